Source: an optimization exercise on an open RTL-to-GDS flow (aim: small area, a short achievable clock period and few clock cycles per item). Production flows keep margins and buffers that such runs may drop. RTL that was checked went through simulation tests only; none was proved equivalent to the original. The runs stand in the order in which they began. Some may have run side by side, so a run need not build on the results above it, and the first need not be the original design. Some runs may be left out. An edit can pass the tests and still lose a function that they never use. Only the layout flow was run in runs 2 to 15 and 19 to 21; the RTL was not checked for function there.

==> design/flow/design.v <==
module basediv(
  input                          clk           ,
  input                          reset         ,
  input  [31:0] x,
  input  [31:0] y,
  input         in_valid,
  input         div_signed,
  output reg    in_ready,
  output reg    out_valid,
  output [31:0] s,
  output [31:0] r
);
reg [63:0] dividend;
reg [31:0] divisor,qutient,remain;
reg doing,divisor_s,dividend_s;
reg [5:0] count;
wire calculate_done,ready_to_doing,doing_to_done,done_to_ready;
assign ready_to_doing = in_ready && in_valid;
assign doing_to_done  =  calculate_done;
assign done_to_ready  = out_valid;
assign calculate_done = doing &&  count == 6'h20;
always @(posedge clk) begin
    if (reset  || done_to_ready) begin
        in_ready <= 1'b1;
    end
    else if (ready_to_doing) begin
        in_ready <= 1'b0;
    end 
end
always @(posedge clk) begin
    if (reset || doing_to_done ) begin
        doing <= 1'b0;
    end
    else if (ready_to_doing) begin
        doing <= 1'b1;
    end 
end
always @(posedge clk) begin
    if (reset || done_to_ready ) begin
        out_valid <= 1'b0;
    end
    else if (doing_to_done) begin
        out_valid <= 1'b1;
    end 
end
always @(posedge clk) begin
    if (reset) begin
        divisor_s <= 1'b0;
        dividend_s <= 1'b0;        
    end
    else if (ready_to_doing) begin
        divisor_s <= div_signed & y[31];
        dividend_s <= div_signed & x[31];
    end    
end
wire sub_cout;
wire [32:0] sub_result;
wire op_correct;
wire [31:0] qutient_correct,remain_correct;
wire [31:0] x_adder_result,y_adder_result,x_abs,y_abs;
wire [31:0] x_adder_src1,y_adder_src1;
assign x_adder_src1 = op_correct ? dividend[63:32] : x;
assign y_adder_src1 = op_correct ? qutient : y;
adder_32 x_adder(
    .src1  (~x_adder_src1),
    .src2  ({32'b1}),
    .cin    (1'b0),
    .cout   (),
    .result (x_adder_result)
);
adder_32 y_adder(
    .src1  (~y_adder_src1),
    .src2  ({32'b1}),
    .cin    (1'b0),
    .cout   (),
    .result (y_adder_result)
);
adder_33 suber(
    .src1  (dividend[63:31]),
    .src2  ({1'b1,~divisor}),
    .cin    (1'b1),
    .cout   (sub_cout),
    .result (sub_result)
);
assign x_abs = div_signed & x[31] ? x_adder_result : x ;
assign y_abs = div_signed & y[31] ? y_adder_result : y ;
always @(posedge clk) begin
    if (ready_to_doing) begin
        dividend <= {32'b0,x_abs};
        divisor <= y_abs;
    end
    else if (doing ) begin
       dividend <= sub_cout ? {sub_result[31:0],dividend[30:0],1'b0} : {dividend[62:0],1'b0};
    end
end
always @(posedge clk) begin
    if (reset || done_to_ready ) begin
        count <= 6'b0;
    end
    else if (doing) begin
        count <= count +1'b1;
    end
end
wire qutient_need_correct,remain_need_correct;
assign op_correct = calculate_done;
assign remain_correct  = x_adder_result;
assign qutient_correct = y_adder_result;
assign qutient_need_correct = ~dividend_s & divisor_s | dividend_s & ~divisor_s;
assign remain_need_correct  = dividend_s;
always @(posedge clk ) begin
    if (op_correct) begin
        remain  <= remain_need_correct  ? remain_correct  : dividend[63:32];
    end
   if (op_correct) begin
        qutient <= qutient_need_correct ? qutient_correct : qutient;
    end 
    else if (doing) begin
        qutient <= {qutient[30:0],sub_cout};
    end    
end
assign s = qutient;
assign r = remain;
endmodule
module adder_32 (
    input [31:0] src1,
    input [31:0] src2,
    input        cin,
    output       cout,
    output [31:0] result
);
assign {cout, result} = src1 + src2 + {31'b0,cin};
endmodule
module adder_33 (
    input [32:0] src1,
    input [32:0] src2,
    input        cin,
    output       cout,
    output [32:0] result
);
assign {cout, result} = src1 + src2 + {32'b0,cin};
endmodule
==> design/flow/run.sh <==
#!/bin/bash
# synth_recipe.tcl (not shown) runs the flow's synth.tcl, then flattens the netlist and writes it again
# the make line also repeats each setting of config.mk as NAME=value (left out here)
make -C /OpenROAD-flow-scripts/flow DESIGN_CONFIG=/design/flow/config.mk WORK_HOME=/design/flow/orfs CLKGATE_MAP_FILE= SYNTH_SCRIPT=/design/flow/synth_recipe.tcl finish
==> design/flow/config.mk <==
export PLATFORM = sky130hd
export DESIGN_NAME = basediv
export DESIGN_NICKNAME = basediv
export VERILOG_FILES = /design/flow/design.v
export SDC_FILE = /design/flow/constraint.sdc
export NUM_CORES = 4
export LEC_CHECK = 0
export CAP_MARGIN = 20
export CORE_MARGIN = 2
export CORE_UTILIZATION = 40
export SLEW_MARGIN = 20
==> design/flow/constraint.sdc <==
create_clock -name core_clock -period 5.5 [get_ports {clk}]
set_input_delay 1.1000 -clock core_clock [delete_from_list [all_inputs] [get_ports {clk}]]
set_output_delay 1.1000 -clock core_clock [all_outputs]
set_load 0.01 [all_outputs]
==> out/qor.txt, run 1 <==
STA
-----------------------------------------------------------------------------------------------------
Period utilization                                                                              81.6%
Final count of hold timing violations                                                               0
Hold slack                                                                                   0.474 ns
Final total negative setup slack                                                                 0 ns
Fin worst setup slack                                                                         1.01 ns
Clock period minus worst slack                                                                4.49 ns
Transition at the pin with the smallest max-transition slack                                  1.03 ns
Highest clock rate                                                                            223 MHz
Number of max-slew violations in the final report                                                   0
Relative slew slack                                                                             31.4%
Worst Clk Skew                                                                              0.0127 ns
Final-report setup violation count                                                                  0
Unrepaired setup endpoints after global routing                                                 false

CTS
-----------------------------------------------------------------------------------------------------
Number of post-CTS setup repair buffers                                                             0
Number of resized instances in the post-cts repair step                                             0
Max H-tree Level                                                                                    4
Cell at the root of the clock tree                                                          clkbuf_16
Clock buffer depth                                                                                  2
Clock latency (worst-skew pair)                                                               0.45 ns
TritonCTS sink count                                                                              171
Clock tree from TritonCTS                                                                        done
Clk pin slew, worst setup/hold paths                                                          0.07 ns
CTS Hold Bufs                                                                                       0
Number of buffers added by the clock tree synthesis step                                           17

FINISH
-----------------------------------------------------------------------------------------------------
Layout cells sized above 1                                                                      5.14%
Fill cells                                                                                      3,052
Net count of the finished layout                                                                1,706
Synth-to-Final Area Change                                                                      17.7%

GRT
-----------------------------------------------------------------------------------------------------
Vias in the first global route                                                                 11,100
GRT Resource Usage Total                                                                        23.8%
Antenna violations before repair                                                                    1
Wire length of the first global-routing pass                                             62,500 microns
Largest net degree at the start of global routing                                                 168
Overflow after GRT                                                                                  0

SETUP PATH
-----------------------------------------------------------------------------------------------------
Critical path's largest stage delay                                                           0.71 ns
Startpoint kind of the worst setup timing path                                           primary input
Cell chain of the critical path                                                          clkdlybuf4s50_1, mux2i_1, ha_1, inv_1, nor4b_2, mux2i_1, a21oi_2, nor4b_1, and4bb_1, xor2_1, nor2_1, o21ai_1
Required time worst endpoint                                                                  5.78 ns
Critical path endpoint category                                                              register
Critical path class                                                                      primary input to register
Critical path fanouts, max                                                                          7
Critical-path top delay cell                                                                  nor4b_1
Cell occurring most often along the worst timing path                                         mux2i_1
Arrival @ worst endpoint                                                                      4.76 ns

DETAILED ROUTING
-----------------------------------------------------------------------------------------------------
Length of routed met2 wiring                                                             18,900 microns
Average wire per standard cell                                                           19.6 microns
Count of antenna-violating nets left after detailed routing                                         0
Routed wire length on met3                                                               1860 microns
Vias per cell                                                                                    5.87
DRC                                                                                                 0
Via count                                                                                      11,800
Initial drt markers                                                                             1,090
Highest metal layer used by the detailed router                                                  met4
First-pass iteration count of the detailed router                                                   7
Drt total wl                                                                             39,600 microns
Length of routed wiring on met1                                                          18,300 microns

LOGIC SYNTHESIS
-----------------------------------------------------------------------------------------------------
Number of enable flip-flop cells after synthesis                                                  128
Portion of the post-synthesis area used by sequential elements                                  37.2%
Post-synthesis share of cell area spent on full adders, half adders and majority gates          3.72%
Area share of the leading cell type in the synthesized netlist                                  30.4%
Share of cell area taken by muxes after synthesis                                               4.72%
Flip-flop cell with the highest count after synthesis                                        edfxtp_1
Main combinational cell family by area after synthesis                                   compound AO/OA/AOI/OAI gates
Number of warnings reported in the yosys synthesis log                                              1
Simple-gate share of the synthesized area                                                       19.6%
Library cell occupying the most area in the post-synthesis netlist                           edfxtp_1
Avg Synthesized Cell Area                                                                  8.26 sq um
Complex-gate fraction of the synthesized area                                                   23.3%
Number of different library cells in the post-synthesis netlist                                    74
Asr flop ratio synth                                                                               0%
Number of nets produced by synthesis                                                            1,637
Cell types occupying the most area after synthesis                                       edfxtp_1 (30%), a21oi_1 (6.9%), dfxtp_1 (6.8%), nor2_1 (5.4%), nand2_1 (4.9%)
Number of cells produced by synthesis                                                           1,532
Area of the mapped netlist                                                               12,700 sq um
Register bit count reported by yosys                                                              171
Xor-xnor portion of the synthesized cell area                                                   6.51%

FLOORPLAN
-----------------------------------------------------------------------------------------------------
Number of placed I/O pins                                                                         134
Number of rows in the core area                                                                    65
Die Span X                                                                                182 microns
Die boundary height                                                                       182 microns
Initial Util                                                                                    40.3%
Area of the die                                                                          33,100 sq um
Area of the placeable core                                                               31,400 sq um

PLACED DESIGN
-----------------------------------------------------------------------------------------------------
Global placer's final weighted congestion                                                       0.910
Number of buffer cells added on primary ports                                                     133
Worst setup timing slack at the placement stage                                              0.664 ns
HPWL Detailed                                                                            28,400 microns

MIN PATH
-----------------------------------------------------------------------------------------------------
Worst Hold Class                                                                         register to register

FLOW RUN
-----------------------------------------------------------------------------------------------------
Max-cap viol count                                                                                  0

RUN STATUS
-----------------------------------------------------------------------------------------------------
Status                                                                                   complete, no violations

## logic make-up after synthesis
family / Yosys count
multiplexers: 58
adder cells (fa/ha/maj): 37
flip-flops: 171
AO/OA/AOI/OAI: 481
XOR/XNOR: 94
buffers and inverters: 159
AND/OR/NAND/NOR: 532
## through the flow
stage | instances | utilization (%) | cell area (sq um)
after floorplan | 1532 | - | 12700
after global placement | 1984 | 45.5 | 14300
after detailed placement | 1984 | 45.5 | 14300
after CTS | 2016 | 47.5 | 14900
after global routing | 2017 | 47.5 | 14900
final | 2017 | 47.5 | 14900
## synth_stat cells (all sizes together), types with 7 or more instances
| library cell | number |
|---|---|
| o21a | 9 |
| clkbuf | 70 |
| dfxtp | 43 |
| nor2 | 182 |
| a221oi | 11 |
| o21ai | 133 |
| nor3b | 9 |
| a21oi | 178 |
| nand4 | 12 |
| a31oi | 19 |
| mux2 | 13 |
| nor3 | 66 |
| edfxtp | 128 |
| nor4b | 7 |
| nor4 | 17 |
| a2111oi | 9 |
| nand3 | 13 |
| and3 | 8 |
| o211ai | 7 |
| nand2 | 164 |
| ha | 36 |
| a211oi | 21 |
| a21o | 19 |
| or4 | 9 |
| buf | 31 |
| o22ai | 11 |
| inv | 58 |
| mux2i | 45 |
| or3 | 21 |
| xnor2 | 60 |
| o31ai | 7 |
| xor2 | 34 |
## routing by layer
metal | vias to the layer above | track usage [%]
li1 | 5762 | -
met1 | 5650 | 32.7
met2 | 389 | 40.0
met3 | 35 | 2.87
met4 | 0 | 5.71
met5 | - | 0
## cell usage in the layout, fill, tap and decap left out, drive strengths merged, types with 11 or more instances in the layout
master / count
nor2: 182
a21oi: 178
nand2: 164
clkdlybuf4s50: 133
o21ai: 133
edfxtp: 128
inv: 69
nor3: 66
xnor2: 60
mux2i: 45
dfxtp: 43
ha: 36
xor2: 34
or3: 21
a211oi: 21
clkbuf: 20
a21o: 19
a31oi: 19
buf: 18
nor4: 17
mux2: 13
nand3: 13
nand4: 12
a221oi: 11
o22ai: 11
## final cells by class
class | count | area, sq um | share of cell area, %
multi-input combinational | 1202 | 7340 | 49.3
sequential | 171 | 4710 | 31.6
timing repair buffer | 151 | 1500 | 10.1
tap | 402 | 503 | 3.38
clock buffer | 20 | 489 | 3.28
inverter | 58 | 220 | 1.48
clock inverter | 12 | 131 | 0.882
antenna | 1 | 2.50 | 0.0168
## sequential cells by signal, summed over array words and instances, names as in the netlist
signal,flops
dividend,64
divisor,32
qutient,32
remain,32
count,6
dividend_s,1
divisor_s,1
doing,1
in_ready,1
out_valid,1
## final timing paths
| path | start | to | slack [ns] | cells after the start |
|---|---|---|---|---|
| setup / recovery | x[0] | dividend[30]$_DFFE_PP_ | 1.01 | 12 |
| hold / removal | divisor_s$_SDFFE_PP0P_ | divisor_s$_SDFFE_PP0P_ | 0.47 | 2 |
| setup reg to reg | count[0]$_SDFFE_PP0P_ | dividend[30]$_DFFE_PP_ | 1.06 | 14 |
| hold reg to reg | divisor_s$_SDFFE_PP0P_ | divisor_s$_SDFFE_PP0P_ | 0.47 | 2 |
## worst max-delay path, delay by kind of cell
| kind | cells | cell delay, ns |
|---|---|---|
| xor+xnor | 1 | 0.20 |
| simple gates | 4 | 1.44 |
| buf+inv | 2 | 0.61 |
| compound gates | 2 | 0.57 |
| mux | 2 | 0.52 |
| fa+ha+maj | 1 | 0.33 |
Testbench counts, summed over its fixed seeds: cycles 112,000, items 3,200.
Power of run 1 is not shown: the default activity estimate is doubtful for this run.
==> inputs of run 2 (changes only) <==
==> design/flow/design.v (replaced) <==
module basediv(
  input             clk,
  input             reset,
  input      [31:0] x,
  input      [31:0] y,
  input             in_valid,
  input             div_signed,
  output            in_ready,
  output reg        out_valid,
  output     [31:0] s,
  output     [31:0] r
);
reg        busy;       
reg        prep;       
reg [31:0] R;          
reg [31:0] Q;          
reg [32:0] D;          
reg [4:0]  cnt;        
reg        sx, sy, sq;
assign in_ready = ~busy;
wire accept = in_valid & ~busy;
function [5:0] lzc32(input [31:0] v);
  integer i;
  reg found;
  begin
    lzc32 = 6'd32;
    found = 1'b0;
    for (i = 31; i >= 0; i = i - 1)
      if (!found && v[i]) begin
        lzc32 = 31 - i;
        found = 1'b1;
      end
  end
endfunction
wire [31:0] rneg = (R ^ {32{sx}}) + {31'b0, sx};
wire [31:0] xm  = R ^ {32{sx}};
wire [31:0] ym  = Q ^ {32{sy}};
wire [5:0]  lzx = lzc32(xm);
wire [5:0]  lzy0 = lzc32(ym);
wire [5:0]  lzy = (lzy0 == 6'd32) ? 6'd31 : lzy0;
wire [6:0]  kd  = {1'b0, lzy} + {6'b0, sx} - {1'b0, lzx};
wire        skip  = kd[6];
wire        yzero = ~sy & (lzy0 == 6'd32);
wire [4:0]  k   = kd[4:0];
wire [32:0] dsh = ({sy, Q} << k) ^ {33{~sy}};
wire [33:0] sum  = {2'b0, R} + {1'b0, D} + {33'b0, ~sy};
wire        cond = sum[33];
always @(posedge clk) begin
  if (reset) begin
    busy <= 1'b0;
    prep <= 1'b0;
    out_valid <= 1'b0;
  end else if (accept) begin
    busy <= 1'b1;
    prep <= 1'b1;
    out_valid <= 1'b0;
  end else if (prep) begin
    prep <= 1'b0;
    if (skip | yzero) begin
      busy <= 1'b0;
      out_valid <= 1'b1;
    end
  end else if (busy) begin
    if (cnt == 5'd0) begin
      busy <= 1'b0;
      out_valid <= 1'b1;
    end
  end else begin
    out_valid <= 1'b0;
  end
end
always @(posedge clk) begin
  if (accept) begin
    R  <= x;
    Q  <= y;
    sx <= div_signed & x[31];
    sy <= div_signed & y[31];
    sq <= div_signed & (x[31] ^ y[31]);
  end else if (prep) begin
    R   <= rneg;
    Q   <= {32{sq ^ yzero}};
    D   <= dsh;
    cnt <= k;
  end else if (busy) begin
    if (cond) R <= sum[31:0];
    Q   <= {Q[30:0], cond ^ sq};
    D   <= {1'b1, D[32:1]};
    cnt <= cnt - 5'd1;
  end
end
assign s = Q + {31'b0, sq};
assign r = rneg;
endmodule
==> run 2 against run 1 <==
Still clean. Synthesized area shrank 3.9%. Sequential cell count shrank 63. Core utilization grew 4.7 points. Cell area grew 4.2%. Global-route usage grew 2.0 points. Worst hold slack gained 0.044 ns. Non-clock buffer count grew 163. Setup slack lost 0.83 ns.
==> out/qor.txt, run 2 <==
RUN STATUS
---------------------------------------------------------------------------------
Status                                                               complete, no violations

LOGIC SYNTHESIS
---------------------------------------------------------------------------------
Portion of the post-synthesis area used by sequential elements              26.4%
Area share of the leading cell type in the synthesized netlist              25.9%
Number of cells produced by synthesis                                       1,536
Library cell with the highest instance count after synthesis              nand2_1
Post-synth top cells                                                 nand2_1 (165), nor2_1 (151), a21oi_1 (146), edfxtp_1 (105), xnor2_1 (105)
Area of the mapped netlist                                           12,200 sq um
Avg Synthesized Cell Area                                              7.92 sq um
Flip-flop cell with the highest count after synthesis                    edfxtp_1
Library cell occupying the most area in the post-synthesis netlist       edfxtp_1
Number of different library cells in the post-synthesis netlist                83
Number of warnings reported in the yosys synthesis log                          1
Register bit count reported by yosys                                          108
Cell types occupying the most area after synthesis                   edfxtp_1 (26%), xnor2_1 (7.6%), a21oi_1 (6.0%), nand2_1 (5.1%), ha_1 (5.0%)
Number of nets produced by synthesis                                        1,656
Asr flop ratio synth                                                           0%
Number of enable flip-flop cells after synthesis                              105

DETAILED ROUTING
---------------------------------------------------------------------------------
Drt total wl                                                         41,400 microns
Average wire per standard cell                                       19.5 microns
Initial drt markers                                                         1,196
First-pass iteration count of the detailed router                               5
Via count                                                                  12,400
Vias per cell                                                                5.83
DRC                                                                             0
Count of antenna-violating nets left after detailed routing                     0

GRT
---------------------------------------------------------------------------------
Overflow after GRT                                                              0
Largest net degree at the start of global routing                              82
Vias in the first global route                                             11,500
Wire length of the first global-routing pass                         64,000 microns
Antenna violations before repair                                                1
GRT Resource Usage Total                                                    25.8%

FLOORPLAN
---------------------------------------------------------------------------------
Number of rows in the core area                                                63
Area of the placeable core                                           29,800 sq um
Number of placed I/O pins                                                     134
Area of the die                                                      31,800 sq um
Die Span X                                                            178 microns
Die boundary height                                                   178 microns
Initial Util                                                                40.8%

SETUP PATH
---------------------------------------------------------------------------------
Reg2reg end                                                          D[15]$_DFFE_PP_
Critical path fanouts, max                                                      8
Worst Reg-to-Reg Cells                                                         23
Critical path class                                                  register to register
R2R setup slack                                                           0.18 ns
Critical path endpoint category                                          register
Origin of the critical flop-to-flop path                             Q[18]$_DFFE_PP_
Required time worst endpoint                                              5.63 ns
Arrival @ worst endpoint                                                  5.45 ns
Start point of the critical path                                     Q[18]$_DFFE_PP_
Capturing element of the worst setup path                            D[15]$_DFFE_PP_
Startpoint kind of the worst setup timing path                           register

STA
---------------------------------------------------------------------------------
Unrepaired setup endpoints after global routing                              true
Final count of hold timing violations                                           0
Period utilization                                                          96.8%
Worst Clk Skew                                                          0.0203 ns
Transition at the pin with the smallest max-transition slack             0.913 ns
Number of max-slew violations in the final report                               0
Highest clock rate                                                        188 MHz
Clock period minus worst slack                                            5.32 ns
Relative slew slack                                                         39.1%
Final-report setup violation count                                              0

FINISH
---------------------------------------------------------------------------------
Number of antenna repair diodes                                                 0
Fill cells                                                                  2,904
Largest Register                                                                D
Largest regs                                                         D: 33 flops, Q: 32 flops, R: 32 flops
Area taken by multi-input logic gates                                  8540 sq um
Layout cells sized above 1                                                  18.1%
Synth-to-Final Area Change                                                  27.7%
Number of flip-flops in the largest register                                   33
Storage cell area                                                      3220 sq um
Net count of the finished layout                                            1,846
Final Core Density                                                          52.1%
Leading cell type in the layout, fill and taps excluded                     buf_4
Most frequent cells in the layout                                    buf_4 (169), nand2_1 (163), nor2_1 (149)

CTS
---------------------------------------------------------------------------------
Clock latency (worst-skew pair)                                           0.39 ns
Clock tree from TritonCTS                                                    done
Number of buffers added by the clock tree synthesis step                        9
Max H-tree Level                                                                3
Cell at the root of the clock tree                                      clkbuf_16
Clock buffer depth                                                              2
Clk pin slew, worst setup/hold paths                                      0.10 ns
TritonCTS sink count                                                          108

FLOW RUN
---------------------------------------------------------------------------------
Max-cap viol count                                                              0

MIN PATH
---------------------------------------------------------------------------------
Worst Hold Class                                                     register to register
Worst Hold Launch                                                    busy$_SDFFE_PP0P_

PLACED DESIGN
---------------------------------------------------------------------------------
Global placer's final weighted congestion                                   0.958
Number of buffer cells added on primary ports                                 133
HPWL Detailed                                                        31,000 microns

run 2: cell types whose count changed after synthesis, sizes merged, moves of 32 or more:
cell	previous run	this run
a21oi	178	146
xnor2	60	106
nand3	13	49
clkbuf	70	104
dfxtp	43	3
run 2: how the worst min path moves through the flow:
stage	end	cells past startpoint
2_1_floorplan	busy$_SDFFE_PP0P_	2
3_3_place_gp	busy$_SDFFE_PP0P_	2
3_5_place_dp	busy$_SDFFE_PP0P_	2
4_1_cts	busy$_SDFFE_PP0P_	2
5_1_grt	busy$_SDFFE_PP0P_	2
6_report	busy$_SDFFE_PP0P_	2
run 2: kinds of logic after synthesis:
| logic type | after synthesis | share of synthesized area [%] |
|---|---|---|
| buf+inv | 180 | 6.01 |
| flops | 108 | 26.4 |
| simple gates | 539 | 20.8 |
| fa+ha+maj | 52 | 5.54 |
| mux | 76 | 8.13 |
| other cells | 1 | 0.0308 |
| xor+xnor | 146 | 10.6 |
| compound gates | 434 | 22.5 |
run 2: per-stage QoR:
stage,setup WS (ns),hold slack (ns),area (sq um),setup TNS [ns],cells
global placement,-0.198,0.497,14800,-1.74,2083
detailed placement,-0.166,0.502,14800,-1.26,2083
floorplan,0.0274,0.473,12200,0,1536
finish,0.178,0.518,15500,0,2121
global route,-0.0947,0.539,15500,-0.870,2121
CTS,0.0332,0.517,15100,0,2100
run 2: final cells by class:
class | count | share of cell area, %
clock inverter | 5 | 0.403
timing repair buffer | 314 | 18.2
clock buffer | 11 | 1.50
tap | 390 | 3.14
multi-input combinational | 1248 | 55.0
sequential | 108 | 20.7
inverter | 45 | 1.09
run 2: critical path, cell delays in order (launching register included):
cell       delay [ns]
edfxtp_1         0.47
or4_4            0.53
nor3_2           0.15
a21oi_2          0.08
nor3_4           0.27
nand2_2          0.12
a21oi_4          0.17
a31oi_1          0.13
mux2i_2          0.27
a2111oi_4        0.08
ha_1             0.33
inv_1            0.06
ha_1             0.16
inv_1            0.07
fa_2             0.62
buf_8            0.15
mux2_2           0.35
nor2_1           0.09
a21oi_1          0.07
mux2i_2          0.25
a21oi_2          0.10
and2_4           0.15
xnor2_1          0.11
mux2_2           0.27
run 2: metal layers:
| layer | vias up | track usage (%) | share of wire (%) |
|---|---|---|---|
| met1 | 5913 | 37.2 | 47 |
| met4 | 0 | 6.13 | 1.5 |
| met5 | - | 0 | 0 |
| met2 | 434 | 39.1 | 44 |
| li1 | 5976 | - | - |
| met3 | 34 | 5.86 | 8.0 |
run 2: timing repair:
action | in CTS | in global routing
hold buffers | 0 | 0
pin swaps | 0 | 18
setup buffers | 1 | 19
hold endpoints to repair | 0 | 0
cloned | 0 | 2
setup endpoints to repair | 19 | 33
resized for setup | 4 | 74
Power of run 2 is not shown: the default activity estimate is doubtful for this run.
==> inputs of run 3 (changes only) <==
==> design/flow/design.v (replaced) <==
module basediv(
  input             clk,
  input             reset,
  input      [31:0] x,
  input      [31:0] y,
  input             in_valid,
  input             div_signed,
  output            in_ready,
  output reg        out_valid,
  output     [31:0] s,
  output     [31:0] r
);
reg        busy;       
reg        prep;       
reg [31:0] R;          
reg [31:0] Q;          
reg [32:0] D;          
reg [4:0]  cnt;        
reg [4:0]  lzxr;       
reg        xzero;      
reg        sx, sy, sq;
assign in_ready = ~busy;
wire accept = in_valid & ~busy;
function [5:0] lzc32(input [31:0] a);    
  reg [15:0] v1; reg [15:0] c1;
  reg [7:0]  v2; reg [15:0] c2;
  reg [3:0]  v3; reg [11:0] c3;
  reg [1:0]  v4; reg [7:0]  c4;
  integer i;
  begin
    for (i = 0; i < 16; i = i + 1) begin
      v1[i] = a[2*i+1] | a[2*i];
      c1[i] = ~a[2*i+1];
    end
    for (i = 0; i < 8; i = i + 1) begin
      v2[i] = v1[2*i+1] | v1[2*i];
      c2[2*i+1] = ~v1[2*i+1];
      c2[2*i]   = v1[2*i+1] ? c1[2*i+1] : c1[2*i];
    end
    for (i = 0; i < 4; i = i + 1) begin
      v3[i] = v2[2*i+1] | v2[2*i];
      c3[3*i+2] = ~v2[2*i+1];
      c3[3*i+1 -: 2] = v2[2*i+1] ? c2[4*i+3 -: 2] : c2[4*i+1 -: 2];
    end
    for (i = 0; i < 2; i = i + 1) begin
      v4[i] = v3[2*i+1] | v3[2*i];
      c4[4*i+3] = ~v3[2*i+1];
      c4[4*i+2 -: 3] = v3[2*i+1] ? c3[6*i+5 -: 3] : c3[6*i+2 -: 3];
    end
    lzc32 = {v4[1] | v4[0], ~v4[1], v4[1] ? c4[7:4] : c4[3:0]};
  end
endfunction
function [31:0] inc32(input [31:0] a, input cin);
  reg [31:0] p;
  integer i, d;
  begin
    p = a;
    for (d = 1; d < 32; d = d * 2)
      for (i = 31; i >= 0; i = i - 1)
        if ((i / d) % 2 == 1) p[i] = p[i] & p[(i / d) * d - 1];
    inc32 = a ^ {p[30:0] & {31{cin}}, cin};
  end
endfunction
wire        sx_in = div_signed & x[31];
wire        sy_in = div_signed & y[31];
wire [5:0]  lzx_in = lzc32(x ^ {32{sx_in}});
wire [5:0]  lzy_in = lzc32(y ^ {32{sy_in}});
wire [5:0]  kd    = {1'b0, cnt} - {1'b0, lzxr};
wire        skip  = kd[5] | xzero;
wire        yzero = ~sy & (Q == 32'd0);
wire [4:0]  k     = kd[4:0];
wire [32:0] dsh   = ({sy, Q} << k) ^ {33{~sy}};
wire [31:0] rneg = inc32(R ^ {32{sx}}, sx);
reg  [33:0] c;
reg  [32:0] G, P;
integer i, d;
wire [32:0] pa = {1'b0, R} ^ D;
wire [32:0] ga = {1'b0, R} & D;
wire        cin = ~sy;
always @* begin
  G = ga; P = pa;
  G[0] = ga[0] | (pa[0] & cin);
  for (d = 1; d < 33; d = d * 2)
    for (i = 2*d-1; i < 33; i = i + 2*d) begin
      G[i] = G[i] | (P[i] & G[i-d]);
      P[i] = P[i] & P[i-d];
    end
  for (d = 16; d >= 1; d = d / 2)
    for (i = 3*d-1; i < 33; i = i + 2*d) begin
      G[i] = G[i] | (P[i] & G[i-d]);
      P[i] = P[i] & P[i-d];
    end
  c[0] = cin;
  for (i = 0; i < 33; i = i + 1) c[i+1] = G[i];
end
wire [31:0] sum  = pa[31:0] ^ c[31:0];
wire        cond = c[33];
always @(posedge clk) begin
  if (reset) begin
    busy <= 1'b0;
    prep <= 1'b0;
    out_valid <= 1'b0;
  end else if (accept) begin
    busy <= 1'b1;
    prep <= 1'b1;
    out_valid <= 1'b0;
  end else if (prep) begin
    prep <= 1'b0;
    if (skip | yzero) begin
      busy <= 1'b0;
      out_valid <= 1'b1;
    end
  end else if (busy) begin
    if (cnt == 5'd0) begin
      busy <= 1'b0;
      out_valid <= 1'b1;
    end
  end else begin
    out_valid <= 1'b0;
  end
end
always @(posedge clk) begin
  if (accept) begin
    R     <= x;
    Q     <= y;
    cnt   <= lzy_in[4:0];
    lzxr  <= lzx_in[4:0] - {4'b0, sx_in};
    xzero <= ~lzx_in[5] & ~sx_in;
    sx    <= sx_in;
    sy    <= sy_in;
    sq    <= sx_in ^ sy_in;
  end else if (prep) begin
    R   <= rneg;
    Q   <= {32{sq ^ yzero}};
    D   <= dsh;
    cnt <= k;
  end else if (busy) begin
    if (cond) R <= sum;
    Q   <= {Q[30:0], cond ^ sq};
    D   <= {1'b1, D[32:1]};
    cnt <= cnt - 5'd1;
  end
end
assign s = inc32(Q, sq);
assign r = rneg;
endmodule
==> run 3 against run 2 <==
Critical path type is now register to output pin. Non-clock buffer count shrank 159. Die area down 7.4%. Critical endpoint is now r[30]. Sequential share of layout area increased by 4.5 points. Register-to-register slack improved by 0.79 ns.
==> out/qor.txt, run 3 <==
GRT
---------------------------------------------------------------------------------
Overflow after GRT                                                              0
Largest net degree at the start of global routing                              78
Wire length of the first global-routing pass                         54,100 microns
GRT Resource Usage Total                                                    23.9%
Vias in the first global route                                              9,707
Antenna violations before repair                                                0

FINISH
---------------------------------------------------------------------------------
Layout cells sized above 1                                                  8.18%
Fill cells                                                                  2,651
Area taken by multi-input logic gates                                  7330 sq um
Net count of the finished layout                                            1,556
Number of antenna repair diodes                                                 0
Final Core Density                                                          48.7%
Leading cell type in the layout, fill and taps excluded                   nand2_1
Synth-to-Final Area Change                                                  20.1%
Number of flip-flops in the largest register                                   33
Largest regs                                                         D: 33 flops, Q: 32 flops, R: 32 flops
Storage cell area                                                      3400 sq um
Largest Register                                                                D
Number of standard cells in the final layout excluding fillers              1,820
Most frequent cells in the layout                                    nand2_1 (189), o21ai_0 (146), clkdlybuf4s50_1 (133)

CTS
---------------------------------------------------------------------------------
Clock latency (worst-skew pair)                                           0.43 ns
Clock buffer depth                                                              2
Clock tree from TritonCTS                                                    done
Number of resized instances in the post-cts repair step                         0
Cell at the root of the clock tree                                      clkbuf_16
Number of post-CTS setup repair buffers                                         0
TritonCTS sink count                                                          114
Clk pin slew, worst setup/hold paths                                      0.06 ns
CTS Hold Bufs                                                                   0
Max H-tree Level                                                                4
Number of buffers added by the clock tree synthesis step                       17

STA
---------------------------------------------------------------------------------
Final count of hold timing violations                                           0
Number of max-slew violations in the final report                               0
Transition at the pin with the smallest max-transition slack              1.00 ns
Highest clock rate                                                        207 MHz
Relative slew slack                                                         33.4%
Final total negative setup slack                                             0 ns
Unrepaired setup endpoints after global routing                             false
Clock period minus worst slack                                            4.82 ns
Final-report setup violation count                                              0
Period utilization                                                          87.7%
Worst Clk Skew                                                          0.0104 ns

FLOW RUN
---------------------------------------------------------------------------------
Max-cap viol count                                                              0

FLOORPLAN
---------------------------------------------------------------------------------
Area of the die                                                      29,500 sq um
Number of placed I/O pins                                                     134
Initial Util                                                                40.6%
Die Span X                                                            172 microns
Die boundary height                                                   172 microns
Number of rows in the core area                                                61
Area of the placeable core                                           27,700 sq um

RUN STATUS
---------------------------------------------------------------------------------
Status                                                               complete, no violations

DETAILED ROUTING
---------------------------------------------------------------------------------
Initial drt markers                                                         1,005
DRC                                                                             0
First-pass iteration count of the detailed router                               5
Drt total wl                                                         34,900 microns
Vias per cell                                                                5.75
Average wire per standard cell                                       19.2 microns
Count of antenna-violating nets left after detailed routing                     0
Via count                                                                  10,500

SETUP PATH
---------------------------------------------------------------------------------
Required time worst endpoint                                              4.40 ns
Critical-path top delay cell                                         clkdlybuf4s50_1
Critical path class                                                  register to output pin
Startpoint kind of the worst setup timing path                           register
Worst Reg-to-Reg Cells                                                         15
Critical path's largest stage delay                                       0.61 ns
Cell chain of the critical path                                      inv_1, ha_1, or4_1, or2_1, or3_4, nor2b_4, nand2_1, o31ai_2, xnor2_1, clkdlybuf4s50_1
Critical path endpoint category                                        output pin
Arrival @ worst endpoint                                                  3.72 ns
Critical path fanouts, max                                                      5

LOGIC SYNTHESIS
---------------------------------------------------------------------------------
Avg Synthesized Cell Area                                              8.35 sq um
Number of nets produced by synthesis                                        1,472
Flip-flop cell with the highest count after synthesis                    edfxtp_1
Asr flop ratio synth                                                           0%
Library cell occupying the most area in the post-synthesis netlist       edfxtp_1
Post-synth top cells                                                 nand2_1 (189), o21ai_0 (146), edfxtp_1 (111), xnor2_1 (101), nor2_1 (98)
Number of different library cells in the post-synthesis netlist                74
Portion of the post-synthesis area used by sequential elements              30.2%
Number of warnings reported in the yosys synthesis log                          1
Number of cells produced by synthesis                                       1,345
Cell types occupying the most area after synthesis                   edfxtp_1 (30%), xnor2_1 (7.9%), o21ai_0 (6.5%), nand2_1 (6.3%), ha_1 (4.6%)
Area share of the leading cell type in the synthesized netlist              29.7%
Area of the mapped netlist                                           11,200 sq um
Number of enable flip-flop cells after synthesis                              111
Library cell with the highest instance count after synthesis              nand2_1
Register bit count reported by yosys                                          114

MIN PATH
---------------------------------------------------------------------------------
Worst Hold Class                                                     register to register
Hold-critical path depth                                                        2

PLACED DESIGN
---------------------------------------------------------------------------------
Number of buffer cells added on primary ports                                 133
Global placer's final weighted congestion                                   0.885
Cell count after placement                                                  1,788
HPWL Detailed                                                        26,400 microns

run 3: metal layers:
layer  track usage [%]  vias to the layer above  share of wire [%]
li1                  -                     5057                  -
met1              35.5                     4997                 47
met2              37.1                      386                 46
met3              2.90                       25                6.2
met4              5.08                        0               0.90
met5                 0                        -                  0
run 3: cells by family (layout without fill, tap and decap cells):
group | count (synthesis) | in the layout | synth area share [%]
xor+xnor | 124 | 124 | 9.66
flops | 114 | 114 | 30.2
simple gates | 457 | 457 | 18.9
compound gates | 379 | 379 | 20.6
mux | 69 | 69 | 8.01
buf+inv | 143 | 240 | 4.84
fa+ha+maj | 59 | 59 | 7.77
run 3: worst max-delay path: cells and delay by family (launching register included):
| kind | cells | cell delay [ns] |
|---|---|---|
| compound gates | 1 | 0.21 |
| fa+ha+maj | 1 | 0.36 |
| flops | 1 | 0.37 |
| buf+inv | 2 | 0.67 |
| xor+xnor | 1 | 0.23 |
| simple gates | 5 | 1.47 |
run 3: final cells by class:
cell class,count,share of cell area [%]
tap,378,3.51
timing repair buffer,155,11.2
clock buffer,17,3.15
sequential,114,25.2
inverter,53,1.47
multi-input combinational,1088,54.3
clock inverter,15,1.17
run 3: path summary, 6_finish.rpt:
check | from | endpoint | slack [ns]
worst max-delay path | R[0]$_DFFE_PP_ | r[30] | 0.68
worst min-delay path | out_valid$_SDFFE_PP0P_ | out_valid$_SDFFE_PP0P_ | 0.51
worst max register to register | D[0]$_DFFE_PP_ | R[31]$_DFFE_PP_ | 0.97
worst min register to register | out_valid$_SDFFE_PP0P_ | out_valid$_SDFFE_PP0P_ | 0.51
run 3: stage by stage:
step | setup slack (ns) | area, sq um | hold WS, ns
after floorplan | 0.635 | 11200 | 0.470
after global placement | 1.18 | 12900 | 0.499
after detailed placement | 1.06 | 12900 | 0.497
after CTS | 0.684 | 13500 | 0.514
after global routing | 0.563 | 13500 | 0.540
final | 0.678 | 13500 | 0.511
Power of run 3 is not shown: the default activity estimate is doubtful for this run.
==> inputs of run 4 (changes only) <==
--- a/design/flow/config.mk
+++ b/design/flow/config.mk
@@ -8,4 +8,5 @@
 export CAP_MARGIN = 20
 export CORE_MARGIN = 2
 export CORE_UTILIZATION = 40
+export SETUP_SLACK_MARGIN = 2.5
 export SLEW_MARGIN = 20
==> run 4 against run 3 <==
Still clean on timing, DRC and antenna. Sequential cell count did not move. Clock-buffer cell count unchanged. Cell area increased by 23%. Wire length is 19% higher. Via count increased by 13%. Core utilization up 11 points. Clock skew is 0.00062 ns higher. Highest routed layer unchanged.
==> out/qor.txt, run 4 <==
DETAILED ROUTING
-----------------------------------------------------------------------------------------------------
Initial drt markers                                                                             1,319
Via count                                                                                      11,800
Drt total wl                                                                             41,400 microns
First-pass iteration count of the detailed router                                                   5
DRC                                                                                                 0
Vias per cell                                                                                    5.94
Count of antenna-violating nets left after detailed routing                                         0
Average wire per standard cell                                                           20.9 microns

SETUP PATH
-----------------------------------------------------------------------------------------------------
CP bufs+invs                                                                                        2
Required time worst endpoint                                                                  4.40 ns
Cell family with the largest share of critical-path delay                                simple AND/OR/NAND/NOR gates
Critical-path top delay cell                                                                 edfxtp_1
Critical path endpoint category                                                            output pin
Critical path fanouts, max                                                                          5
Critical path's largest stage delay                                                           0.45 ns
Startpoint kind of the worst setup timing path                                               register
Arrival @ worst endpoint                                                                      3.15 ns
Critical path class                                                                      register to output pin
Cell chain of the critical path                                                          ha_4, or4_4, or2_1, or3_4, nor2b_4, nand2_4, buf_6, o31ai_4, xnor2_2, buf_2

FLOORPLAN
-----------------------------------------------------------------------------------------------------
Number of rows in the core area                                                                    61
Area of the placeable core                                                               27,700 sq um
Number of placed I/O pins                                                                         134
Die Span X                                                                                172 microns
Initial Util                                                                                    40.6%
Area of the die                                                                          29,500 sq um
Die boundary height                                                                       172 microns

GRT
-----------------------------------------------------------------------------------------------------
Largest net degree at the start of global routing                                                  89
Vias in the first global route                                                                 10,700
Wire length of the first global-routing pass                                             59,900 microns
GRT Resource Usage Total                                                                        26.5%
Antenna violations before repair                                                                    1
Overflow after GRT                                                                                  0

CTS
-----------------------------------------------------------------------------------------------------
Clock tree from TritonCTS                                                                        done
Clk pin slew, worst setup/hold paths                                                          0.06 ns
TritonCTS sink count                                                                              114
Number of buffers added by the clock tree synthesis step                                           17
CTS Hold Bufs                                                                                       0
Cell at the root of the clock tree                                                          clkbuf_16
Clock buffer depth                                                                                  2
Clock latency (worst-skew pair)                                                               0.43 ns
Max H-tree Level                                                                                    4

LOGIC SYNTHESIS
-----------------------------------------------------------------------------------------------------
Complex-gate fraction of the synthesized area                                                   20.6%
Library cell with the highest instance count after synthesis                                  nand2_1
Number of nets produced by synthesis                                                            1,472
Area share of the leading cell type in the synthesized netlist                                  29.7%
Post-synthesis share of cell area spent on full adders, half adders and majority gates          7.77%
Cell types occupying the most area after synthesis                                       edfxtp_1 (30%), xnor2_1 (7.9%), o21ai_0 (6.5%), nand2_1 (6.3%), ha_1 (4.6%)
Number of warnings reported in the yosys synthesis log                                              1
Share of cell area taken by muxes after synthesis                                               8.01%
Flip-flop cell with the highest count after synthesis                                        edfxtp_1
Number of cells produced by synthesis                                                           1,345
Xor-xnor portion of the synthesized cell area                                                   9.66%
Area of the mapped netlist                                                               11,200 sq um
Asr flop ratio synth                                                                               0%
Post-synth top cells                                                                     nand2_1 (189), o21ai_0 (146), edfxtp_1 (111), xnor2_1 (101), nor2_1 (98)
Number of enable flip-flop cells after synthesis                                                  111
Simple-gate share of the synthesized area                                                       18.9%
Portion of the post-synthesis area used by sequential elements                                  30.2%
Main combinational cell family by area after synthesis                                   compound AO/OA/AOI/OAI gates
Number of different library cells in the post-synthesis netlist                                    74
Register bit count reported by yosys                                                              114
Avg Synthesized Cell Area                                                                  8.35 sq um
Library cell occupying the most area in the post-synthesis netlist                           edfxtp_1

PLACED DESIGN
-----------------------------------------------------------------------------------------------------
Global placer's final weighted congestion                                                       0.893
Standard cell area after detailed placement                                              13,400 sq um
HPWL Detailed                                                                            26,800 microns
Number of buffer cells added on primary ports                                                     133

FINISH
-----------------------------------------------------------------------------------------------------
Synth-to-Final Area Change                                                                      47.9%
Area taken by multi-input logic gates                                                      9090 sq um
Storage cell area                                                                          3400 sq um
Number of flip-flops in the largest register                                                       33
Fill cells                                                                                      2,306
Layout cells sized above 1                                                                      37.2%
Largest Register                                                                                    D
Most frequent cells in the layout                                                        nand2_1 (159), buf_4 (114), edfxtp_1 (111)
Final Cell Area                                                                          16,600 sq um
Leading cell type in the layout, fill and taps excluded                                       nand2_1
Net count of the finished layout                                                                1,721
Number of antenna repair diodes                                                                     0
Largest regs                                                                             D: 33 flops, Q: 32 flops, R: 32 flops

STA
-----------------------------------------------------------------------------------------------------
Number of max-slew violations in the final report                                                   0
Clock period minus worst slack                                                                4.25 ns
Highest clock rate                                                                            236 MHz
Final-report setup violation count                                                                  0
Worst Clk Skew                                                                              0.0111 ns
Transition at the pin with the smallest max-transition slack                                  1.04 ns
Relative slew slack                                                                             30.7%
Final count of hold timing violations                                                               0
Final total negative setup slack                                                                 0 ns
Period utilization                                                                              77.2%
Unrepaired setup endpoints after global routing                                                  true

RUN STATUS
-----------------------------------------------------------------------------------------------------
Status                                                                                   complete, no violations

FLOW RUN
-----------------------------------------------------------------------------------------------------
Max-cap viol count                                                                                  0

MIN PATH
-----------------------------------------------------------------------------------------------------
Worst Hold Class                                                                         register to register

==> run 4: through the flow <==
step                instances  worst slack (ns)  hold WS (ns)  utilization, %
floorplan                1345              1.66         0.481               -
global placement         1785              1.22         0.501            48.3
detailed placement       1785              1.14         0.509            48.3
CTS                      1917              1.19         0.522            55.4
global route             1985              1.18         0.540            60.0
finish                   1985              1.25         0.543            60.0
==> run 4: layout make-up <==
type	instances	area share, %
tap	378	2.84
sequential	114	20.4
timing repair inverter	3	0.128
clock inverter	15	1.03
inverter	53	1.39
timing repair buffer	313	16.9
clock buffer	17	2.56
multi-input combinational	1092	54.7
==> run 4: path summary, 6_finish.rpt <==
path                           from                      to  slack, ns  cells past startpoint
max                    sx$_DFFE_PP_                   r[26]       1.25                     10
min          out_valid$_SDFFE_PP0P_  out_valid$_SDFFE_PP0P_       0.54                      2
max reg2reg            sy$_DFFE_PP_         R[31]$_DFFE_PP_       1.74                     16
min reg2reg  out_valid$_SDFFE_PP0P_  out_valid$_SDFFE_PP0P_       0.54                      2
==> run 4: routing by layer <==
layer  vias up  part of all wire, %  global-route usage, %  wire [microns]
li1       5392                    -                      -               -
met1      5738                   43                   38.5           17900
met3        80                  8.0                   3.73            3290
met2       590                   46                   41.0           19200
met5         -                    0                      0               0
met4         0                  2.3                   7.74             972
==> run 4: timing repair <==
item | in CTS | in global routing
cloned | 7 | 2
resized for setup | 440 | 173
endpoints found under the hold margin | 0 | 0
setup endpoints to repair | 195 | 188
pin swaps | 120 | 114
buffers inserted | 93 | 66
==> run 4: kinds of logic (layout without fill, tap and decap cells) <==
family | count (synthesis) | count (layout)
buf+inv | 143 | 401
xor+xnor | 124 | 126
mux | 69 | 69
simple gates | 457 | 459
fa+ha+maj | 59 | 59
compound gates | 379 | 379
flops | 114 | 114
==> run 4: worst min-delay path, stage by stage (launching register included) <==
cell     delay (ns)
dfxtp_1        0.32
nor2_1         0.11
nor3_1         0.06
Power of run 4 is not shown: the default activity estimate is doubtful for this run.
==> inputs of run 5 (changes only) <==
--- a/design/flow/config.mk
+++ b/design/flow/config.mk
@@ -8,5 +8,5 @@
 export CAP_MARGIN = 20
 export CORE_MARGIN = 2
 export CORE_UTILIZATION = 40
-export SETUP_SLACK_MARGIN = 2.5
+export SETUP_SLACK_MARGIN = 1.5
 export SLEW_MARGIN = 20
==> run 5 against run 4 <==
Still clean. First-iteration DRC count shrank 11%. Register-to-register slack lost 0.27 ns. Worst hold slack lost 0.020 ns. Clock-buffer cell count grew 1. Global-route usage shrank 1.7 points. Critical endpoint is now r[27].
==> out/qor.txt, run 5 <==
DETAILED ROUTING
---------------------------------------------------------------------------------
Average wire per standard cell                                       19.9 microns
Drt total wl                                                         37,200 microns
Via count                                                                  10,800
DRC                                                                             0
Count of antenna-violating nets left after detailed routing                     0
Vias per cell                                                                5.80
Initial drt markers                                                         1,173
First-pass iteration count of the detailed router                               5

LOGIC SYNTHESIS
---------------------------------------------------------------------------------
Library cell occupying the most area in the post-synthesis netlist       edfxtp_1
Number of cells produced by synthesis                                       1,345
Flip-flop cell with the highest count after synthesis                    edfxtp_1
Asr flop ratio synth                                                           0%
Post-synth top cells                                                 nand2_1 (189), o21ai_0 (146), edfxtp_1 (111), xnor2_1 (101), nor2_1 (98)
Portion of the post-synthesis area used by sequential elements              30.2%
Library cell with the highest instance count after synthesis              nand2_1
Number of warnings reported in the yosys synthesis log                          1
Area share of the leading cell type in the synthesized netlist              29.7%
Area of the mapped netlist                                           11,200 sq um
Number of nets produced by synthesis                                        1,472
Cell types occupying the most area after synthesis                   edfxtp_1 (30%), xnor2_1 (7.9%), o21ai_0 (6.5%), nand2_1 (6.3%), ha_1 (4.6%)
Avg Synthesized Cell Area                                              8.35 sq um
Register bit count reported by yosys                                          114
Number of different library cells in the post-synthesis netlist                74
Number of enable flip-flop cells after synthesis                              111

SETUP PATH
---------------------------------------------------------------------------------
Cell chain of the critical path                                      ha_4, or4_4, or2_4, or3_4, nor2b_4, buf_6, nand2_4, o41ai_4, xnor2_1, buf_2
Critical path fanouts, max                                                      5
Required time worst endpoint                                              4.40 ns
Critical-path top delay cell                                             edfxtp_1
Critical path class                                                  register to output pin
Arrival @ worst endpoint                                                  3.10 ns
Startpoint kind of the worst setup timing path                           register
Critical path endpoint category                                        output pin
Critical path's largest stage delay                                       0.44 ns

CTS
---------------------------------------------------------------------------------
Cell at the root of the clock tree                                      clkbuf_16
TritonCTS sink count                                                          114
Clk pin slew, worst setup/hold paths                                      0.06 ns
Clock latency (worst-skew pair)                                           0.42 ns
Clock buffer depth                                                              2
Max H-tree Level                                                                4
Number of buffers added by the clock tree synthesis step                       17
Clock tree from TritonCTS                                                    done

GRT
---------------------------------------------------------------------------------
Vias in the first global route                                             10,100
Antenna violations before repair                                                0
Wire length of the first global-routing pass                         56,400 microns
Global-route met2 utilization                                               38.4%
Largest net degree at the start of global routing                              83
Global-route track usage on met3                                            3.45%
Overflow after GRT                                                              0
Met1 layer usage reported by global route                                   36.8%
GRT busiest layer                                                            met2
GRT Resource Usage Total                                                    24.9%

FINISH
---------------------------------------------------------------------------------
Storage cell area                                                      3400 sq um
Number of flip-flops in the largest register                                   33
Final Cell Area                                                      14,300 sq um
Net count of the finished layout                                            1,608
Fill cells                                                                  2,623
Largest regs                                                         D: 33 flops, Q: 32 flops, R: 32 flops
Largest Register                                                                D
Layout cells sized above 1                                                  16.7%
Number of antenna repair diodes                                                 0
Area taken by multi-input logic gates                                  7750 sq um
Leading cell type in the layout, fill and taps excluded                   nand2_1
Synth-to-Final Area Change                                                  27.1%
Most frequent cells in the layout                                    nand2_1 (182), o21ai_0 (133), edfxtp_1 (111)

PLACED DESIGN
---------------------------------------------------------------------------------
Global placer's final weighted congestion                                   0.908
Number of buffer cells added on primary ports                                 133
Worst setup timing slack at the placement stage                           1.07 ns
Standard cell area after detailed placement                          12,900 sq um
HPWL Detailed                                                        26,400 microns

STA
---------------------------------------------------------------------------------
Number of max-slew violations in the final report                               0
Worst Clk Skew                                                         0.00837 ns
Final total negative setup slack                                             0 ns
Fin worst setup slack                                                     1.30 ns
Unrepaired setup endpoints after global routing                              true
Highest clock rate                                                        238 MHz
Period utilization                                                          76.4%
Final-report setup violation count                                              0
Relative slew slack                                                         35.3%
Transition at the pin with the smallest max-transition slack             0.971 ns
Clock period minus worst slack                                            4.20 ns
Final count of hold timing violations                                           0

MIN PATH
---------------------------------------------------------------------------------
Worst Hold Class                                                     register to register

FLOORPLAN
---------------------------------------------------------------------------------
Area of the die                                                      29,500 sq um
Initial Util                                                                40.6%
Number of placed I/O pins                                                     134
Number of rows in the core area                                                61
Die boundary height                                                   172 microns
Die Span X                                                            172 microns
Area of the placeable core                                           27,700 sq um

FLOW RUN
---------------------------------------------------------------------------------
Max-cap viol count                                                              0

RUN STATUS
---------------------------------------------------------------------------------
Status                                                               complete, no violations

[run 5: cell count changes in the layout (fill, tap and decap cells not counted), moves of 18 or more]
cell,previous run,this run
nand2_1,159,182
nand2_2,22,2
a21oi_1,65,89
o21ai_0,101,133
buf_4,114,67
buf_2,52,23
clkdlybuf4s50_1,53,98
a21oi_2,20,2
xnor2_1,48,84
xnor2_2,50,17
buf_6,54,4
[run 5: what timing repair did]
| action | 4_1_cts | 5_1_grt |
|---|---|---|
| gates resized for setup | 149 | 57 |
| buffers inserted | 28 | 22 |
| pin swaps | 28 | 44 |
| setup endpoints to repair | 76 | 71 |
| cloned | 1 | 1 |
| hold buffers | 0 | 0 |
[run 5: logic make-up after synthesis]
group / count (synthesis) / share of synthesized area, %
multiplexers: 69 / 8.01
adder cells (fa/ha/maj): 59 / 7.77
AND/OR/NAND/NOR: 457 / 18.9
AO/OA/AOI/OAI: 379 / 20.6
XOR/XNOR: 124 / 9.66
flip-flops: 114 / 30.2
buffers and inverters: 143 / 4.84
[run 5: worst paths after layout]
check                               from                      to  slack, ns  cells after the start
setup / recovery            sx$_DFFE_PP_                   r[27]       1.30                     10
hold / removal    out_valid$_SDFFE_PP0P_  out_valid$_SDFFE_PP0P_       0.52                      2
setup reg to reg          R[0]$_DFFE_PP_         R[31]$_DFFE_PP_       1.47                     16
hold reg to reg   out_valid$_SDFFE_PP0P_  out_valid$_SDFFE_PP0P_       0.52                      2
[run 5: area by class of cell]
| type | instances | share of cell area, % |
|---|---|---|
| timing repair buffer | 207 | 12.9 |
| clock buffer | 18 | 3.01 |
| clock inverter | 12 | 1.33 |
| sequential | 114 | 23.8 |
| tap | 378 | 3.31 |
| inverter | 53 | 1.43 |
| multi-input combinational | 1088 | 54.3 |
[run 5: layer usage]
layer / vias to the layer above / share of wire [%] / wire, microns
met4: 0 / 1.5 / 567
met2: 443 / 46 / 17100
met5: - / 0 / 0
met1: 5203 / 45 / 16700
li1: 5158 / - / -
met3: 40 / 7.6 / 2820
[run 5: worst max-delay path, delay by kind of cell, from the launching register on]
family                     cells  cell delay [ns]
DFF                            1             0.44
adders and majority gates      1             0.27
and+or+nand+nor                5             1.26
xor gates and xnor gates       1             0.18
buffers and inverters          2             0.30
AOI/OAI and AO/OA              1             0.21
[run 5: through the flow]
| step | hold slack [ns] | util (%) | instances |
|---|---|---|---|
| final | 0.523 | 51.5 | 1870 |
| after global routing | 0.537 | 51.5 | 1870 |
| after CTS | 0.514 | 50.2 | 1847 |
| after detailed placement | 0.495 | 46.6 | 1788 |
| after global placement | 0.501 | 46.6 | 1788 |
| after floorplan | 0.470 | - | 1345 |
Power of run 5 is not shown: the default activity estimate is doubtful for this run.
==> inputs of run 6 (changes only) <==
--- a/design/flow/design.v
+++ b/design/flow/design.v
@@ -12,9 +12,9 @@
 );
 reg        busy;       
 reg        prep;       
-reg [31:0] R;          
+reg [32:0] R;          
 reg [31:0] Q;          
-reg [32:0] D;          
+reg [33:0] D;          
 reg [4:0]  cnt;        
 reg [4:0]  lzxr;       
 reg        xzero;      
@@ -69,32 +69,32 @@
 wire        skip  = kd[5] | xzero;
 wire        yzero = ~sy & (Q == 32'd0);
 wire [4:0]  k     = kd[4:0];
-wire [32:0] dsh   = ({sy, Q} << k) ^ {33{~sy}};
-wire [31:0] rneg = inc32(R ^ {32{sx}}, sx);
-reg  [33:0] c;
-reg  [32:0] G, P;
+wire [33:0] dsh   = ({sy, sy, Q} << k) ^ {34{~sq}};
+wire [33:0] a   = {R[32], R};
+wire        cin = ~sq;
+wire [33:0] pa  = a ^ D;
+wire [33:0] ga  = a & D;
+reg  [33:0] G, P;
 integer i, d;
-wire [32:0] pa = {1'b0, R} ^ D;
-wire [32:0] ga = {1'b0, R} & D;
-wire        cin = ~sy;
 always @* begin
   G = ga; P = pa;
   G[0] = ga[0] | (pa[0] & cin);
-  for (d = 1; d < 33; d = d * 2)
-    for (i = 2*d-1; i < 33; i = i + 2*d) begin
+  for (d = 1; d < 34; d = d * 2)
+    for (i = 2*d-1; i < 34; i = i + 2*d) begin
       G[i] = G[i] | (P[i] & G[i-d]);
       P[i] = P[i] & P[i-d];
     end
   for (d = 16; d >= 1; d = d / 2)
-    for (i = 3*d-1; i < 33; i = i + 2*d) begin
+    for (i = 3*d-1; i < 34; i = i + 2*d) begin
       G[i] = G[i] | (P[i] & G[i-d]);
       P[i] = P[i] & P[i-d];
     end
-  c[0] = cin;
-  for (i = 0; i < 33; i = i + 1) c[i+1] = G[i];
 end
-wire [31:0] sum  = pa[31:0] ^ c[31:0];
-wire        cond = c[33];
+wire [33:0] cy   = {G[32:0], cin};
+wire [33:0] T    = pa ^ cy;
+wire [33:0] kz   = {a[32:0] | D[32:0], cin};
+wire        tz   = (pa == kz);
+wire        cond = sx ? (T[33] | tz) : ~T[33];
 always @(posedge clk) begin
   if (reset) begin
     busy <= 1'b0;
@@ -121,7 +121,7 @@
 end
 always @(posedge clk) begin
   if (accept) begin
-    R     <= x;
+    R     <= {sx_in, x};
     Q     <= y;
     cnt   <= lzy_in[4:0];
     lzxr  <= lzx_in[4:0] - {4'b0, sx_in};
@@ -130,17 +130,16 @@
     sy    <= sy_in;
     sq    <= sx_in ^ sy_in;
   end else if (prep) begin
-    R   <= rneg;
     Q   <= {32{sq ^ yzero}};
     D   <= dsh;
     cnt <= k;
   end else if (busy) begin
-    if (cond) R <= sum;
+    if (cond) R <= T[32:0];
     Q   <= {Q[30:0], cond ^ sq};
-    D   <= {1'b1, D[32:1]};
+    D   <= {~sx, D[33:1]};
     cnt <= cnt - 5'd1;
   end
 end
 assign s = inc32(Q, sq);
-assign r = rneg;
+assign r = R[31:0];
 endmodule
--- a/design/flow/config.mk
+++ b/design/flow/config.mk
@@ -8,5 +8,4 @@
 export CAP_MARGIN = 20
 export CORE_MARGIN = 2
 export CORE_UTILIZATION = 40
-export SETUP_SLACK_MARGIN = 1.5
 export SLEW_MARGIN = 20
==> run 6 against run 5 <==
Maximum frequency down 10%. Critical endpoint is now s[30]. Sequential share of layout area up 1.4 points. Critical path type unchanged. First-iteration DRC count down 23%. Die area up 4.8%. Clock skew up 0.0053 ns. Core utilization down 4.0 points. Wire length down 8.3%. Synthesized cell count down 2.4%.
==> out/qor.txt, run 6 <==
RUN STATUS
---------------------------------------------------------------------------------
Status                                                               complete, no violations

LOGIC SYNTHESIS
---------------------------------------------------------------------------------
Asr flop ratio synth                                                           0%
Number of warnings reported in the yosys synthesis log                          1
Register bit count reported by yosys                                          116
Area share of the leading cell type in the synthesized netlist              28.8%
Flip-flop cell with the highest count after synthesis                    edfxtp_1
Cell types occupying the most area after synthesis                   edfxtp_1 (29%), ha_1 (7.8%), xnor2_1 (7.0%), mux2i_1 (5.5%), a21oi_1 (4.8%)
Library cell occupying the most area in the post-synthesis netlist       edfxtp_1
Area of the mapped netlist                                           11,800 sq um
Number of cells produced by synthesis                                       1,313
Library cell with the highest instance count after synthesis               nor2_1
Portion of the post-synthesis area used by sequential elements              29.3%
Number of enable flip-flop cells after synthesis                              113
Avg Synthesized Cell Area                                              8.98 sq um
Number of different library cells in the post-synthesis netlist                79
Post-synth top cells                                                 nor2_1 (140), nand2_1 (115), edfxtp_1 (113), a21oi_1 (112), inv_1 (100)
Number of nets produced by synthesis                                        1,473

STA
---------------------------------------------------------------------------------
Final-report setup violation count                                              0
Number of max-slew violations in the final report                               0
Final total negative setup slack                                             0 ns
Transition at the pin with the smallest max-transition slack             0.885 ns
Fin worst setup slack                                                    0.820 ns
Clock period minus worst slack                                            4.68 ns
Unrepaired setup endpoints after global routing                             false
Hold slack                                                               0.629 ns
Final count of hold timing violations                                           0
Highest clock rate                                                        214 MHz
Period utilization                                                          85.1%
Worst Clk Skew                                                          0.0137 ns
Relative slew slack                                                         40.7%

CTS
---------------------------------------------------------------------------------
Clock buffer depth                                                              2
Max H-tree Level                                                                4
Clock tree from TritonCTS                                                    done
TritonCTS sink count                                                          116
CTS Hold Bufs                                                                   0
Clk pin slew, worst setup/hold paths                                      0.06 ns
Clock latency (worst-skew pair)                                           0.43 ns
Cell at the root of the clock tree                                      clkbuf_16
Number of post-CTS setup repair buffers                                         0
Number of resized instances in the post-cts repair step                         0
Number of buffers added by the clock tree synthesis step                       17

MIN PATH
---------------------------------------------------------------------------------
Hold-critical path depth                                                        2
Worst Hold Class                                                     register to register

PLACED DESIGN
---------------------------------------------------------------------------------
Cell count after placement                                                  1,746
Number of buffer cells added on primary ports                                 133
HPWL Detailed                                                        26,400 microns
Worst setup timing slack at the placement stage                          0.888 ns
Global placer's final weighted congestion                                   0.891

FINISH
---------------------------------------------------------------------------------
Largest regs                                                         D: 34 flops, R: 33 flops, Q: 32 flops
Leading cell type in the layout, fill and taps excluded                    nor2_1
Layout cells sized above 1                                                  7.68%
Number of flip-flops in the largest register                                   34
Synth-to-Final Area Change                                                  16.5%
Most frequent cells in the layout                                    nor2_1 (140), clkdlybuf4s50_1 (133), nand2_1 (114)
Number of antenna repair diodes                                                 0
Number of standard cells in the final layout excluding fillers              1,777
Net count of the finished layout                                            1,541
Largest Register                                                                D

SETUP PATH
---------------------------------------------------------------------------------
Critical path class                                                  register to output pin
Worst Reg-to-Reg Cells                                                         16
Critical path endpoint category                                        output pin
Critical path's largest stage delay                                       0.56 ns
Startpoint kind of the worst setup timing path                           register
Required time worst endpoint                                              4.40 ns
Critical-path top delay cell                                         clkdlybuf4s50_1
Cell occurring most often along the worst timing path                      nor4_4
Cell chain of the critical path                                      buf_4, nand4_4, nor4_4, nand2_4, nor4_4, nand3_1, xnor2_1, clkdlybuf4s50_1
Critical path fanouts, max                                                     40
Arrival @ worst endpoint                                                  3.58 ns

GRT
---------------------------------------------------------------------------------
Vias in the first global route                                              9,333
GRT Resource Usage Total                                                    21.9%
Wire length of the first global-routing pass                         52,300 microns
Largest net degree at the start of global routing                              62
Antenna violations before repair                                                1
Overflow after GRT                                                              0

FLOORPLAN
---------------------------------------------------------------------------------
Area of the placeable core                                           28,900 sq um
Initial Util                                                                40.8%
Area of the die                                                      30,900 sq um
Number of rows in the core area                                                62
Die Span X                                                            176 microns
Die boundary height                                                   176 microns
Number of placed I/O pins                                                     134

DETAILED ROUTING
---------------------------------------------------------------------------------
Initial drt markers                                                           901
Drt total wl                                                         34,100 microns
Average wire per standard cell                                       19.2 microns
Via count                                                                   9,826
Vias per cell                                                                5.53
First-pass iteration count of the detailed router                               5
DRC                                                                             0
Count of antenna-violating nets left after detailed routing                     0

FLOW RUN
---------------------------------------------------------------------------------
Max-cap viol count                                                              0

## run 6: cell types whose count changed after synthesis, sizes merged, moves of 29 or more
cell / previous run / this run
o21ai: 149 / 42
buf: 21 / 63
inv: 53 / 100
nor2: 98 / 140
clkbuf: 69 / 40
nand2: 191 / 116
ha: 41 / 73
## run 6: area by class of cell
class                           instances  area [sq um]
Fill cell                            2748         15100
Timing Repair Buffer                  154          1490
Inverter                              101           379
Clock inverter                         14           163
Clock buffer                           17           425
Sequential cell                       116          3450
Multi-Input combinational cell        991          7340
Tap cell                              384           480
## run 6: critical path: cells and delay by family, from the launching register on
kind / cells / cell delay (ns)
XOR/XNOR: 1 / 0.18
buffers and inverters: 2 / 1.09
flip-flops: 1 / 0.36
AND/OR/NAND/NOR: 5 / 1.50
## run 6: worst paths after layout
path	end	slack, ns	from
setup / recovery	s[30]	0.82	sq$_DFFE_PP_
hold / removal	busy$_SDFFE_PP0P_	0.63	busy$_SDFFE_PP0P_
setup reg to reg	R[6]$_DFFE_PP_	0.87	R[0]$_DFFE_PP_
hold reg to reg	busy$_SDFFE_PP0P_	0.63	busy$_SDFFE_PP0P_
## run 6: kinds of logic after synthesis
group                      synth area share [%]
buffers and inverters                      8.70
adders and majority gates                  11.0
muxes                                      11.2
and+or+nand+nor                            16.2
DFF                                        29.3
AOI/OAI and AO/OA                          13.9
xor gates and xnor gates                   9.78
## run 6: metal layers
metal  routed length, microns  GRT usage [%]
met5                        0              0
met3                     2160           4.61
met2                    15500           33.7
met1                    16000           31.7
met4                      461           4.89
## run 6: per-stage QoR
stage | instance area (sq um) | util (%)
global route | 13700 | 47.6
finish | 13700 | 47.6
floorplan | 11800 | -
detailed placement | 13100 | 45.5
CTS | 13700 | 47.6
global placement | 13100 | 45.5
Power of run 6 is not shown: the default activity estimate is doubtful for this run.
==> inputs of run 7 (changes only) <==
--- a/design/flow/config.mk
+++ b/design/flow/config.mk
@@ -8,4 +8,5 @@
 export CAP_MARGIN = 20
 export CORE_MARGIN = 2
 export CORE_UTILIZATION = 40
+export SETUP_SLACK_MARGIN = 1.5
 export SLEW_MARGIN = 20
==> run 7 against run 6 <==
Worst hold slack lost 0.011 ns. Maximum frequency up 13%. Cell area grew 4.3%. Synthesized cell count did not move. Setup slack better by 0.52 ns. Via count grew 2.5%. First-iteration DRC count is 6.7% lower. Register-to-register slack gained 0.47 ns.
==> out/qor.txt, run 7 <==
CTS
---------------------------------------------------------------------------------
Number of buffers added by the clock tree synthesis step                       17
Clock tree from TritonCTS                                                    done
Clk pin slew, worst setup/hold paths                                      0.06 ns
Max H-tree Level                                                                4
Cell at the root of the clock tree                                      clkbuf_16
Clock latency (worst-skew pair)                                           0.43 ns
Clock buffer depth                                                              2
TritonCTS sink count                                                          116
CTS Hold Bufs                                                                   0

FINISH
---------------------------------------------------------------------------------
Layout cells sized above 1                                                  11.1%
Storage cell area                                                      3450 sq um
Final Cell Area                                                      14,300 sq um
Largest Register                                                                D
Number of antenna repair diodes                                                 0
Most frequent cells in the layout                                    nor2_1 (140), clkdlybuf4s50_1 (133), edfxtp_1 (113)
Number of flip-flops in the largest register                                   34
Synth-to-Final Area Change                                                  21.5%
Fill cells                                                                  2,754
Leading cell type in the layout, fill and taps excluded                    nor2_1
Area taken by multi-input logic gates                                  7470 sq um
Net count of the finished layout                                            1,575
Largest regs                                                         D: 34 flops, R: 33 flops, Q: 32 flops

STA
---------------------------------------------------------------------------------
Transition at the pin with the smallest max-transition slack              1.13 ns
Relative slew slack                                                         25.0%
Final total negative setup slack                                             0 ns
Final-report setup violation count                                              0
Number of max-slew violations in the final report                               0
Period utilization                                                          75.6%
Highest clock rate                                                        241 MHz
Worst Clk Skew                                                         0.00952 ns
Unrepaired setup endpoints after global routing                              true
Hold slack                                                               0.618 ns
Clock period minus worst slack                                            4.16 ns
Final count of hold timing violations                                           0

DETAILED ROUTING
---------------------------------------------------------------------------------
Vias per cell                                                                5.56
Via count                                                                  10,100
DRC                                                                             0
Initial drt markers                                                           841
Average wire per standard cell                                       19.9 microns
Drt total wl                                                         36,100 microns
First-pass iteration count of the detailed router                               7
Count of antenna-violating nets left after detailed routing                     0

LOGIC SYNTHESIS
---------------------------------------------------------------------------------
Post-synth top cells                                                 nor2_1 (140), nand2_1 (115), edfxtp_1 (113), a21oi_1 (112), inv_1 (100)
Number of warnings reported in the yosys synthesis log                          1
Number of nets produced by synthesis                                        1,473
Number of enable flip-flop cells after synthesis                              113
Area of the mapped netlist                                           11,800 sq um
Library cell occupying the most area in the post-synthesis netlist       edfxtp_1
Cell types occupying the most area after synthesis                   edfxtp_1 (29%), ha_1 (7.8%), xnor2_1 (7.0%), mux2i_1 (5.5%), a21oi_1 (4.8%)
Register bit count reported by yosys                                          116
Area share of the leading cell type in the synthesized netlist              28.8%
Number of different library cells in the post-synthesis netlist                79
Number of cells produced by synthesis                                       1,313
Library cell with the highest instance count after synthesis               nor2_1
Flip-flop cell with the highest count after synthesis                    edfxtp_1
Avg Synthesized Cell Area                                              8.98 sq um
Portion of the post-synthesis area used by sequential elements              29.3%
Asr flop ratio synth                                                           0%

GRT
---------------------------------------------------------------------------------
Vias in the first global route                                              9,684
Largest net degree at the start of global routing                              61
Overflow after GRT                                                              0
Antenna violations before repair                                                1
GRT Resource Usage Total                                                    23.1%
Wire length of the first global-routing pass                         54,900 microns

FLOORPLAN
---------------------------------------------------------------------------------
Die Span X                                                            176 microns
Number of placed I/O pins                                                     134
Area of the die                                                      30,900 sq um
Area of the placeable core                                           28,900 sq um
Number of rows in the core area                                                62
Initial Util                                                                40.8%
Die boundary height                                                   176 microns

RUN STATUS
---------------------------------------------------------------------------------
Status                                                               complete, no violations

SETUP PATH
---------------------------------------------------------------------------------
Required time worst endpoint                                              5.69 ns
Critical path fanouts, max                                                      8
Critical path endpoint category                                          register
R2R setup slack                                                           1.34 ns
Startpoint kind of the worst setup timing path                           register
Arrival @ worst endpoint                                                  4.34 ns
Critical path class                                                  register to register

FLOW RUN
---------------------------------------------------------------------------------
Max-cap viol count                                                              0

MIN PATH
---------------------------------------------------------------------------------
Worst Hold Class                                                     register to register

PLACED DESIGN
---------------------------------------------------------------------------------
Number of buffer cells added on primary ports                                 133
Global placer's final weighted congestion                                   0.886
Standard cell area after detailed placement                          13,100 sq um
HPWL Detailed                                                        26,700 microns

==> run 7: final cells by class <==
type	count	share of cell area, %
clock buffer	17	2.97
timing repair buffer	187	13.1
sequential	116	24.1
clock inverter	15	1.59
multi-input combinational	992	52.2
inverter	101	2.67
tap	384	3.35
==> run 7: worst paths after layout <==
path,start,depth (start not counted),endpoint
worst max register to register,R[0]$_DFFE_PP_,17,R[31]$_DFFE_PP_
worst max-delay path,R[0]$_DFFE_PP_,17,R[31]$_DFFE_PP_
worst min register to register,out_valid$_SDFFE_PP0P_,2,out_valid$_SDFFE_PP0P_
worst min-delay path,out_valid$_SDFFE_PP0P_,2,out_valid$_SDFFE_PP0P_
==> run 7: kinds of logic after synthesis <==
kind of cell    count (synthesis)  share of synthesized area [%]
simple gates                  407                           16.2
compound gates                264                           13.9
buf+inv                       206                           8.70
xor+xnor                      129                           9.78
flops                         116                           29.3
mux                            99                           11.2
fa+ha+maj                      92                           11.0
==> run 7: layer usage <==
metal / global-route usage, % / wire [microns]
met3: 3.48 / 2500
met4: 5.51 / 536
met2: 36.5 / 16600
met1: 33.4 / 16400
met5: 0 / 0
==> run 7: repair_timing <==
action / in CTS / in global routing
cloned: 2 / 2
setup buffers: 16 / 16
resized for setup: 20 / 5
pin swaps: 8 / 6
endpoints found under the setup margin: 53 / 63
==> run 7: per-stage QoR <==
stage,instances,setup WS (ns),util [%]
2_1_floorplan,1313,1.51,-
3_3_place_gp,1744,1.06,45.6
3_5_place_dp,1744,0.968,45.6
4_1_cts,1794,1.42,48.8
5_1_grt,1812,1.20,49.6
6_report,1812,1.34,49.6
==> run 7: worst max-delay path, cell delays in order (launching register included) <==
cell and delay (ns):
edfxtp_1 0.40, inv_2 0.10, fa_2 0.22, inv_2 0.04, fa_2 0.36, a211oi_2 0.22
o211ai_1 0.13, a32oi_1 0.27, nand2_2 0.13, a2111oi_4 0.32, o31ai_2 0.11, a31o_2 0.26
fa_2 0.38, xor2_4 0.19, buf_6 0.15, o2111ai_4 0.25, nand2_4 0.14, clkbuf_16 0.24
Power of run 7 is not shown: the default activity estimate is doubtful for this run.
==> inputs of run 8 (changes only) <==
--- a/design/flow/design.v
+++ b/design/flow/design.v
@@ -74,21 +74,19 @@
 wire        cin = ~sq;
 wire [33:0] pa  = a ^ D;
 wire [33:0] ga  = a & D;
-reg  [33:0] G, P;
+reg  [33:0] G, P, Gn, Pn;
 integer i, d;
 always @* begin
   G = ga; P = pa;
-  G[0] = ga[0] | (pa[0] & cin);
-  for (d = 1; d < 34; d = d * 2)
-    for (i = 2*d-1; i < 34; i = i + 2*d) begin
-      G[i] = G[i] | (P[i] & G[i-d]);
-      P[i] = P[i] & P[i-d];
+  for (d = 1; d < 34; d = d * 2) begin
+    Gn = G; Pn = P;
+    for (i = d; i < 34; i = i + 1) begin
+      Gn[i] = G[i] | (P[i] & G[i-d]);
+      Pn[i] = P[i] & P[i-d];
     end
-  for (d = 16; d >= 1; d = d / 2)
-    for (i = 3*d-1; i < 34; i = i + 2*d) begin
-      G[i] = G[i] | (P[i] & G[i-d]);
-      P[i] = P[i] & P[i-d];
-    end
+    G = Gn; P = Pn;
+  end
+  G = G | (P & {34{cin}});
 end
 wire [33:0] cy   = {G[32:0], cin};
 wire [33:0] T    = pa ^ cy;
==> run 8 against run 7 <==
Non-clock buffer count is 17 lower. Global-route usage is 0.47 points higher. Cell area is 2.6% lower. Worst hold slack worse by 0.0076 ns.
==> out/qor.txt, run 8 <==
LOGIC SYNTHESIS
---------------------------------------------------------------------------------
Area share of the leading cell type in the synthesized netlist              29.0%
Avg Synthesized Cell Area                                              8.27 sq um
Register bit count reported by yosys                                          116
Number of nets produced by synthesis                                        1,562
Cell types occupying the most area after synthesis                   edfxtp_1 (29%), ha_1 (8.1%), a21oi_1 (6.1%), xor2_1 (5.1%), nor2_1 (4.7%)
Library cell with the highest instance count after synthesis               nor2_1
Library cell occupying the most area in the post-synthesis netlist       edfxtp_1
Number of warnings reported in the yosys synthesis log                          1
Asr flop ratio synth                                                           0%
Post-synth top cells                                                 nor2_1 (146), a21oi_1 (143), edfxtp_1 (113), nand2_1 (107), inv_1 (105)
Number of different library cells in the post-synthesis netlist                73
Number of enable flip-flop cells after synthesis                              113
Number of cells produced by synthesis                                       1,416
Area of the mapped netlist                                           11,700 sq um
Portion of the post-synthesis area used by sequential elements              29.5%
Flip-flop cell with the highest count after synthesis                    edfxtp_1

PLACED DESIGN
---------------------------------------------------------------------------------
Number of buffer cells added on primary ports                                 133
Global placer's final weighted congestion                                   0.922
HPWL Detailed                                                        27,800 microns
Cell count after placement                                                  1,831
Worst setup timing slack at the placement stage                          0.872 ns

STA
---------------------------------------------------------------------------------
Clock period minus worst slack                                            3.92 ns
Relative slew slack                                                         33.5%
Number of max-slew violations in the final report                               0
Final count of hold timing violations                                           0
Highest clock rate                                                        255 MHz
Transition at the pin with the smallest max-transition slack             0.997 ns
Period utilization                                                          71.3%
Fin worst setup slack                                                     1.58 ns
Unrepaired setup endpoints after global routing                              true
Final-report setup violation count                                              0
Worst Clk Skew                                                          0.0117 ns
Final total negative setup slack                                             0 ns

FINISH
---------------------------------------------------------------------------------
Largest Register                                                                D
Synth-to-Final Area Change                                                  19.1%
Largest regs                                                         D: 34 flops, R: 33 flops, Q: 32 flops
Net count of the finished layout                                            1,632
Most frequent cells in the layout                                    nor2_1 (143), a21oi_1 (143), clkdlybuf4s50_1 (116)
Number of flip-flops in the largest register                                   34
Number of antenna repair diodes                                                 0
Number of standard cells in the final layout excluding fillers              1,883
Layout cells sized above 1                                                  8.54%

RUN STATUS
---------------------------------------------------------------------------------
Status                                                               complete, no violations

SETUP PATH
---------------------------------------------------------------------------------
Startpoint kind of the worst setup timing path                           register
Worst Reg-to-Reg Cells                                                         13
Arrival @ worst endpoint                                                  2.82 ns
Critical path class                                                  register to output pin
Required time worst endpoint                                              4.40 ns
Critical path fanouts, max                                                      5
Critical path endpoint category                                        output pin
R2R setup slack                                                           1.64 ns

FLOW RUN
---------------------------------------------------------------------------------
Max-cap viol count                                                              0

FLOORPLAN
---------------------------------------------------------------------------------
Number of placed I/O pins                                                     134
Die boundary height                                                   175 microns
Area of the placeable core                                           28,800 sq um
Area of the die                                                      30,700 sq um
Initial Util                                                                40.7%
Die Span X                                                            175 microns
Number of rows in the core area                                                62

GRT
---------------------------------------------------------------------------------
GRT Resource Usage Total                                                    23.6%
Wire length of the first global-routing pass                         56,300 microns
Largest net degree at the start of global routing                              87
Overflow after GRT                                                              0
Vias in the first global route                                              9,911
Antenna violations before repair                                                0

CTS
---------------------------------------------------------------------------------
CTS Hold Bufs                                                                   0
Clock tree from TritonCTS                                                    done
Clock buffer depth                                                              2
Cell at the root of the clock tree                                      clkbuf_16
Max H-tree Level                                                                4
Clk pin slew, worst setup/hold paths                                      0.06 ns
Number of buffers added by the clock tree synthesis step                       17
Clock latency (worst-skew pair)                                           0.42 ns
TritonCTS sink count                                                          116

MIN PATH
---------------------------------------------------------------------------------
Hold-critical path depth                                                        2
Worst Hold Class                                                     register to register

DETAILED ROUTING
---------------------------------------------------------------------------------
Initial drt markers                                                         1,039
Count of antenna-violating nets left after detailed routing                     0
First-pass iteration count of the detailed router                               5
Drt total wl                                                         36,800 microns
Average wire per standard cell                                       19.5 microns
Via count                                                                  10,800
DRC                                                                             0
Vias per cell                                                                5.75

[run 8: path summary, 6_finish.rpt]
| path | from | endpoint |
|---|---|---|
| max | Q[0]$_DFFE_PP_ | s[31] |
| min | busy$_SDFFE_PP0P_ | busy$_SDFFE_PP0P_ |
| max reg2reg | sq$_DFFE_PP_ | R[24]$_DFFE_PP_ |
| min reg2reg | busy$_SDFFE_PP0P_ | busy$_SDFFE_PP0P_ |
[run 8: metrics by stage]
step                      util, %  hold slack [ns]  cell area (sq um)
after floorplan                 -            0.531              11700
after global placement       45.7            0.580              13100
after detailed placement     45.7            0.594              13100
after CTS                    48.1            0.609              13800
after global routing         48.5            0.663              14000
final                        48.5            0.610              14000
[run 8: worst max-delay path, stage by stage (launching register included)]
cell and delay (ns):
edfxtp_1 0.36, and4_4 0.26, nand4_1 0.15, nor2_2 0.16, and4_4 0.23, nand4_1 0.15, nor2_2 0.17, and4_4 0.27
and4_4 0.25, nand3_2 0.10, xnor2_2 0.16, buf_2 0.15
[run 8: cell families (layout without fill, tap and decap cells)]
group                      Yosys count  count (layout)  share of synthesized area [%]
AOI/OAI and AO/OA                  351             351                           17.9
xor gates and xnor gates           125             125                           9.35
adders and majority gates           78              78                           8.46
buffers and inverters              225             308                           8.31
DFF                                116             116                           29.5
muxes                               72              72                           8.24
and+or+nand+nor                    449             449                           18.2
[run 8: cell type report]
type	instances	area, sq um
Fill cell	2820	14800
Multi-Input combinational cell	1075	7420
Inverter	106	400
Timing Repair Buffer	170	1620
Clock inverter	15	154
Sequential cell	116	3450
Clock buffer	17	425
Tap cell	384	480
[run 8: repair_timing]
action / in CTS / in global routing
resized for setup: 27 / 27
endpoints found under the setup margin: 26 / 52
setup buffers: 12 / 8
pin swaps: 4 / 7
gates cloned: 0 / 0
[run 8: metal layers]
metal,vias up,part of all wire [%],global-route usage (%)
met4,0,2.3,6.98
met3,55,6.2,3.24
li1,5159,-,-
met2,406,46,37.0
met5,-,0,0
met1,5208,46,33.8
Power of run 8 is not shown: the default activity estimate is doubtful for this run.
==> inputs of run 9 (changes only) <==
--- a/design/flow/config.mk
+++ b/design/flow/config.mk
@@ -7,6 +7,6 @@
 export LEC_CHECK = 0
 export CAP_MARGIN = 20
 export CORE_MARGIN = 2
-export CORE_UTILIZATION = 40
+export CORE_UTILIZATION = 60
 export SETUP_SLACK_MARGIN = 1.5
 export SLEW_MARGIN = 20
==> run 9 against run 8 <==
Clock-buffer cell count stayed put. Core utilization is 23 points higher. Register-to-register slack better by 0.02 ns. Wire length is 6.0% lower. Cell count is 5.9% lower. Cell area is 0.91% lower. Maximum frequency is 1.8% lower. Worst hold slack better by 0.0062 ns. First-iteration DRC count is 9.7% higher. Via count is 1.0% higher. Die area is 33% lower. Global-route usage is 9.9 points higher. Critical path type unchanged. Critical endpoint unchanged.
==> out/qor.txt, run 9 <==
RUN STATUS
-----------------------------------------------------------------------------------------------------
Status                                                                                   complete, no violations

LOGIC SYNTHESIS
-----------------------------------------------------------------------------------------------------
Complex-gate fraction of the synthesized area                                                   17.9%
Avg Synthesized Cell Area                                                                  8.27 sq um
Post-synth top cells                                                                     nor2_1 (146), a21oi_1 (143), edfxtp_1 (113), nand2_1 (107), inv_1 (105)
Register bit count reported by yosys                                                              116
Cell types occupying the most area after synthesis                                       edfxtp_1 (29%), ha_1 (8.1%), a21oi_1 (6.1%), xor2_1 (5.1%), nor2_1 (4.7%)
Share of cell area taken by muxes after synthesis                                               8.24%
Library cell occupying the most area in the post-synthesis netlist                           edfxtp_1
Number of different library cells in the post-synthesis netlist                                    73
Xor-xnor portion of the synthesized cell area                                                   9.35%
Number of nets produced by synthesis                                                            1,562
Area share of the leading cell type in the synthesized netlist                                  29.0%
Area of the mapped netlist                                                               11,700 sq um
Asr flop ratio synth                                                                               0%
Library cell with the highest instance count after synthesis                                   nor2_1
Portion of the post-synthesis area used by sequential elements                                  29.5%
Main combinational cell family by area after synthesis                                   simple AND/OR/NAND/NOR gates
Post-synthesis share of cell area spent on full adders, half adders and majority gates          8.46%
Flip-flop cell with the highest count after synthesis                                        edfxtp_1
Number of cells produced by synthesis                                                           1,416
Simple-gate share of the synthesized area                                                       18.2%
Number of enable flip-flop cells after synthesis                                                  113
Number of warnings reported in the yosys synthesis log                                              1

FLOORPLAN
-----------------------------------------------------------------------------------------------------
Number of placed I/O pins                                                                         134
Number of rows in the core area                                                                    51
Die Span X                                                                                144 microns
Area of the die                                                                          20,600 sq um
Area of the placeable core                                                               19,300 sq um
Initial Util                                                                                    60.6%
Die boundary height                                                                       144 microns

PLACED DESIGN
-----------------------------------------------------------------------------------------------------
HPWL Detailed                                                                            25,700 microns
Global placer's final weighted congestion                                                       0.922
Number of buffer cells added on primary ports                                                     133

FINISH
-----------------------------------------------------------------------------------------------------
Synth-to-Final Area Change                                                                      18.1%
Number of flip-flops in the largest register                                                       34
Largest Register                                                                                    D
Area taken by multi-input logic gates                                                      7390 sq um
Net count of the finished layout                                                                1,640
Storage cell area                                                                          3450 sq um
Layout cells sized above 1                                                                      8.89%
Largest regs                                                                             D: 34 flops, R: 33 flops, Q: 32 flops
Number of antenna repair diodes                                                                     0
Fill cells                                                                                      1,584
Most frequent cells in the layout                                                        nor2_1 (143), a21oi_1 (143), clkdlybuf4s50_1 (117)

SETUP PATH
-----------------------------------------------------------------------------------------------------
Critical path class                                                                      register to output pin
Worst Reg-to-Reg Cells                                                                             13
Critical path endpoint category                                                            output pin
Critical path fanouts, max                                                                          5
Arrival @ worst endpoint                                                                      2.89 ns
Reg2reg end                                                                              R[3]$_DFFE_PP_
Startpoint kind of the worst setup timing path                                               register
Origin of the critical flop-to-flop path                                                 R[1]$_DFFE_PP_
Required time worst endpoint                                                                  4.40 ns
R2R setup slack                                                                               1.66 ns

MIN PATH
-----------------------------------------------------------------------------------------------------
Hold-critical path depth                                                                            2
Worst Hold Class                                                                         register to register
Worst Hold Endpoint                                                                      out_valid$_SDFFE_PP0P_
Worst Hold Launch                                                                        out_valid$_SDFFE_PP0P_

STA
-----------------------------------------------------------------------------------------------------
Worst Clk Skew                                                                              0.0120 ns
Highest clock rate                                                                            251 MHz
Period utilization                                                                              72.6%
Clock period minus worst slack                                                                3.99 ns
Relative slew slack                                                                             25.3%
Final total negative setup slack                                                                 0 ns
Transition at the pin with the smallest max-transition slack                                  1.12 ns
Unrepaired setup endpoints after global routing                                                  true
Final-report setup violation count                                                                  0
Final count of hold timing violations                                                               0
Number of max-slew violations in the final report                                                   0
Hold slack                                                                                   0.616 ns

DETAILED ROUTING
-----------------------------------------------------------------------------------------------------
Vias per cell                                                                                    6.17
DRC                                                                                                 0
Via count                                                                                      10,900
Initial drt markers                                                                             1,140
Drt total wl                                                                             34,600 microns
Average wire per standard cell                                                           19.5 microns
Count of antenna-violating nets left after detailed routing                                         0
First-pass iteration count of the detailed router                                                   5

GRT
-----------------------------------------------------------------------------------------------------
Overflow after GRT                                                                                  0
Vias in the first global route                                                                  9,766
Largest net degree at the start of global routing                                                  87
Antenna violations before repair                                                                    0
GRT Resource Usage Total                                                                        33.5%
Wire length of the first global-routing pass                                             52,900 microns

CTS
-----------------------------------------------------------------------------------------------------
TritonCTS sink count                                                                              116
Max H-tree Level                                                                                    4
CTS Hold Bufs                                                                                       0
Clock tree from TritonCTS                                                                        done
Clock latency (worst-skew pair)                                                               0.44 ns
Clock buffer depth                                                                                  2
Number of buffers added by the clock tree synthesis step                                           17
Clk pin slew, worst setup/hold paths                                                          0.05 ns
Cell at the root of the clock tree                                                          clkbuf_16

FLOW RUN
-----------------------------------------------------------------------------------------------------
Max-cap viol count                                                                                  0

## run 9: changes by cell type in the layout (fill, tap and decap cells not counted), sizes merged
cell,before,now
buf,39,45
dlygate4sd2,8,3
dlymetal6s2s,5,9
clkinvlp,2,4
bufinv,2,1
clkbuf,19,20
clkdlybuf4s50,116,117
## run 9: timing repair
item                                    in CTS  in global routing
cloned                                       0                  1
endpoints found under the hold margin        0                  0
buffers inserted                            17                 12
gates resized for setup                     19                 27
pin swaps                                    6                  6
endpoints found under the setup margin      55                 57
## run 9: routing by layer
metal / GRT usage [%] / part of all wire (%)
met5: 0 / 0
met2: 47.6 / 42
met4: 9.60 / 2.2
met1: 52.0 / 45
met3: 5.93 / 10
## run 9: final cells by class
class / instances / share of cell area, %
timing repair buffer: 177 / 12.2
tap: 265 / 2.40
multi-input combinational: 1075 / 53.5
clock inverter: 15 / 0.941
sequential: 116 / 25.0
inverter: 106 / 2.93
clock buffer: 17 / 3.08
timing repair inverter: 1 / 0.0362
## run 9: cells by family (layout without fill, tap and decap cells)
kind of cell | Yosys count | count (layout)
flops | 116 | 116
compound gates | 351 | 351
xor+xnor | 125 | 125
buf+inv | 225 | 316
simple gates | 449 | 449
mux | 72 | 72
fa+ha+maj | 78 | 78
## run 9: worst max-delay path by stage
| stage | startpoint | to | slack, ns | cells after the start |
|---|---|---|---|---|
| 5_1_grt | Q[3]$_DFFE_PP_ | s[31] | 1.40 | 10 |
| 6_report | sq$_DFFE_PP_ | s[31] | 1.51 | 11 |
| 4_1_cts | sq$_DFFE_PP_ | s[31] | 1.48 | 11 |
| 2_1_floorplan | R[7]$_DFFE_PP_ | R[0]$_DFFE_PP_ | 1.70 | 12 |
| 3_3_place_gp | x[31] | lzxr[4]$_DFFE_PP_ | 1.10 | 13 |
| 3_5_place_dp | x[31] | lzxr[4]$_DFFE_PP_ | 0.88 | 13 |
## run 9: stage by stage
| step | instances | util (%) | area, sq um | setup WS (ns) |
|---|---|---|---|---|
| after floorplan | 1416 | - | 11700 | 1.70 |
| after global placement | 1710 | 67.1 | 13000 | 1.10 |
| after detailed placement | 1710 | 67.1 | 13000 | 0.883 |
| after CTS | 1759 | 70.8 | 13700 | 1.48 |
| after global routing | 1772 | 71.5 | 13800 | 1.40 |
| final | 1772 | 71.5 | 13800 | 1.51 |
## run 9: critical path, stage by stage (launching register included)
cell and delay, ns:
edfxtp_1 0.37, and4_4 0.25, nand4_1 0.16, nor2_2 0.19, and4_4 0.24, nand4_1 0.15
nor2_2 0.19, and4_4 0.27, and4_4 0.25, nand3_1 0.09, xnor2_1 0.15, clkbuf_2 0.15
Power of run 9 is not shown: the default activity estimate is doubtful for this run.
==> inputs of run 10 (changes only) <==
--- a/design/flow/design.v
+++ b/design/flow/design.v
@@ -16,8 +16,7 @@
 reg [31:0] Q;          
 reg [33:0] D;          
 reg [4:0]  cnt;        
-reg [4:0]  lzxr;       
-reg        xzero;      
+reg        zq;         
 reg        sx, sy, sq;
 assign in_ready = ~busy;
 wire accept = in_valid & ~busy;
@@ -65,11 +64,13 @@
 wire        sy_in = div_signed & y[31];
 wire [5:0]  lzx_in = lzc32(x ^ {32{sx_in}});
 wire [5:0]  lzy_in = lzc32(y ^ {32{sy_in}});
-wire [5:0]  kd    = {1'b0, cnt} - {1'b0, lzxr};
-wire        skip  = kd[5] | xzero;
+wire [4:0]  lzxe   = lzx_in[4:0] - {4'b0, sx_in};
+wire [5:0]  kd     = {1'b0, lzy_in[4:0]} - {1'b0, lzxe};
+wire        xzero  = ~lzx_in[5] & ~sx_in;
+wire        yz_in  = ~lzy_in[5] & ~sy_in;
+wire        early  = (kd[5] | xzero) & ~yz_in;
 wire        yzero = ~sy & (Q == 32'd0);
-wire [4:0]  k     = kd[4:0];
-wire [33:0] dsh   = ({sy, sy, Q} << k) ^ {34{~sq}};
+wire [33:0] dsh   = ({sy, sy, Q} << cnt) ^ {34{~sq}};
 wire [33:0] a   = {R[32], R};
 wire        cin = ~sq;
 wire [33:0] pa  = a ^ D;
@@ -99,12 +100,12 @@
     prep <= 1'b0;
     out_valid <= 1'b0;
   end else if (accept) begin
-    busy <= 1'b1;
-    prep <= 1'b1;
-    out_valid <= 1'b0;
+    busy <= ~early;
+    prep <= ~early;
+    out_valid <= early;
   end else if (prep) begin
     prep <= 1'b0;
-    if (skip | yzero) begin
+    if (yzero) begin
       busy <= 1'b0;
       out_valid <= 1'b1;
     end
@@ -121,16 +122,14 @@
   if (accept) begin
     R     <= {sx_in, x};
     Q     <= y;
-    cnt   <= lzy_in[4:0];
-    lzxr  <= lzx_in[4:0] - {4'b0, sx_in};
-    xzero <= ~lzx_in[5] & ~sx_in;
+    cnt   <= kd[4:0];
+    zq    <= early;
     sx    <= sx_in;
     sy    <= sy_in;
     sq    <= sx_in ^ sy_in;
   end else if (prep) begin
     Q   <= {32{sq ^ yzero}};
     D   <= dsh;
-    cnt <= k;
   end else if (busy) begin
     if (cond) R <= T[32:0];
     Q   <= {Q[30:0], cond ^ sq};
@@ -138,6 +137,6 @@
     cnt <= cnt - 5'd1;
   end
 end
-assign s = inc32(Q, sq);
+assign s = inc32(Q, sq) & {32{~zq}};
 assign r = R[31:0];
 endmodule
--- a/design/flow/config.mk
+++ b/design/flow/config.mk
@@ -7,6 +7,6 @@
 export LEC_CHECK = 0
 export CAP_MARGIN = 20
 export CORE_MARGIN = 2
-export CORE_UTILIZATION = 60
+export CORE_UTILIZATION = 40
 export SETUP_SLACK_MARGIN = 1.5
 export SLEW_MARGIN = 20
==> run 10 against run 9 <==
Clock skew increased by 0.0082 ns. Clock-buffer cell count decreased by 8. Die area increased by 50%. Sequential cell count decreased by 5. Highest routed layer unchanged. Worst hold slack improved by 0.030 ns. Synthesized area increased by 0.92%. Critical endpoint is now out_valid$_SDFFE_PP0P_.
==> out/qor.txt, run 10 <==
RUN STATUS
---------------------------------------------------------------------------------
Status                                                               complete, no violations

SETUP PATH
---------------------------------------------------------------------------------
Startpoint kind of the worst setup timing path                       primary input
R2R setup slack                                                           1.87 ns
Cell chain of the critical path                                      buf_12, buf_4, and2_4, buf_12, or3_4, a21oi_2, a32oi_2, a21oi_2, a21oi_2, o32ai_4, ha_4, nor2b_2, o21ai_2, a21boi_2, o21a_1, o22a_1, o21ai_2, a31o_1, nor2b_1
Critical path endpoint category                                          register
Required time worst endpoint                                              5.80 ns
Critical path's largest stage delay                                       0.34 ns
Worst Reg-to-Reg Cells                                                         10
Critical path fanouts, max                                                      9
Cell occurring most often along the worst timing path                     a21oi_2
Origin of the critical flop-to-flop path                             R[32]$_DFFE_PP_
Critical-path top delay cell                                              o32ai_4
Reg2reg end                                                          R[11]$_DFFE_PP_
Critical path class                                                  primary input to register
Arrival @ worst endpoint                                                  4.33 ns

FINISH
---------------------------------------------------------------------------------
Net count of the finished layout                                            1,681
Largest Register                                                                D
Most frequent cells in the layout                                    nor2_1 (188), a21oi_1 (127), edfxtp_1 (108)
Largest regs                                                         D: 34 flops, R: 33 flops, Q: 32 flops
Number of flip-flops in the largest register                                   34
Number of antenna repair diodes                                                 0
Synth-to-Final Area Change                                                  19.7%
Fill cells                                                                  2,824
Leading cell type in the layout, fill and taps excluded                    nor2_1
Layout cells sized above 1                                                  13.1%

MIN PATH
---------------------------------------------------------------------------------
Worst Hold Endpoint                                                  D[10]$_DFFE_PP_
Hold-critical path depth                                                        2
Worst Hold Launch                                                    D[11]$_DFFE_PP_
Worst Hold Class                                                     register to register

LOGIC SYNTHESIS
---------------------------------------------------------------------------------
Library cell occupying the most area in the post-synthesis netlist       edfxtp_1
Asr flop ratio synth                                                           0%
Flip-flop cell with the highest count after synthesis                    edfxtp_1
Number of enable flip-flop cells after synthesis                              108
Avg Synthesized Cell Area                                              8.16 sq um
Number of warnings reported in the yosys synthesis log                          1
Post-synth top cells                                                 nor2_1 (191), a21oi_1 (132), edfxtp_1 (108), nand2_1 (107), inv_1 (90)
Register bit count reported by yosys                                          111
Cell types occupying the most area after synthesis                   edfxtp_1 (27%), ha_1 (8.0%), xor2_1 (6.1%), nor2_1 (6.1%), a21oi_1 (5.6%)
Portion of the post-synthesis area used by sequential elements              28.0%
Library cell with the highest instance count after synthesis               nor2_1
Number of cells produced by synthesis                                       1,449
Area of the mapped netlist                                           11,800 sq um
Area share of the leading cell type in the synthesized netlist              27.4%
Number of different library cells in the post-synthesis netlist                73
Number of nets produced by synthesis                                        1,595

STA
---------------------------------------------------------------------------------
Unrepaired setup endpoints after global routing                              true
Period utilization                                                          73.3%
Number of max-slew violations in the final report                               0
Final count of hold timing violations                                           0
Final-report setup violation count                                              0
Highest clock rate                                                        248 MHz
Worst Clk Skew                                                          0.0203 ns
Hold slack                                                               0.646 ns
Transition at the pin with the smallest max-transition slack              1.04 ns
Final total negative setup slack                                             0 ns
Clock period minus worst slack                                            4.03 ns
Relative slew slack                                                         30.0%

GRT
---------------------------------------------------------------------------------
Vias in the first global route                                             10,300
Overflow after GRT                                                              0
Antenna violations before repair                                                0
GRT Resource Usage Total                                                    24.4%
Largest net degree at the start of global routing                              71
Wire length of the first global-routing pass                         58,700 microns

DETAILED ROUTING
---------------------------------------------------------------------------------
Drt total wl                                                         38,600 microns
Initial drt markers                                                         1,058
Average wire per standard cell                                       20.1 microns
DRC                                                                             0
Via count                                                                  11,000
Count of antenna-violating nets left after detailed routing                     0
First-pass iteration count of the detailed router                               5
Vias per cell                                                                5.73

CTS
---------------------------------------------------------------------------------
Clk pin slew, worst setup/hold paths                                      0.08 ns
Cell at the root of the clock tree                                      clkbuf_16
CTS Hold Bufs                                                                   0
Clock latency (worst-skew pair)                                           0.37 ns
Number of buffers added by the clock tree synthesis step                        9
Max H-tree Level                                                                3
TritonCTS sink count                                                          111
Clock buffer depth                                                              2
Clock tree from TritonCTS                                                    done

FLOORPLAN
---------------------------------------------------------------------------------
Number of rows in the core area                                                62
Area of the die                                                      30,900 sq um
Number of placed I/O pins                                                     134
Initial Util                                                                40.8%
Die Span X                                                            176 microns
Die boundary height                                                   176 microns
Area of the placeable core                                           28,900 sq um

FLOW RUN
---------------------------------------------------------------------------------
Max-cap viol count                                                              0

PLACED DESIGN
---------------------------------------------------------------------------------
Number of buffer cells added on primary ports                                 133
Global placer's final weighted congestion                                   0.890
HPWL Detailed                                                        28,900 microns

## run 10: changes by cell type after synthesis, moves of 7 or more
cell,previous run,this run
nor2_1,146,191
nor3_1,21,41
xnor2_1,57,41
inv_1,105,90
xor2_1,68,82
a21oi_1,143,132
o21ai_0,85,75
o31ai_1,7,17
mux2i_1,48,40
mux2_2,5,12
## run 10: metrics by stage
stage / instance area (sq um) / instances / util, % / setup WS, ns
global route: 14100 / 1924 / 48.9 / 1.27
finish: 14100 / 1924 / 48.9 / 1.47
floorplan: 11900 / 1449 / - / 1.28
CTS: 14000 / 1911 / 48.3 / 1.43
global placement: 13300 / 1857 / 45.8 / 0.494
detailed placement: 13300 / 1857 / 45.8 / 0.419
## run 10: area by class of cell
type / instances / area, sq um / share of cell area, %
multi-input combinational: 1119 / 7850 / 55.5
sequential: 111 / 3300 / 23.4
timing repair buffer: 200 / 1830 / 13.0
tap: 384 / 480 / 3.40
inverter: 94 / 360 / 2.55
clock buffer: 9 / 225 / 1.59
clock inverter: 7 / 83.8 / 0.593
## run 10: worst max path at each step
stage / startpoint / end / slack (ns) / cells past startpoint
3_3_place_gp: div_signed / out_valid$_SDFFE_PP0P_ / 0.49 / 19
5_1_grt: y[3] / out_valid$_SDFFE_PP0P_ / 1.27 / 17
6_report: div_signed / out_valid$_SDFFE_PP0P_ / 1.47 / 19
3_5_place_dp: div_signed / out_valid$_SDFFE_PP0P_ / 0.42 / 19
2_1_floorplan: div_signed / out_valid$_SDFFE_PP0P_ / 1.28 / 19
4_1_cts: div_signed / out_valid$_SDFFE_PP0P_ / 1.43 / 19
## run 10: layer usage
layer | up-vias | track usage [%] | part of all wire, %
li1 | 5293 | - | -
met1 | 5312 | 35.7 | 46
met2 | 398 | 39.3 | 46
met3 | 29 | 2.36 | 6.1
met4 | 0 | 5.06 | 1.5
met5 | - | 0 | 0
## run 10: timing repair
| action | 4_1_cts | 5_1_grt |
|---|---|---|
| buffers inserted | 36 | 12 |
| gates cloned | 2 | 0 |
| resized for setup | 102 | 53 |
| endpoints found under the setup margin | 25 | 15 |
| pin swaps | 30 | 31 |
## run 10: cell families after synthesis
kind of cell	Yosys count	share of synthesized area (%)
and+or+nand+nor	510	20.2
AOI/OAI and AO/OA	332	17.2
buffers and inverters	220	8.18
xor gates and xnor gates	123	9.12
DFF	111	28.0
adders and majority gates	78	8.39
muxes	75	8.91
## run 10: worst max-delay path: cells and delay by family
| family | cells | cell delay [ns] |
|---|---|---|
| compound gates | 11 | 1.85 |
| fa+ha+maj | 1 | 0.25 |
| buf+inv | 3 | 0.39 |
| simple gates | 4 | 0.75 |
Power of run 10 is not shown: the default activity estimate is doubtful for this run.
==> inputs of run 11 (changes only) <==
--- a/design/flow/config.mk
+++ b/design/flow/config.mk
@@ -8,5 +8,5 @@
 export CAP_MARGIN = 20
 export CORE_MARGIN = 2
 export CORE_UTILIZATION = 40
-export SETUP_SLACK_MARGIN = 1.5
+export SETUP_SLACK_MARGIN = 2.0
 export SLEW_MARGIN = 20
==> run 11 against run 10 <==
Largest cell class unchanged. Highest routed layer unchanged. Cell area rose by 1.4%. First-iteration DRC count rose by 7.3%. Synthesized cell count did not move. Global-route usage rose by 0.24 points. Setup slack improved by 0.029 ns. Synthesized area did not move. Die area did not move. Critical path type unchanged. Worst hold slack improved by 0.010 ns. Clock-buffer cell count did not move.
==> out/qor.txt, run 11 <==
DETAILED ROUTING
---------------------------------------------------------------------------------
DRC                                                                             0
Drt total wl                                                         38,400 microns
Average wire per standard cell                                       19.8 microns
First-pass iteration count of the detailed router                               5
Count of antenna-violating nets left after detailed routing                     0
Via count                                                                  11,100
Length of routed wiring on met1                                      17,500 microns
Routed wire length on met3                                           2560 microns
Initial drt markers                                                         1,135
Vias per cell                                                                5.73
Length of routed met2 wiring                                         17,600 microns
Highest metal layer used by the detailed router                              met4

PLACED DESIGN
---------------------------------------------------------------------------------
Number of buffer cells added on primary ports                                 133
Global placer's final weighted congestion                                   0.905
HPWL Detailed                                                        28,700 microns

STA
---------------------------------------------------------------------------------
Final total negative setup slack                                             0 ns
Clock period minus worst slack                                            4.00 ns
Final count of hold timing violations                                           0
Worst Clk Skew                                                          0.0143 ns
Final-report setup violation count                                              0
Number of max-slew violations in the final report                               0
Period utilization                                                          72.8%
Transition at the pin with the smallest max-transition slack              1.06 ns
Unrepaired setup endpoints after global routing                              true
Highest clock rate                                                        250 MHz
Relative slew slack                                                         29.5%

CTS
---------------------------------------------------------------------------------
Clock buffer depth                                                              2
Number of buffers added by the clock tree synthesis step                        9
Clk pin slew, worst setup/hold paths                                      0.08 ns
CTS Hold Bufs                                                                   0
Cell at the root of the clock tree                                      clkbuf_16
Clock tree from TritonCTS                                                    done
Clock latency (worst-skew pair)                                           0.37 ns
Max H-tree Level                                                                3
TritonCTS sink count                                                          111

LOGIC SYNTHESIS
---------------------------------------------------------------------------------
Asr flop ratio synth                                                           0%
Number of enable flip-flop cells after synthesis                              108
Area share of the leading cell type in the synthesized netlist              27.4%
Area of the mapped netlist                                           11,800 sq um
Flip-flop cell with the highest count after synthesis                    edfxtp_1
Number of nets produced by synthesis                                        1,595
Post-synth top cells                                                 nor2_1 (191), a21oi_1 (132), edfxtp_1 (108), nand2_1 (107), inv_1 (90)
Portion of the post-synthesis area used by sequential elements              28.0%
Register bit count reported by yosys                                          111
Cell types occupying the most area after synthesis                   edfxtp_1 (27%), ha_1 (8.0%), xor2_1 (6.1%), nor2_1 (6.1%), a21oi_1 (5.6%)
Avg Synthesized Cell Area                                              8.16 sq um
Library cell with the highest instance count after synthesis               nor2_1
Number of cells produced by synthesis                                       1,449
Number of warnings reported in the yosys synthesis log                          1
Library cell occupying the most area in the post-synthesis netlist       edfxtp_1
Number of different library cells in the post-synthesis netlist                73

GRT
---------------------------------------------------------------------------------
Wire length of the first global-routing pass                         59,300 microns
Largest net degree at the start of global routing                              71
Antenna violations before repair                                                0
GRT Resource Usage Total                                                    24.7%
Vias in the first global route                                             10,600
Overflow after GRT                                                              0

FLOORPLAN
---------------------------------------------------------------------------------
Die Span X                                                            176 microns
Die boundary height                                                   176 microns
Initial Util                                                                40.8%
Area of the placeable core                                           28,900 sq um
Number of rows in the core area                                                62
Area of the die                                                      30,900 sq um
Number of placed I/O pins                                                     134

SETUP PATH
---------------------------------------------------------------------------------
Critical path class                                                  primary input to register
Critical-path top delay cell                                              a211o_1
Cell family with the largest share of critical-path delay            compound AO/OA/AOI/OAI gates
Startpoint kind of the worst setup timing path                       primary input
CP bufs+invs                                                                    3
R2R setup slack                                                           2.24 ns
Worst Reg-to-Reg Cells                                                         10
Required time worst endpoint                                              5.80 ns
Cell chain of the critical path                                      buf_6, buf_6, buf_4, a211o_1, o22a_1, nor2_4, nand3_4, nor3_4, a22oi_2, ha_2, ha_4, ha_4, nor2b_4, o21ai_2, a21boi_2, o21a_1, o22a_1, o21ai_2, a31o_1, nor2b_1
Reg2reg end                                                          R[14]$_DFFE_PP_
Critical path fanouts, max                                                      4
Critical path endpoint category                                          register
Origin of the critical flop-to-flop path                             R[32]$_DFFE_PP_
Critical path's largest stage delay                                       0.30 ns
Arrival @ worst endpoint                                                  4.30 ns

FINISH
---------------------------------------------------------------------------------
Leading cell type in the layout, fill and taps excluded                    nor2_1
Fill cells                                                                  2,783
Storage cell area                                                      3300 sq um
Largest Register                                                                D
Net count of the finished layout                                            1,693
Area taken by multi-input logic gates                                  8070 sq um
Number of flip-flops in the largest register                                   34
Layout cells sized above 1                                                  16.8%
Synth-to-Final Area Change                                                  21.3%
Largest regs                                                         D: 34 flops, R: 33 flops, Q: 32 flops
Number of antenna repair diodes                                                 0
Most frequent cells in the layout                                    nor2_1 (186), a21oi_1 (127), edfxtp_1 (108)

FLOW RUN
---------------------------------------------------------------------------------
Max-cap viol count                                                              0

MIN PATH
---------------------------------------------------------------------------------
Hold-critical path depth                                                        2
Worst Hold Endpoint                                                  D[0]$_DFFE_PP_
Worst Hold Launch                                                    D[1]$_DFFE_PP_
Worst Hold Class                                                     register to register

RUN STATUS
---------------------------------------------------------------------------------
Status                                                               complete, no violations

==> run 11: worst max-delay path by stage <==
stage | start | endpoint | slack, ns | cells past startpoint
6_report | div_signed | out_valid$_SDFFE_PP0P_ | 1.50 | 20
5_1_grt | x[30] | out_valid$_SDFFE_PP0P_ | 1.33 | 17
4_1_cts | div_signed | out_valid$_SDFFE_PP0P_ | 1.39 | 20
3_5_place_dp | div_signed | out_valid$_SDFFE_PP0P_ | 0.36 | 20
3_3_place_gp | div_signed | out_valid$_SDFFE_PP0P_ | 0.45 | 20
2_1_floorplan | div_signed | out_valid$_SDFFE_PP0P_ | 1.28 | 19
==> run 11: through the flow <==
step / setup slack (ns) / cells / hold slack (ns) / utilization [%] / cell area (sq um)
finish: 1.50 / 1936 / 0.656 / 49.6 / 14300
floorplan: 1.28 / 1449 / 0.592 / - / 11900
CTS: 1.39 / 1920 / 0.650 / 48.4 / 14000
detailed placement: 0.362 / 1859 / 0.644 / 45.9 / 13300
global route: 1.33 / 1936 / 0.706 / 49.6 / 14300
global placement: 0.451 / 1859 / 0.630 / 45.8 / 13300
==> run 11: layer usage <==
metal  GRT usage [%]  vias to the layer above
met5               0                        -
met4            6.03                        0
met3            3.87                       44
met2            39.1                      405
met1            35.2                     5309
li1                -                     5334
==> run 11: layout make-up <==
class	count	area share (%)
multi-input combinational	1119	56.3
sequential	111	23.0
timing repair buffer	212	12.7
tap	384	3.35
inverter	94	2.51
clock buffer	9	1.57
clock inverter	7	0.506
==> run 11: kinds of logic after synthesis <==
family | Yosys count | share of synthesized area, %
adder cells (fa/ha/maj) | 78 | 8.39
XOR/XNOR | 123 | 9.12
AO/OA/AOI/OAI | 332 | 17.2
multiplexers | 75 | 8.91
AND/OR/NAND/NOR | 510 | 20.2
flip-flops | 111 | 28.0
buffers and inverters | 220 | 8.18
==> run 11: timing repair <==
| action | 4_1_cts | 5_1_grt |
|---|---|---|
| pin swaps | 32 | 40 |
| setup buffers | 44 | 16 |
| gates resized for setup | 169 | 105 |
| setup endpoints to repair | 67 | 80 |
| cloned | 1 | 0 |
==> run 11: tightest hold or removal path, delay by kind of cell (launching register included) <==
family	cells	cell delay, ns
DFF	1	0.36
AOI/OAI and AO/OA	1	0.13
buffers and inverters	1	0.06
Power of run 11 is not shown: the default activity estimate is doubtful for this run.
==> inputs of run 12 (changes only) <==
--- a/design/flow/design.v
+++ b/design/flow/design.v
@@ -17,6 +17,8 @@
 reg [33:0] D;          
 reg [4:0]  cnt;        
 reg        zq;         
+reg        ok;         
+reg        fix;        
 reg        sx, sy, sq;
 assign in_ready = ~busy;
 wire accept = in_valid & ~busy;
@@ -71,10 +73,12 @@
 wire        early  = (kd[5] | xzero) & ~yz_in;
 wire        yzero = ~sy & (Q == 32'd0);
 wire [33:0] dsh   = ({sy, sy, Q} << cnt) ^ {34{~sq}};
+wire        f   = ~ok;
 wire [33:0] a   = {R[32], R};
-wire        cin = ~sq;
-wire [33:0] pa  = a ^ D;
-wire [33:0] ga  = a & D;
+wire [33:0] b   = D ^ {34{f}};
+wire        cin = ~sq ^ f;
+wire [33:0] pa  = a ^ b;
+wire [33:0] ga  = a & b;
 reg  [33:0] G, P, Gn, Pn;
 integer i, d;
 always @* begin
@@ -91,13 +95,15 @@
 end
 wire [33:0] cy   = {G[32:0], cin};
 wire [33:0] T    = pa ^ cy;
-wire [33:0] kz   = {a[32:0] | D[32:0], cin};
+wire [33:0] kz   = {a[32:0] | b[32:0], cin};
 wire        tz   = (pa == kz);
-wire        cond = sx ? (T[33] | tz) : ~T[33];
+wire        tok  = sx ? (T[33] | tz) : ~T[33];
+wire        last = (cnt == 5'd0);
 always @(posedge clk) begin
   if (reset) begin
     busy <= 1'b0;
     prep <= 1'b0;
+    fix  <= 1'b0;
     out_valid <= 1'b0;
   end else if (accept) begin
     busy <= ~early;
@@ -109,10 +115,18 @@
       busy <= 1'b0;
       out_valid <= 1'b1;
     end
+  end else if (fix) begin
+    fix  <= 1'b0;
+    busy <= 1'b0;
+    out_valid <= 1'b1;
   end else if (busy) begin
-    if (cnt == 5'd0) begin
-      busy <= 1'b0;
-      out_valid <= 1'b1;
+    if (last) begin
+      if (tok) begin
+        busy <= 1'b0;
+        out_valid <= 1'b1;
+      end else begin
+        fix <= 1'b1;
+      end
     end
   end else begin
     out_valid <= 1'b0;
@@ -121,6 +135,7 @@
 always @(posedge clk) begin
   if (accept) begin
     R     <= {sx_in, x};
+    ok    <= 1'b1;
     Q     <= y;
     cnt   <= kd[4:0];
     zq    <= early;
@@ -130,10 +145,13 @@
   end else if (prep) begin
     Q   <= {32{sq ^ yzero}};
     D   <= dsh;
+  end else if (fix) begin
+    R   <= T[32:0];
   end else if (busy) begin
-    if (cond) R <= T[32:0];
-    Q   <= {Q[30:0], cond ^ sq};
-    D   <= {~sx, D[33:1]};
+    R   <= T[32:0];
+    ok  <= tok;
+    Q   <= {Q[30:0], tok ^ sq};
+    if (!last) D <= {~sx, D[33:1]};
     cnt <= cnt - 5'd1;
   end
 end
--- a/design/flow/config.mk
+++ b/design/flow/config.mk
@@ -8,5 +8,5 @@
 export CAP_MARGIN = 20
 export CORE_MARGIN = 2
 export CORE_UTILIZATION = 40
-export SETUP_SLACK_MARGIN = 2.0
+export SETUP_SLACK_MARGIN = 1.5
 export SLEW_MARGIN = 20
==> run 12 against run 11 <==
Still clean on timing, DRC and antenna. Synthesized cell count up 5.9%. Global-route usage down 1.7 points. Clock-buffer cell count up 10. Clock skew down 0.0059 ns. Setup slack worse by 0.20 ns. Register-to-register slack worse by 0.80 ns. Via count up 4.8%. Cell area up 5.3%. Non-clock buffer count down 19. Maximum frequency down 4.8%. Cell count up 4.4%. Highest routed layer unchanged.
==> out/qor.txt, run 12 <==
CTS
-----------------------------------------------------------------------------------------------------
Cell at the root of the clock tree                                                          clkbuf_16
Number of buffers added by the clock tree synthesis step                                           17
Clock tree from TritonCTS                                                                        done
Clock buffer depth                                                                                  2
Clock latency (worst-skew pair)                                                               0.42 ns
Clk pin slew, worst setup/hold paths                                                          0.05 ns
Max H-tree Level                                                                                    4
CTS Hold Bufs                                                                                       0
TritonCTS sink count                                                                              113

STA
-----------------------------------------------------------------------------------------------------
Worst Clk Skew                                                                             0.00844 ns
Transition at the pin with the smallest max-transition slack                                  1.03 ns
Final-report setup violation count                                                                  0
Final total negative setup slack                                                                 0 ns
Period utilization                                                                              76.5%
Number of max-slew violations in the final report                                                   0
Clock period minus worst slack                                                                4.21 ns
Final count of hold timing violations                                                               0
Unrepaired setup endpoints after global routing                                                  true
Highest clock rate                                                                            238 MHz
Relative slew slack                                                                             31.1%

FLOORPLAN
-----------------------------------------------------------------------------------------------------
Area of the die                                                                          32,900 sq um
Area of the placeable core                                                               30,700 sq um
Die Span X                                                                                181 microns
Number of placed I/O pins                                                                         134
Number of rows in the core area                                                                    64
Initial Util                                                                                    40.9%
Die boundary height                                                                       181 microns

DETAILED ROUTING
-----------------------------------------------------------------------------------------------------
Length of routed met2 wiring                                                             17,700 microns
First-pass iteration count of the detailed router                                                   5
Highest metal layer used by the detailed router                                                  met4
Via count                                                                                      11,600
Routed wire length on met3                                                               2160 microns
Drt total wl                                                                             38,800 microns
Initial drt markers                                                                               880
Count of antenna-violating nets left after detailed routing                                         0
Average wire per standard cell                                                           19.2 microns
Length of routed wiring on met1                                                          18,200 microns
DRC                                                                                                 0
Vias per cell                                                                                    5.75

GRT
-----------------------------------------------------------------------------------------------------
Wire length of the first global-routing pass                                             59,300 microns
Antenna violations before repair                                                                    0
Vias in the first global route                                                                 10,700
Overflow after GRT                                                                                  0
Largest net degree at the start of global routing                                                  88
GRT Resource Usage Total                                                                        23.0%

MIN PATH
-----------------------------------------------------------------------------------------------------
Worst Hold Class                                                                         register to register

PLACED DESIGN
-----------------------------------------------------------------------------------------------------
HPWL Detailed                                                                            29,300 microns
Global placer's final weighted congestion                                                       0.894
Number of buffer cells added on primary ports                                                     133

FINISH
-----------------------------------------------------------------------------------------------------
Net count of the finished layout                                                                1,759
Largest Register                                                                                    D
Number of antenna repair diodes                                                                     0
Leading cell type in the layout, fill and taps excluded                                        nor2_1
Synth-to-Final Area Change                                                                      20.0%
Largest regs                                                                             D: 34 flops, R: 33 flops, Q: 32 flops
Number of flip-flops in the largest register                                                       34
Layout cells sized above 1                                                                      13.9%
Most frequent cells in the layout                                                        nor2_1 (145), nand2_1 (133), a21oi_1 (111)

LOGIC SYNTHESIS
-----------------------------------------------------------------------------------------------------
Post-synth top cells                                                                     nor2_1 (147), nand2_1 (136), a21oi_1 (115), edfxtp_1 (108), inv_1 (104)
Area share of the leading cell type in the synthesized netlist                                  25.8%
Avg Synthesized Cell Area                                                                  8.20 sq um
Share of cell area taken by muxes after synthesis                                               7.24%
Complex-gate fraction of the synthesized area                                                   17.9%
Library cell occupying the most area in the post-synthesis netlist                           edfxtp_1
Number of warnings reported in the yosys synthesis log                                              1
Main combinational cell family by area after synthesis                                   simple AND/OR/NAND/NOR gates
Asr flop ratio synth                                                                               0%
Library cell with the highest instance count after synthesis                                   nor2_1
Register bit count reported by yosys                                                              113
Number of cells produced by synthesis                                                           1,534
Area of the mapped netlist                                                               12,600 sq um
Number of nets produced by synthesis                                                            1,680
Number of different library cells in the post-synthesis netlist                                    76
Number of enable flip-flop cells after synthesis                                                  108
Cell types occupying the most area after synthesis                                       edfxtp_1 (26%), ha_1 (7.6%), xnor2_1 (6.4%), xor2_1 (5.3%), a21oi_1 (4.6%)
Flip-flop cell with the highest count after synthesis                                        edfxtp_1
Simple-gate share of the synthesized area                                                       20.1%
Portion of the post-synthesis area used by sequential elements                                  26.6%
Post-synthesis share of cell area spent on full adders, half adders and majority gates          7.88%
Xor-xnor portion of the synthesized cell area                                                   11.9%

SETUP PATH
-----------------------------------------------------------------------------------------------------
Arrival @ worst endpoint                                                                      4.57 ns
Startpoint kind of the worst setup timing path                                           primary input
Required time worst endpoint                                                                  5.87 ns
Critical path fanouts, max                                                                         18
Critical path endpoint category                                                              register
Critical path class                                                                      primary input to register

RUN STATUS
-----------------------------------------------------------------------------------------------------
Status                                                                                   complete, no violations

FLOW RUN
-----------------------------------------------------------------------------------------------------
Max-cap viol count                                                                                  0

-- run 12: changes by cell type in the layout (fill, tap and decap cells not counted), sizes merged, moves of 17 or more --
cell | before | now
xnor2 | 41 | 92
nand2 | 107 | 136
a211o | 5 | 28
buf | 96 | 71
clkdlybuf4s50 | 59 | 88
nor3b | 1 | 26
dlygate4sd2 | 34 | 17
nor2 | 191 | 149
-- run 12: worst paths after layout --
kind	start	end	slack, ns	depth (start not counted)
setup / recovery	y[31]	out_valid$_SDFFE_PP0P_	1.29	22
hold / removal	fix$_SDFFE_PP0P_	fix$_SDFFE_PP0P_	0.51	2
setup reg to reg	ok$_SDFFE_PP1P_	out_valid$_SDFFE_PP0P_	1.44	14
hold reg to reg	fix$_SDFFE_PP0P_	fix$_SDFFE_PP0P_	0.51	2
-- run 12: timing repair --
action | in CTS | in global routing
hold endpoints to repair | 0 | 0
gates cloned | 1 | 0
gates resized for setup | 96 | 66
buffers inserted | 21 | 17
endpoints found under the setup margin | 35 | 25
pin swaps | 30 | 20
-- run 12: cell type report --
type	count	area, sq um
clock inverter	12	166
timing repair inverter	1	8.76
timing repair buffer	193	1740
tap	396	495
fill	2961	15700
clock buffer	19	433
multi-input combinational	1180	8480
inverter	107	417
sequential	113	3350
-- run 12: per-stage QoR --
stage,hold slack (ns),std cells,setup slack [ns],util [%],cell area (sq um)
final,0.514,2021,1.29,49.1,15100
after global placement,0.493,1950,0.259,45.6,14000
after global routing,0.542,2021,1.07,49.1,15100
after detailed placement,0.504,1951,0.178,45.7,14100
after CTS,0.511,2004,1.34,48.3,14900
after floorplan,0.464,1534,1.21,-,12700
-- run 12: layer usage --
layer  GRT usage [%]  vias to the layer above
met2            36.4                      383
met1            33.0                     5623
met4            5.76                        0
li1                -                     5574
met3            2.92                       42
met5               0                        -
-- run 12: cell families after synthesis --
kind of cell,after synthesis
and+or+nand+nor,514
AOI/OAI and AO/OA,350
adders and majority gates,78
muxes,69
buffers and inverters,241
DFF,113
xor gates and xnor gates,169
-- run 12: worst max-delay path: stages --
cell,delay (ns)
buf_2,0.16
nand2_4,0.08
inv_4,0.11
buf_12,0.15
or3_1,0.10
nand2_1,0.06
a22oi_2,0.16
o22ai_1,0.12
a221oi_2,0.27
a21oi_1,0.08
a311oi_2,0.33
a31oi_1,0.16
mux2_4,0.32
ha_4,0.24
nor2b_4,0.12
o21ai_2,0.17
a21oi_2,0.10
o21ai_2,0.16
a21oi_2,0.08
a41oi_2,0.19
nand2b_4,0.16
o211a_1,0.13
Power of run 12 is not shown: the default activity estimate is doubtful for this run.
==> inputs of run 13 (changes only) <==
--- a/design/flow/config.mk
+++ b/design/flow/config.mk
@@ -8,5 +8,5 @@
 export CAP_MARGIN = 20
 export CORE_MARGIN = 2
 export CORE_UTILIZATION = 40
-export SETUP_SLACK_MARGIN = 1.5
+export SETUP_SLACK_MARGIN = 2.0
 export SLEW_MARGIN = 20
==> run 13 against run 12 <==
Still clean. Synthesized area unchanged. Clock skew up 0.0046 ns. Cell count up 2.5%. Maximum frequency increased by 0.46%. Critical path depth is 3 lower. Sequential cell count unchanged. Via count up 1.7%. First-iteration DRC count rose by 16%. Die area unchanged. Worst hold slack worse by 0.0034 ns. Sequential share of layout area shrank 1.5 points. Synthesized cell count did not move.
==> out/qor.txt, run 13 <==
RUN STATUS
---------------------------------------------------------------------------------
Status                                                               complete, no violations

FINISH
---------------------------------------------------------------------------------
Number of standard cells in the final layout excluding fillers              2,071
Number of flip-flops in the largest register                                   34
Final Cell Area                                                      16,200 sq um
Largest regs                                                         D: 34 flops, R: 33 flops, Q: 32 flops
Storage cell area                                                      3350 sq um
Number of antenna repair diodes                                                 0
Fill cells                                                                  2,873
Largest Register                                                                D
Synth-to-Final Area Change                                                  28.9%
Layout cells sized above 1                                                  23.5%
Leading cell type in the layout, fill and taps excluded                    nor2_1
Most frequent cells in the layout                                    nor2_1 (143), nand2_1 (129), edfxtp_1 (108)
Final Core Density                                                          52.7%
Net count of the finished layout                                            1,808
Area taken by multi-input logic gates                                  9210 sq um

LOGIC SYNTHESIS
---------------------------------------------------------------------------------
Number of nets produced by synthesis                                        1,680
Number of enable flip-flop cells after synthesis                              108
Register bit count reported by yosys                                          113
Library cell with the highest instance count after synthesis               nor2_1
Area of the mapped netlist                                           12,600 sq um
Area share of the leading cell type in the synthesized netlist              25.8%
Asr flop ratio synth                                                           0%
Post-synth top cells                                                 nor2_1 (147), nand2_1 (136), a21oi_1 (115), edfxtp_1 (108), inv_1 (104)
Number of warnings reported in the yosys synthesis log                          1
Cell types occupying the most area after synthesis                   edfxtp_1 (26%), ha_1 (7.6%), xnor2_1 (6.4%), xor2_1 (5.3%), a21oi_1 (4.6%)
Library cell occupying the most area in the post-synthesis netlist       edfxtp_1
Avg Synthesized Cell Area                                              8.20 sq um
Portion of the post-synthesis area used by sequential elements              26.6%
Flip-flop cell with the highest count after synthesis                    edfxtp_1
Number of cells produced by synthesis                                       1,534
Number of different library cells in the post-synthesis netlist                76

FLOORPLAN
---------------------------------------------------------------------------------
Number of placed I/O pins                                                     134
Die boundary height                                                   181 microns
Area of the die                                                      32,900 sq um
Die Span X                                                            181 microns
Area of the placeable core                                           30,700 sq um
Number of rows in the core area                                                64
Initial Util                                                                40.9%

MIN PATH
---------------------------------------------------------------------------------
Worst Hold Class                                                     register to register

SETUP PATH
---------------------------------------------------------------------------------
Startpoint kind of the worst setup timing path                       primary input
Required time worst endpoint                                              5.87 ns
Critical path class                                                  primary input to register
Arrival @ worst endpoint                                                  4.55 ns
Critical path endpoint category                                          register
Critical path fanouts, max                                                      3

CTS
---------------------------------------------------------------------------------
Cell at the root of the clock tree                                      clkbuf_16
Clock tree from TritonCTS                                                    done
TritonCTS sink count                                                          113
Max H-tree Level                                                                4
Number of buffers added by the clock tree synthesis step                       17
Clock latency (worst-skew pair)                                           0.43 ns
Clock buffer depth                                                              2
Clk pin slew, worst setup/hold paths                                      0.06 ns

PLACED DESIGN
---------------------------------------------------------------------------------
Global placer's final weighted congestion                                   0.880
Standard cell area after detailed placement                          14,000 sq um
Number of buffer cells added on primary ports                                 133
HPWL Detailed                                                        29,300 microns
Cell count after placement                                                  1,948

GRT
---------------------------------------------------------------------------------
Wire length of the first global-routing pass                         61,200 microns
Overflow after GRT                                                              0
Vias in the first global route                                             10,900
Antenna violations before repair                                                2
GRT Resource Usage Total                                                    23.6%
Largest net degree at the start of global routing                              59

DETAILED ROUTING
---------------------------------------------------------------------------------
First-pass iteration count of the detailed router                               5
Drt total wl                                                         40,900 microns
Average wire per standard cell                                       19.7 microns
DRC                                                                             0
Initial drt markers                                                         1,023
Via count                                                                  11,800
Count of antenna-violating nets left after detailed routing                     0
Vias per cell                                                                5.71

FLOW RUN
---------------------------------------------------------------------------------
Max-cap viol count                                                              0

STA
---------------------------------------------------------------------------------
Period utilization                                                          76.1%
Unrepaired setup endpoints after global routing                              true
Final total negative setup slack                                             0 ns
Final-report setup violation count                                              0
Worst Clk Skew                                                          0.0131 ns
Number of max-slew violations in the final report                               0
Highest clock rate                                                        239 MHz
Relative slew slack                                                         48.0%
Clock period minus worst slack                                            4.19 ns
Final count of hold timing violations                                           0
Transition at the pin with the smallest max-transition slack             0.772 ns

[run 13: cell counts after synthesis]
No cell type changed its count.
[run 13: what timing repair did]
action                     CTS  global route
pin swaps                   44            82
setup endpoints to repair   51            47
buffers inserted            53            36
resized for setup          216           168
gates cloned                 1             1
hold buffers                 0             0
[run 13: worst paths after layout]
check / start / end / slack, ns / cells past startpoint
worst max register to register: ok$_SDFFE_PP1P_ / R[32]$_DFFE_PP_ / 1.95 / 14
worst min-delay path: fix$_SDFFE_PP0P_ / fix$_SDFFE_PP0P_ / 0.51 / 2
worst min register to register: fix$_SDFFE_PP0P_ / fix$_SDFFE_PP0P_ / 0.51 / 2
worst max-delay path: y[8] / out_valid$_SDFFE_PP0P_ / 1.31 / 19
[run 13: worst max-delay path, cell delays in order]
cell	delay (ns)
clkdlybuf4s15_1	0.25
nor3_2	0.26
o32ai_2	0.13
a22oi_2	0.19
o22ai_1	0.12
a221oi_2	0.28
a21oi_1	0.08
a311oi_2	0.34
a31oi_1	0.16
mux2_4	0.32
ha_4	0.24
nor2b_4	0.12
o21ai_2	0.16
a21oi_2	0.08
o21ai_2	0.15
a21oi_2	0.07
a41oi_2	0.20
nand2b_4	0.17
o211a_1	0.14
[run 13: layout make-up]
| cell class | instances | area share [%] |
|---|---|---|
| Clock inverter | 14 | 0.826 |
| Inverter | 107 | 2.58 |
| Clock buffer | 18 | 2.65 |
| Timing Repair inverter | 1 | 0.0540 |
| Multi-Input combinational cell | 1180 | 56.8 |
| Tap cell | 396 | 3.06 |
| Sequential cell | 113 | 20.6 |
| Timing Repair Buffer | 242 | 13.4 |
[run 13: per-stage QoR]
stage,setup WS (ns),hold slack [ns]
detailed placement,0.210,0.501
finish,1.31,0.511
global route,1.13,0.569
CTS,1.31,0.510
floorplan,1.21,0.464
global placement,0.243,0.488
[run 13: cells by family after synthesis]
family | count (synthesis) | synth area share (%)
AO/OA/AOI/OAI | 350 | 17.9
AND/OR/NAND/NOR | 514 | 20.1
adder cells (fa/ha/maj) | 78 | 7.88
buffers and inverters | 241 | 8.34
flip-flops | 113 | 26.6
XOR/XNOR | 169 | 11.9
multiplexers | 69 | 7.24
[run 13: per-layer routing]
metal / up-vias / global-route usage [%] / share of wire (%)
met3: 47 / 3.71 / 6.2
met1: 5689 / 34.1 / 46
met5: - / 0 / 0
met2: 407 / 37.0 / 46
li1: 5680 / - / -
met4: 0 / 5.59 / 1.9
Power of run 13 is not shown: the default activity estimate is doubtful for this run.
==> inputs of run 14 (changes only) <==
--- a/design/flow/design.v
+++ b/design/flow/design.v
@@ -16,9 +16,8 @@
 reg [31:0] Q;          
 reg [33:0] D;          
 reg [4:0]  cnt;        
+reg [4:0]  lzxr;       
 reg        zq;         
-reg        ok;         
-reg        fix;        
 reg        sx, sy, sq;
 assign in_ready = ~busy;
 wire accept = in_valid & ~busy;
@@ -51,6 +50,28 @@
     lzc32 = {v4[1] | v4[0], ~v4[1], v4[1] ? c4[7:4] : c4[3:0]};
   end
 endfunction
+function lt5(input [4:0] a, input [4:0] b);
+  reg [4:0] l, e;
+  begin
+    l = ~a & b;
+    e = ~(a ^ b);
+    lt5 = l[4] | e[4] & (l[3] | e[3] & (l[2] | e[2] & (l[1] | e[1] & l[0])));
+  end
+endfunction
+function [4:0] sub5(input [4:0] a, input [4:0] b);
+  reg [4:0] p, g, c;
+  begin
+    p = a ^ ~b;
+    g = a & ~b;
+    c[0] = 1'b1;
+    c[1] = g[0] | p[0];
+    c[2] = g[1] | p[1] & g[0] | p[1] & p[0];
+    c[3] = g[2] | p[2] & g[1] | p[2] & p[1] & g[0] | p[2] & p[1] & p[0];
+    c[4] = g[3] | p[3] & g[2] | p[3] & p[2] & g[1] | p[3] & p[2] & p[1] & g[0]
+         | p[3] & p[2] & p[1] & p[0];
+    sub5 = p ^ c;
+  end
+endfunction
 function [31:0] inc32(input [31:0] a, input cin);
   reg [31:0] p;
   integer i, d;
@@ -64,21 +85,18 @@
 endfunction
 wire        sx_in = div_signed & x[31];
 wire        sy_in = div_signed & y[31];
-wire [5:0]  lzx_in = lzc32(x ^ {32{sx_in}});
+wire [5:0]  lzx_in = lzc32(sx_in ? {~x[30:0], 1'b1} : x);
 wire [5:0]  lzy_in = lzc32(y ^ {32{sy_in}});
-wire [4:0]  lzxe   = lzx_in[4:0] - {4'b0, sx_in};
-wire [5:0]  kd     = {1'b0, lzy_in[4:0]} - {1'b0, lzxe};
-wire        xzero  = ~lzx_in[5] & ~sx_in;
+wire        xzero  = ~lzx_in[5];
 wire        yz_in  = ~lzy_in[5] & ~sy_in;
-wire        early  = (kd[5] | xzero) & ~yz_in;
+wire        early  = (lt5(lzy_in[4:0], lzx_in[4:0]) | xzero) & ~yz_in;
 wire        yzero = ~sy & (Q == 32'd0);
-wire [33:0] dsh   = ({sy, sy, Q} << cnt) ^ {34{~sq}};
-wire        f   = ~ok;
+wire [4:0]  k     = sub5(cnt, lzxr);
+wire [33:0] dsh   = ({sy, sy, Q} << k) ^ {34{~sq}};
 wire [33:0] a   = {R[32], R};
-wire [33:0] b   = D ^ {34{f}};
-wire        cin = ~sq ^ f;
-wire [33:0] pa  = a ^ b;
-wire [33:0] ga  = a & b;
+wire        cin = ~sq;
+wire [33:0] pa  = a ^ D;
+wire [33:0] ga  = a & D;
 reg  [33:0] G, P, Gn, Pn;
 integer i, d;
 always @* begin
@@ -95,15 +113,13 @@
 end
 wire [33:0] cy   = {G[32:0], cin};
 wire [33:0] T    = pa ^ cy;
-wire [33:0] kz   = {a[32:0] | b[32:0], cin};
+wire [33:0] kz   = {a[32:0] | D[32:0], cin};
 wire        tz   = (pa == kz);
-wire        tok  = sx ? (T[33] | tz) : ~T[33];
-wire        last = (cnt == 5'd0);
+wire        cond = sx ? (T[33] | tz) : ~T[33];
 always @(posedge clk) begin
   if (reset) begin
     busy <= 1'b0;
     prep <= 1'b0;
-    fix  <= 1'b0;
     out_valid <= 1'b0;
   end else if (accept) begin
     busy <= ~early;
@@ -115,18 +131,10 @@
       busy <= 1'b0;
       out_valid <= 1'b1;
     end
-  end else if (fix) begin
-    fix  <= 1'b0;
-    busy <= 1'b0;
-    out_valid <= 1'b1;
   end else if (busy) begin
-    if (last) begin
-      if (tok) begin
-        busy <= 1'b0;
-        out_valid <= 1'b1;
-      end else begin
-        fix <= 1'b1;
-      end
+    if (cnt == 5'd0) begin
+      busy <= 1'b0;
+      out_valid <= 1'b1;
     end
   end else begin
     out_valid <= 1'b0;
@@ -135,9 +143,9 @@
 always @(posedge clk) begin
   if (accept) begin
     R     <= {sx_in, x};
-    ok    <= 1'b1;
     Q     <= y;
-    cnt   <= kd[4:0];
+    cnt   <= lzy_in[4:0];
+    lzxr  <= lzx_in[4:0];
     zq    <= early;
     sx    <= sx_in;
     sy    <= sy_in;
@@ -145,13 +153,11 @@
   end else if (prep) begin
     Q   <= {32{sq ^ yzero}};
     D   <= dsh;
-  end else if (fix) begin
-    R   <= T[32:0];
+    cnt <= k;
   end else if (busy) begin
-    R   <= T[32:0];
-    ok  <= tok;
-    Q   <= {Q[30:0], tok ^ sq};
-    if (!last) D <= {~sx, D[33:1]};
+    if (cond) R <= T[32:0];
+    Q   <= {Q[30:0], cond ^ sq};
+    D   <= {~sx, D[33:1]};
     cnt <= cnt - 5'd1;
   end
 end
--- a/design/flow/config.mk
+++ b/design/flow/config.mk
@@ -8,5 +8,5 @@
 export CAP_MARGIN = 20
 export CORE_MARGIN = 2
 export CORE_UTILIZATION = 40
-export SETUP_SLACK_MARGIN = 2.0
+export SETUP_SLACK_MARGIN = 1.5
 export SLEW_MARGIN = 20
==> run 14 against run 13 <==
Setup slack better by 0.17 ns. Non-clock buffer count down 57. Register-to-register slack worse by 0.22 ns. Critical path type is now register to output pin.
==> out/qor.txt, run 14 <==
MIN PATH
---------------------------------------------------------------------------------
Worst Hold Endpoint                                                  out_valid$_SDFFE_PP0P_
Worst Hold Launch                                                    out_valid$_SDFFE_PP0P_
Hold-critical path depth                                                        1
Worst Hold Class                                                     register to register

STA
---------------------------------------------------------------------------------
Final total negative setup slack                                             0 ns
Transition at the pin with the smallest max-transition slack             0.832 ns
Unrepaired setup endpoints after global routing                              true
Final count of hold timing violations                                           0
Final-report setup violation count                                              0
Highest clock rate                                                        249 MHz
Number of max-slew violations in the final report                               0
Period utilization                                                          73.0%
Fin worst setup slack                                                     1.49 ns
Worst Clk Skew                                                          0.0113 ns
Clock period minus worst slack                                            4.01 ns
Relative slew slack                                                         44.6%

PLACED DESIGN
---------------------------------------------------------------------------------
Number of buffer cells added on primary ports                                 133
Worst setup timing slack at the placement stage                          0.527 ns
Cell count after placement                                                  1,896
HPWL Detailed                                                        28,400 microns
Global placer's final weighted congestion                                   0.920

CTS
---------------------------------------------------------------------------------
Cell at the root of the clock tree                                      clkbuf_16
Max H-tree Level                                                                4
Clock latency (worst-skew pair)                                           0.43 ns
TritonCTS sink count                                                          116
Clk pin slew, worst setup/hold paths                                      0.06 ns
Number of buffers added by the clock tree synthesis step                       17
Clock tree from TritonCTS                                                    done
Clock buffer depth                                                              2

FINISH
---------------------------------------------------------------------------------
Fill cells                                                                  2,837
Leading cell type in the layout, fill and taps excluded                    nor2_1
Layout cells sized above 1                                                  10.0%
Net count of the finished layout                                            1,701
Most frequent cells in the layout                                    nor2_1 (188), edfxtp_1 (113), nand2_1 (108)
Largest Register                                                                D
Number of antenna repair diodes                                                 0
Area taken by multi-input logic gates                                  7820 sq um
Storage cell area                                                      3450 sq um
Number of flip-flops in the largest register                                   34
Largest regs                                                         D: 34 flops, R: 33 flops, Q: 32 flops
Synth-to-Final Area Change                                                  19.8%
Final Core Density                                                          48.7%
Number of standard cells in the final layout excluding fillers              1,957

FLOORPLAN
---------------------------------------------------------------------------------
Area of the die                                                      31,600 sq um
Die boundary height                                                   178 microns
Die Span X                                                            178 microns
Area of the placeable core                                           29,700 sq um
Number of rows in the core area                                                63
Number of placed I/O pins                                                     134
Initial Util                                                                40.6%

LOGIC SYNTHESIS
---------------------------------------------------------------------------------
Number of enable flip-flop cells after synthesis                              113
Post-synth top cells                                                 nor2_1 (190), edfxtp_1 (113), nand2_1 (112), a21oi_1 (107), inv_1 (102)
Library cell with the highest instance count after synthesis               nor2_1
Flip-flop cell with the highest count after synthesis                    edfxtp_1
Portion of the post-synthesis area used by sequential elements              28.6%
Area share of the leading cell type in the synthesized netlist              28.1%
Cell types occupying the most area after synthesis                   edfxtp_1 (28%), ha_1 (8.1%), mux2i_1 (7.5%), nor2_1 (5.9%), xnor2_1 (5.5%)
Asr flop ratio synth                                                           0%
Area of the mapped netlist                                           12,100 sq um
Number of nets produced by synthesis                                        1,620
Number of cells produced by synthesis                                       1,473
Number of warnings reported in the yosys synthesis log                          1
Library cell occupying the most area in the post-synthesis netlist       edfxtp_1
Register bit count reported by yosys                                          116
Number of different library cells in the post-synthesis netlist                77
Avg Synthesized Cell Area                                              8.20 sq um

FLOW RUN
---------------------------------------------------------------------------------
Max-cap viol count                                                              0

GRT
---------------------------------------------------------------------------------
Antenna violations before repair                                                0
Overflow after GRT                                                              0
Vias in the first global route                                             10,300
Largest net degree at the start of global routing                              72
Wire length of the first global-routing pass                         58,300 microns
GRT Resource Usage Total                                                    23.9%

SETUP PATH
---------------------------------------------------------------------------------
Critical path fanouts, max                                                      3
Arrival @ worst endpoint                                                  2.91 ns
Reg2reg end                                                          R[10]$_DFFE_PP_
Critical path class                                                  register to output pin
R2R setup slack                                                           1.73 ns
Required time worst endpoint                                              4.40 ns
Origin of the critical flop-to-flop path                             R[13]$_DFFE_PP_
Critical path endpoint category                                        output pin
Worst Reg-to-Reg Cells                                                         11
Startpoint kind of the worst setup timing path                           register

RUN STATUS
---------------------------------------------------------------------------------
Status                                                               complete, no violations

DETAILED ROUTING
---------------------------------------------------------------------------------
Count of antenna-violating nets left after detailed routing                     0
Via count                                                                  11,200
Average wire per standard cell                                       19.3 microns
Initial drt markers                                                           898
First-pass iteration count of the detailed router                               6
Drt total wl                                                         37,800 microns
Vias per cell                                                                5.71
DRC                                                                             0

run 14: changes by cell type after synthesis, sizes merged, moves of 20 or more:
| cell | delta |
|---|---|
| xor2 | -27 |
| a211o | -20 |
| nand2 | -23 |
| nor3b | -22 |
| nor2 | +41 |
| mux2i | +59 |
run 14: layout make-up:
type,instances,share of cell area [%]
timing repair buffer,185,12.0
clock inverter,15,1.07
sequential,116,23.9
tap,390,3.37
timing repair inverter,1,0.0346
inverter,103,2.72
multi-input combinational,1130,54.0
clock buffer,17,2.94
run 14: cell families (layout without fill, tap and decap cells):
group | Yosys count | after routing | share of synthesized area, %
buffers and inverters | 227 | 321 | 8.46
AND/OR/NAND/NOR | 494 | 494 | 19.3
multiplexers | 111 | 111 | 9.42
XOR/XNOR | 127 | 127 | 9.27
flip-flops | 116 | 116 | 28.6
adder cells (fa/ha/maj) | 79 | 79 | 8.25
AO/OA/AOI/OAI | 319 | 319 | 16.7
run 14: metrics by stage:
stage               hold WS, ns  area (sq um)
finish                    0.524         14500
global route              0.543         14500
CTS                       0.529         14300
detailed placement        0.506         13500
global placement          0.497         13500
floorplan                 0.540         12100
run 14: worst max-delay path: stages, from the launching register on:
cell and delay, ns:
edfxtp_1 0.40, and4_4 0.28, nand4_4 0.13, nor4_4 0.20
nand4_2 0.18, nor4_4 0.39, nand4_1 0.21, buf_4 0.20
nor3_4 0.15, xnor2_2 0.15, nor2_1 0.06, clkbuf_2 0.13
run 14: what timing repair did:
item / in CTS / in global routing
hold buffers: 0 / 0
cloned: 1 / 0
setup endpoints to repair: 56 / 50
pin swaps: 14 / 22
buffers inserted: 20 / 8
gates resized for setup: 46 / 32
run 14: worst max path at each step:
| stage | depth (start not counted) | end | slack [ns] | start |
|---|---|---|---|---|
| final | 11 | s[31] | 1.49 | sq$_DFFE_PP_ |
| after global routing | 11 | s[31] | 1.33 | sq$_DFFE_PP_ |
| after CTS | 10 | s[30] | 1.33 | sq$_DFFE_PP_ |
| after detailed placement | 16 | out_valid$_SDFFE_PP0P_ | 0.53 | div_signed |
| after global placement | 16 | out_valid$_SDFFE_PP0P_ | 0.58 | div_signed |
| after floorplan | 1 | D[0]$_DFFE_PP_ | 1.50 | in_valid |
run 14: layer usage:
metal	wire length [microns]	up-vias	GRT usage (%)
met1	17500	5360	34.9
met4	448	0	5.23
met3	2700	29	3.68
li1	-	5368	-
met5	0	-	0
met2	17100	419	37.0
Power of run 14 is not shown: the default activity estimate is doubtful for this run.
==> inputs of run 15 (changes only) <==
--- a/design/flow/design.v
+++ b/design/flow/design.v
@@ -18,6 +18,8 @@
 reg [4:0]  cnt;        
 reg [4:0]  lzxr;       
 reg        zq;         
+reg        ok;         
+reg        fix;        
 reg        sx, sy, sq;
 assign in_ready = ~busy;
 wire accept = in_valid & ~busy;
@@ -93,10 +95,12 @@
 wire        yzero = ~sy & (Q == 32'd0);
 wire [4:0]  k     = sub5(cnt, lzxr);
 wire [33:0] dsh   = ({sy, sy, Q} << k) ^ {34{~sq}};
+wire        f   = ~ok;
 wire [33:0] a   = {R[32], R};
-wire        cin = ~sq;
-wire [33:0] pa  = a ^ D;
-wire [33:0] ga  = a & D;
+wire [33:0] b   = D ^ {34{f}};
+wire        cin = ~sq ^ f;
+wire [33:0] pa  = a ^ b;
+wire [33:0] ga  = a & b;
 reg  [33:0] G, P, Gn, Pn;
 integer i, d;
 always @* begin
@@ -113,13 +117,15 @@
 end
 wire [33:0] cy   = {G[32:0], cin};
 wire [33:0] T    = pa ^ cy;
-wire [33:0] kz   = {a[32:0] | D[32:0], cin};
+wire [33:0] kz   = {a[32:0] | b[32:0], cin};
 wire        tz   = (pa == kz);
-wire        cond = sx ? (T[33] | tz) : ~T[33];
+wire        tok  = sx ? (T[33] | tz) : ~T[33];
+wire        last = (cnt == 5'd0);
 always @(posedge clk) begin
   if (reset) begin
     busy <= 1'b0;
     prep <= 1'b0;
+    fix  <= 1'b0;
     out_valid <= 1'b0;
   end else if (accept) begin
     busy <= ~early;
@@ -131,10 +137,18 @@
       busy <= 1'b0;
       out_valid <= 1'b1;
     end
+  end else if (fix) begin
+    fix  <= 1'b0;
+    busy <= 1'b0;
+    out_valid <= 1'b1;
   end else if (busy) begin
-    if (cnt == 5'd0) begin
-      busy <= 1'b0;
-      out_valid <= 1'b1;
+    if (last) begin
+      if (tok) begin
+        busy <= 1'b0;
+        out_valid <= 1'b1;
+      end else begin
+        fix <= 1'b1;
+      end
     end
   end else begin
     out_valid <= 1'b0;
@@ -143,6 +157,7 @@
 always @(posedge clk) begin
   if (accept) begin
     R     <= {sx_in, x};
+    ok    <= 1'b1;
     Q     <= y;
     cnt   <= lzy_in[4:0];
     lzxr  <= lzx_in[4:0];
@@ -154,10 +169,13 @@
     Q   <= {32{sq ^ yzero}};
     D   <= dsh;
     cnt <= k;
+  end else if (fix) begin
+    R   <= T[32:0];
   end else if (busy) begin
-    if (cond) R <= T[32:0];
-    Q   <= {Q[30:0], cond ^ sq};
-    D   <= {~sx, D[33:1]};
+    R   <= T[32:0];
+    ok  <= tok;
+    Q   <= {Q[30:0], tok ^ sq};
+    if (!last) D <= {~sx, D[33:1]};
     cnt <= cnt - 5'd1;
   end
 end
==> run 15 against run 14 <==
Still clean. Maximum frequency decreased by 0.34%. Wire length is 11% higher. Global-route usage is 0.83 points higher. Clock skew rose by 0.0095 ns. Sequential cell count rose by 2. Die area up 5.7%. Cell count is 5.7% higher. Critical path depth did not move. Via count grew 5.1%. Sequential share of layout area shrank 1.2 points. Highest routed layer unchanged.
==> out/qor.txt, run 15 <==
RUN STATUS
---------------------------------------------------------------------------------
Status                                                               complete, no violations

LOGIC SYNTHESIS
---------------------------------------------------------------------------------
Number of nets produced by synthesis                                        1,708
Number of warnings reported in the yosys synthesis log                          1
Number of cells produced by synthesis                                       1,561
Post-synth top cells                                                 nor2_1 (140), nand2_1 (135), xnor2_1 (116), edfxtp_1 (113), inv_1 (108)
Number of enable flip-flop cells after synthesis                              113
Register bit count reported by yosys                                          118
Area share of the leading cell type in the synthesized netlist              26.6%
Number of different library cells in the post-synthesis netlist                83
Avg Synthesized Cell Area                                              8.18 sq um
Portion of the post-synthesis area used by sequential elements              27.3%
Flip-flop cell with the highest count after synthesis                    edfxtp_1
Area of the mapped netlist                                           12,800 sq um
Asr flop ratio synth                                                           0%
Library cell with the highest instance count after synthesis               nor2_1
Library cell occupying the most area in the post-synthesis netlist       edfxtp_1
Cell types occupying the most area after synthesis                   edfxtp_1 (27%), xnor2_1 (8.0%), ha_1 (7.6%), mux2i_1 (6.0%), nor2_1 (4.1%)

FINISH
---------------------------------------------------------------------------------
Largest Register                                                                D
Largest regs                                                         D: 34 flops, R: 33 flops, Q: 32 flops
Number of flip-flops in the largest register                                   34
Leading cell type in the layout, fill and taps excluded                    nor2_1
Number of standard cells in the final layout excluding fillers              2,068
Layout cells sized above 1                                                  11.4%
Synth-to-Final Area Change                                                  20.6%
Most frequent cells in the layout                                    nor2_1 (138), nand2_1 (131), xnor2_1 (114)
Fill cells                                                                  2,989
Net count of the finished layout                                            1,799

STA
---------------------------------------------------------------------------------
Number of max-slew violations in the final report                               0
Clock period minus worst slack                                            4.03 ns
Unrepaired setup endpoints after global routing                              true
Final count of hold timing violations                                           0
Transition at the pin with the smallest max-transition slack              1.07 ns
Period utilization                                                          73.2%
Final total negative setup slack                                             0 ns
Final-report setup violation count                                              0
Highest clock rate                                                        248 MHz
Relative slew slack                                                         28.5%
Worst Clk Skew                                                          0.0208 ns

MIN PATH
---------------------------------------------------------------------------------
Hold-critical path depth                                                        2
Worst Hold Launch                                                    fix$_SDFFE_PP0P_
Worst Hold Class                                                     register to register
Worst Hold Endpoint                                                  fix$_SDFFE_PP0P_

CTS
---------------------------------------------------------------------------------
Clock latency (worst-skew pair)                                           0.44 ns
Clock buffer depth                                                              2
Cell at the root of the clock tree                                      clkbuf_16
TritonCTS sink count                                                          118
Clk pin slew, worst setup/hold paths                                      0.06 ns
Max H-tree Level                                                                4
Number of buffers added by the clock tree synthesis step                       17
Clock tree from TritonCTS                                                    done

GRT
---------------------------------------------------------------------------------
Largest net degree at the start of global routing                              90
Antenna violations before repair                                                0
Overflow after GRT                                                              0
GRT Resource Usage Total                                                    24.7%
Wire length of the first global-routing pass                         64,000 microns
Vias in the first global route                                             11,300

SETUP PATH
---------------------------------------------------------------------------------
Critical path fanouts, max                                                      3
Arrival @ worst endpoint                                                  2.93 ns
Startpoint kind of the worst setup timing path                           register
R2R setup slack                                                           1.69 ns
Origin of the critical flop-to-flop path                             ok$_SDFFE_PP1P_
Critical path endpoint category                                        output pin
Critical path class                                                  register to output pin
Reg2reg end                                                          Q[0]$_DFFE_PP_
Worst Reg-to-Reg Cells                                                         13
Required time worst endpoint                                              4.40 ns

PLACED DESIGN
---------------------------------------------------------------------------------
Global placer's final weighted congestion                                   0.899
Cell count after placement                                                  1,983
HPWL Detailed                                                        31,300 microns
Number of buffer cells added on primary ports                                 133

DETAILED ROUTING
---------------------------------------------------------------------------------
Via count                                                                  11,800
Count of antenna-violating nets left after detailed routing                     0
Initial drt markers                                                         1,066
Vias per cell                                                                5.68
First-pass iteration count of the detailed router                               7
DRC                                                                             0
Drt total wl                                                         41,900 microns
Average wire per standard cell                                       20.3 microns

FLOORPLAN
---------------------------------------------------------------------------------
Area of the placeable core                                           31,500 sq um
Number of placed I/O pins                                                     134
Initial Util                                                                40.6%
Number of rows in the core area                                                65
Area of the die                                                      33,400 sq um
Die Span X                                                            183 microns
Die boundary height                                                   183 microns

FLOW RUN
---------------------------------------------------------------------------------
Max-cap viol count                                                              0

-- run 15: cell count changes in the layout (fill, tap and decap cells not counted), moves of 12 or more --
| cell | previous run | this run |
|---|---|---|
| o21ai_1 | 0 | 87 |
| nor2_1 | 188 | 138 |
| xnor2_1 | 73 | 114 |
| nand2_1 | 108 | 131 |
| o21ai_0 | 73 | 52 |
| buf_4 | 47 | 66 |
| a21oi_1 | 106 | 88 |
| mux2i_1 | 90 | 75 |
| nand3_1 | 45 | 33 |
-- run 15: kinds of logic after synthesis --
kind of cell | after synthesis | share of synthesized area, %
AOI/OAI and AO/OA | 379 | 18.4
muxes | 108 | 8.78
adders and majority gates | 79 | 7.80
buffers and inverters | 246 | 8.54
xor gates and xnor gates | 171 | 12.1
DFF | 118 | 27.3
and+or+nand+nor | 460 | 17.0
-- run 15: stage by stage --
stage / instance area [sq um] / worst slack, ns / util, % / hold slack, ns
final: 15400 / 1.47 / 48.9 / 0.561
after detailed placement: 14100 / 0.686 / 44.9 / 0.545
after CTS: 15000 / 1.35 / 47.6 / 0.555
after global routing: 15400 / 1.28 / 48.9 / 0.612
after floorplan: 12800 / 1.50 / - / 0.492
after global placement: 14100 / 0.767 / 44.9 / 0.530
-- run 15: worst max-delay path by stage --
stage                          from                     end  slack, ns  cells after the start
global placement              y[31]  out_valid$_SDFFE_PP0P_       0.77                     17
detailed placement            y[31]  out_valid$_SDFFE_PP0P_       0.69                     17
floorplan                  in_valid          D[0]$_DFFE_PP_       1.50                      1
global route        Q[15]$_DFFE_PP_                   s[31]       1.28                     10
CTS                    sq$_DFFE_PP_                   s[21]       1.35                     10
finish                 sq$_DFFE_PP_                   s[31]       1.47                     11
-- run 15: per-layer routing --
layer  global-route usage [%]  part of all wire [%]
met5                        0                     0
met4                     8.23                   2.9
met3                     3.61                   5.6
met2                     42.0                    48
met1                     32.2                    44
-- run 15: timing repair --
item	4_1_cts	5_1_grt
setup endpoints to repair	27	24
endpoints found under the hold margin	0	0
hold buffers	0	0
cloned	0	1
pin swaps	19	14
buffers inserted	21	29
resized for setup	63	51
-- run 15: cell type report --
class	count	area, sq um	share of cell area, %
diodes	1	2.50	0.0162
clock buffers	24	502	3.26
clock inverters	8	120	0.780
inverters	111	433	2.81
multi-input cells	1197	8430	54.7
flip-flops and latches	118	3500	22.7
well taps	402	503	3.26
repair buffers	206	1910	12.4
repair inverters	1	8.76	0.0569
-- run 15: worst max-delay path, stage by stage, from the launching register on --
cell	delay [ns]
edfxtp_1	0.43
and4_4	0.28
nand4_1	0.19
nor4_4	0.25
nand4_1	0.19
buf_4	0.20
nor3_4	0.23
nand4_1	0.19
nor2_2	0.18
xnor2_1	0.14
nor2_1	0.05
buf_2	0.15
Power of run 15 is not shown: the default activity estimate is doubtful for this run.
==> inputs of run 16 (changes only) <==
--- a/design/flow/design.v
+++ b/design/flow/design.v
@@ -15,11 +15,10 @@
 reg [32:0] R;          
 reg [31:0] Q;          
 reg [33:0] D;          
+reg        yz;         
 reg [4:0]  cnt;        
 reg [4:0]  lzxr;       
 reg        zq;         
-reg        ok;         
-reg        fix;        
 reg        sx, sy, sq;
 assign in_ready = ~busy;
 wire accept = in_valid & ~busy;
@@ -74,33 +73,28 @@
     sub5 = p ^ c;
   end
 endfunction
-function [31:0] inc32(input [31:0] a, input cin);
-  reg [31:0] p;
-  integer i, d;
-  begin
-    p = a;
-    for (d = 1; d < 32; d = d * 2)
-      for (i = 31; i >= 0; i = i - 1)
-        if ((i / d) % 2 == 1) p[i] = p[i] & p[(i / d) * d - 1];
-    inc32 = a ^ {p[30:0] & {31{cin}}, cin};
-  end
-endfunction
 wire        sx_in = div_signed & x[31];
 wire        sy_in = div_signed & y[31];
+wire        sq_in = sx_in ^ sy_in;
 wire [5:0]  lzx_in = lzc32(sx_in ? {~x[30:0], 1'b1} : x);
 wire [5:0]  lzy_in = lzc32(y ^ {32{sy_in}});
 wire        xzero  = ~lzx_in[5];
 wire        yz_in  = ~lzy_in[5] & ~sy_in;
 wire        early  = (lt5(lzy_in[4:0], lzx_in[4:0]) | xzero) & ~yz_in;
-wire        yzero = ~sy & (Q == 32'd0);
 wire [4:0]  k     = sub5(cnt, lzxr);
-wire [33:0] dsh   = ({sy, sy, Q} << k) ^ {34{~sq}};
-wire        f   = ~ok;
+reg  [33:0] dsh;
+integer j, m;
+always @* begin
+  dsh = D;
+  for (j = 0; j < 5; j = j + 1)
+    if (k[j])
+      for (m = 33; m >= 0; m = m - 1)
+        dsh[m] = (m >= (1 << j)) ? dsh[m - (1 << j)] : ~sq;
+end
 wire [33:0] a   = {R[32], R};
-wire [33:0] b   = D ^ {34{f}};
-wire        cin = ~sq ^ f;
-wire [33:0] pa  = a ^ b;
-wire [33:0] ga  = a & b;
+wire        cin = ~sq;
+wire [33:0] pa  = a ^ D;
+wire [33:0] ga  = a & D;
 reg  [33:0] G, P, Gn, Pn;
 integer i, d;
 always @* begin
@@ -117,15 +111,13 @@
 end
 wire [33:0] cy   = {G[32:0], cin};
 wire [33:0] T    = pa ^ cy;
-wire [33:0] kz   = {a[32:0] | b[32:0], cin};
+wire [33:0] kz   = {a[32:0] | D[32:0], cin};
 wire        tz   = (pa == kz);
-wire        tok  = sx ? (T[33] | tz) : ~T[33];
-wire        last = (cnt == 5'd0);
+wire        cond = sx ? (T[33] | tz) : ~T[33];
 always @(posedge clk) begin
   if (reset) begin
     busy <= 1'b0;
     prep <= 1'b0;
-    fix  <= 1'b0;
     out_valid <= 1'b0;
   end else if (accept) begin
     busy <= ~early;
@@ -133,22 +125,14 @@
     out_valid <= early;
   end else if (prep) begin
     prep <= 1'b0;
-    if (yzero) begin
+    if (yz | ~cond) begin
       busy <= 1'b0;
       out_valid <= 1'b1;
     end
-  end else if (fix) begin
-    fix  <= 1'b0;
-    busy <= 1'b0;
-    out_valid <= 1'b1;
   end else if (busy) begin
-    if (last) begin
-      if (tok) begin
-        busy <= 1'b0;
-        out_valid <= 1'b1;
-      end else begin
-        fix <= 1'b1;
-      end
+    if (cnt == 5'd0) begin
+      busy <= 1'b0;
+      out_valid <= 1'b1;
     end
   end else begin
     out_valid <= 1'b0;
@@ -157,28 +141,27 @@
 always @(posedge clk) begin
   if (accept) begin
     R     <= {sx_in, x};
-    ok    <= 1'b1;
-    Q     <= y;
+    D     <= {sy_in, sy_in, y} ^ {34{~sq_in}};
     cnt   <= lzy_in[4:0];
     lzxr  <= lzx_in[4:0];
     zq    <= early;
+    yz    <= yz_in;
     sx    <= sx_in;
     sy    <= sy_in;
-    sq    <= sx_in ^ sy_in;
+    sq    <= sq_in;
   end else if (prep) begin
-    Q   <= {32{sq ^ yzero}};
+    if (sq & cond) R <= T[32:0];
+    zq  <= ~yz & ~cond;
+    Q   <= {{31{yz}}, yz & ~sq};
     D   <= dsh;
     cnt <= k;
-  end else if (fix) begin
-    R   <= T[32:0];
   end else if (busy) begin
-    R   <= T[32:0];
-    ok  <= tok;
-    Q   <= {Q[30:0], tok ^ sq};
-    if (!last) D <= {~sx, D[33:1]};
+    if (cond) R <= T[32:0];
+    Q   <= {Q[30:0], cond};
+    D   <= {~sx, D[33:1]};
     cnt <= cnt - 5'd1;
   end
 end
-assign s = inc32(Q, sq) & {32{~zq}};
+assign s = (Q ^ {32{sq}}) & {32{~zq}};
 assign r = R[31:0];
 endmodule
==> run 16 against run 15 <==
First-iteration DRC count is 16% higher. Die area is 6.1% lower. Wire length is 9.1% lower. Sequential share of layout area is 1.9 points higher. Non-clock buffer count is 47 lower.
==> out/qor.txt, run 16 <==
GRT
---------------------------------------------------------------------------------
Wire length of the first global-routing pass                         59,300 microns
Vias in the first global route                                             10,100
GRT Resource Usage Total                                                    24.5%
Antenna violations before repair                                                0
Largest net degree at the start of global routing                              78
Overflow after GRT                                                              0

STA
---------------------------------------------------------------------------------
Worst Clk Skew                                                          0.0122 ns
Clock period minus worst slack                                            3.82 ns
Unrepaired setup endpoints after global routing                             false
Final-report setup violation count                                              0
Highest clock rate                                                        262 MHz
Number of max-slew violations in the final report                               0
Final count of hold timing violations                                           0
Transition at the pin with the smallest max-transition slack              1.02 ns
Relative slew slack                                                         31.8%
Period utilization                                                          69.5%
Final total negative setup slack                                             0 ns

DETAILED ROUTING
---------------------------------------------------------------------------------
Average wire per standard cell                                       20.5 microns
Via count                                                                  10,800
First-pass iteration count of the detailed router                               6
Vias per cell                                                                5.78
Count of antenna-violating nets left after detailed routing                     0
Drt total wl                                                         38,100 microns
DRC                                                                             0
Initial drt markers                                                         1,232

FLOORPLAN
---------------------------------------------------------------------------------
Die Span X                                                            177 microns
Number of rows in the core area                                                63
Initial Util                                                                40.5%
Area of the die                                                      31,400 sq um
Area of the placeable core                                           29,600 sq um
Number of placed I/O pins                                                     134
Die boundary height                                                   177 microns

SETUP PATH
---------------------------------------------------------------------------------
Critical path class                                                  primary input to register
Required time worst endpoint                                              5.65 ns
Arrival @ worst endpoint                                                  3.97 ns
Cell family with the largest share of critical-path delay            compound AO/OA/AOI/OAI gates
Critical-path top delay cell                                         clkdlybuf4s50_1
Critical path endpoint category                                          register
Startpoint kind of the worst setup timing path                       primary input
Critical path fanouts, max                                                     36
Cell chain of the critical path                                      clkdlybuf4s50_1, buf_12, a211o_1, a22oi_4, nor3b_4, nand3_2, inv_2, nand3_1, o21ai_2, ha_1, a41oi_2, o21bai_2, nand2_1, o2bb2ai_1
CP bufs+invs                                                                    3
Critical path's largest stage delay                                       0.48 ns

CTS
---------------------------------------------------------------------------------
Clock latency (worst-skew pair)                                           0.42 ns
Clock tree from TritonCTS                                                    done
Cell at the root of the clock tree                                      clkbuf_16
Max H-tree Level                                                                4
TritonCTS sink count                                                          116
CTS Hold Bufs                                                                   0
Clk pin slew, worst setup/hold paths                                      0.06 ns
Clock buffer depth                                                              2
Number of buffers added by the clock tree synthesis step                       17

FINISH
---------------------------------------------------------------------------------
Area taken by multi-input logic gates                                  7430 sq um
Fill cells                                                                  2,844
Number of standard cells in the final layout excluding fillers              1,863
Storage cell area                                                      3450 sq um
Most frequent cells in the layout                                    clkdlybuf4s50_1 (132), inv_1 (130), o21ai_0 (114)
Number of flip-flops in the largest register                                   34
Largest regs                                                         D: 34 flops, R: 33 flops, Q: 32 flops
Net count of the finished layout                                            1,606
Largest Register                                                                D
Layout cells sized above 1                                                  7.81%
Leading cell type in the layout, fill and taps excluded              clkdlybuf4s50_1
Final Core Density                                                          47.5%
Synth-to-Final Area Change                                                  17.3%
Number of antenna repair diodes                                                 0

LOGIC SYNTHESIS
---------------------------------------------------------------------------------
Number of cells produced by synthesis                                       1,403
Avg Synthesized Cell Area                                              8.54 sq um
Post-synth top cells                                                 inv_1 (132), o21ai_0 (117), edfxtp_1 (113), nand2_1 (110), nor2_1 (97)
Number of nets produced by synthesis                                        1,549
Asr flop ratio synth                                                           0%
Portion of the post-synthesis area used by sequential elements              28.8%
Number of different library cells in the post-synthesis netlist                87
Number of enable flip-flop cells after synthesis                              113
Number of warnings reported in the yosys synthesis log                          1
Area of the mapped netlist                                           12,000 sq um
Cell types occupying the most area after synthesis                   edfxtp_1 (28%), ha_1 (8.0%), mux2i_1 (6.6%), xnor2_1 (5.8%), o21ai_0 (4.9%)
Flip-flop cell with the highest count after synthesis                    edfxtp_1
Area share of the leading cell type in the synthesized netlist              28.3%
Library cell with the highest instance count after synthesis                inv_1
Library cell occupying the most area in the post-synthesis netlist       edfxtp_1
Register bit count reported by yosys                                          116

PLACED DESIGN
---------------------------------------------------------------------------------
Global placer's final weighted congestion                                   0.987
Number of buffer cells added on primary ports                                 133
HPWL Detailed                                                        29,300 microns
Cell count after placement                                                  1,826

RUN STATUS
---------------------------------------------------------------------------------
Status                                                               complete, no violations

MIN PATH
---------------------------------------------------------------------------------
Worst Hold Class                                                     register to register

FLOW RUN
---------------------------------------------------------------------------------
Max-cap viol count                                                              0

## run 16: cells by family (layout without fill, tap and decap cells)
kind of cell	Yosys count	after routing	synth area share, %
compound gates	399	399	22.5
simple gates	346	346	13.6
buf+inv	254	324	9.68
flops	116	116	28.8
xor+xnor	111	111	8.40
mux	99	99	8.79
fa+ha+maj	78	78	8.21
## run 16: cell type report
class | instances | share of cell area (%)
Multi-Input combinational cell | 1033 | 52.9
Sequential cell | 116 | 24.6
Timing Repair Buffer | 159 | 11.0
Inverter | 133 | 3.55
Tap cell | 390 | 3.47
Clock buffer | 17 | 3.03
Clock inverter | 15 | 1.55
## run 16: repair_timing
item / 4_1_cts / 5_1_grt
setup buffers: 1 / 4
pin swaps: 1 / 0
gates resized for setup: 7 / 9
setup endpoints to repair: 24 / 3
## run 16: final timing paths
kind,startpoint,to,slack (ns),cells past startpoint
worst min register to register,busy$_SDFFE_PP0P_,busy$_SDFFE_PP0P_,0.51,2
worst max-delay path,div_signed,zq$_DFFE_PP_,1.68,14
worst max register to register,cnt[1]$_DFFE_PP_,D[24]$_DFFE_PP_,1.79,11
worst min-delay path,busy$_SDFFE_PP0P_,busy$_SDFFE_PP0P_,0.51,2
## run 16: layer usage
metal / wire, microns / vias to the layer above / global-route usage (%)
met1: 17900 / 5128 / 36.5
met3: 2720 / 50 / 3.37
met4: 870 / 0 / 6.99
met2: 16600 / 440 / 36.6
li1: - / 5159 / -
met5: 0 / - / 0
## run 16: metrics by stage
| stage | setup slack (ns) | instance area (sq um) | hold WS, ns |
|---|---|---|---|
| after floorplan | 1.84 | 12000 | 0.456 |
| after global placement | 0.873 | 13300 | 0.484 |
| after detailed placement | 0.749 | 13300 | 0.507 |
| after CTS | 1.53 | 14000 | 0.517 |
| after global routing | 1.50 | 14100 | 0.546 |
| final | 1.68 | 14100 | 0.506 |
## run 16: worst register-to-register path, cell delays in order (launching register included)
cell and delay, ns:
edfxtp_1 0.42, ha_1 0.42, xnor2_4 0.78, buf_4 0.40, mux2i_1 0.31, mux2i_1 0.15
mux2i_1 0.27, nand2_1 0.10, o211ai_1 0.13, o211ai_1 0.19, o211ai_1 0.16, o21ai_0 0.10
Testbench counts for the RTL of run 16, summed over its fixed seeds: cycles 23,329, items 3,200.
Power of run 16 is not shown: the default activity estimate is doubtful for this run.
==> inputs of run 17 (changes only) <==
--- a/design/flow/config.mk
+++ b/design/flow/config.mk
@@ -8,5 +8,5 @@
 export CAP_MARGIN = 20
 export CORE_MARGIN = 2
 export CORE_UTILIZATION = 40
-export SETUP_SLACK_MARGIN = 1.5
+export SETUP_SLACK_MARGIN = 2.0
 export SLEW_MARGIN = 20
==> run 17 against run 16 <==
Clock skew shrank 0.0038 ns. Non-clock buffer count grew 47. Wire length grew 2.0%. Cell count grew 2.6%. Clock-buffer cell count is the same. Critical endpoint is now R[21]$_DFFE_PP_. Register-to-register slack gained 0.25 ns. Synthesized area is the same. Sequential cell count is the same. Still clean on timing, DRC and antenna. Die area is the same. Worst hold slack lost 0.017 ns. Sequential share of layout area shrank 1.3 points. Via count grew 1.6%.
==> out/qor.txt, run 17 <==
STA
---------------------------------------------------------------------------------
Worst Clk Skew                                                         0.00839 ns
Transition at the pin with the smallest max-transition slack              1.02 ns
Final count of hold timing violations                                           0
Unrepaired setup endpoints after global routing                              true
Final-report setup violation count                                              0
Highest clock rate                                                        289 MHz
Period utilization                                                          62.9%
Relative slew slack                                                         31.8%
Clock period minus worst slack                                            3.46 ns
Number of max-slew violations in the final report                               0
Final total negative setup slack                                             0 ns

PLACED DESIGN
---------------------------------------------------------------------------------
Cell count after placement                                                  1,827
Global placer's final weighted congestion                                   0.938
Number of buffer cells added on primary ports                                 133
HPWL Detailed                                                        28,500 microns

CTS
---------------------------------------------------------------------------------
TritonCTS sink count                                                          116
Clock tree from TritonCTS                                                    done
Clk pin slew, worst setup/hold paths                                      0.06 ns
Clock latency (worst-skew pair)                                           0.43 ns
Clock buffer depth                                                              2
CTS Hold Bufs                                                                   0
Cell at the root of the clock tree                                      clkbuf_16
Max H-tree Level                                                                4
Number of buffers added by the clock tree synthesis step                       17

FINISH
---------------------------------------------------------------------------------
Number of standard cells in the final layout excluding fillers              1,911
Most frequent cells in the layout                                    inv_1 (129), edfxtp_1 (113), nand2_1 (107), o21ai_0 (107), nor2_1 (97)
Layout cells sized above 1                                                  13.7%
Leading cell type in the layout, fill and taps excluded                     inv_1
Synth-to-Final Area Change                                                  23.7%
Largest regs                                                         D: 34 flops, R: 33 flops, Q: 32 flops
Number of antenna repair diodes                                                 0
Storage cell area                                                      3460 sq um
Largest Register                                                                D
Area taken by multi-input logic gates                                  7710 sq um
Final Core Density                                                          50.1%
Number of flip-flops in the largest register                                   34
Fill cells                                                                  2,769
Net count of the finished layout                                            1,654

FLOORPLAN
---------------------------------------------------------------------------------
Number of placed I/O pins                                                     134
Initial Util                                                                40.5%
Die Span X                                                            177 microns
Die boundary height                                                   177 microns
Area of the die                                                      31,400 sq um
Area of the placeable core                                           29,600 sq um
Number of rows in the core area                                                63

DETAILED ROUTING
---------------------------------------------------------------------------------
Initial drt markers                                                           995
Via count                                                                  10,900
DRC                                                                             0
Drt total wl                                                         38,900 microns
Average wire per standard cell                                       20.3 microns
First-pass iteration count of the detailed router                               6
Vias per cell                                                                5.73
Count of antenna-violating nets left after detailed routing                     0

SETUP PATH
---------------------------------------------------------------------------------
Required time worst endpoint                                              5.63 ns
Critical path endpoint category                                          register
Critical path's largest stage delay                                       0.47 ns
Critical path fanouts, max                                                     17
Cell family with the largest share of critical-path delay            compound AO/OA/AOI/OAI gates
Cell chain of the critical path                                      inv_1, ha_2, a211oi_1, nand2_1, a311oi_2, nor4b_2, a31oi_2, o21a_1, o21ai_2, mux2_4, o21ai_4, buf_12
Critical path class                                                  register to register
R2R setup slack                                                           2.04 ns
Startpoint kind of the worst setup timing path                           register
CP bufs+invs                                                                    2
Critical-path top delay cell                                             edfxtp_1
Arrival @ worst endpoint                                                  3.59 ns

GRT
---------------------------------------------------------------------------------
GRT Resource Usage Total                                                    24.0%
Antenna violations before repair                                                2
Wire length of the first global-routing pass                         57,700 microns
Overflow after GRT                                                              0
Largest net degree at the start of global routing                              70
Vias in the first global route                                              9,922

LOGIC SYNTHESIS
---------------------------------------------------------------------------------
Number of different library cells in the post-synthesis netlist                87
Number of warnings reported in the yosys synthesis log                          1
Asr flop ratio synth                                                           0%
Area of the mapped netlist                                           12,000 sq um
Area share of the leading cell type in the synthesized netlist              28.3%
Library cell occupying the most area in the post-synthesis netlist       edfxtp_1
Post-synth top cells                                                 inv_1 (132), o21ai_0 (117), edfxtp_1 (113), nand2_1 (110), nor2_1 (97)
Number of nets produced by synthesis                                        1,549
Avg Synthesized Cell Area                                              8.54 sq um
Cell types occupying the most area after synthesis                   edfxtp_1 (28%), ha_1 (8.0%), mux2i_1 (6.6%), xnor2_1 (5.8%), o21ai_0 (4.9%)
Portion of the post-synthesis area used by sequential elements              28.8%
Library cell with the highest instance count after synthesis                inv_1
Flip-flop cell with the highest count after synthesis                    edfxtp_1
Register bit count reported by yosys                                          116
Number of cells produced by synthesis                                       1,403
Number of enable flip-flop cells after synthesis                              113

MIN PATH
---------------------------------------------------------------------------------
Worst Hold Class                                                     register to register

FLOW RUN
---------------------------------------------------------------------------------
Max-cap viol count                                                              0

RUN STATUS
---------------------------------------------------------------------------------
Status                                                               complete, no violations

-- run 17: cell counts after synthesis --
Identical to the previous run, type by type.
-- run 17: worst reg2reg max path, stage by stage, from the launching register on --
cell	delay, ns
edfxtp_1	0.47
inv_1	0.09
ha_2	0.31
a211oi_1	0.26
nand2_1	0.12
a311oi_2	0.38
nor4b_2	0.13
a31oi_2	0.23
o21a_1	0.21
o21ai_2	0.09
mux2_4	0.37
o21ai_4	0.28
buf_12	0.21
-- run 17: metrics by stage --
step           setup WS [ns]  area (sq um)  hold WS (ns)
2_1_floorplan           2.00         12000         0.456
3_3_place_gp           0.864         13300         0.472
3_5_place_dp           0.799         13300         0.474
4_1_cts                 2.00         14300         0.482
5_1_grt                 1.92         14800         0.523
6_report                2.04         14800         0.489
-- run 17: area by class of cell --
type                            instances  area share [%]
Sequential cell                       116            23.3
Inverter                              133            3.40
Multi-Input combinational cell       1034            52.0
Timing Repair Buffer                  206            13.6
Clock inverter                         15            1.47
Tap cell                              390            3.29
Clock buffer                           17            2.87
-- run 17: layer usage --
layer	global-route usage (%)	wire length, microns	part of all wire (%)	vias up
met1	34.5	17700	45	5167
met5	0	24	0.062	-
li1	-	-	-	5256
met3	5.39	3130	8.0	58
met4	7.02	1040	2.7	4
met2	35.9	17000	44	460
-- run 17: timing repair --
| item | in CTS | in global routing |
|---|---|---|
| gates cloned | 2 | 3 |
| setup buffers | 17 | 29 |
| pin swaps | 20 | 30 |
| endpoints found under the setup margin | 56 | 61 |
| endpoints found under the hold margin | 0 | 0 |
| resized for setup | 70 | 74 |
-- run 17: cells by family (layout without fill, tap and decap cells) --
group,after synthesis,in the layout,share of synthesized area (%)
compound gates,399,399,22.5
xor+xnor,111,112,8.40
fa+ha+maj,78,78,8.21
buf+inv,254,371,9.68
flops,116,116,28.8
mux,99,99,8.79
simple gates,346,346,13.6
-- run 17: worst paths after layout --
check / start / to / depth (start not counted)
max: R[18]$_DFFE_PP_ / R[21]$_DFFE_PP_ / 12
min: busy$_SDFFE_PP0P_ / busy$_SDFFE_PP0P_ / 2
max reg2reg: R[18]$_DFFE_PP_ / R[21]$_DFFE_PP_ / 12
min reg2reg: busy$_SDFFE_PP0P_ / busy$_SDFFE_PP0P_ / 2
Power of run 17 is not shown: the default activity estimate is doubtful for this run.
==> inputs of run 18 (changes only) <==
--- a/design/flow/config.mk
+++ b/design/flow/config.mk
@@ -8,5 +8,5 @@
 export CAP_MARGIN = 20
 export CORE_MARGIN = 2
 export CORE_UTILIZATION = 40
-export SETUP_SLACK_MARGIN = 2.0
+export SETUP_SLACK_MARGIN = 2.5
 export SLEW_MARGIN = 20
==> run 18 against run 17 <==
Still clean. Worst hold slack lost 0.0058 ns. Global-route usage grew 3.2 points. Setup slack gained 0.0084 ns. Clock-buffer cell count is the same. Maximum frequency grew 0.24%. Critical endpoint is now busy$_SDFFE_PP0P_. Largest cell class unchanged.
==> out/qor.txt, run 18 <==
STA
---------------------------------------------------------------------------------
Final total negative setup slack                                             0 ns
Final count of hold timing violations                                           0
Worst Clk Skew                                                          0.0127 ns
Highest clock rate                                                        290 MHz
Clock period minus worst slack                                            3.45 ns
Period utilization                                                          62.7%
Hold slack                                                               0.483 ns
Relative slew slack                                                         30.0%
Number of max-slew violations in the final report                               0
Final-report setup violation count                                              0
Unrepaired setup endpoints after global routing                              true
Transition at the pin with the smallest max-transition slack              1.05 ns

LOGIC SYNTHESIS
---------------------------------------------------------------------------------
Number of nets produced by synthesis                                        1,549
Portion of the post-synthesis area used by sequential elements              28.8%
Post-synth top cells                                                 inv_1 (132), o21ai_0 (117), edfxtp_1 (113), nand2_1 (110), nor2_1 (97)
Asr flop ratio synth                                                           0%
Flip-flop cell with the highest count after synthesis                    edfxtp_1
Avg Synthesized Cell Area                                              8.54 sq um
Area share of the leading cell type in the synthesized netlist              28.3%
Number of different library cells in the post-synthesis netlist                87
Register bit count reported by yosys                                          116
Cell types occupying the most area after synthesis                   edfxtp_1 (28%), ha_1 (8.0%), mux2i_1 (6.6%), xnor2_1 (5.8%), o21ai_0 (4.9%)
Library cell with the highest instance count after synthesis                inv_1
Number of warnings reported in the yosys synthesis log                          1
Library cell occupying the most area in the post-synthesis netlist       edfxtp_1
Number of cells produced by synthesis                                       1,403
Number of enable flip-flop cells after synthesis                              113
Area of the mapped netlist                                           12,000 sq um

DETAILED ROUTING
---------------------------------------------------------------------------------
First-pass iteration count of the detailed router                               6
Vias per cell                                                                5.92
DRC                                                                             0
Initial drt markers                                                         1,343
Count of antenna-violating nets left after detailed routing                     0
Average wire per standard cell                                       22.0 microns
Drt total wl                                                         44,200 microns
Via count                                                                  11,900

PLACED DESIGN
---------------------------------------------------------------------------------
Cell count after placement                                                  1,827
Global placer's final weighted congestion                                   0.954
Number of buffer cells added on primary ports                                 133
HPWL Detailed                                                        29,000 microns

SETUP PATH
---------------------------------------------------------------------------------
Critical path fanouts, max                                                      9
Critical path class                                                  primary input to register
Startpoint kind of the worst setup timing path                       primary input
Arrival @ worst endpoint                                                  3.76 ns
Critical path endpoint category                                          register
Required time worst endpoint                                              5.81 ns

MIN PATH
---------------------------------------------------------------------------------
Worst Hold Class                                                     register to register

GRT
---------------------------------------------------------------------------------
Largest net degree at the start of global routing                              62
Met1 layer usage reported by global route                                   37.9%
Global-route met2 utilization                                               43.2%
Global-route track usage on met3                                            3.16%
Antenna violations before repair                                                1
Overflow after GRT                                                              0
Vias in the first global route                                             11,000
GRT busiest layer                                                            met2
Wire length of the first global-routing pass                         65,200 microns
GRT Resource Usage Total                                                    27.2%

FINISH
---------------------------------------------------------------------------------
Final Core Density                                                          55.6%
Most frequent cells in the layout                                    buf_4 (126), inv_1 (119), edfxtp_1 (113)
Synth-to-Final Area Change                                                  37.2%
Largest Register                                                                D
Number of flip-flops in the largest register                                   34
Largest regs                                                         D: 34 flops, R: 33 flops, Q: 32 flops
Number of standard cells in the final layout excluding fillers              2,005
Fill cells                                                                  2,636
Net count of the finished layout                                            1,748
Storage cell area                                                      3450 sq um
Leading cell type in the layout, fill and taps excluded                     buf_4
Number of antenna repair diodes                                                 0
Layout cells sized above 1                                                  25.1%
Area taken by multi-input logic gates                                  8440 sq um

CTS
---------------------------------------------------------------------------------
Clk pin slew, worst setup/hold paths                                      0.06 ns
Clock buffer depth                                                              2
Number of buffers added by the clock tree synthesis step                       17
Clock latency (worst-skew pair)                                           0.44 ns
Clock tree from TritonCTS                                                    done
Cell at the root of the clock tree                                      clkbuf_16
Max H-tree Level                                                                4
TritonCTS sink count                                                          116

FLOW RUN
---------------------------------------------------------------------------------
Max-cap viol count                                                              0

FLOORPLAN
---------------------------------------------------------------------------------
Number of rows in the core area                                                63
Initial Util                                                                40.5%
Die boundary height                                                   177 microns
Number of placed I/O pins                                                     134
Die Span X                                                            177 microns
Area of the die                                                      31,400 sq um
Area of the placeable core                                           29,600 sq um

RUN STATUS
---------------------------------------------------------------------------------
Status                                                               complete, no violations

[run 18: cell counts after synthesis]
No cell type changed its count.
[run 18: routing by layer]
| metal | vias up | share of wire [%] | routed length, microns |
|---|---|---|---|
| met5 | - | 0 | 0 |
| met4 | 0 | 3.5 | 1560 |
| met3 | 94 | 7.9 | 3490 |
| met2 | 615 | 46 | 20300 |
| met1 | 5698 | 43 | 18800 |
| li1 | 5470 | - | - |
[run 18: worst paths after layout]
path	start	end	slack [ns]	depth (start not counted)
max	div_signed	busy$_SDFFE_PP0P_	2.05	14
min	busy$_SDFFE_PP0P_	busy$_SDFFE_PP0P_	0.48	2
max reg2reg	D[11]$_DFFE_PP_	R[32]$_DFFE_PP_	2.15	15
min reg2reg	busy$_SDFFE_PP0P_	busy$_SDFFE_PP0P_	0.48	2
[run 18: worst max-delay path: stages]
cell	delay, ns
buf_8	0.10
buf_12	0.12
buf_6	0.14
a211o_1	0.34
a22oi_4	0.24
nor3b_4	0.28
nand3_4	0.12
buf_4	0.16
o31ai_4	0.37
a41oi_4	0.21
buf_6	0.17
o31ai_4	0.19
a21o_1	0.16
o41ai_2	0.06
[run 18: cell families (layout without fill, tap and decap cells)]
logic type               after synthesis  in the layout  share of synthesized area, %
multiplexers                          99             99                          8.79
buffers and inverters                254            464                          9.68
XOR/XNOR                             111            113                          8.40
AND/OR/NAND/NOR                      346            346                          13.6
AO/OA/AOI/OAI                        399            399                          22.5
flip-flops                           116            116                          28.8
adder cells (fa/ha/maj)               78             78                          8.21
[run 18: through the flow]
stage	setup slack (ns)	instance area, sq um
floorplan	2.01	12100
global placement	0.848	13400
detailed placement	0.750	13400
CTS	2.08	15700
global route	2.00	16400
finish	2.05	16400
[run 18: area by class of cell]
cell class	instances	area share, %
Clock buffer	17	2.59
Inverter	133	3.10
Multi-Input combinational cell	1035	51.4
Tap cell	390	2.97
Sequential cell	116	21.0
Clock inverter	15	1.19
Timing Repair Buffer	299	17.8
[run 18: repair_timing]
action,in CTS,in global routing
gates cloned,10,2
pin swaps,57,58
setup buffers,106,28
resized for setup,263,117
endpoints found under the setup margin,140,83
hold buffers,0,0
Power of run 18 is not shown: the default activity estimate is doubtful for this run.
==> inputs of run 19 (changes only) <==
--- a/design/flow/design.v
+++ b/design/flow/design.v
@@ -152,16 +152,16 @@
   end else if (prep) begin
     if (sq & cond) R <= T[32:0];
     zq  <= ~yz & ~cond;
-    Q   <= {{31{yz}}, yz & ~sq};
+    Q   <= yz ? {{31{~sq}}, 1'b1} : {32{sq}};
     D   <= dsh;
     cnt <= k;
   end else if (busy) begin
     if (cond) R <= T[32:0];
-    Q   <= {Q[30:0], cond};
+    Q   <= {Q[30:0], cond ^ sq};
     D   <= {~sx, D[33:1]};
     cnt <= cnt - 5'd1;
   end
 end
-assign s = (Q ^ {32{sq}}) & {32{~zq}};
+assign s = Q & {32{~zq}};
 assign r = R[31:0];
 endmodule
--- a/design/flow/config.mk
+++ b/design/flow/config.mk
@@ -8,5 +8,5 @@
 export CAP_MARGIN = 20
 export CORE_MARGIN = 2
 export CORE_UTILIZATION = 40
-export SETUP_SLACK_MARGIN = 2.5
+export SETUP_SLACK_MARGIN = 2.0
 export SLEW_MARGIN = 20
==> run 19 against run 18 <==
Still clean on timing, DRC and antenna. Setup slack got worse by 0.18 ns. Register-to-register slack got worse by 0.25 ns. Core utilization fell by 3.7 points. Synthesized cell count decreased by 2.5%. Non-clock buffer count decreased by 64. Clock skew fell by 0.0018 ns. First-iteration DRC count down 6.6%. Global-route usage is 0.62 points lower. Synthesized area fell by 3.6%. Critical path type unchanged. Critical endpoint unchanged.
==> out/qor.txt, run 19 <==
RUN STATUS
---------------------------------------------------------------------------------
Status                                                               complete, no violations

FINISH
---------------------------------------------------------------------------------
Largest regs                                                         D: 34 flops, R: 33 flops, Q: 32 flops
Final Cell Area                                                      14,800 sq um
Number of standard cells in the final layout excluding fillers              1,911
Leading cell type in the layout, fill and taps excluded                     inv_1
Synth-to-Final Area Change                                                  28.3%
Fill cells                                                                  2,761
Largest Register                                                                D
Most frequent cells in the layout                                    inv_1 (127), edfxtp_1 (113), nor2_1 (108)
Number of flip-flops in the largest register                                   34
Net count of the finished layout                                            1,662
Layout cells sized above 1                                                  18.1%
Number of antenna repair diodes                                                 0

GRT
---------------------------------------------------------------------------------
Antenna violations before repair                                                0
Overflow after GRT                                                              0
Vias in the first global route                                             10,400
Wire length of the first global-routing pass                         61,800 microns
GRT Resource Usage Total                                                    26.6%
Largest net degree at the start of global routing                              92

SETUP PATH
---------------------------------------------------------------------------------
Critical path endpoint category                                          register
Critical-path top delay cell                                                or4_4
Arrival @ worst endpoint                                                  3.95 ns
Critical path fanouts, max                                                      5
R2R setup slack                                                           1.90 ns
Critical path's largest stage delay                                       0.53 ns
Cell chain of the critical path                                      clkdlybuf4s15_2, or4_4, o22ai_4, nand2_2, a221o_1, o2111ai_2, o21ai_2, ha_2, and3_4, o211ai_1, o211ai_1, nand2_2, o31a_1
Origin of the critical flop-to-flop path                             D[2]$_DFFE_PP_
Startpoint kind of the worst setup timing path                       primary input
Worst Reg-to-Reg Cells                                                         13
Required time worst endpoint                                              5.82 ns
Reg2reg end                                                          R[11]$_DFFE_PP_
Critical path class                                                  primary input to register

CTS
---------------------------------------------------------------------------------
Cell at the root of the clock tree                                      clkbuf_16
Max H-tree Level                                                                4
CTS Hold Bufs                                                                   0
TritonCTS sink count                                                          116
Number of buffers added by the clock tree synthesis step                       17
Clock latency (worst-skew pair)                                           0.43 ns
Clock buffer depth                                                              2
Clock tree from TritonCTS                                                    done
Clk pin slew, worst setup/hold paths                                      0.07 ns

LOGIC SYNTHESIS
---------------------------------------------------------------------------------
Number of nets produced by synthesis                                        1,516
Number of warnings reported in the yosys synthesis log                          1
Register bit count reported by yosys                                          116
Cell types occupying the most area after synthesis                   edfxtp_1 (29%), ha_1 (8.6%), mux2i_1 (6.2%), xnor2_1 (5.8%), o21ai_0 (4.6%)
Flip-flop cell with the highest count after synthesis                    edfxtp_1
Number of different library cells in the post-synthesis netlist                87
Avg Synthesized Cell Area                                              8.44 sq um
Number of enable flip-flop cells after synthesis                              113
Post-synth top cells                                                 inv_1 (134), edfxtp_1 (113), nand2_1 (113), nor2_1 (111), o21ai_0 (106)
Asr flop ratio synth                                                           0%
Library cell occupying the most area in the post-synthesis netlist       edfxtp_1
Number of cells produced by synthesis                                       1,368
Portion of the post-synthesis area used by sequential elements              29.9%
Area share of the leading cell type in the synthesized netlist              29.4%
Library cell with the highest instance count after synthesis                inv_1
Area of the mapped netlist                                           11,500 sq um

PLACED DESIGN
---------------------------------------------------------------------------------
Standard cell area after detailed placement                          13,000 sq um
Cell count after placement                                                  1,794
HPWL Detailed                                                        28,600 microns
Global placer's final weighted congestion                                   0.974
Number of buffer cells added on primary ports                                 133

STA
---------------------------------------------------------------------------------
Period utilization                                                          66.0%
Final count of hold timing violations                                           0
Clock period minus worst slack                                            3.63 ns
Worst Clk Skew                                                          0.0109 ns
Transition at the pin with the smallest max-transition slack              1.11 ns
Final-report setup violation count                                              0
Highest clock rate                                                        276 MHz
Relative slew slack                                                         26.0%
Final total negative setup slack                                             0 ns
Number of max-slew violations in the final report                               0
Unrepaired setup endpoints after global routing                              true

MIN PATH
---------------------------------------------------------------------------------
Worst Hold Endpoint                                                  out_valid$_SDFFE_PP0P_
Hold-critical path depth                                                        2
Worst Hold Launch                                                    out_valid$_SDFFE_PP0P_
Worst Hold Class                                                     register to register

FLOORPLAN
---------------------------------------------------------------------------------
Area of the die                                                      30,200 sq um
Die boundary height                                                   174 microns
Area of the placeable core                                           28,500 sq um
Die Span X                                                            174 microns
Number of rows in the core area                                                62
Initial Util                                                                40.5%
Number of placed I/O pins                                                     134

DETAILED ROUTING
---------------------------------------------------------------------------------
First-pass iteration count of the detailed router                               7
Via count                                                                  11,100
Count of antenna-violating nets left after detailed routing                     0
DRC                                                                             0
Drt total wl                                                         41,200 microns
Initial drt markers                                                         1,254
Average wire per standard cell                                       21.6 microns
Vias per cell                                                                5.82

FLOW RUN
---------------------------------------------------------------------------------
Max-cap viol count                                                              0

run 19: cell types whose count changed after synthesis, moves of 9 or more:
cell | before | now
o21a_1 | 18 | 9
o31ai_1 | 21 | 12
xor2_1 | 29 | 16
clkbuf_1 | 39 | 49
o21ai_0 | 117 | 106
nor2_1 | 97 | 111
buf_2 | 27 | 17
run 19: layout make-up:
class	instances	area [sq um]	area share (%)
timing repair buffer	235	2120	14.3
sequential	116	3450	23.3
inverter	136	512	3.45
tap	384	480	3.24
multi-input combinational	1008	7670	51.7
clock buffer	17	425	2.87
clock inverter	15	158	1.06
run 19: logic make-up (layout without fill, tap and decap cells):
family | Yosys count | count (layout) | share of synthesized area, %
fa+ha+maj | 80 | 80 | 8.73
xor+xnor | 95 | 95 | 7.33
flops | 116 | 116 | 29.9
buf+inv | 249 | 403 | 9.39
mux | 85 | 85 | 7.71
simple gates | 366 | 367 | 14.9
compound gates | 377 | 381 | 22.1
run 19: worst max-delay path, delay by kind of cell:
| family | cells | cell delay (ns) |
|---|---|---|
| compound gates | 7 | 1.37 |
| simple gates | 4 | 0.91 |
| fa+ha+maj | 1 | 0.33 |
| buf+inv | 1 | 0.22 |
run 19: how the worst max path moves through the flow:
stage                          start                     end  depth (start not counted)
after floorplan                y[11]            zq$_DFFE_PP_                         14
after global placement    div_signed            zq$_DFFE_PP_                         13
after detailed placement  div_signed            zq$_DFFE_PP_                         13
after CTS                      y[11]            zq$_DFFE_PP_                         15
after global routing           y[13]  out_valid$_SDFFE_PP0P_                         16
final                          x[14]       busy$_SDFFE_PP0P_                         13
run 19: timing repair:
action,in CTS,in global routing
pin swaps,46,27
cloned,5,0
endpoints found under the hold margin,0,0
buffers inserted,61,19
resized for setup,178,52
endpoints found under the setup margin,72,48
run 19: layer usage:
layer / up-vias / part of all wire (%) / track usage (%)
li1: 5191 / - / -
met1: 5384 / 45 / 36.9
met2: 475 / 45 / 41.5
met3: 63 / 7.1 / 4.72
met4: 0 / 3.5 / 9.80
met5: - / 0 / 0
run 19: metrics by stage:
stage | hold slack [ns] | setup slack (ns) | util (%)
3_3_place_gp | 0.489 | 0.508 | 45.5
2_1_floorplan | 0.493 | 1.79 | -
4_1_cts | 0.516 | 1.95 | 50.8
3_5_place_dp | 0.485 | 0.482 | 45.5
6_report | 0.533 | 1.87 | 51.9
5_1_grt | 0.558 | 1.78 | 51.9
Power of run 19 is not shown: the default activity estimate is doubtful for this run.
==> inputs of run 20 (changes only) <==
--- a/design/flow/design.v
+++ b/design/flow/design.v
@@ -101,10 +101,11 @@
   G = ga; P = pa;
   for (d = 1; d < 34; d = d * 2) begin
     Gn = G; Pn = P;
-    for (i = d; i < 34; i = i + 1) begin
-      Gn[i] = G[i] | (P[i] & G[i-d]);
-      Pn[i] = P[i] & P[i-d];
-    end
+    for (i = 0; i < 34; i = i + 1)
+      if (i % (2*d) >= d) begin
+        Gn[i] = G[i] | (P[i] & G[(i / (2*d)) * (2*d) + d - 1]);
+        Pn[i] = P[i] & P[(i / (2*d)) * (2*d) + d - 1];
+      end
     G = Gn; P = Pn;
   end
   G = G | (P & {34{cin}});
==> run 20 against run 19 <==
Sequential share of layout area fell by 0.15 points. Global-route usage increased by 1.1 points. Via count rose by 2.2%. Die area down 0.54%. Still clean. Maximum frequency shrank 9.5%. Cell count is 2.4% higher. Synthesized area shrank 0.55%. Setup slack worse by 0.38 ns.
==> out/qor.txt, run 20 <==
FINISH
---------------------------------------------------------------------------------
Largest Register                                                                D
Final Core Density                                                          52.4%
Number of antenna repair diodes                                                 0
Number of flip-flops in the largest register                                   34
Synth-to-Final Area Change                                                  29.9%
Largest regs                                                         D: 34 flops, R: 33 flops, Q: 32 flops
Most frequent cells in the layout                                    nand2_1 (135), inv_1 (131), nor2_1 (122)
Leading cell type in the layout, fill and taps excluded                   nand2_1
Layout cells sized above 1                                                  17.4%
Final Cell Area                                                      14,900 sq um
Net count of the finished layout                                            1,707

STA
---------------------------------------------------------------------------------
Final count of hold timing violations                                           0
Number of max-slew violations in the final report                               0
Unrepaired setup endpoints after global routing                              true
Transition at the pin with the smallest max-transition slack              1.10 ns
Relative slew slack                                                         26.5%
Highest clock rate                                                        249 MHz
Period utilization                                                          72.9%
Clock period minus worst slack                                            4.01 ns
Worst Clk Skew                                                          0.0128 ns
Hold slack                                                               0.604 ns
Final total negative setup slack                                             0 ns
Final-report setup violation count                                              0

SETUP PATH
---------------------------------------------------------------------------------
Capturing element of the worst setup path                            zq$_DFFE_PP_
Origin of the critical flop-to-flop path                             D[0]$_DFFE_PP_
Critical path fanouts, max                                                      5
Required time worst endpoint                                              5.64 ns
CP bufs+invs                                                                    2
Arrival @ worst endpoint                                                  4.16 ns
R2R setup slack                                                           1.62 ns
Worst path depth                                                               18
Critical path's largest stage delay                                       0.37 ns
Critical path endpoint category                                          register
Cell family with the largest share of critical-path delay            compound AO/OA/AOI/OAI gates
Critical path class                                                  primary input to register
Start point of the critical path                                             x[3]
Critical-path top delay cell                                               nor4_1
Worst Reg-to-Reg Cells                                                         16
Cell chain of the critical path                                      dlygate4sd2_1, nor2_1, nor3_1, nor3_1, nor4_1, a31oi_1, o22ai_1, a221o_1, nand2_2, ha_2, a21o_1, a21o_1, a21oi_4, o41ai_4, a32oi_1, buf_4, or2_4, o31ai_1
Reg2reg end                                                          R[32]$_DFFE_PP_
Startpoint kind of the worst setup timing path                       primary input

LOGIC SYNTHESIS
---------------------------------------------------------------------------------
Area of the mapped netlist                                           11,500 sq um
Flip-flop cell with the highest count after synthesis                    edfxtp_1
Register bit count reported by yosys                                          116
Number of nets produced by synthesis                                        1,546
Avg Synthesized Cell Area                                              8.22 sq um
Number of warnings reported in the yosys synthesis log                          1
Library cell with the highest instance count after synthesis              nand2_1
Asr flop ratio synth                                                           0%
Number of enable flip-flop cells after synthesis                              113
Number of different library cells in the post-synthesis netlist                86
Library cell occupying the most area in the post-synthesis netlist       edfxtp_1
Area share of the leading cell type in the synthesized netlist              29.5%
Post-synth top cells                                                 nand2_1 (139), inv_1 (135), nor2_1 (126), o21ai_0 (114), edfxtp_1 (113)
Cell types occupying the most area after synthesis                   edfxtp_1 (30%), ha_1 (8.6%), mux2i_1 (6.7%), o21ai_0 (5.0%), nand2_1 (4.5%)
Number of cells produced by synthesis                                       1,398
Portion of the post-synthesis area used by sequential elements              30.1%

FLOORPLAN
---------------------------------------------------------------------------------
Area of the placeable core                                           28,500 sq um
Die boundary height                                                   173 microns
Number of rows in the core area                                                62
Die Span X                                                            173 microns
Number of placed I/O pins                                                     134
Initial Util                                                                40.3%
Area of the die                                                      30,100 sq um

CTS
---------------------------------------------------------------------------------
TritonCTS sink count                                                          116
Max H-tree Level                                                                4
Clk pin slew, worst setup/hold paths                                      0.06 ns
Clock buffer depth                                                              2
Clock latency (worst-skew pair)                                           0.43 ns
Clock tree from TritonCTS                                                    done
Number of buffers added by the clock tree synthesis step                       17
Cell at the root of the clock tree                                      clkbuf_16
CTS Hold Bufs                                                                   0

GRT
---------------------------------------------------------------------------------
Largest net degree at the start of global routing                              71
GRT Resource Usage Total                                                    27.6%
Antenna violations before repair                                                0
Overflow after GRT                                                              0
Wire length of the first global-routing pass                         63,900 microns
Vias in the first global route                                             10,700

MIN PATH
---------------------------------------------------------------------------------
Worst Hold Class                                                     register to register

DETAILED ROUTING
---------------------------------------------------------------------------------
DRC                                                                             0
Via count                                                                  11,400
Average wire per standard cell                                       21.8 microns
Vias per cell                                                                5.81
First-pass iteration count of the detailed router                               6
Count of antenna-violating nets left after detailed routing                     0
Drt total wl                                                         42,700 microns
Initial drt markers                                                         1,236

PLACED DESIGN
---------------------------------------------------------------------------------
Global placer's final weighted congestion                                   0.939
Standard cell area after detailed placement                          13,000 sq um
HPWL Detailed                                                        29,200 microns
Number of buffer cells added on primary ports                                 133

FLOW RUN
---------------------------------------------------------------------------------
Max-cap viol count                                                              0

RUN STATUS
---------------------------------------------------------------------------------
Status                                                               complete, no violations

==> run 20: cell families after synthesis <==
family	synth area share, %
xor gates and xnor gates	7.68
adders and majority gates	8.78
DFF	30.1
muxes	7.59
AOI/OAI and AO/OA	19.9
buffers and inverters	9.58
and+or+nand+nor	16.4
==> run 20: layout make-up <==
cell class	count	area [sq um]
multi-input cells	1034	7520
well taps	384	480
inverters	138	537
flip-flops and latches	116	3450
repair inverters	1	8.76
fillers	2689	13600
clock inverters	15	155
clock buffers	17	425
repair buffers	251	2330
==> run 20: worst min path at each step <==
stage                      start  cells past startpoint           endpoint
3_5_place_dp      Q[8]$_DFFE_PP_                      2     Q[9]$_DFFE_PP_
5_1_grt          Q[21]$_DFFE_PP_                      2    Q[22]$_DFFE_PP_
3_3_place_gp      Q[9]$_DFFE_PP_                      2    Q[10]$_DFFE_PP_
4_1_cts           Q[9]$_DFFE_PP_                      2    Q[10]$_DFFE_PP_
2_1_floorplan  busy$_SDFFE_PP0P_                      3  busy$_SDFFE_PP0P_
6_report          Q[9]$_DFFE_PP_                      2    Q[10]$_DFFE_PP_
==> run 20: what timing repair did <==
item / in CTS / in global routing
pin swaps: 39 / 26
cloned: 8 / 0
setup buffers: 72 / 17
resized for setup: 192 / 34
endpoints found under the setup margin: 47 / 58
==> run 20: per-layer routing <==
layer / part of all wire (%) / track usage, % / up-vias
met5: 0 / 0 / -
met4: 5.2 / 14.1 / 0
met3: 8.9 / 6.82 / 143
met2: 45 / 42.6 / 606
met1: 41 / 36.1 / 5355
li1: - / - / 5259
==> run 20: worst register-to-register path, cell delays in order (launching register included) <==
cell	delay [ns]
edfxtp_1	0.41
inv_2	0.08
ha_4	0.25
nor2b_4	0.15
o31a_2	0.16
o211ai_1	0.12
buf_4	0.18
a2111oi_4	0.50
nor2_4	0.08
buf_6	0.14
o311ai_4	0.23
a21oi_2	0.14
nor3b_4	0.18
ha_2	0.18
a221o_2	0.50
buf_8	0.19
buf_12	0.14
==> run 20: per-stage QoR <==
stage | std cells | setup WS, ns
finish | 1956 | 1.49
global route | 1956 | 1.41
CTS | 1939 | 1.58
detailed placement | 1827 | 0.231
global placement | 1827 | 0.325
floorplan | 1398 | 1.66
Power of run 20 is not shown: the default activity estimate is doubtful for this run.
==> inputs of run 21 (changes only) <==
--- a/design/flow/design.v
+++ b/design/flow/design.v
@@ -101,13 +101,19 @@
   G = ga; P = pa;
   for (d = 1; d < 34; d = d * 2) begin
     Gn = G; Pn = P;
-    for (i = 0; i < 34; i = i + 1)
-      if (i % (2*d) >= d) begin
-        Gn[i] = G[i] | (P[i] & G[(i / (2*d)) * (2*d) + d - 1]);
-        Pn[i] = P[i] & P[(i / (2*d)) * (2*d) + d - 1];
+    for (i = 1; i < 34; i = i + 2)
+      if (i >= d) begin
+        Gn[i] = G[i] | (P[i] & G[i-d]);
+        Pn[i] = P[i] & P[i-d];
       end
     G = Gn; P = Pn;
   end
+  Gn = G; Pn = P;
+  for (i = 2; i < 34; i = i + 2) begin
+    Gn[i] = G[i] | (P[i] & G[i-1]);
+    Pn[i] = P[i] & P[i-1];
+  end
+  G = Gn; P = Pn;
   G = G | (P & {34{cin}});
 end
 wire [33:0] cy   = {G[32:0], cin};
==> run 21 against run 20 <==
Still clean. Worst hold slack got worse by 0.12 ns. Cell area rose by 0.33%. Maximum frequency up 7.8%. Core utilization fell by 0.40 points. Die area grew 1.9%. Critical path type unchanged. Highest routed layer unchanged.
==> out/qor.txt, run 21 <==
STA
---------------------------------------------------------------------------------
Relative slew slack                                                         32.1%
Final total negative setup slack                                             0 ns
Period utilization                                                          67.6%
Final count of hold timing violations                                           0
Final-report setup violation count                                              0
Transition at the pin with the smallest max-transition slack              1.02 ns
Fin worst setup slack                                                     1.78 ns
Worst Clk Skew                                                          0.0121 ns
Unrepaired setup endpoints after global routing                              true
Number of max-slew violations in the final report                               0
Highest clock rate                                                        269 MHz
Clock period minus worst slack                                            3.72 ns

DETAILED ROUTING
---------------------------------------------------------------------------------
Via count                                                                  10,900
Initial drt markers                                                         1,270
First-pass iteration count of the detailed router                               5
Average wire per standard cell                                       21.4 microns
Drt total wl                                                         40,300 microns
Count of antenna-violating nets left after detailed routing                     0
Vias per cell                                                                5.77
DRC                                                                             0

LOGIC SYNTHESIS
---------------------------------------------------------------------------------
Number of enable flip-flop cells after synthesis                              113
Area share of the leading cell type in the synthesized netlist              29.0%
Number of warnings reported in the yosys synthesis log                          1
Portion of the post-synthesis area used by sequential elements              29.5%
Cell types occupying the most area after synthesis                   edfxtp_1 (29%), ha_1 (8.4%), mux2i_1 (6.7%), o21ai_0 (4.3%), o211ai_1 (4.1%)
Avg Synthesized Cell Area                                              8.71 sq um
Number of nets produced by synthesis                                        1,493
Number of different library cells in the post-synthesis netlist               101
Number of cells produced by synthesis                                       1,345
Library cell with the highest instance count after synthesis                inv_1
Library cell occupying the most area in the post-synthesis netlist       edfxtp_1
Area of the mapped netlist                                           11,700 sq um
Post-synth top cells                                                 inv_1 (122), edfxtp_1 (113), nor2_1 (111), o21ai_0 (101), nand2_1 (97)
Register bit count reported by yosys                                          116
Asr flop ratio synth                                                           0%
Flip-flop cell with the highest count after synthesis                    edfxtp_1

FINISH
---------------------------------------------------------------------------------
Area taken by multi-input logic gates                                  7840 sq um
Synth-to-Final Area Change                                                  27.8%
Largest Register                                                                D
Net count of the finished layout                                            1,635
Largest regs                                                         D: 34 flops, R: 33 flops, Q: 32 flops
Number of antenna repair diodes                                                 0
Number of flip-flops in the largest register                                   34
Most frequent cells in the layout                                    inv_1 (116), edfxtp_1 (113), nor2_1 (110)
Storage cell area                                                      3450 sq um
Leading cell type in the layout, fill and taps excluded                     inv_1
Final Core Density                                                          52.0%
Layout cells sized above 1                                                  19.9%
Final Cell Area                                                      15,000 sq um
Fill cells                                                                  2,729

FLOORPLAN
---------------------------------------------------------------------------------
Area of the die                                                      30,700 sq um
Die Span X                                                            175 microns
Area of the placeable core                                           28,800 sq um
Number of placed I/O pins                                                     134
Die boundary height                                                   175 microns
Number of rows in the core area                                                62
Initial Util                                                                40.7%

SETUP PATH
---------------------------------------------------------------------------------
Critical path's largest stage delay                                       0.43 ns
Required time worst endpoint                                              5.78 ns
Critical path endpoint category                                          register
Origin of the critical flop-to-flop path                             R[3]$_DFFE_PP_
Critical path class                                                  primary input to register
R2R setup slack                                                           1.95 ns
Reg2reg end                                                          R[5]$_DFFE_PP_
Critical-path top delay cell                                                or4_4
Arrival @ worst endpoint                                                  4.00 ns
Worst Reg-to-Reg Cells                                                         15
Critical path fanouts, max                                                      5
Startpoint kind of the worst setup timing path                       primary input
Cell chain of the critical path                                      buf_12, and2_4, or4_4, a32oi_4, a2111oi_4, o211ai_1, a22o_1, nand2_1, a32oi_2, ha_2, a21o_1, a21o_1, a21oi_2, a21oi_2, a311oi_2, buf_4, or2_1, o22ai_1

GRT
---------------------------------------------------------------------------------
Antenna violations before repair                                                0
Largest net degree at the start of global routing                              62
Overflow after GRT                                                              0
GRT Resource Usage Total                                                    25.6%
Vias in the first global route                                             10,200
Wire length of the first global-routing pass                         60,400 microns

RUN STATUS
---------------------------------------------------------------------------------
Status                                                               complete, no violations

MIN PATH
---------------------------------------------------------------------------------
Worst Hold Launch                                                    out_valid$_SDFFE_PP0P_
Worst Hold Class                                                     register to register
Hold-critical path depth                                                        1
Worst Hold Endpoint                                                  out_valid$_SDFFE_PP0P_

PLACED DESIGN
---------------------------------------------------------------------------------
Number of buffer cells added on primary ports                                 133
Worst setup timing slack at the placement stage                          0.342 ns
HPWL Detailed                                                        28,000 microns
Global placer's final weighted congestion                                   0.964
Standard cell area after detailed placement                          13,000 sq um

CTS
---------------------------------------------------------------------------------
Clock tree from TritonCTS                                                    done
Clk pin slew, worst setup/hold paths                                      0.06 ns
TritonCTS sink count                                                          116
Max H-tree Level                                                                4
CTS Hold Bufs                                                                   0
Cell at the root of the clock tree                                      clkbuf_16
Number of buffers added by the clock tree synthesis step                       17
Clock buffer depth                                                              2
Clock latency (worst-skew pair)                                           0.44 ns

FLOW RUN
---------------------------------------------------------------------------------
Max-cap viol count                                                              0

==> run 21: changes by cell type after synthesis, moves of 7 or more <==
cell,delta
a211oi_1,-7
buf_6,+10
o21ai_0,-13
o21ai_1,+18
o31ai_1,-8
nor3_1,-20
nor2_1,-15
mux2_2,+17
clkbuf_1,-26
o22ai_1,-22
inv_1,-13
o211ai_1,+46
nand2_1,-42
and3_1,-8
==> run 21: per-stage QoR <==
step,hold slack (ns),std cells
2_1_floorplan,0.471,1345
3_3_place_gp,0.481,1773
3_5_place_dp,0.483,1773
4_1_cts,0.498,1851
5_1_grt,0.525,1884
6_report,0.488,1884
==> run 21: timing repair <==
item,CTS,global route
cloned,3,2
setup buffers,43,31
hold endpoints to repair,0,0
endpoints found under the setup margin,55,54
pin swaps,39,24
resized for setup,188,76
==> run 21: worst max-delay path by stage <==
stage                           from           end  slack (ns)  depth (start not counted)
after floorplan           div_signed  zq$_DFFE_PP_        1.60                         14
after global placement    div_signed  zq$_DFFE_PP_        0.36                         18
after detailed placement  div_signed  zq$_DFFE_PP_        0.34                         18
after CTS                 div_signed  zq$_DFFE_PP_        1.78                         18
after global routing      div_signed  zq$_DFFE_PP_        1.67                         18
final                     div_signed  zq$_DFFE_PP_        1.78                         18
==> run 21: cells by family after synthesis <==
logic type / after synthesis / share of synthesized area [%]
adders and majority gates: 80 / 8.61
buffers and inverters: 235 / 9.91
and+or+nand+nor: 344 / 14.2
DFF: 116 / 29.5
AOI/OAI and AO/OA: 368 / 20.6
xor gates and xnor gates: 101 / 7.91
muxes: 101 / 9.28
==> run 21: critical path, delay by kind of cell <==
kind | cells | cell delay (ns)
compound gates | 11 | 1.53
buf+inv | 2 | 0.30
fa+ha+maj | 1 | 0.21
simple gates | 4 | 0.86
==> run 21: routing by layer <==
| layer | vias to the layer above | part of all wire, % | GRT usage, % |
|---|---|---|---|
| met5 | - | 0 | 0 |
| met2 | 506 | 46 | 41.4 |
| met4 | 0 | 3.1 | 7.71 |
| li1 | 5076 | - | - |
| met1 | 5231 | 44 | 35.5 |
| met3 | 63 | 7.0 | 3.52 |
==> run 21: cell type report <==
| class | count | area share [%] |
|---|---|---|
| Multi-Input combinational cell | 997 | 52.4 |
| Sequential cell | 116 | 23.1 |
| Timing Repair Buffer | 232 | 14.2 |
| Tap cell | 384 | 3.21 |
| Inverter | 123 | 3.09 |
| Clock buffer | 17 | 2.84 |
| Clock inverter | 15 | 1.24 |
Power of run 21 is not shown: the default activity estimate is doubtful for this run.
==> inputs of run 22 (changes only) <==
--- a/design/flow/design.v
+++ b/design/flow/design.v
@@ -51,12 +51,18 @@
     lzc32 = {v4[1] | v4[0], ~v4[1], v4[1] ? c4[7:4] : c4[3:0]};
   end
 endfunction
-function lt5(input [4:0] a, input [4:0] b);
-  reg [4:0] l, e;
+function msbgt8(input [7:0] a, input [7:0] b);
+  reg [7:0] va, vb, g;
+  integer i, w;
   begin
-    l = ~a & b;
-    e = ~(a ^ b);
-    lt5 = l[4] | e[4] & (l[3] | e[3] & (l[2] | e[2] & (l[1] | e[1] & l[0])));
+    va = a; vb = b; g = b & ~a;
+    for (w = 4; w >= 1; w = w / 2)
+      for (i = 0; i < w; i = i + 1) begin
+        g[i]  = vb[2*i+1] & (~va[2*i+1] | g[2*i+1]) | ~vb[2*i+1] & ~va[2*i+1] & g[2*i];
+        va[i] = va[2*i+1] | va[2*i];
+        vb[i] = vb[2*i+1] | vb[2*i];
+      end
+    msbgt8 = g[0];
   end
 endfunction
 function [4:0] sub5(input [4:0] a, input [4:0] b);
@@ -76,12 +82,21 @@
 wire        sx_in = div_signed & x[31];
 wire        sy_in = div_signed & y[31];
 wire        sq_in = sx_in ^ sy_in;
-wire [5:0]  lzx_in = lzc32(sx_in ? {~x[30:0], 1'b1} : x);
-wire [5:0]  lzy_in = lzc32(y ^ {32{sy_in}});
-wire        xzero  = ~lzx_in[5];
-wire        yz_in  = ~lzy_in[5] & ~sy_in;
-wire        early  = (lt5(lzy_in[4:0], lzx_in[4:0]) | xzero) & ~yz_in;
+wire [31:0] xe     = sx_in ? {~x[30:0], 1'b1} : x;
+wire [31:0] ye     = y ^ {32{sy_in}};
+wire [5:0]  lzx_in = lzc32(xe);
+wire [5:0]  lzy_in = lzc32(ye);
+reg  [7:0]  xn, yn;
+integer n;
+always @* for (n = 0; n < 8; n = n + 1) begin
+  xn[n] = |xe[4*n+3 -: 4];
+  yn[n] = |ye[4*n+3 -: 4];
+end
+wire        xzero  = ~|xn;
+wire        yz_in  = ~|yn & ~sy_in;
+wire        early  = (msbgt8(xn, yn) | xzero) & ~yz_in;
 wire [4:0]  k     = sub5(cnt, lzxr);
+wire        k0    = (k == 5'd0);
 reg  [33:0] dsh;
 integer j, m;
 always @* begin
@@ -101,19 +116,12 @@
   G = ga; P = pa;
   for (d = 1; d < 34; d = d * 2) begin
     Gn = G; Pn = P;
-    for (i = 1; i < 34; i = i + 2)
-      if (i >= d) begin
-        Gn[i] = G[i] | (P[i] & G[i-d]);
-        Pn[i] = P[i] & P[i-d];
-      end
+    for (i = d; i < 34; i = i + 1) begin
+      Gn[i] = G[i] | (P[i] & G[i-d]);
+      Pn[i] = P[i] & P[i-d];
+    end
     G = Gn; P = Pn;
   end
-  Gn = G; Pn = P;
-  for (i = 2; i < 34; i = i + 2) begin
-    Gn[i] = G[i] | (P[i] & G[i-1]);
-    Pn[i] = P[i] & P[i-1];
-  end
-  G = Gn; P = Pn;
   G = G | (P & {34{cin}});
 end
 wire [33:0] cy   = {G[32:0], cin};
@@ -132,7 +140,7 @@
     out_valid <= early;
   end else if (prep) begin
     prep <= 1'b0;
-    if (yz | ~cond) begin
+    if (yz | ~cond | k0) begin
       busy <= 1'b0;
       out_valid <= 1'b1;
     end
@@ -157,9 +165,9 @@
     sy    <= sy_in;
     sq    <= sq_in;
   end else if (prep) begin
-    if (sq & cond) R <= T[32:0];
+    if ((sq | k0) & cond) R <= T[32:0];
     zq  <= ~yz & ~cond;
-    Q   <= yz ? {{31{~sq}}, 1'b1} : {32{sq}};
+    Q   <= yz ? {{31{~sq}}, 1'b1} : {{31{sq}}, sq | k0 & cond};
     D   <= dsh;
     cnt <= k;
   end else if (busy) begin
==> design/flow/flow/run.sh (new file) <==
#!/bin/bash
# Standard layout with two changes: the port buffers use the smallest buffer
# cell, and ABC's mapping skips its own buffering and gate sizing (the
# timing-driven repair after placement sizes the gates instead).
set -e
rm -rf scripts_mod
cp -r "$FLOW_HOME/scripts" scripts_mod
grep -v -e '^buffer' -e '^upsize' -e '^dnsize' "$FLOW_HOME/scripts/abc_speed.script" > scripts_mod/abc_speed.script
cp scripts_mod/abc_speed.script abc_speed_script.log
export SCRIPTS_DIR="$PWD/scripts_mod"
export BUFFER_PORTS_ARGS="-buffer_cell sky130_fd_sc_hd__buf_1"
bash standard.sh > standard.log 2>&1
==> design/flow/standard.sh (new file) <==
#!/bin/bash
# synth_recipe.tcl (not shown) runs the flow's synth.tcl, then flattens the netlist and writes it again
# the make line also repeats each setting of config.mk as NAME=value (left out here)
make -C /OpenROAD-flow-scripts/flow DESIGN_CONFIG=/design/flow/config.mk WORK_HOME=/design/flow/orfs CLKGATE_MAP_FILE= SYNTH_SCRIPT=/design/flow/synth_recipe.tcl "${@:-finish}"
--- a/design/flow/config.mk
+++ b/design/flow/config.mk
@@ -7,6 +7,7 @@
 export LEC_CHECK = 0
 export CAP_MARGIN = 20
 export CORE_MARGIN = 2
-export CORE_UTILIZATION = 40
+export CORE_UTILIZATION = 65
+export CTS_BUF_LIST = sky130_fd_sc_hd__clkbuf_8
 export SETUP_SLACK_MARGIN = 2.0
 export SLEW_MARGIN = 20
removed: design/flow/run.sh
==> run 22 against run 21 <==
Highest routed layer unchanged. Critical path type is now register to register. Cell count down 9.6%. Global-route usage increased by 14 points. Setup slack improved by 0.25 ns. Critical path depth down 9. Synthesized area down 4.1%. Still clean on timing, DRC and antenna. Maximum frequency grew 7.3%.
==> out/qor.txt, run 22 <==
RUN STATUS
---------------------------------------------------------------------------------
Status                                                               complete, no violations

CTS
---------------------------------------------------------------------------------
Cell at the root of the clock tree                                       clkbuf_8
Clk pin slew, worst setup/hold paths                                      0.08 ns
Clock tree from TritonCTS                                                    done
Max H-tree Level                                                                4
Clock latency (worst-skew pair)                                           0.47 ns
CTS Hold Bufs                                                                   0
Number of buffers added by the clock tree synthesis step                       17
TritonCTS sink count                                                          116
Clock buffer depth                                                              2

FLOORPLAN
---------------------------------------------------------------------------------
Area of the die                                                      18,400 sq um
Number of rows in the core area                                                48
Initial Util                                                                65.7%
Die Span X                                                            135 microns
Number of placed I/O pins                                                     134
Die boundary height                                                   135 microns
Area of the placeable core                                           17,100 sq um

FINISH
---------------------------------------------------------------------------------
Number of antenna repair diodes                                                 0
Largest Register                                                                D
Number of standard cells in the final layout excluding fillers              1,703
Number of flip-flops in the largest register                                   34
Net count of the finished layout                                            1,607
Leading cell type in the layout, fill and taps excluded                    nor2_1
Most frequent cells in the layout                                    nor2_1 (132), buf_1 (131), clkinv_1 (126)
Fill cells                                                                  1,382
Largest regs                                                         D: 34 flops, R: 33 flops, Q: 32 flops
Area taken by multi-input logic gates                                  7330 sq um
Storage cell area                                                      3450 sq um
Final Core Density                                                          75.1%
Layout cells sized above 1                                                  7.24%
Synth-to-Final Area Change                                                  14.4%

STA
---------------------------------------------------------------------------------
Period utilization                                                          63.1%
Transition at the pin with the smallest max-transition slack              1.12 ns
Worst Clk Skew                                                          0.0167 ns
Hold slack                                                               0.500 ns
Relative slew slack                                                         24.9%
Final-report setup violation count                                              0
Final total negative setup slack                                             0 ns
Clock period minus worst slack                                            3.47 ns
Unrepaired setup endpoints after global routing                              true
Number of max-slew violations in the final report                               0
Final count of hold timing violations                                           0
Highest clock rate                                                        288 MHz

MIN PATH
---------------------------------------------------------------------------------
Worst Hold Class                                                     register to register

DETAILED ROUTING
---------------------------------------------------------------------------------
DRC                                                                             0
Initial drt markers                                                         1,527
Count of antenna-violating nets left after detailed routing                     0
Drt total wl                                                         36,500 microns
Average wire per standard cell                                       21.4 microns
First-pass iteration count of the detailed router                               7
Vias per cell                                                                6.57
Via count                                                                  11,200

LOGIC SYNTHESIS
---------------------------------------------------------------------------------
Number of cells produced by synthesis                                       1,305
Asr flop ratio synth                                                           0%
Number of enable flip-flop cells after synthesis                              113
Cell types occupying the most area after synthesis                   edfxtp_1 (30%), ha_1 (8.1%), mux2i_1 (6.9%), o21ai_0 (5.6%), nor2_1 (4.5%)
Flip-flop cell with the highest count after synthesis                    edfxtp_1
Number of different library cells in the post-synthesis netlist                65
Register bit count reported by yosys                                          116
Library cell occupying the most area in the post-synthesis netlist       edfxtp_1
Number of nets produced by synthesis                                        1,447
Library cell with the highest instance count after synthesis               nor2_1
Area share of the leading cell type in the synthesized netlist              30.2%
Number of warnings reported in the yosys synthesis log                          1
Area of the mapped netlist                                           11,200 sq um
Portion of the post-synthesis area used by sequential elements              30.7%
Avg Synthesized Cell Area                                              8.61 sq um
Post-synth top cells                                                 nor2_1 (136), clkinv_1 (129), o21ai_0 (125), edfxtp_1 (113), nand2_1 (85)

SETUP PATH
---------------------------------------------------------------------------------
Required time worst endpoint                                              5.69 ns
Critical path class                                                  register to register
Critical path fanouts, max                                                     20
Arrival @ worst endpoint                                                  3.66 ns
Startpoint kind of the worst setup timing path                           register
Critical path endpoint category                                          register

GRT
---------------------------------------------------------------------------------
Largest net degree at the start of global routing                              86
Overflow after GRT                                                              0
GRT Resource Usage Total                                                    39.2%
Antenna violations before repair                                                0
GRT busiest layer                                                            met2
Vias in the first global route                                              9,833
Met1 layer usage reported by global route                                   55.4%
Wire length of the first global-routing pass                         54,700 microns
Global-route track usage on met3                                            6.73%
Global-route met2 utilization                                               57.9%

PLACED DESIGN
---------------------------------------------------------------------------------
Cell count after placement                                                  1,644
Global placer's final weighted congestion                                    1.01
Number of buffer cells added on primary ports                                 133
HPWL Detailed                                                        26,400 microns

FLOW RUN
---------------------------------------------------------------------------------
Max-cap viol count                                                              0

-- run 22: cell types whose count changed after synthesis, sizes merged, moves of 21 or more --
cell	before	now
clkinv	0	129
inv	123	0
o211ai	66	11
buf	72	32
clkbuf	40	0
nor2	115	136
-- run 22: cell families after synthesis --
group           Yosys count  synth area share [%]
xor+xnor                100                  7.79
buf+inv                 161                  6.45
flops                   116                  30.7
fa+ha+maj                74                  8.31
compound gates          393                  22.5
mux                     105                  9.85
simple gates            356                  14.3
-- run 22: what timing repair did --
action / in CTS / in global routing
cloned: 3 / 2
buffers inserted: 6 / 16
setup endpoints to repair: 74 / 59
pin swaps: 6 / 7
resized for setup: 21 / 14
-- run 22: metal layers --
| metal | share of wire (%) | vias up |
|---|---|---|
| li1 | - | 5156 |
| met5 | 0 | - |
| met2 | 43 | 751 |
| met4 | 5.6 | 0 |
| met3 | 11 | 145 |
| met1 | 40 | 5135 |
-- run 22: critical path: stages, from the launching register on --
cell and delay, ns:
edfxtp_1 0.41, clkinv_2 0.13, ha_4 0.26, o21a_1 0.21
nor3_2 0.45, nor2_2 0.37, o31ai_1 0.54, a21oi_1 0.22
a211oi_1 0.43, o22ai_1 0.15
-- run 22: layout make-up --
| type | instances | share of cell area, % |
|---|---|---|
| clock buffers | 17 | 1.82 |
| clock inverters | 15 | 1.32 |
| inverters | 129 | 3.84 |
| multi-input cells | 1031 | 57.0 |
| flip-flops and latches | 116 | 26.9 |
| well taps | 225 | 2.19 |
| repair buffers | 170 | 6.97 |
-- run 22: path summary, 6_finish.rpt --
path	from	cells past startpoint	endpoint	slack, ns
worst max-delay path	cnt[0]$_DFFE_PP_	9	D[24]$_DFFE_PP_	2.03
worst min-delay path	out_valid$_SDFFE_PP0P_	2	out_valid$_SDFFE_PP0P_	0.50
worst max register to register	cnt[0]$_DFFE_PP_	9	D[24]$_DFFE_PP_	2.03
worst min register to register	out_valid$_SDFFE_PP0P_	2	out_valid$_SDFFE_PP0P_	0.50
-- run 22: stage by stage --
| stage | area (sq um) | worst slack [ns] |
|---|---|---|
| 2_1_floorplan | 11400 | 2.00 |
| 3_3_place_gp | 12000 | 1.31 |
| 3_5_place_dp | 12000 | 1.23 |
| 4_1_cts | 12600 | 2.02 |
| 5_1_grt | 12900 | 1.94 |
| 6_report | 12900 | 2.03 |
Testbench counts for the RTL of run 22, summed over its fixed seeds: cycles 23,250, items 3,200.
Power of run 22 is not shown: the default activity estimate is doubtful for this run.

[port drivers added, routing unchanged]
In the flow no input, the clock included, has a driving cell. The finished layouts below were timed again as built, in two steps.
Step 1 assumes that a clkbuf_16 drives the clock port and a buf_2 every other input.
Step 2, shift: input delay + t, output delay - t, t = (earliest + latest rising clock arrival at the registers) / 2. This alone moves slack from input paths to output paths.
Three values: no drivers, after step 1, after step 2; two values: the first two.
run | t (ns) | setup slack, ns | worst slew at a driven data input, ns
run 1 | 0.491 | 1.011 / 1.034 / 0.543 | 0.08
run 2 | 0.431 | 0.178 / 0.178 / 0.178 | 0.04
run 3 | 0.472 | 0.678 / 0.630 / 0.965 | 0.04
run 4 | 0.471 | 1.254 / 1.210 / 1.680 | 0.07
run 5 | 0.461 | 1.299 / 1.248 / 1.302 | 0.04
run 6 | 0.466 | 0.820 / 0.775 / 0.871 | 0.05
run 7 | 0.475 | 1.344 / 1.344 / 1.275 | 0.05
run 8 | 0.467 | 1.581 / 1.530 / 1.302 | 0.04
run 9 | 0.477 | 1.510 / 1.463 / 1.295 | 0.03
run 10 | 0.410 | 1.467 / 1.472 / 1.062 | 0.06
run 11 | 0.411 | 1.495 / 1.513 / 1.102 | 0.04
run 12 | 0.473 | 1.293 / 1.322 / 0.850 | 0.05
run 13 | 0.473 | 1.312 / 1.343 / 0.870 | 0.05
run 14 | 0.474 | 1.486 / 1.438 / 1.190 | 0.05
run 15 | 0.480 | 1.473 / 1.422 / 1.272 | 0.06
run 16 | 0.471 | 1.678 / 1.709 / 1.238 | 0.05
run 17 | 0.474 | 2.043 / 2.043 / 1.628 | 0.05
run 18 | 0.485 | 2.051 / 2.065 / 1.580 | 0.05
run 19 | 0.475 | 1.870 / 1.896 / 1.420 | 0.06
run 20 | 0.475 | 1.488 / 1.494 / 1.019 | 0.06
run 21 | 0.484 | 1.779 / 1.781 / 1.297 | 0.06
run 22 | 0.499 | 2.032 / 2.032 / 1.573 | 0.03
After both steps setup and hold are still met in every run listed. The setup slack of run 21, which loses most, moves by +0.002 ns with the drivers and by -0.482 ns with both steps.
